From an optimization exercise on the open Yosys and OpenROAD flow, aimed at small area, a short achievable clock period and few clock cycles per item; shortcuts taken in it are not production practice. Where RTL was checked, it was by simulation tests only, not by an equivalence proof against the original. Order is by start time. A run may have started before the one above it ended, and the first run may already hold edits. The series may have gaps, and a smaller design here may also do less where the tests do not look. Only the layout flow was run in runs 3 to 7; the RTL was not checked for function there.

File: design/flow/design.v
`timescale 1ns/10ps
module IOTDF( clk, rst, in_en, iot_in, fn_sel, busy, valid, iot_out);
input          clk;
input          rst;
input          in_en;
input  [7:0]   iot_in;
input  [2:0]   fn_sel;
output         busy;
output         valid;
output [127:0] iot_out;
    localparam S_IDLE = 0;
    localparam S_LOAD = 1;
    localparam S_ENC  = 2;
    localparam S_DEC  = 3;
    localparam S_CRC  = 4;
    localparam S_SORT = 5;
    localparam S_DONE = 6;
    reg [2:0]   state_r, state_w;
    reg [127:0] data_r, data_w, iot_out;
    reg [6:0]   cnt_r, cnt_w;
    reg [55:0]  cypher_key_r, cypher_key_w;
    reg [3:0]   crc_temp1_w;
    reg [3:0]   crc_one_r, crc_one_w;
    reg         busy, valid;
    integer i;
    wire [6:0] index_w = cnt_r << 3;
    wire [47:0] sub_key_w = PC2(cypher_key_r);
    wire xor1_w = crc_one_r[3];
    wire xor2_w = crc_temp1_w[3];
    wire pad_1_w = (cnt_r >= 4) ? data_r[cnt_r - 4] : 0;
    wire pad_2_w = (cnt_r >= 5) ? data_r[cnt_r - 5] : 0;
    wire cypher_key_en = (state_r == S_ENC || state_r == S_DEC);
    wire crc_en = (state_r == S_CRC || state_r == S_LOAD);
    wire high_en = (state_r == S_LOAD) || (state_r == S_SORT) || (state_r == S_CRC && cnt_r == 1);
    wire low_en = (state_r == S_LOAD) || (state_r == S_SORT) || (state_r == S_DEC) || (state_r == S_ENC) || (state_r == S_CRC && cnt_r == 1);
    always @(*) begin
        state_w = state_r;
        data_w = data_r;
        cnt_w = cnt_r;
        cypher_key_w = cypher_key_r;
        crc_one_w = crc_one_r;
        busy = 1;
        valid = 0;
        iot_out = data_r;
        crc_temp1_w = data_r[127 -: 4];
        case (state_r)
            S_IDLE: begin
                state_w = S_LOAD;
            end 
            S_LOAD: begin
                busy = 0;
                valid = 0;
                if (in_en) begin
                    data_w[index_w +: 8] = iot_in;
                    if (cnt_r == 15) begin
                        case (fn_sel)
                            1: state_w = S_ENC;
                            2: state_w = S_DEC;
                            3: begin
                                state_w = S_CRC;
                                crc_one_w = data_w[127:124];
                            end
                            4: state_w = S_SORT;
                        endcase
                        cnt_w = (state_w == S_CRC) ? 127 : 0;
                    end
                    else begin
                        cnt_w = cnt_r + 1;
                        state_w = S_LOAD;
                    end
                end
            end
            S_ENC: begin
                if (cnt_r == 0) begin
                    data_w[63:0] = initial_permutation(data_r[63:0]);
                    cypher_key_w = PC1(data_r[127:64]);
                    cypher_key_w[27:0] = {cypher_key_w[26:0], cypher_key_w[27]};
                    cypher_key_w[55:28] = {cypher_key_w[54:28], cypher_key_w[55]};
                    cnt_w = cnt_r + 1;
                end
                else if (cnt_r == 17) begin
                    data_w[63:0] = final_permutation({data_r[31:0], data_r[63:32]});
                    cnt_w = 0;
                    state_w = S_DONE;
                end
                else if (cnt_r == 1 || cnt_r == 8 || cnt_r == 15) begin
                    data_w[63:0] = {data_r[31:0], data_r[63:32] ^ F(data_r[31:0], sub_key_w)};
                    cypher_key_w[27:0] = {cypher_key_r[26:0], cypher_key_r[27]};
                    cypher_key_w[55:28] = {cypher_key_r[54:28], cypher_key_r[55]};
                    cnt_w = cnt_r + 1;
                end
                else begin
                    data_w[63:0] = {data_r[31:0], data_r[63:32] ^ F(data_r[31:0], sub_key_w)};
                    cypher_key_w[27:0] = {cypher_key_r[25:0], cypher_key_r[27:26]};
                    cypher_key_w[55:28] = {cypher_key_r[53:28], cypher_key_r[55:54]};
                    cnt_w = cnt_r + 1;
                end
            end
            S_DEC: begin
                if (cnt_r == 0) begin
                    data_w[63:0] = initial_permutation(data_r[63:0]);
                    cypher_key_w = PC1(data_r[127:64]);
                    cnt_w = cnt_r + 1;
                end
                else if (cnt_r == 17) begin
                    data_w[63:0] = final_permutation({data_r[31:0], data_r[63:32]});
                    cnt_w = 0;
                    state_w = S_DONE;
                end
                else if (cnt_r == 1 || cnt_r == 8 || cnt_r == 15) begin
                    data_w[63:0] = {data_r[31:0], data_r[63:32] ^ F(data_r[31:0], sub_key_w)};
                    cypher_key_w[27:0] = {cypher_key_r[0], cypher_key_r[27:1]};
                    cypher_key_w[55:28] = {cypher_key_r[28], cypher_key_r[55:29]};
                    cnt_w = cnt_r + 1;
                end
                else begin
                    data_w[63:0] = {data_r[31:0], data_r[63:32] ^ F(data_r[31:0], sub_key_w)};
                    cypher_key_w[27:0] = {cypher_key_r[1:0], cypher_key_r[27:2]};
                    cypher_key_w[55:28] = {cypher_key_r[29:28], cypher_key_r[55:30]};
                    cnt_w = cnt_r + 1;
                end
            end
            S_CRC: begin
                crc_temp1_w = xor1_w ? {(crc_one_r[2:0] ^ 3'b101), pad_1_w} : {crc_one_r[2:0], pad_1_w};
                crc_one_w = xor2_w ? {(crc_temp1_w[2:0] ^ 3'b101), pad_2_w} : {crc_temp1_w[2:0], pad_2_w};
                cnt_w = cnt_r - 2;
                if (cnt_r == 1) begin
                    state_w = S_DONE;
                    cnt_w = 0;
                    data_w = {125'b0, crc_one_w[3:1]};   
                    crc_one_w = 3'b0;
                end
            end
            S_SORT: begin
                if (cnt_r == 16) begin
                    state_w = S_DONE;
                    cnt_w = 0;
                end
                else begin
                    state_w = S_SORT;
                    cnt_w = cnt_r + 1;
                    if (cnt_r[0]) begin
                        for (i = 0; i < 16; i = i + 2) begin
                            if (data_r[i * 8 +: 8] > data_r[(i + 1) * 8 +: 8]) begin
                                data_w[i * 8 +: 8] = data_r[(i + 1) * 8 +: 8];
                                data_w[(i + 1) * 8 +: 8] = data_r[i * 8 +: 8];
                            end
                        end
                    end
                    else begin
                        for (i = 1; i < 15; i = i + 2) begin
                            if (data_r[i * 8 +: 8] > data_r[(i + 1) * 8 +: 8]) begin
                                data_w[i * 8 +: 8] = data_r[(i + 1) * 8 +: 8];
                                data_w[(i + 1) * 8 +: 8] = data_r[i * 8 +: 8];
                            end
                        end
                    end
                end
            end
            S_DONE: begin
                valid = 1;
                state_w = S_LOAD;
            end
        endcase
    end
    always @(posedge clk or posedge rst) begin
        if (rst) begin
            state_r <= S_IDLE;
            data_r <= 0;
            cnt_r <= 0;
            cypher_key_r <= 0;
            crc_one_r <= 0;
        end
        else begin
            state_r <= state_w;
            cnt_r <= cnt_w;
            if (cypher_key_en) begin
                cypher_key_r <= cypher_key_w;
            end
            if (high_en) begin
                data_r[127:64] <= data_w[127:64];
            end
            if (low_en) begin
                data_r[63:0] <= data_w[63:0];
            end
            if (crc_en) begin
                crc_one_r <= crc_one_w;
            end
        end
    end
    function automatic [63:0] initial_permutation;
        input [63:0] i_data;
        begin
            initial_permutation = {i_data[6],  i_data[14], i_data[22], i_data[30],
                                   i_data[38], i_data[46], i_data[54], i_data[62],
                                   i_data[4],  i_data[12], i_data[20], i_data[28],
                                   i_data[36], i_data[44], i_data[52], i_data[60],
                                   i_data[2],  i_data[10], i_data[18], i_data[26],
                                   i_data[34], i_data[42], i_data[50], i_data[58],
                                   i_data[0],  i_data[8],  i_data[16], i_data[24],
                                   i_data[32], i_data[40], i_data[48], i_data[56],
                                   i_data[7],  i_data[15], i_data[23], i_data[31],
                                   i_data[39], i_data[47], i_data[55], i_data[63],
                                   i_data[5],  i_data[13], i_data[21], i_data[29],
                                   i_data[37], i_data[45], i_data[53], i_data[61],
                                   i_data[3],  i_data[11], i_data[19], i_data[27],
                                   i_data[35], i_data[43], i_data[51], i_data[59],
                                   i_data[1],  i_data[9],  i_data[17], i_data[25],
                                   i_data[33], i_data[41], i_data[49], i_data[57]};
        end
    endfunction
    function automatic [63:0] final_permutation;
        input [63:0] i_data;
        begin
            final_permutation = {i_data[24], i_data[56], i_data[16], i_data[48],
                                 i_data[8],  i_data[40], i_data[0],  i_data[32],
                                 i_data[25], i_data[57], i_data[17], i_data[49],
                                 i_data[9],  i_data[41], i_data[1],  i_data[33],
                                 i_data[26], i_data[58], i_data[18], i_data[50],
                                 i_data[10], i_data[42], i_data[2],  i_data[34],
                                 i_data[27], i_data[59], i_data[19], i_data[51],
                                 i_data[11], i_data[43], i_data[3],  i_data[35],
                                 i_data[28], i_data[60], i_data[20], i_data[52],
                                 i_data[12], i_data[44], i_data[4],  i_data[36],
                                 i_data[29], i_data[61], i_data[21], i_data[53],
                                 i_data[13], i_data[45], i_data[5],  i_data[37],
                                 i_data[30], i_data[62], i_data[22], i_data[54],
                                 i_data[14], i_data[46], i_data[6],  i_data[38],
                                 i_data[31], i_data[63], i_data[23], i_data[55],
                                 i_data[15], i_data[47], i_data[7],  i_data[39]};
        end
    endfunction
    function automatic [31:0] P;
        input [31:0] i_data;
        begin
            P = {i_data[16], i_data[25], i_data[12], i_data[11],
                 i_data[3],  i_data[20], i_data[4],  i_data[15],
                 i_data[31], i_data[17], i_data[9],  i_data[6],
                 i_data[27], i_data[14], i_data[1],  i_data[22],
                 i_data[30], i_data[24], i_data[8],  i_data[18],
                 i_data[0],  i_data[5],  i_data[29], i_data[23],
                 i_data[13], i_data[19], i_data[2],  i_data[26],
                 i_data[10], i_data[21], i_data[28], i_data[7]};
        end
    endfunction
    function automatic [55:0] PC1;
        input [63:0] i_data;
        begin
            PC1 = {i_data[7],  i_data[15], i_data[23], i_data[31],
                   i_data[39], i_data[47], i_data[55], i_data[63],
                   i_data[6],  i_data[14], i_data[22], i_data[30],
                   i_data[38], i_data[46], i_data[54], i_data[62],
                   i_data[5],  i_data[13], i_data[21], i_data[29],
                   i_data[37], i_data[45], i_data[53], i_data[61],
                   i_data[4],  i_data[12], i_data[20], i_data[28],
                   i_data[1],  i_data[9],  i_data[17], i_data[25],
                   i_data[33], i_data[41], i_data[49], i_data[57],
                   i_data[2],  i_data[10], i_data[18], i_data[26],
                   i_data[34], i_data[42], i_data[50], i_data[58],
                   i_data[3],  i_data[11], i_data[19], i_data[27],
                   i_data[35], i_data[43], i_data[51], i_data[59],
                   i_data[36], i_data[44], i_data[52], i_data[60]};
        end
    endfunction
    function automatic [47:0] PC2;
        input [55:0] i_data;
        begin
            PC2 = {i_data[42], i_data[39], i_data[45], i_data[32], 
                   i_data[55], i_data[51], i_data[53], i_data[28],
                   i_data[41], i_data[50], i_data[35], i_data[46], 
                   i_data[33], i_data[37], i_data[44], i_data[52],
                   i_data[30], i_data[48], i_data[40], i_data[49], 
                   i_data[29], i_data[36], i_data[43], i_data[54],
                   i_data[15], i_data[4],  i_data[25], i_data[19], 
                   i_data[9],  i_data[1],  i_data[26], i_data[16],
                   i_data[5],  i_data[11], i_data[23], i_data[8], 
                   i_data[12], i_data[7],  i_data[17], i_data[0],
                   i_data[22], i_data[3],  i_data[10], i_data[14], 
                   i_data[6],  i_data[20], i_data[27], i_data[24]};
        end
    endfunction
    function automatic [47:0] expansion;
        input [31:0] i_data;
        begin
            expansion = {i_data[0],  i_data[31], i_data[30], i_data[29], i_data[28], i_data[27],
                         i_data[28], i_data[27], i_data[26], i_data[25], i_data[24], i_data[23],
                         i_data[24], i_data[23], i_data[22], i_data[21], i_data[20], i_data[19],
                         i_data[20], i_data[19], i_data[18], i_data[17], i_data[16], i_data[15],
                         i_data[16], i_data[15], i_data[14], i_data[13], i_data[12], i_data[11],
                         i_data[12], i_data[11], i_data[10], i_data[9],  i_data[8],  i_data[7],
                         i_data[8],  i_data[7],  i_data[6],  i_data[5],  i_data[4],  i_data[3],
                         i_data[4],  i_data[3],  i_data[2],  i_data[1],  i_data[0], i_data[31]};
        end
    endfunction
    function automatic [3:0] S1;
        input [5:0] i_data;
        begin
            reg [3:0] col_num_w;
            reg [1:0] row_num_w;
            col_num_w = i_data[4:1];
            row_num_w = {i_data[5], i_data[0]};
            case (col_num_w)
                4'b0000: begin
                    case (row_num_w)
                        2'b00: S1 = 14; 2'b01: S1 = 0; 2'b10: S1 = 4; 2'b11: S1 = 15; 
                    endcase
                end 
                4'b0001: begin
                    case (row_num_w)
                        2'b00: S1 = 4; 2'b01: S1 = 15; 2'b10: S1 = 1; 2'b11: S1 = 12; 
                    endcase
                end
                4'b0010: begin
                    case (row_num_w)
                        2'b00: S1 = 13; 2'b01: S1 = 7; 2'b10: S1 = 14; 2'b11: S1 = 8; 
                    endcase
                end
                4'b0011: begin
                    case (row_num_w)
                        2'b00: S1 = 1; 2'b01: S1 = 4; 2'b10: S1 = 8; 2'b11: S1 = 2; 
                    endcase
                end
                4'b0100: begin
                    case (row_num_w)
                        2'b00: S1 = 2; 2'b01: S1 = 14; 2'b10: S1 = 13; 2'b11: S1 = 4; 
                    endcase
                end
                4'b0101: begin
                    case (row_num_w)
                        2'b00: S1 = 15; 2'b01: S1 = 2; 2'b10: S1 = 6; 2'b11: S1 = 9; 
                    endcase
                end
                4'b0110: begin
                    case (row_num_w)
                        2'b00: S1 = 11; 2'b01: S1 = 13; 2'b10: S1 = 2; 2'b11: S1 = 1; 
                    endcase
                end
                4'b0111: begin
                    case (row_num_w)
                        2'b00: S1 = 8; 2'b01: S1 = 1; 2'b10: S1 = 11; 2'b11: S1 = 7; 
                    endcase
                end
                4'b1000: begin
                    case (row_num_w)
                        2'b00: S1 = 3; 2'b01: S1 = 10; 2'b10: S1 = 15; 2'b11: S1 = 5; 
                    endcase
                end
                4'b1001: begin
                    case (row_num_w)
                        2'b00: S1 = 10; 2'b01: S1 = 6; 2'b10: S1 = 12; 2'b11: S1 = 11; 
                    endcase
                end
                4'b1010: begin
                    case (row_num_w)
                        2'b00: S1 = 6; 2'b01: S1 = 12; 2'b10: S1 = 9; 2'b11: S1 = 3; 
                    endcase
                end
                4'b1011: begin
                    case (row_num_w)
                        2'b00: S1 = 12; 2'b01: S1 = 11; 2'b10: S1 = 7; 2'b11: S1 = 14; 
                    endcase
                end
                4'b1100: begin
                    case (row_num_w)
                        2'b00: S1 = 5; 2'b01: S1 = 9; 2'b10: S1 = 3; 2'b11: S1 = 10; 
                    endcase
                end
                4'b1101: begin
                    case (row_num_w)
                        2'b00: S1 = 9; 2'b01: S1 = 5; 2'b10: S1 = 10; 2'b11: S1 = 0; 
                    endcase
                end
                4'b1110: begin
                    case (row_num_w)
                        2'b00: S1 = 0; 2'b01: S1 = 3; 2'b10: S1 = 5; 2'b11: S1 = 6; 
                    endcase
                end
                4'b1111: begin
                    case (row_num_w)
                        2'b00: S1 = 7; 2'b01: S1 = 8; 2'b10: S1 = 0; 2'b11: S1 = 13; 
                    endcase
                end
            endcase
        end
    endfunction
    function automatic [3:0] S2;
        input [5:0] i_data;
        begin
            reg [3:0] col_num_w;
            reg [1:0] row_num_w;
            col_num_w = i_data[4:1];
            row_num_w = {i_data[5], i_data[0]};
            case (col_num_w)
                4'b0000: begin
                    case (row_num_w)
                        2'b00: S2 = 15; 2'b01: S2 = 3; 2'b10: S2 = 0; 2'b11: S2 = 13; 
                    endcase
                end 
                4'b0001: begin
                    case (row_num_w)
                        2'b00: S2 = 1; 2'b01: S2 = 13; 2'b10: S2 = 14; 2'b11: S2 = 8; 
                    endcase
                end
                4'b0010: begin
                    case (row_num_w)
                        2'b00: S2 = 8; 2'b01: S2 = 4; 2'b10: S2 = 7; 2'b11: S2 = 10; 
                    endcase
                end
                4'b0011: begin
                    case (row_num_w)
                        2'b00: S2 = 14; 2'b01: S2 = 7; 2'b10: S2 = 11; 2'b11: S2 = 1; 
                    endcase
                end
                4'b0100: begin
                    case (row_num_w)
                        2'b00: S2 = 6; 2'b01: S2 = 15; 2'b10: S2 = 10; 2'b11: S2 = 3; 
                    endcase
                end
                4'b0101: begin
                    case (row_num_w)
                        2'b00: S2 = 11; 2'b01: S2 = 2; 2'b10: S2 = 4; 2'b11: S2 = 15; 
                    endcase
                end
                4'b0110: begin
                    case (row_num_w)
                        2'b00: S2 = 3; 2'b01: S2 = 8; 2'b10: S2 = 13; 2'b11: S2 = 4; 
                    endcase
                end
                4'b0111: begin
                    case (row_num_w)
                        2'b00: S2 = 4; 2'b01: S2 = 14; 2'b10: S2 = 1; 2'b11: S2 = 2; 
                    endcase
                end
                4'b1000: begin
                    case (row_num_w)
                        2'b00: S2 = 9; 2'b01: S2 = 12; 2'b10: S2 = 5; 2'b11: S2 = 11; 
                    endcase
                end
                4'b1001: begin
                    case (row_num_w)
                        2'b00: S2 = 7; 2'b01: S2 = 0; 2'b10: S2 = 8; 2'b11: S2 = 6; 
                    endcase
                end
                4'b1010: begin
                    case (row_num_w)
                        2'b00: S2 = 2; 2'b01: S2 = 1; 2'b10: S2 = 12; 2'b11: S2 = 7; 
                    endcase
                end
                4'b1011: begin
                    case (row_num_w)
                        2'b00: S2 = 13; 2'b01: S2 = 10; 2'b10: S2 = 6; 2'b11: S2 = 12; 
                    endcase
                end
                4'b1100: begin
                    case (row_num_w)
                        2'b00: S2 = 12; 2'b01: S2 = 6; 2'b10: S2 = 9; 2'b11: S2 = 0; 
                    endcase
                end
                4'b1101: begin
                    case (row_num_w)
                        2'b00: S2 = 0; 2'b01: S2 = 9; 2'b10: S2 = 3; 2'b11: S2 = 5; 
                    endcase
                end
                4'b1110: begin
                    case (row_num_w)
                        2'b00: S2 = 5; 2'b01: S2 = 11; 2'b10: S2 = 2; 2'b11: S2 = 14; 
                    endcase
                end
                4'b1111: begin
                    case (row_num_w)
                        2'b00: S2 = 10; 2'b01: S2 = 5; 2'b10: S2 = 15; 2'b11: S2 = 9; 
                    endcase
                end
            endcase
        end
    endfunction
    function automatic [3:0] S3;
        input [5:0] i_data;
        begin
            reg [3:0] col_num_w;
            reg [1:0] row_num_w;
            col_num_w = i_data[4:1];
            row_num_w = {i_data[5], i_data[0]};
            case (col_num_w)
                4'b0000: begin
                    case (row_num_w)
                        2'b00: S3 = 10; 2'b01: S3 = 13; 2'b10: S3 = 13; 2'b11: S3 = 1; 
                    endcase
                end
                4'b0001: begin
                    case (row_num_w)
                        2'b00: S3 = 0; 2'b01: S3 = 7; 2'b10: S3 = 6; 2'b11: S3 = 10; 
                    endcase
                end
                4'b0010: begin
                    case (row_num_w)
                        2'b00: S3 = 9; 2'b01: S3 = 0; 2'b10: S3 = 4; 2'b11: S3 = 13; 
                    endcase
                end
                4'b0011: begin
                    case (row_num_w)
                        2'b00: S3 = 14; 2'b01: S3 = 9; 2'b10: S3 = 9; 2'b11: S3 = 0; 
                    endcase
                end
                4'b0100: begin
                    case (row_num_w)
                        2'b00: S3 = 6; 2'b01: S3 = 3; 2'b10: S3 = 8; 2'b11: S3 = 6; 
                    endcase
                end
                4'b0101: begin
                    case (row_num_w)
                        2'b00: S3 = 3; 2'b01: S3 = 4; 2'b10: S3 = 15; 2'b11: S3 = 9; 
                    endcase
                end
                4'b0110: begin
                    case (row_num_w)
                        2'b00: S3 = 15; 2'b01: S3 = 6; 2'b10: S3 = 3; 2'b11: S3 = 8; 
                    endcase
                end
                4'b0111: begin
                    case (row_num_w)
                        2'b00: S3 = 5; 2'b01: S3 = 10; 2'b10: S3 = 0; 2'b11: S3 = 7; 
                    endcase
                end
                4'b1000: begin
                    case (row_num_w)
                        2'b00: S3 = 1; 2'b01: S3 = 2; 2'b10: S3 = 11; 2'b11: S3 = 4; 
                    endcase
                end
                4'b1001: begin
                    case (row_num_w)
                        2'b00: S3 = 13; 2'b01: S3 = 8; 2'b10: S3 = 1; 2'b11: S3 = 15; 
                    endcase
                end
                4'b1010: begin
                    case (row_num_w)
                        2'b00: S3 = 12; 2'b01: S3 = 5; 2'b10: S3 = 2; 2'b11: S3 = 14; 
                    endcase
                end
                4'b1011: begin
                    case (row_num_w)
                        2'b00: S3 = 7; 2'b01: S3 = 14; 2'b10: S3 = 12; 2'b11: S3 = 3; 
                    endcase
                end
                4'b1100: begin
                    case (row_num_w)
                        2'b00: S3 = 11; 2'b01: S3 = 12; 2'b10: S3 = 5; 2'b11: S3 = 11; 
                    endcase
                end
                4'b1101: begin
                    case (row_num_w)
                        2'b00: S3 = 4; 2'b01: S3 = 11; 2'b10: S3 = 10; 2'b11: S3 = 5; 
                    endcase
                end
                4'b1110: begin
                    case (row_num_w)
                        2'b00: S3 = 2; 2'b01: S3 = 15; 2'b10: S3 = 14; 2'b11: S3 = 2; 
                    endcase
                end
                4'b1111: begin
                    case (row_num_w)
                        2'b00: S3 = 8; 2'b01: S3 = 1; 2'b10: S3 = 7; 2'b11: S3 = 12; 
                    endcase
                end
            endcase
        end
    endfunction
    function automatic [3:0] S4;
        input [5:0] i_data;
        begin
            reg [3:0] col_num_w;
            reg [1:0] row_num_w;
            col_num_w = i_data[4:1];
            row_num_w = {i_data[5], i_data[0]};
            case (col_num_w)
                4'b0000: begin
                    case (row_num_w)
                        2'b00: S4 = 7; 2'b01: S4 = 13; 2'b10: S4 = 10; 2'b11: S4 = 3; 
                    endcase
                end
                4'b0001: begin
                    case (row_num_w)
                        2'b00: S4 = 13; 2'b01: S4 = 8; 2'b10: S4 = 6; 2'b11: S4 = 15; 
                    endcase
                end
                4'b0010: begin
                    case (row_num_w)
                        2'b00: S4 = 14; 2'b01: S4 = 11; 2'b10: S4 = 9; 2'b11: S4 = 0; 
                    endcase
                end
                4'b0011: begin
                    case (row_num_w)
                        2'b00: S4 = 3; 2'b01: S4 = 5; 2'b10: S4 = 0; 2'b11: S4 = 6; 
                    endcase
                end
                4'b0100: begin
                    case (row_num_w)
                        2'b00: S4 = 0; 2'b01: S4 = 6; 2'b10: S4 = 12; 2'b11: S4 = 10; 
                    endcase
                end
                4'b0101: begin
                    case (row_num_w)
                        2'b00: S4 = 6; 2'b01: S4 = 15; 2'b10: S4 = 11; 2'b11: S4 = 1; 
                    endcase
                end
                4'b0110: begin
                    case (row_num_w)
                        2'b00: S4 = 9; 2'b01: S4 = 0; 2'b10: S4 = 7; 2'b11: S4 = 13; 
                    endcase
                end
                4'b0111: begin
                    case (row_num_w)
                        2'b00: S4 = 10; 2'b01: S4 = 3; 2'b10: S4 = 13; 2'b11: S4 = 8; 
                    endcase
                end
                4'b1000: begin
                    case (row_num_w)
                        2'b00: S4 = 1; 2'b01: S4 = 4; 2'b10: S4 = 15; 2'b11: S4 = 9; 
                    endcase
                end
                4'b1001: begin
                    case (row_num_w)
                        2'b00: S4 = 2; 2'b01: S4 = 7; 2'b10: S4 = 1; 2'b11: S4 = 4; 
                    endcase
                end
                4'b1010: begin
                    case (row_num_w)
                        2'b00: S4 = 8; 2'b01: S4 = 2; 2'b10: S4 = 3; 2'b11: S4 = 5; 
                    endcase
                end
                4'b1011: begin
                    case (row_num_w)
                        2'b00: S4 = 5; 2'b01: S4 = 12; 2'b10: S4 = 14; 2'b11: S4 = 11; 
                    endcase
                end
                4'b1100: begin
                    case (row_num_w)
                        2'b00: S4 = 11; 2'b01: S4 = 1; 2'b10: S4 = 5; 2'b11: S4 = 12; 
                    endcase
                end
                4'b1101: begin
                    case (row_num_w)
                        2'b00: S4 = 12; 2'b01: S4 = 10; 2'b10: S4 = 2; 2'b11: S4 = 7; 
                    endcase
                end
                4'b1110: begin
                    case (row_num_w)
                        2'b00: S4 = 4; 2'b01: S4 = 14; 2'b10: S4 = 8; 2'b11: S4 = 2; 
                    endcase
                end
                4'b1111: begin
                    case (row_num_w)
                        2'b00: S4 = 15; 2'b01: S4 = 9; 2'b10: S4 = 4; 2'b11: S4 = 14; 
                    endcase
                end
            endcase
        end
    endfunction
    function automatic [3:0] S5;
        input [5:0] i_data;
        begin
            reg [3:0] col_num_w;
            reg [1:0] row_num_w;
            col_num_w = i_data[4:1];
            row_num_w = {i_data[5], i_data[0]};
            case (col_num_w)
                4'b0000: begin
                    case (row_num_w)
                        2'b00: S5 = 2; 2'b01: S5 = 14; 2'b10: S5 = 4; 2'b11: S5 = 11; 
                    endcase
                end
                4'b0001: begin
                    case (row_num_w)
                        2'b00: S5 = 12; 2'b01: S5 = 11; 2'b10: S5 = 2; 2'b11: S5 = 8; 
                    endcase
                end
                4'b0010: begin
                    case (row_num_w)
                        2'b00: S5 = 4; 2'b01: S5 = 2; 2'b10: S5 = 1; 2'b11: S5 = 12; 
                    endcase
                end
                4'b0011: begin
                    case (row_num_w)
                        2'b00: S5 = 1; 2'b01: S5 = 12; 2'b10: S5 = 11; 2'b11: S5 = 7; 
                    endcase
                end
                4'b0100: begin
                    case (row_num_w)
                        2'b00: S5 = 7; 2'b01: S5 = 4; 2'b10: S5 = 10; 2'b11: S5 = 1; 
                    endcase
                end
                4'b0101: begin
                    case (row_num_w)
                        2'b00: S5 = 10; 2'b01: S5 = 7; 2'b10: S5 = 13; 2'b11: S5 = 14; 
                    endcase
                end
                4'b0110: begin
                    case (row_num_w)
                        2'b00: S5 = 11; 2'b01: S5 = 13; 2'b10: S5 = 7; 2'b11: S5 = 2; 
                    endcase
                end
                4'b0111: begin
                    case (row_num_w)
                        2'b00: S5 = 6; 2'b01: S5 = 1; 2'b10: S5 = 8; 2'b11: S5 = 13; 
                    endcase
                end
                4'b1000: begin
                    case (row_num_w)
                        2'b00: S5 = 8; 2'b01: S5 = 5; 2'b10: S5 = 15; 2'b11: S5 = 6; 
                    endcase
                end
                4'b1001: begin
                    case (row_num_w)
                        2'b00: S5 = 5; 2'b01: S5 = 0; 2'b10: S5 = 9; 2'b11: S5 = 15; 
                    endcase
                end
                4'b1010: begin
                    case (row_num_w)
                        2'b00: S5 = 3; 2'b01: S5 = 15; 2'b10: S5 = 12; 2'b11: S5 = 0; 
                    endcase
                end
                4'b1011: begin
                    case (row_num_w)
                        2'b00: S5 = 15; 2'b01: S5 = 10; 2'b10: S5 = 5; 2'b11: S5 = 9; 
                    endcase
                end
                4'b1100: begin
                    case (row_num_w)
                        2'b00: S5 = 13; 2'b01: S5 = 3; 2'b10: S5 = 6; 2'b11: S5 = 10; 
                    endcase
                end
                4'b1101: begin
                    case (row_num_w)
                        2'b00: S5 = 0; 2'b01: S5 = 9; 2'b10: S5 = 3; 2'b11: S5 = 4; 
                    endcase
                end
                4'b1110: begin
                    case (row_num_w)
                        2'b00: S5 = 14; 2'b01: S5 = 8; 2'b10: S5 = 0; 2'b11: S5 = 5; 
                    endcase
                end
                4'b1111: begin
                    case (row_num_w)
                        2'b00: S5 = 9; 2'b01: S5 = 6; 2'b10: S5 = 14; 2'b11: S5 = 3; 
                    endcase
                end
            endcase
        end
    endfunction
    function automatic [3:0] S6;
        input [5:0] i_data;
        begin
            reg [3:0] col_num_w;
            reg [1:0] row_num_w;
            col_num_w = i_data[4:1];
            row_num_w = {i_data[5], i_data[0]};
            case (col_num_w)
                4'b0000: begin
                    case (row_num_w)
                        2'b00: S6 = 12; 2'b01: S6 = 10; 2'b10: S6 = 9; 2'b11: S6 = 4; 
                    endcase
                end
                4'b0001: begin
                    case (row_num_w)
                        2'b00: S6 = 1; 2'b01: S6 = 15; 2'b10: S6 = 14; 2'b11: S6 = 3; 
                    endcase
                end
                4'b0010: begin
                    case (row_num_w)
                        2'b00: S6 = 10; 2'b01: S6 = 4; 2'b10: S6 = 15; 2'b11: S6 = 2; 
                    endcase
                end
                4'b0011: begin
                    case (row_num_w)
                        2'b00: S6 = 15; 2'b01: S6 = 2; 2'b10: S6 = 5; 2'b11: S6 = 12; 
                    endcase
                end
                4'b0100: begin
                    case (row_num_w)
                        2'b00: S6 = 9; 2'b01: S6 = 7; 2'b10: S6 = 2; 2'b11: S6 = 9; 
                    endcase
                end
                4'b0101: begin
                    case (row_num_w)
                        2'b00: S6 = 2; 2'b01: S6 = 12; 2'b10: S6 = 8; 2'b11: S6 = 5; 
                    endcase
                end
                4'b0110: begin
                    case (row_num_w)
                        2'b00: S6 = 6; 2'b01: S6 = 9; 2'b10: S6 = 12; 2'b11: S6 = 15; 
                    endcase
                end
                4'b0111: begin
                    case (row_num_w)
                        2'b00: S6 = 8; 2'b01: S6 = 5; 2'b10: S6 = 3; 2'b11: S6 = 10; 
                    endcase
                end
                4'b1000: begin
                    case (row_num_w)
                        2'b00: S6 = 0; 2'b01: S6 = 6; 2'b10: S6 = 7; 2'b11: S6 = 11; 
                    endcase
                end
                4'b1001: begin
                    case (row_num_w)
                        2'b00: S6 = 13; 2'b01: S6 = 1; 2'b10: S6 = 0; 2'b11: S6 = 14; 
                    endcase
                end
                4'b1010: begin
                    case (row_num_w)
                        2'b00: S6 = 3; 2'b01: S6 = 13; 2'b10: S6 = 4; 2'b11: S6 = 1; 
                    endcase
                end
                4'b1011: begin
                    case (row_num_w)
                        2'b00: S6 = 4; 2'b01: S6 = 14; 2'b10: S6 = 10; 2'b11: S6 = 7; 
                    endcase
                end
                4'b1100: begin
                    case (row_num_w)
                        2'b00: S6 = 14; 2'b01: S6 = 0; 2'b10: S6 = 1; 2'b11: S6 = 6; 
                    endcase
                end
                4'b1101: begin
                    case (row_num_w)
                        2'b00: S6 = 7; 2'b01: S6 = 11; 2'b10: S6 = 13; 2'b11: S6 = 0; 
                    endcase
                end
                4'b1110: begin
                    case (row_num_w)
                        2'b00: S6 = 5; 2'b01: S6 = 3; 2'b10: S6 = 11; 2'b11: S6 = 8; 
                    endcase
                end
                4'b1111: begin
                    case (row_num_w)
                        2'b00: S6 = 11; 2'b01: S6 = 8; 2'b10: S6 = 6; 2'b11: S6 = 13; 
                    endcase
                end
            endcase
        end
    endfunction
    function automatic [3:0] S7;
        input [5:0] i_data;
        begin
            reg [3:0] col_num_w;
            reg [1:0] row_num_w;
            col_num_w = i_data[4:1];
            row_num_w = {i_data[5], i_data[0]};
            case (col_num_w)
                4'b0000: begin
                    case (row_num_w)
                        2'b00: S7 = 4; 2'b01: S7 = 13; 2'b10: S7 = 1; 2'b11: S7 = 6; 
                    endcase
                end
                4'b0001: begin
                    case (row_num_w)
                        2'b00: S7 = 11; 2'b01: S7 = 0; 2'b10: S7 = 4; 2'b11: S7 = 11; 
                    endcase
                end
                4'b0010: begin
                    case (row_num_w)
                        2'b00: S7 = 2; 2'b01: S7 = 11; 2'b10: S7 = 11; 2'b11: S7 = 13; 
                    endcase
                end
                4'b0011: begin
                    case (row_num_w)
                        2'b00: S7 = 14; 2'b01: S7 = 7; 2'b10: S7 = 13; 2'b11: S7 = 8; 
                    endcase
                end
                4'b0100: begin
                    case (row_num_w)
                        2'b00: S7 = 15; 2'b01: S7 = 4; 2'b10: S7 = 12; 2'b11: S7 = 1; 
                    endcase
                end
                4'b0101: begin
                    case (row_num_w)
                        2'b00: S7 = 0; 2'b01: S7 = 9; 2'b10: S7 = 3; 2'b11: S7 = 4; 
                    endcase
                end
                4'b0110: begin
                    case (row_num_w)
                        2'b00: S7 = 8; 2'b01: S7 = 1; 2'b10: S7 = 7; 2'b11: S7 = 10; 
                    endcase
                end
                4'b0111: begin
                    case (row_num_w)
                        2'b00: S7 = 13; 2'b01: S7 = 10; 2'b10: S7 = 14; 2'b11: S7 = 7; 
                    endcase
                end
                4'b1000: begin
                    case (row_num_w)
                        2'b00: S7 = 3; 2'b01: S7 = 14; 2'b10: S7 = 10; 2'b11: S7 = 9; 
                    endcase
                end
                4'b1001: begin
                    case (row_num_w)
                        2'b00: S7 = 12; 2'b01: S7 = 3; 2'b10: S7 = 15; 2'b11: S7 = 5; 
                    endcase
                end
                4'b1010: begin
                    case (row_num_w)
                        2'b00: S7 = 9; 2'b01: S7 = 5; 2'b10: S7 = 6; 2'b11: S7 = 0; 
                    endcase
                end
                4'b1011: begin
                    case (row_num_w)
                        2'b00: S7 = 7; 2'b01: S7 = 12; 2'b10: S7 = 8; 2'b11: S7 = 15; 
                    endcase
                end
                4'b1100: begin
                    case (row_num_w)
                        2'b00: S7 = 5; 2'b01: S7 = 2; 2'b10: S7 = 0; 2'b11: S7 = 14; 
                    endcase
                end
                4'b1101: begin
                    case (row_num_w)
                        2'b00: S7 = 10; 2'b01: S7 = 15; 2'b10: S7 = 5; 2'b11: S7 = 2; 
                    endcase
                end
                4'b1110: begin
                    case (row_num_w)
                        2'b00: S7 = 6; 2'b01: S7 = 8; 2'b10: S7 = 9; 2'b11: S7 = 3; 
                    endcase
                end
                4'b1111: begin
                    case (row_num_w)
                        2'b00: S7 = 1; 2'b01: S7 = 6; 2'b10: S7 = 2; 2'b11: S7 = 12; 
                    endcase
                end
            endcase
        end
    endfunction
    function automatic [3:0] S8;
        input [5:0] i_data;
        begin
            reg [3:0] col_num_w;
            reg [1:0] row_num_w;
            col_num_w = i_data[4:1];
            row_num_w = {i_data[5], i_data[0]};
            case (col_num_w)
                4'b0000: begin
                    case (row_num_w)
                        2'b00: S8 = 13; 2'b01: S8 = 1; 2'b10: S8 = 7; 2'b11: S8 = 2; 
                    endcase
                end
                4'b0001: begin
                    case (row_num_w)
                        2'b00: S8 = 2; 2'b01: S8 = 15; 2'b10: S8 = 11; 2'b11: S8 = 1; 
                    endcase
                end
                4'b0010: begin
                    case (row_num_w)
                        2'b00: S8 = 8; 2'b01: S8 = 13; 2'b10: S8 = 4; 2'b11: S8 = 14; 
                    endcase
                end
                4'b0011: begin
                    case (row_num_w)
                        2'b00: S8 = 4; 2'b01: S8 = 8; 2'b10: S8 = 1; 2'b11: S8 = 7; 
                    endcase
                end
                4'b0100: begin
                    case (row_num_w)
                        2'b00: S8 = 6; 2'b01: S8 = 10; 2'b10: S8 = 9; 2'b11: S8 = 4; 
                    endcase
                end
                4'b0101: begin
                    case (row_num_w)
                        2'b00: S8 = 15; 2'b01: S8 = 3; 2'b10: S8 = 12; 2'b11: S8 = 10; 
                    endcase
                end
                4'b0110: begin
                    case (row_num_w)
                        2'b00: S8 = 11; 2'b01: S8 = 7; 2'b10: S8 = 14; 2'b11: S8 = 8; 
                    endcase
                end
                4'b0111: begin
                    case (row_num_w)
                        2'b00: S8 = 1; 2'b01: S8 = 4; 2'b10: S8 = 2; 2'b11: S8 = 13; 
                    endcase
                end
                4'b1000: begin
                    case (row_num_w)
                        2'b00: S8 = 10; 2'b01: S8 = 12; 2'b10: S8 = 0; 2'b11: S8 = 15; 
                    endcase
                end
                4'b1001: begin
                    case (row_num_w)
                        2'b00: S8 = 9; 2'b01: S8 = 5; 2'b10: S8 = 6; 2'b11: S8 = 12; 
                    endcase
                end
                4'b1010: begin
                    case (row_num_w)
                        2'b00: S8 = 3; 2'b01: S8 = 6; 2'b10: S8 = 10; 2'b11: S8 = 9; 
                    endcase
                end
                4'b1011: begin
                    case (row_num_w)
                        2'b00: S8 = 14; 2'b01: S8 = 11; 2'b10: S8 = 13; 2'b11: S8 = 0; 
                    endcase
                end
                4'b1100: begin
                    case (row_num_w)
                        2'b00: S8 = 5; 2'b01: S8 = 0; 2'b10: S8 = 15; 2'b11: S8 = 3; 
                    endcase
                end
                4'b1101: begin
                    case (row_num_w)
                        2'b00: S8 = 0; 2'b01: S8 = 14; 2'b10: S8 = 3; 2'b11: S8 = 5; 
                    endcase
                end
                4'b1110: begin
                    case (row_num_w)
                        2'b00: S8 = 12; 2'b01: S8 = 9; 2'b10: S8 = 5; 2'b11: S8 = 6; 
                    endcase
                end
                4'b1111: begin
                    case (row_num_w)
                        2'b00: S8 = 7; 2'b01: S8 = 2; 2'b10: S8 = 8; 2'b11: S8 = 11; 
                    endcase
                end
            endcase
        end
    endfunction
    function automatic [31:0] F;
        input [31:0] right_data;
        input [47:0] sub_key;
        begin
            reg [47:0] s_data;
            reg [31:0] sbox_out_w;
            s_data = expansion(right_data) ^ sub_key;
            sbox_out_w = {S1(s_data[47:42]), S2(s_data[41:36]), S3(s_data[35:30]), S4(s_data[29:24]), S5(s_data[23:18]), S6(s_data[17:12]), S7(s_data[11:6]), S8(s_data[5:0])};
            F = P(sbox_out_w);
        end
    endfunction
endmodule
File: design/flow/run.sh
#!/bin/bash
# synth_recipe.tcl (not shown) runs the flow's synth.tcl, then flattens the netlist and writes it again
# the make line also repeats each setting of config.mk as NAME=value (left out here)
make -C /OpenROAD-flow-scripts/flow DESIGN_CONFIG=/design/flow/config.mk WORK_HOME=/design/flow/orfs CLKGATE_MAP_FILE= SYNTH_SCRIPT=/design/flow/synth_recipe.tcl finish
File: design/flow/config.mk
export PLATFORM = sky130hd
export DESIGN_NAME = IOTDF
export DESIGN_NICKNAME = IOTDF
export VERILOG_FILES = /design/flow/design.v
export SDC_FILE = /design/flow/constraint.sdc
export NUM_CORES = 4
export LEC_CHECK = 0
export CAP_MARGIN = 20
export CORE_MARGIN = 2
export CORE_UTILIZATION = 40
export SLEW_MARGIN = 20
File: design/flow/constraint.sdc
create_clock -name core_clock -period 6.0 [get_ports {clk}]
set_input_delay 1.2000 -clock core_clock [delete_from_list [all_inputs] [get_ports {clk}]]
set_output_delay 1.2000 -clock core_clock [all_outputs]
set_load 0.01 [all_outputs]
==> impl_metrics.yaml, run 1 <==
clocking:
  worstSkewPairLatency_ps: 530
  htreeDepth: 4
  cts-buffers-inserted: 17
  cts-root-buf: "clkbuf_16"
  clk_pin_slew_worst_paths_ps: 90
  postCtsSetupBuffers: 0
  cts.path.max_buffers: 2
  cts_tree: "built"
  cts.sinks: 198
  ctsResizeCount: 0
  cts-hold-fix-buffers: 0
synthesis:
  async_flop_share: 1.000
  syn_avg_cell_area_um2: 7.442
  synthTopCellsByArea: "dfrtp_1 (19%), ha_1 (8.8%), a21oi_1 (8.1%)"
  synth_seq_cells: 198
  synth-main-ff-cell: "dfrtp_1"
  syn_nets: 3716
  ys_warn_count: 1
  synth_cells: 3518
  synth_seq_area_share: 0.1892
  synth_top_area_cell: "dfrtp_1"
  synth_cell_types: 90
  synth_edf_count: 0
  synth_top_area_frac: 0.1892
  syn_area_um2: 26180
drt:
  viasPerCell: 6.962
  drt_iter0_markers: 5477
  wire_per_inst_um: 29.99
  ant_nets: 0
  post-route-drc-count: 0
  drtPass1Iterations: 7
  drt-total-wl_mm: 130.7
  vias: 30350
final_layout:
  synthToLayoutAreaGrowth_pct: 10.38
  nFillCells: 6668
  finalNetCount: 3685
  drive_above_1_share: 0.07086
timing:
  skew_ps: 17.60
  worstMarginPinSlew_ps: 1211
  finalMaxSlewViolations: 0
  relSlewSlack: 0.1901
  tns_ps: 0
  final-hold-violation-count: 0
  final.period_utilization: 0.7137
  period_needed_ps: 4282
  timing.fmax_mhz: 233.5
  rsz0062_at_grt: "false"
  finalSetupViolCount: 0
global_route:
  grt_pass1_vias: 27530
  grt_pass1_wl_mm: 189.2
  antenna_found_initial: 6
  grt_max_degree: 134
  grt_overflow: 0
  grtUsageTotal: 0.3778
floorplan:
  core_um2: 64580
  die-area_um2: 67520
  fp.dieW_um: 259.8
  row_count: 93
  io_pins: 144
  dieHeight_um: 259.8
  start_util: 0.4054
worst_setup_path:
  cp.arrival_ps: 4700
  path_max_fanout: 16
  cp_common_cell: "a21oi_1"
  critPathKind: "reg -> reg"
  start_kind: "register"
  path_cells: "inv_1, ha_1, or3b_4, nor2_4, nand2_1, o21a_4, a21oi_4, o21ai_1, a21oi_1, a21oi_1, a31o_2"
  crit_required_ps: 6420
  crit_slowest_cell: "a21oi_1"
  crit_path_max_incr_delay_ps: 790
  crit_path_end_kind: "register"
placed_design:
  dp_hpwl_mm: 91.32
  port_buffers: 143
  place_congestion: 1.064
hold_path:
  hold_path_class: "reg -> reg"
status:
  status: "no timing/DRC/antenna violations"
run:
  cap_violations: 0
[kinds of logic (layout without fill, tap and decap cells)]
family,Yosys count,in the layout,share of synthesized area
simple gates,1011,1011,0.1688
fa+ha+maj,185,185,0.08832
buf+inv,468,450,0.07489
compound gates,1319,1319,0.3244
other cells,0,4,0
flops,198,198,0.1892
mux,189,189,0.1033
xor+xnor,148,148,0.05094
[metrics by stage]
step	hold slack (ps)	area, um2	utilization	instances	worst slack [ps]
finish	555.9	28900	0.4475	4359	1718
global route	584.4	28890	0.4474	4356	1621
CTS	547.3	28870	0.4470	4355	1926
detailed placement	529.1	28250	0.4375	4323	1928
global placement	523.5	28250	0.4375	4323	1995
floorplan	498.3	26190	-	3518	2240
[flip-flops by register name, indices dropped and copies added, names as in the netlist]
signal and flops:
data_r 128, cnt_r 7, crc_one_r 4, state_r 3, cypher_key_r 56
[critical path, delay by kind of cell, from the launching register on]
kind	cells	cell delay (ps)
AOI/OAI and AO/OA	6	1990
and+or+nand+nor	3	910
DFF	1	530
adders and majority gates	1	480
buffers and inverters	1	260
[path summary, 6_finish.rpt]
check,startpoint,endpoint,slack [ps],depth (start not counted)
setup / recovery,cnt_r[3],data_r[42],1720,11
setup reg to reg,cnt_r[3],data_r[42],1720,11
min in group asynchronous,rst,data_r[123],1210,3
hold / removal,crc_one_r[0],crc_one_r[0],560,2
hold reg to reg,crc_one_r[0],crc_one_r[0],560,2
max in group asynchronous,rst,cnt_r[0],3960,3
[per-layer routing]
metal / up-vias / part of all wire / global-route usage
li1: 12990 / - / -
met5: - / 0.00031 / 0
met3: 588 / 0.14 / 0.1365
met1: 14360 / 0.38 / 0.4885
met4: 6 / 0.074 / 0.2211
met2: 2404 / 0.40 / 0.5375
[cells in the mapped netlist (8+ instances only)]
library cell  number
a2111oi_0          9
a211oi_1          65
a21boi_0           8
a21o_1            33
a21oi_1          424
a221oi_1          29
a222oi_1           8
a22o_1            20
a22oi_1           16
a311oi_1          37
a31oi_1           56
a32oi_1           21
and2_1            12
and3_1            16
buf_1             22
buf_2             73
clkbuf_1         192
dfrtp_1          198
ha_1             184
inv_1            167
mux2_2            19
mux2i_1          112
mux4_1            17
mux4_2            41
nand2_1          394
nand2b_1          25
nand3_1           84
nand4_1           34
nor2_1           305
nor2b_1           32
nor3_1            73
nor4_1             8
o211ai_1          43
o21a_1            27
o21ai_0          248
o221ai_1          32
o22a_1            19
o22ai_1           87
o2bb2ai_1         46
o31ai_1            8
o32ai_1           10
xnor2_1           96
xor2_1            47
[final cells by class]
class	count	area, um2	share of cell area
multi-input combinational	2852	19360	0.6700
antenna	4	10.01	0.0003464
tap	855	1070	0.03702
sequential	198	4959	0.1716
inverter	169	638.1	0.02208
clock buffer	18	439.2	0.01520
clock inverter	14	178.9	0.006191
timing repair buffer	249	2243	0.07763
[layout by cell type, fill, tap and decap left out, types with 31 or more instances in the layout]
cell	Yosys	routed
a21oi_1	424	424
nand3_1	84	83
a31oi_1	56	55
nand4_1	34	34
nor2b_1	32	31
buf_4	1	104
nor3_1	73	73
a311oi_1	37	37
mux4_2	41	41
o22ai_1	87	87
a211oi_1	65	65
clkdlybuf4s50_1	0	143
o221ai_1	32	32
nor2_1	305	302
nand2_1	394	391
xor2_1	47	47
ha_1	184	183
o2bb2ai_1	46	46
a21o_1	33	33
dfrtp_1	198	197
xnor2_1	96	94
inv_1	167	166
o211ai_1	43	43
o21ai_0	248	248
mux2i_1	112	112
Testbench counts, summed over its fixed seeds: cycles 48,104, blocks 1,024.
Power of run 1 is not shown: the default activity estimate is doubtful for this run.
==> inputs of run 2 (changes only) <==
==> design/flow/design.v (replaced) <==
`timescale 1ns/10ps
module IOTDF( clk, rst, in_en, iot_in, fn_sel, busy, valid, iot_out);
input          clk;
input          rst;
input          in_en;
input  [7:0]   iot_in;
input  [2:0]   fn_sel;
output         busy;
output         valid;
output [127:0] iot_out;
    reg        v_r;           
    reg  [7:0] x_r;
    reg  [1:0] f_r;           
    reg  [3:0] cnt;           
    reg        ld;            
    reg  [1:0] ldf;           
    reg  [2:0] crc;           
    reg  [4:0] rnd;           
    reg        valid_r;
    reg        enc;           
    reg  [127:0] ir;
    reg  [55:0] kreg;         
    reg  [7:0]  par;          
    reg  [63:0] lr;           
    wire is16 = v_r ? (cnt == 4'd14) : (cnt == 4'd15);
    assign busy = is16 & (rnd > 5'd2);
    assign valid = valid_r;
    wire take = in_en & ~busy;
    always @(posedge clk or posedge rst) begin
        if (rst) v_r <= 1'b0;
        else     v_r <= take;
    end
    always @(posedge clk) begin
        x_r <= iot_in;
        f_r <= fn_sel[1:0];
    end
    wire smode = (f_r == 2'b00);
    wire cmode = (f_r == 2'b11);
    wire [7:0] xe = cmode ? 8'd0 : x_r;
    wire [7:0] ib0 = ir[7:0];
    wire [7:0] ib1 = ir[15:8];
    wire [7:0] ib2 = ir[23:16];
    wire [7:0] ib3 = ir[31:24];
    wire [7:0] ib4 = ir[39:32];
    wire [7:0] ib5 = ir[47:40];
    wire [7:0] ib6 = ir[55:48];
    wire [7:0] ib7 = ir[63:56];
    wire [7:0] ib8 = ir[71:64];
    wire [7:0] ib9 = ir[79:72];
    wire [7:0] ib10 = ir[87:80];
    wire [7:0] ib11 = ir[95:88];
    wire [7:0] ib12 = ir[103:96];
    wire [7:0] ib13 = ir[111:104];
    wire [7:0] ib14 = ir[119:112];
    wire [7:0] ib15 = ir[127:120];
    wire [7:0] xs = {xe[6], xe[7], xe[4], xe[5], xe[2], xe[3], xe[0], xe[1]};
    wire [7:0] cv0 = {ib0[6], ib0[7], ib0[4], ib0[5], ib0[2], ib0[3], ib0[0], ib0[1]};
    wire [7:0] cv1 = {ib1[6], ib1[7], ib1[4], ib1[5], ib1[2], ib1[3], ib1[0], ib1[1]};
    wire [7:0] cv2 = {ib2[6], ib2[7], ib2[4], ib2[5], ib2[2], ib2[3], ib2[0], ib2[1]};
    wire [7:0] cv3 = {ib3[6], ib3[7], ib3[4], ib3[5], ib3[2], ib3[3], ib3[0], ib3[1]};
    wire [7:0] cv4 = {ib4[6], ib4[7], ib4[4], ib4[5], ib4[2], ib4[3], ib4[0], ib4[1]};
    wire [7:0] cv5 = {ib5[6], ib5[7], ib5[4], ib5[5], ib5[2], ib5[3], ib5[0], ib5[1]};
    wire [7:0] cv6 = {ib6[6], ib6[7], ib6[4], ib6[5], ib6[2], ib6[3], ib6[0], ib6[1]};
    wire [7:0] cv7 = {ib7[6], ib7[7], ib7[4], ib7[5], ib7[2], ib7[3], ib7[0], ib7[1]};
    wire [7:0] cv8 = ib8;
    wire [7:0] cv9 = ib9;
    wire [7:0] cv10 = ib10;
    wire [7:0] cv11 = ib11;
    wire [7:0] cv12 = ib12;
    wire [7:0] cv13 = ib13;
    wire [7:0] cv14 = ib14;
    wire [7:0] cv15 = ib15;
    wire [15:0] c;
    assign c[0] = v_r & (~smode | 1'b1 | (cv0 < x_r));
    assign c[1] = v_r & (~smode | (cnt < 4'd15) | (cv1 < x_r));
    assign c[2] = v_r & (~smode | (cnt < 4'd14) | (cv2 < x_r));
    assign c[3] = v_r & (~smode | (cnt < 4'd13) | (cv3 < x_r));
    assign c[4] = v_r & (~smode | (cnt < 4'd12) | (cv4 < x_r));
    assign c[5] = v_r & (~smode | (cnt < 4'd11) | (cv5 < x_r));
    assign c[6] = v_r & (~smode | (cnt < 4'd10) | (cv6 < x_r));
    assign c[7] = v_r & (~smode | (cnt < 4'd9) | (cv7 < x_r));
    assign c[8] = v_r & (~smode | (cnt < 4'd8) | (cv8 < x_r));
    assign c[9] = v_r & (~smode | (cnt < 4'd7) | (cv9 < x_r));
    assign c[10] = v_r & (~smode | (cnt < 4'd6) | (cv10 < x_r));
    assign c[11] = v_r & (~smode | (cnt < 4'd5) | (cv11 < x_r));
    assign c[12] = v_r & (~smode | (cnt < 4'd4) | (cv12 < x_r));
    assign c[13] = v_r & (~smode | (cnt < 4'd3) | (cv13 < x_r));
    assign c[14] = v_r & (~smode | (cnt < 4'd2) | (cv14 < x_r));
    assign c[15] = v_r & (~smode | (cnt < 4'd1) | (cv15 < x_r));
    wire [127:0] ir_n;
    assign ir_n[7:0] = c[1] ? ib1 : (c[0] ? xs : ib0);
    assign ir_n[15:8] = c[2] ? ib2 : (c[1] ? xs : ib1);
    assign ir_n[23:16] = c[3] ? ib3 : (c[2] ? xs : ib2);
    assign ir_n[31:24] = c[4] ? ib4 : (c[3] ? xs : ib3);
    assign ir_n[39:32] = c[5] ? ib5 : (c[4] ? xs : ib4);
    assign ir_n[47:40] = c[6] ? ib6 : (c[5] ? xs : ib5);
    assign ir_n[55:48] = c[7] ? ib7 : (c[6] ? xs : ib6);
    assign ir_n[63:56] = c[8] ? (smode ? {ib8[6], ib8[7], ib8[4], ib8[5], ib8[2], ib8[3], ib8[0], ib8[1]} : ib8) : (c[7] ? xs : ib7);
    assign ir_n[71:64] = c[9] ? ib9 : (c[8] ? xe : ib8);
    assign ir_n[79:72] = c[10] ? ib10 : (c[9] ? xe : ib9);
    assign ir_n[87:80] = c[11] ? ib11 : (c[10] ? xe : ib10);
    assign ir_n[95:88] = c[12] ? ib12 : (c[11] ? xe : ib11);
    assign ir_n[103:96] = c[13] ? ib13 : (c[12] ? xe : ib12);
    assign ir_n[111:104] = c[14] ? ib14 : (c[13] ? xe : ib13);
    assign ir_n[119:112] = c[15] ? ib15 : (c[14] ? xe : ib14);
    assign ir_n[127:120] = c[15] ? xe : ib15;
    function [2:0] mulx;
        input [2:0] a;
        mulx = {a[1] ^ a[2], a[0], a[2]};
    endfunction
    function [2:0] bmod;
        input [7:0] bt;
        integer i;
        begin
            bmod = 3'd0;
            for (i = 7; i >= 0; i = i - 1) bmod = mulx(bmod) ^ {2'b0, bt[i]};
        end
    endfunction
    wire [2:0] crc_prev = (cnt == 4'd0) ? 3'd0 : mulx(mulx(mulx(mulx(mulx(mulx(crc))))));
    wire [2:0] crc_n = crc_prev ^ mulx(mulx(mulx(mulx(bmod(x_r)))));
    always @(posedge clk or posedge rst) begin
        if (rst) begin
            cnt <= 4'd0;
            ld <= 1'b0;
        end else begin
            if (v_r) cnt <= cnt + 4'd1;
            ld <= v_r & (cnt == 4'd15);
        end
    end
    always @(posedge clk) begin
        if (v_r) begin
            ir <= ir_n;
            crc <= crc_n;
        end
        if (v_r & (cnt == 4'd15)) ldf <= f_r;
    end
    wire ld_des = ldf[0] ^ ldf[1];
    wire ld_enc = ldf == 2'b01;
    wire ld_crc = ldf == 2'b11;
    wire [63:0] dlo = {ir[63:4], ir[3] | (ld_crc & crc[2]), ir[2], ir[1] | (ld_crc & crc[0]), ir[0] | (ld_crc & crc[1])};
    wire [63:0] dhi = ir[127:64];
    wire [63:0] ip_d = {dlo[6], dlo[14], dlo[22], dlo[30], dlo[38], dlo[46], dlo[54], dlo[62], dlo[4], dlo[12], dlo[20], dlo[28], dlo[36], dlo[44], dlo[52], dlo[60], dlo[2], dlo[10], dlo[18], dlo[26], dlo[34], dlo[42], dlo[50], dlo[58], dlo[0], dlo[8], dlo[16], dlo[24], dlo[32], dlo[40], dlo[48], dlo[56], dlo[7], dlo[15], dlo[23], dlo[31], dlo[39], dlo[47], dlo[55], dlo[63], dlo[5], dlo[13], dlo[21], dlo[29], dlo[37], dlo[45], dlo[53], dlo[61], dlo[3], dlo[11], dlo[19], dlo[27], dlo[35], dlo[43], dlo[51], dlo[59], dlo[1], dlo[9], dlo[17], dlo[25], dlo[33], dlo[41], dlo[49], dlo[57]};
    wire [55:0] pc1_d = {dhi[7], dhi[15], dhi[23], dhi[31], dhi[39], dhi[47], dhi[55], dhi[63], dhi[6], dhi[14], dhi[22], dhi[30], dhi[38], dhi[46], dhi[54], dhi[62], dhi[5], dhi[13], dhi[21], dhi[29], dhi[37], dhi[45], dhi[53], dhi[61], dhi[4], dhi[12], dhi[20], dhi[28], dhi[1], dhi[9], dhi[17], dhi[25], dhi[33], dhi[41], dhi[49], dhi[57], dhi[2], dhi[10], dhi[18], dhi[26], dhi[34], dhi[42], dhi[50], dhi[58], dhi[3], dhi[11], dhi[19], dhi[27], dhi[35], dhi[43], dhi[51], dhi[59], dhi[36], dhi[44], dhi[52], dhi[60]};
    wire [7:0] par_d = {dhi[56], dhi[48], dhi[40], dhi[32], dhi[24], dhi[16], dhi[8], dhi[0]};
    wire [31:0] L = lr[63:32];
    wire [31:0] R = lr[31:0];
    wire [47:0] K = {kreg[42], kreg[39], kreg[45], kreg[32], kreg[55], kreg[51], kreg[53], kreg[28], kreg[41], kreg[50], kreg[35], kreg[46], kreg[33], kreg[37], kreg[44], kreg[52], kreg[30], kreg[48], kreg[40], kreg[49], kreg[29], kreg[36], kreg[43], kreg[54], kreg[15], kreg[4], kreg[25], kreg[19], kreg[9], kreg[1], kreg[26], kreg[16], kreg[5], kreg[11], kreg[23], kreg[8], kreg[12], kreg[7], kreg[17], kreg[0], kreg[22], kreg[3], kreg[10], kreg[14], kreg[6], kreg[20], kreg[27], kreg[24]};
    wire [47:0] ER = {R[0], R[31], R[30], R[29], R[28], R[27], R[28], R[27], R[26], R[25], R[24], R[23], R[24], R[23], R[22], R[21], R[20], R[19], R[20], R[19], R[18], R[17], R[16], R[15], R[16], R[15], R[14], R[13], R[12], R[11], R[12], R[11], R[10], R[9], R[8], R[7], R[8], R[7], R[6], R[5], R[4], R[3], R[4], R[3], R[2], R[1], R[0], R[31]};
    wire [47:0] SX = ER ^ K;
    wire [31:0] SO;
    sbox1 u_s1 (.a(SX[47:42]), .y(SO[31:28]));
    sbox2 u_s2 (.a(SX[41:36]), .y(SO[27:24]));
    sbox3 u_s3 (.a(SX[35:30]), .y(SO[23:20]));
    sbox4 u_s4 (.a(SX[29:24]), .y(SO[19:16]));
    sbox5 u_s5 (.a(SX[23:18]), .y(SO[15:12]));
    sbox6 u_s6 (.a(SX[17:12]), .y(SO[11:8]));
    sbox7 u_s7 (.a(SX[11:6]), .y(SO[7:4]));
    sbox8 u_s8 (.a(SX[5:0]), .y(SO[3:0]));
    wire [31:0] F = {SO[16], SO[25], SO[12], SO[11], SO[3], SO[20], SO[4], SO[15], SO[31], SO[17], SO[9], SO[6], SO[27], SO[14], SO[1], SO[22], SO[30], SO[24], SO[8], SO[18], SO[0], SO[5], SO[29], SO[23], SO[13], SO[19], SO[2], SO[26], SO[10], SO[21], SO[28], SO[7]};
    wire [55:0] km = ld ? pc1_d : kreg;
    wire [27:0] kc = km[55:28];
    wire [27:0] kd = km[27:0];
    wire [55:0] k_l1 = {kc[26:0], kc[27], kd[26:0], kd[27]};
    wire [55:0] k_l2 = {kc[25:0], kc[27:26], kd[25:0], kd[27:26]};
    wire [55:0] k_r1 = {kc[0], kc[27:1], kd[0], kd[27:1]};
    wire [55:0] k_r2 = {kc[1:0], kc[27:2], kd[1:0], kd[27:2]};
    wire single = (rnd == 5'd16) | (rnd == 5'd9) | (rnd == 5'd2);
    reg [55:0] k_n;
    always @(*) begin
        if (ld)                   k_n = ld_enc ? k_l1 : km;
        else if (rnd == 5'd1)     k_n = enc ? km : k_r1;
        else if (single)          k_n = enc ? k_l1 : k_r1;
        else                      k_n = enc ? k_l2 : k_r2;
    end
    always @(posedge clk or posedge rst) begin
        if (rst) begin
            rnd <= 5'd0;
            valid_r <= 1'b0;
        end else begin
            if (ld) rnd <= ld_des ? 5'd16 : 5'd0;
            else if (rnd != 5'd0) rnd <= rnd - 5'd1;
            valid_r <= (ld & ~ld_des) | (rnd == 5'd1);
        end
    end
    always @(posedge clk) begin
        kreg <= k_n;
        lr <= ld ? ip_d : {R, L ^ F};
        if (ld) begin
            par <= par_d;
            enc <= ld_enc;
        end
    end
    wire [63:0] okey = {kreg[48], kreg[40], kreg[32], kreg[0], kreg[4], kreg[12], kreg[20], par[7], kreg[49], kreg[41], kreg[33], kreg[1], kreg[5], kreg[13], kreg[21], par[6], kreg[50], kreg[42], kreg[34], kreg[2], kreg[6], kreg[14], kreg[22], par[5], kreg[51], kreg[43], kreg[35], kreg[3], kreg[7], kreg[15], kreg[23], par[4], kreg[52], kreg[44], kreg[36], kreg[28], kreg[8], kreg[16], kreg[24], par[3], kreg[53], kreg[45], kreg[37], kreg[29], kreg[9], kreg[17], kreg[25], par[2], kreg[54], kreg[46], kreg[38], kreg[30], kreg[10], kreg[18], kreg[26], par[1], kreg[55], kreg[47], kreg[39], kreg[31], kreg[11], kreg[19], kreg[27], par[0]};
    wire [63:0] rl = {R, L};
    wire [63:0] odat = {rl[24], rl[56], rl[16], rl[48], rl[8], rl[40], rl[0], rl[32], rl[25], rl[57], rl[17], rl[49], rl[9], rl[41], rl[1], rl[33], rl[26], rl[58], rl[18], rl[50], rl[10], rl[42], rl[2], rl[34], rl[27], rl[59], rl[19], rl[51], rl[11], rl[43], rl[3], rl[35], rl[28], rl[60], rl[20], rl[52], rl[12], rl[44], rl[4], rl[36], rl[29], rl[61], rl[21], rl[53], rl[13], rl[45], rl[5], rl[37], rl[30], rl[62], rl[22], rl[54], rl[14], rl[46], rl[6], rl[38], rl[31], rl[63], rl[23], rl[55], rl[15], rl[47], rl[7], rl[39]};
    assign iot_out = {okey, odat};
endmodule
module sbox1(input [5:0] a, output reg [3:0] y);
    always @(*) begin
        case (a)
            6'd0: y = 4'd14;
            6'd1: y = 4'd0;
            6'd2: y = 4'd4;
            6'd3: y = 4'd15;
            6'd4: y = 4'd13;
            6'd5: y = 4'd7;
            6'd6: y = 4'd1;
            6'd7: y = 4'd4;
            6'd8: y = 4'd2;
            6'd9: y = 4'd14;
            6'd10: y = 4'd15;
            6'd11: y = 4'd2;
            6'd12: y = 4'd11;
            6'd13: y = 4'd13;
            6'd14: y = 4'd8;
            6'd15: y = 4'd1;
            6'd16: y = 4'd3;
            6'd17: y = 4'd10;
            6'd18: y = 4'd10;
            6'd19: y = 4'd6;
            6'd20: y = 4'd6;
            6'd21: y = 4'd12;
            6'd22: y = 4'd12;
            6'd23: y = 4'd11;
            6'd24: y = 4'd5;
            6'd25: y = 4'd9;
            6'd26: y = 4'd9;
            6'd27: y = 4'd5;
            6'd28: y = 4'd0;
            6'd29: y = 4'd3;
            6'd30: y = 4'd7;
            6'd31: y = 4'd8;
            6'd32: y = 4'd4;
            6'd33: y = 4'd15;
            6'd34: y = 4'd1;
            6'd35: y = 4'd12;
            6'd36: y = 4'd14;
            6'd37: y = 4'd8;
            6'd38: y = 4'd8;
            6'd39: y = 4'd2;
            6'd40: y = 4'd13;
            6'd41: y = 4'd4;
            6'd42: y = 4'd6;
            6'd43: y = 4'd9;
            6'd44: y = 4'd2;
            6'd45: y = 4'd1;
            6'd46: y = 4'd11;
            6'd47: y = 4'd7;
            6'd48: y = 4'd15;
            6'd49: y = 4'd5;
            6'd50: y = 4'd12;
            6'd51: y = 4'd11;
            6'd52: y = 4'd9;
            6'd53: y = 4'd3;
            6'd54: y = 4'd7;
            6'd55: y = 4'd14;
            6'd56: y = 4'd3;
            6'd57: y = 4'd10;
            6'd58: y = 4'd10;
            6'd59: y = 4'd0;
            6'd60: y = 4'd5;
            6'd61: y = 4'd6;
            6'd62: y = 4'd0;
            6'd63: y = 4'd13;
        endcase
    end
endmodule
module sbox2(input [5:0] a, output reg [3:0] y);
    always @(*) begin
        case (a)
            6'd0: y = 4'd15;
            6'd1: y = 4'd3;
            6'd2: y = 4'd1;
            6'd3: y = 4'd13;
            6'd4: y = 4'd8;
            6'd5: y = 4'd4;
            6'd6: y = 4'd14;
            6'd7: y = 4'd7;
            6'd8: y = 4'd6;
            6'd9: y = 4'd15;
            6'd10: y = 4'd11;
            6'd11: y = 4'd2;
            6'd12: y = 4'd3;
            6'd13: y = 4'd8;
            6'd14: y = 4'd4;
            6'd15: y = 4'd14;
            6'd16: y = 4'd9;
            6'd17: y = 4'd12;
            6'd18: y = 4'd7;
            6'd19: y = 4'd0;
            6'd20: y = 4'd2;
            6'd21: y = 4'd1;
            6'd22: y = 4'd13;
            6'd23: y = 4'd10;
            6'd24: y = 4'd12;
            6'd25: y = 4'd6;
            6'd26: y = 4'd0;
            6'd27: y = 4'd9;
            6'd28: y = 4'd5;
            6'd29: y = 4'd11;
            6'd30: y = 4'd10;
            6'd31: y = 4'd5;
            6'd32: y = 4'd0;
            6'd33: y = 4'd13;
            6'd34: y = 4'd14;
            6'd35: y = 4'd8;
            6'd36: y = 4'd7;
            6'd37: y = 4'd10;
            6'd38: y = 4'd11;
            6'd39: y = 4'd1;
            6'd40: y = 4'd10;
            6'd41: y = 4'd3;
            6'd42: y = 4'd4;
            6'd43: y = 4'd15;
            6'd44: y = 4'd13;
            6'd45: y = 4'd4;
            6'd46: y = 4'd1;
            6'd47: y = 4'd2;
            6'd48: y = 4'd5;
            6'd49: y = 4'd11;
            6'd50: y = 4'd8;
            6'd51: y = 4'd6;
            6'd52: y = 4'd12;
            6'd53: y = 4'd7;
            6'd54: y = 4'd6;
            6'd55: y = 4'd12;
            6'd56: y = 4'd9;
            6'd57: y = 4'd0;
            6'd58: y = 4'd3;
            6'd59: y = 4'd5;
            6'd60: y = 4'd2;
            6'd61: y = 4'd14;
            6'd62: y = 4'd15;
            6'd63: y = 4'd9;
        endcase
    end
endmodule
module sbox3(input [5:0] a, output reg [3:0] y);
    always @(*) begin
        case (a)
            6'd0: y = 4'd10;
            6'd1: y = 4'd13;
            6'd2: y = 4'd0;
            6'd3: y = 4'd7;
            6'd4: y = 4'd9;
            6'd5: y = 4'd0;
            6'd6: y = 4'd14;
            6'd7: y = 4'd9;
            6'd8: y = 4'd6;
            6'd9: y = 4'd3;
            6'd10: y = 4'd3;
            6'd11: y = 4'd4;
            6'd12: y = 4'd15;
            6'd13: y = 4'd6;
            6'd14: y = 4'd5;
            6'd15: y = 4'd10;
            6'd16: y = 4'd1;
            6'd17: y = 4'd2;
            6'd18: y = 4'd13;
            6'd19: y = 4'd8;
            6'd20: y = 4'd12;
            6'd21: y = 4'd5;
            6'd22: y = 4'd7;
            6'd23: y = 4'd14;
            6'd24: y = 4'd11;
            6'd25: y = 4'd12;
            6'd26: y = 4'd4;
            6'd27: y = 4'd11;
            6'd28: y = 4'd2;
            6'd29: y = 4'd15;
            6'd30: y = 4'd8;
            6'd31: y = 4'd1;
            6'd32: y = 4'd13;
            6'd33: y = 4'd1;
            6'd34: y = 4'd6;
            6'd35: y = 4'd10;
            6'd36: y = 4'd4;
            6'd37: y = 4'd13;
            6'd38: y = 4'd9;
            6'd39: y = 4'd0;
            6'd40: y = 4'd8;
            6'd41: y = 4'd6;
            6'd42: y = 4'd15;
            6'd43: y = 4'd9;
            6'd44: y = 4'd3;
            6'd45: y = 4'd8;
            6'd46: y = 4'd0;
            6'd47: y = 4'd7;
            6'd48: y = 4'd11;
            6'd49: y = 4'd4;
            6'd50: y = 4'd1;
            6'd51: y = 4'd15;
            6'd52: y = 4'd2;
            6'd53: y = 4'd14;
            6'd54: y = 4'd12;
            6'd55: y = 4'd3;
            6'd56: y = 4'd5;
            6'd57: y = 4'd11;
            6'd58: y = 4'd10;
            6'd59: y = 4'd5;
            6'd60: y = 4'd14;
            6'd61: y = 4'd2;
            6'd62: y = 4'd7;
            6'd63: y = 4'd12;
        endcase
    end
endmodule
module sbox4(input [5:0] a, output reg [3:0] y);
    always @(*) begin
        case (a)
            6'd0: y = 4'd7;
            6'd1: y = 4'd13;
            6'd2: y = 4'd13;
            6'd3: y = 4'd8;
            6'd4: y = 4'd14;
            6'd5: y = 4'd11;
            6'd6: y = 4'd3;
            6'd7: y = 4'd5;
            6'd8: y = 4'd0;
            6'd9: y = 4'd6;
            6'd10: y = 4'd6;
            6'd11: y = 4'd15;
            6'd12: y = 4'd9;
            6'd13: y = 4'd0;
            6'd14: y = 4'd10;
            6'd15: y = 4'd3;
            6'd16: y = 4'd1;
            6'd17: y = 4'd4;
            6'd18: y = 4'd2;
            6'd19: y = 4'd7;
            6'd20: y = 4'd8;
            6'd21: y = 4'd2;
            6'd22: y = 4'd5;
            6'd23: y = 4'd12;
            6'd24: y = 4'd11;
            6'd25: y = 4'd1;
            6'd26: y = 4'd12;
            6'd27: y = 4'd10;
            6'd28: y = 4'd4;
            6'd29: y = 4'd14;
            6'd30: y = 4'd15;
            6'd31: y = 4'd9;
            6'd32: y = 4'd10;
            6'd33: y = 4'd3;
            6'd34: y = 4'd6;
            6'd35: y = 4'd15;
            6'd36: y = 4'd9;
            6'd37: y = 4'd0;
            6'd38: y = 4'd0;
            6'd39: y = 4'd6;
            6'd40: y = 4'd12;
            6'd41: y = 4'd10;
            6'd42: y = 4'd11;
            6'd43: y = 4'd1;
            6'd44: y = 4'd7;
            6'd45: y = 4'd13;
            6'd46: y = 4'd13;
            6'd47: y = 4'd8;
            6'd48: y = 4'd15;
            6'd49: y = 4'd9;
            6'd50: y = 4'd1;
            6'd51: y = 4'd4;
            6'd52: y = 4'd3;
            6'd53: y = 4'd5;
            6'd54: y = 4'd14;
            6'd55: y = 4'd11;
            6'd56: y = 4'd5;
            6'd57: y = 4'd12;
            6'd58: y = 4'd2;
            6'd59: y = 4'd7;
            6'd60: y = 4'd8;
            6'd61: y = 4'd2;
            6'd62: y = 4'd4;
            6'd63: y = 4'd14;
        endcase
    end
endmodule
module sbox5(input [5:0] a, output reg [3:0] y);
    always @(*) begin
        case (a)
            6'd0: y = 4'd2;
            6'd1: y = 4'd14;
            6'd2: y = 4'd12;
            6'd3: y = 4'd11;
            6'd4: y = 4'd4;
            6'd5: y = 4'd2;
            6'd6: y = 4'd1;
            6'd7: y = 4'd12;
            6'd8: y = 4'd7;
            6'd9: y = 4'd4;
            6'd10: y = 4'd10;
            6'd11: y = 4'd7;
            6'd12: y = 4'd11;
            6'd13: y = 4'd13;
            6'd14: y = 4'd6;
            6'd15: y = 4'd1;
            6'd16: y = 4'd8;
            6'd17: y = 4'd5;
            6'd18: y = 4'd5;
            6'd19: y = 4'd0;
            6'd20: y = 4'd3;
            6'd21: y = 4'd15;
            6'd22: y = 4'd15;
            6'd23: y = 4'd10;
            6'd24: y = 4'd13;
            6'd25: y = 4'd3;
            6'd26: y = 4'd0;
            6'd27: y = 4'd9;
            6'd28: y = 4'd14;
            6'd29: y = 4'd8;
            6'd30: y = 4'd9;
            6'd31: y = 4'd6;
            6'd32: y = 4'd4;
            6'd33: y = 4'd11;
            6'd34: y = 4'd2;
            6'd35: y = 4'd8;
            6'd36: y = 4'd1;
            6'd37: y = 4'd12;
            6'd38: y = 4'd11;
            6'd39: y = 4'd7;
            6'd40: y = 4'd10;
            6'd41: y = 4'd1;
            6'd42: y = 4'd13;
            6'd43: y = 4'd14;
            6'd44: y = 4'd7;
            6'd45: y = 4'd2;
            6'd46: y = 4'd8;
            6'd47: y = 4'd13;
            6'd48: y = 4'd15;
            6'd49: y = 4'd6;
            6'd50: y = 4'd9;
            6'd51: y = 4'd15;
            6'd52: y = 4'd12;
            6'd53: y = 4'd0;
            6'd54: y = 4'd5;
            6'd55: y = 4'd9;
            6'd56: y = 4'd6;
            6'd57: y = 4'd10;
            6'd58: y = 4'd3;
            6'd59: y = 4'd4;
            6'd60: y = 4'd0;
            6'd61: y = 4'd5;
            6'd62: y = 4'd14;
            6'd63: y = 4'd3;
        endcase
    end
endmodule
module sbox6(input [5:0] a, output reg [3:0] y);
    always @(*) begin
        case (a)
            6'd0: y = 4'd12;
            6'd1: y = 4'd10;
            6'd2: y = 4'd1;
            6'd3: y = 4'd15;
            6'd4: y = 4'd10;
            6'd5: y = 4'd4;
            6'd6: y = 4'd15;
            6'd7: y = 4'd2;
            6'd8: y = 4'd9;
            6'd9: y = 4'd7;
            6'd10: y = 4'd2;
            6'd11: y = 4'd12;
            6'd12: y = 4'd6;
            6'd13: y = 4'd9;
            6'd14: y = 4'd8;
            6'd15: y = 4'd5;
            6'd16: y = 4'd0;
            6'd17: y = 4'd6;
            6'd18: y = 4'd13;
            6'd19: y = 4'd1;
            6'd20: y = 4'd3;
            6'd21: y = 4'd13;
            6'd22: y = 4'd4;
            6'd23: y = 4'd14;
            6'd24: y = 4'd14;
            6'd25: y = 4'd0;
            6'd26: y = 4'd7;
            6'd27: y = 4'd11;
            6'd28: y = 4'd5;
            6'd29: y = 4'd3;
            6'd30: y = 4'd11;
            6'd31: y = 4'd8;
            6'd32: y = 4'd9;
            6'd33: y = 4'd4;
            6'd34: y = 4'd14;
            6'd35: y = 4'd3;
            6'd36: y = 4'd15;
            6'd37: y = 4'd2;
            6'd38: y = 4'd5;
            6'd39: y = 4'd12;
            6'd40: y = 4'd2;
            6'd41: y = 4'd9;
            6'd42: y = 4'd8;
            6'd43: y = 4'd5;
            6'd44: y = 4'd12;
            6'd45: y = 4'd15;
            6'd46: y = 4'd3;
            6'd47: y = 4'd10;
            6'd48: y = 4'd7;
            6'd49: y = 4'd11;
            6'd50: y = 4'd0;
            6'd51: y = 4'd14;
            6'd52: y = 4'd4;
            6'd53: y = 4'd1;
            6'd54: y = 4'd10;
            6'd55: y = 4'd7;
            6'd56: y = 4'd1;
            6'd57: y = 4'd6;
            6'd58: y = 4'd13;
            6'd59: y = 4'd0;
            6'd60: y = 4'd11;
            6'd61: y = 4'd8;
            6'd62: y = 4'd6;
            6'd63: y = 4'd13;
        endcase
    end
endmodule
module sbox7(input [5:0] a, output reg [3:0] y);
    always @(*) begin
        case (a)
            6'd0: y = 4'd4;
            6'd1: y = 4'd13;
            6'd2: y = 4'd11;
            6'd3: y = 4'd0;
            6'd4: y = 4'd2;
            6'd5: y = 4'd11;
            6'd6: y = 4'd14;
            6'd7: y = 4'd7;
            6'd8: y = 4'd15;
            6'd9: y = 4'd4;
            6'd10: y = 4'd0;
            6'd11: y = 4'd9;
            6'd12: y = 4'd8;
            6'd13: y = 4'd1;
            6'd14: y = 4'd13;
            6'd15: y = 4'd10;
            6'd16: y = 4'd3;
            6'd17: y = 4'd14;
            6'd18: y = 4'd12;
            6'd19: y = 4'd3;
            6'd20: y = 4'd9;
            6'd21: y = 4'd5;
            6'd22: y = 4'd7;
            6'd23: y = 4'd12;
            6'd24: y = 4'd5;
            6'd25: y = 4'd2;
            6'd26: y = 4'd10;
            6'd27: y = 4'd15;
            6'd28: y = 4'd6;
            6'd29: y = 4'd8;
            6'd30: y = 4'd1;
            6'd31: y = 4'd6;
            6'd32: y = 4'd1;
            6'd33: y = 4'd6;
            6'd34: y = 4'd4;
            6'd35: y = 4'd11;
            6'd36: y = 4'd11;
            6'd37: y = 4'd13;
            6'd38: y = 4'd13;
            6'd39: y = 4'd8;
            6'd40: y = 4'd12;
            6'd41: y = 4'd1;
            6'd42: y = 4'd3;
            6'd43: y = 4'd4;
            6'd44: y = 4'd7;
            6'd45: y = 4'd10;
            6'd46: y = 4'd14;
            6'd47: y = 4'd7;
            6'd48: y = 4'd10;
            6'd49: y = 4'd9;
            6'd50: y = 4'd15;
            6'd51: y = 4'd5;
            6'd52: y = 4'd6;
            6'd53: y = 4'd0;
            6'd54: y = 4'd8;
            6'd55: y = 4'd15;
            6'd56: y = 4'd0;
            6'd57: y = 4'd14;
            6'd58: y = 4'd5;
            6'd59: y = 4'd2;
            6'd60: y = 4'd9;
            6'd61: y = 4'd3;
            6'd62: y = 4'd2;
            6'd63: y = 4'd12;
        endcase
    end
endmodule
module sbox8(input [5:0] a, output reg [3:0] y);
    always @(*) begin
        case (a)
            6'd0: y = 4'd13;
            6'd1: y = 4'd1;
            6'd2: y = 4'd2;
            6'd3: y = 4'd15;
            6'd4: y = 4'd8;
            6'd5: y = 4'd13;
            6'd6: y = 4'd4;
            6'd7: y = 4'd8;
            6'd8: y = 4'd6;
            6'd9: y = 4'd10;
            6'd10: y = 4'd15;
            6'd11: y = 4'd3;
            6'd12: y = 4'd11;
            6'd13: y = 4'd7;
            6'd14: y = 4'd1;
            6'd15: y = 4'd4;
            6'd16: y = 4'd10;
            6'd17: y = 4'd12;
            6'd18: y = 4'd9;
            6'd19: y = 4'd5;
            6'd20: y = 4'd3;
            6'd21: y = 4'd6;
            6'd22: y = 4'd14;
            6'd23: y = 4'd11;
            6'd24: y = 4'd5;
            6'd25: y = 4'd0;
            6'd26: y = 4'd0;
            6'd27: y = 4'd14;
            6'd28: y = 4'd12;
            6'd29: y = 4'd9;
            6'd30: y = 4'd7;
            6'd31: y = 4'd2;
            6'd32: y = 4'd7;
            6'd33: y = 4'd2;
            6'd34: y = 4'd11;
            6'd35: y = 4'd1;
            6'd36: y = 4'd4;
            6'd37: y = 4'd14;
            6'd38: y = 4'd1;
            6'd39: y = 4'd7;
            6'd40: y = 4'd9;
            6'd41: y = 4'd4;
            6'd42: y = 4'd12;
            6'd43: y = 4'd10;
            6'd44: y = 4'd14;
            6'd45: y = 4'd8;
            6'd46: y = 4'd2;
            6'd47: y = 4'd13;
            6'd48: y = 4'd0;
            6'd49: y = 4'd15;
            6'd50: y = 4'd6;
            6'd51: y = 4'd12;
            6'd52: y = 4'd10;
            6'd53: y = 4'd9;
            6'd54: y = 4'd13;
            6'd55: y = 4'd0;
            6'd56: y = 4'd15;
            6'd57: y = 4'd3;
            6'd58: y = 4'd3;
            6'd59: y = 4'd5;
            6'd60: y = 4'd5;
            6'd61: y = 4'd6;
            6'd62: y = 4'd8;
            6'd63: y = 4'd11;
        endcase
    end
endmodule
==> run 2 against run 1 <==
- area after synthesis down 15%
- via count decreased by 38%
- final area shrank 13%
- critical endpoint is now busy
- still clean on timing, DRC and antenna
- critical path type is now reg -> out
==> impl_metrics.yaml, run 2 <==
final_layout:
  largest_reg_flops: 128
  n_antenna_cell: 0
  synthToLayoutAreaGrowth_pct: 13.77
  top_register: "ir"
  finalNetCount: 2605
  multi_input_comb_area_um2: 14180
  top_regs: "ir x128, lr x64, kreg x56"
  final_cell_mix: "nor2_1 (283), ha_1 (171), mux2_2 (161), edfxtp_1 (142), clkdlybuf4s50_1 (142)"
  nFillCells: 5258
  finish.utilization: 0.4588
  fin_cells: 3149
  seqCellArea_um2: 7172
  drive_above_1_share: 0.1337
  final_common_cell: "nor2_1"
floorplan:
  row_count: 86
  die-area_um2: 57230
  core_um2: 54880
  start_util: 0.4033
  dieHeight_um: 239.2
  fp.dieW_um: 239.2
  io_pins: 144
worst_setup_path:
  start_kind: "register"
  cp.arrival_ps: 2640
  crit_required_ps: 4800
  path_max_fanout: 8
  crit_path_max_incr_delay_ps: 630
  critPathKind: "reg -> out"
  crit_path_end_kind: "output port"
  path_cells: "ha_1, mux2i_1, nor3b_1, clkdlybuf4s50_1"
  crit_slowest_cell: "clkdlybuf4s50_1"
synthesis:
  synth_seq_cells: 284
  synth_most_common_cell: "nor2_1"
  synthAdderAreaFrac: 0.09724
  async_flop_share: 0.04225
  synth_edf_count: 142
  muxShareOfSynthArea: 0.1809
  synth_cells: 2365
  synthTopCellsByCount: "nor2_1 (283), ha_1 (172), mux2_2 (161), edfxtp_1 (142), a21oi_1 (137)"
  synth-simple-area-share: 0.1384
  synth_seq_area_share: 0.3238
  syn_area_um2: 22130
  synth_top_family_by_area: "multiplexers"
  ys_warn_count: 9
  synth_cell_types: 79
  synth-compound-area-share: 0.1584
  synth_top_area_cell: "edfxtp_1"
  synth_xor_area_frac: 0.06134
  syn_nets: 2551
  synth_top_area_frac: 0.1927
  synthTopCellsByArea: "edfxtp_1 (19%), dfxtp_1 (12%), ha_1 (9.7%)"
  synth-main-ff-cell: "edfxtp_1"
  syn_avg_cell_area_um2: 9.358
clocking:
  cts.sinks: 284
  cts-hold-fix-buffers: 0
  cts-buffers-inserted: 34
  worstSkewPairLatency_ps: 530
  cts-root-buf: "clkbuf_16"
  cts.path.max_buffers: 3
  postCtsSetupBuffers: 0
  cts_tree: "built"
  ctsResizeCount: 0
  htreeDepth: 2
  clk_pin_slew_worst_paths_ps: 60
timing:
  period_needed_ps: 3836
  tns_ps: 0
  finalSetupViolCount: 0
  relSlewSlack: 0.2419
  hold_ws_ps: 471.9
  timing.fmax_mhz: 260.7
  final.period_utilization: 0.6393
  worstMarginPinSlew_ps: 1137
  rsz0062_at_grt: "false"
  finalMaxSlewViolations: 0
  skew_ps: 13.70
  final-hold-violation-count: 0
hold_path:
  hold_path_class: "reg -> reg"
placed_design:
  dp_hpwl_mm: 54.25
  port_buffers: 142
  place_congestion: 0.9070
  placed_cells: 3087
global_route:
  grt_overflow: 0
  grt_pass1_vias: 17650
  grt_max_degree: 90
  antenna_found_initial: 0
  grtUsageTotal: 0.2504
  grt_pass1_wl_mm: 109.8
drt:
  viasPerCell: 5.998
  post-route-drc-count: 0
  ant_nets: 0
  drt-total-wl_mm: 73.62
  vias: 18890
  drtPass1Iterations: 5
  drt_iter0_markers: 1976
  wire_per_inst_um: 23.38
status:
  status: "no timing/DRC/antenna violations"
run:
  cap_violations: 0
-- run 2: path summary, 6_finish.rpt --
check                        from  endpoint  slack, ps  cells past startpoint
setup / recovery           cnt[1]      busy       2160                      4
setup reg to reg           lr[27]    lr[23]       2470                      9
hold reg to reg             ir[6]    lr[63]        470                      1
hold / removal              ir[6]    lr[63]        470                      1
max in group asynchronous     rst        ld       4620                      2
min in group asynchronous     rst    rnd[0]       1000                      2
-- run 2: kinds of logic after synthesis --
kind of cell	Yosys count
AO/OA/AOI/OAI	532
XOR/XNOR	134
adder cells (fa/ha/maj)	172
buffers and inverters	219
flip-flops	284
multiplexers	341
AND/OR/NAND/NOR	683
-- run 2: cell type report --
cell class,instances,area share
flip-flops and latches,284,0.2848
inverters,68,0.01014
multi-input cells,1862,0.5632
clock buffers,45,0.03797
repair buffers,169,0.06450
well taps,704,0.03498
clock inverters,17,0.004373
-- run 2: layer usage --
metal  vias up  share of wire  global-route usage
li1       8802              -                   -
met1      9209           0.43              0.3399
met2       746           0.46              0.4041
met3       130          0.071             0.03849
met4         0          0.037             0.08958
met5         -              0                   0
-- run 2: per-stage QoR --
stage	setup WS (ps)	area, um2
after detailed placement	2549	24080
after global placement	2586	24070
final	2164	25180
after floorplan	2811	22130
after CTS	2143	25150
after global routing	2096	25180
-- run 2: critical path, delay by kind of cell, from the launching register on --
| family | cells | cell delay (ps) |
|---|---|---|
| adders and majority gates | 1 | 450 |
| buffers and inverters | 1 | 630 |
| muxes | 1 | 140 |
| DFF | 1 | 540 |
| and+or+nand+nor | 1 | 360 |
Testbench counts for the RTL of run 2, summed over its fixed seeds: cycles 16,979, blocks 1,024.
Power of run 2 is not shown: the default activity estimate is doubtful for this run.
==> inputs of run 3 (changes only) <==
--- a/design/flow/design.v
+++ b/design/flow/design.v
@@ -22,13 +22,24 @@
     reg  [55:0] kreg;         
     reg  [7:0]  par;          
     reg  [63:0] lr;           
-    wire is16 = v_r ? (cnt == 4'd14) : (cnt == 4'd15);
-    assign busy = is16 & (rnd > 5'd2);
+    wire ld_des = ldf[0] ^ ldf[1];
+    wire ld_enc = ldf == 2'b01;
+    wire ld_crc = ldf == 2'b11;
+    reg busy_r;
+    assign busy = busy_r;
     assign valid = valid_r;
-    wire take = in_en & ~busy;
+    wire take = in_en & ~busy_r;
+    wire [3:0] cnt_nx = cnt + {3'd0, v_r};
+    wire [4:0] rnd_nx = ld ? (ld_des ? 5'd16 : 5'd0) : (rnd != 5'd0) ? rnd - 5'd1 : 5'd0;
+    wire is16_nx = take ? (cnt_nx == 4'd14) : (cnt_nx == 4'd15);
     always @(posedge clk or posedge rst) begin
-        if (rst) v_r <= 1'b0;
-        else     v_r <= take;
+        if (rst) begin
+            v_r <= 1'b0;
+            busy_r <= 1'b0;
+        end else begin
+            v_r <= take;
+            busy_r <= is16_nx & (rnd_nx > 5'd2);
+        end
     end
     always @(posedge clk) begin
         x_r <= iot_in;
@@ -88,22 +99,23 @@
     assign c[14] = v_r & (~smode | (cnt < 4'd2) | (cv14 < x_r));
     assign c[15] = v_r & (~smode | (cnt < 4'd1) | (cv15 < x_r));
     wire [127:0] ir_n;
-    assign ir_n[7:0] = c[1] ? ib1 : (c[0] ? xs : ib0);
-    assign ir_n[15:8] = c[2] ? ib2 : (c[1] ? xs : ib1);
-    assign ir_n[23:16] = c[3] ? ib3 : (c[2] ? xs : ib2);
-    assign ir_n[31:24] = c[4] ? ib4 : (c[3] ? xs : ib3);
-    assign ir_n[39:32] = c[5] ? ib5 : (c[4] ? xs : ib4);
-    assign ir_n[47:40] = c[6] ? ib6 : (c[5] ? xs : ib5);
-    assign ir_n[55:48] = c[7] ? ib7 : (c[6] ? xs : ib6);
-    assign ir_n[63:56] = c[8] ? (smode ? {ib8[6], ib8[7], ib8[4], ib8[5], ib8[2], ib8[3], ib8[0], ib8[1]} : ib8) : (c[7] ? xs : ib7);
-    assign ir_n[71:64] = c[9] ? ib9 : (c[8] ? xe : ib8);
-    assign ir_n[79:72] = c[10] ? ib10 : (c[9] ? xe : ib9);
-    assign ir_n[87:80] = c[11] ? ib11 : (c[10] ? xe : ib10);
-    assign ir_n[95:88] = c[12] ? ib12 : (c[11] ? xe : ib11);
-    assign ir_n[103:96] = c[13] ? ib13 : (c[12] ? xe : ib12);
-    assign ir_n[111:104] = c[14] ? ib14 : (c[13] ? xe : ib13);
-    assign ir_n[119:112] = c[15] ? ib15 : (c[14] ? xe : ib14);
-    assign ir_n[127:120] = c[15] ? xe : ib15;
+    assign ir_n[7:0] = c[1] ? ib1 : xs;
+    assign ir_n[15:8] = c[2] ? ib2 : xs;
+    assign ir_n[23:16] = c[3] ? ib3 : xs;
+    assign ir_n[31:24] = c[4] ? ib4 : xs;
+    assign ir_n[39:32] = c[5] ? ib5 : xs;
+    assign ir_n[47:40] = c[6] ? ib6 : xs;
+    assign ir_n[55:48] = c[7] ? ib7 : xs;
+    assign ir_n[63:56] = c[8] ? (smode ? {ib8[6], ib8[7], ib8[4], ib8[5], ib8[2], ib8[3], ib8[0], ib8[1]} : ib8) : xs;
+    assign ir_n[71:64] = c[9] ? ib9 : xe;
+    assign ir_n[79:72] = c[10] ? ib10 : xe;
+    assign ir_n[87:80] = c[11] ? ib11 : xe;
+    assign ir_n[95:88] = c[12] ? ib12 : xe;
+    assign ir_n[103:96] = c[13] ? ib13 : xe;
+    assign ir_n[111:104] = c[14] ? ib14 : xe;
+    assign ir_n[119:112] = c[15] ? ib15 : xe;
+    assign ir_n[127:120] = xe;
+    integer i;
     function [2:0] mulx;
         input [2:0] a;
         mulx = {a[1] ^ a[2], a[0], a[2]};
@@ -123,20 +135,16 @@
             cnt <= 4'd0;
             ld <= 1'b0;
         end else begin
-            if (v_r) cnt <= cnt + 4'd1;
+            cnt <= cnt_nx;
             ld <= v_r & (cnt == 4'd15);
         end
     end
     always @(posedge clk) begin
-        if (v_r) begin
-            ir <= ir_n;
-            crc <= crc_n;
-        end
+        if (v_r) crc <= crc_n;
+        for (i = 0; i < 16; i = i + 1)
+            if (c[i]) ir[8*i +: 8] <= ir_n[8*i +: 8];
         if (v_r & (cnt == 4'd15)) ldf <= f_r;
     end
-    wire ld_des = ldf[0] ^ ldf[1];
-    wire ld_enc = ldf == 2'b01;
-    wire ld_crc = ldf == 2'b11;
     wire [63:0] dlo = {ir[63:4], ir[3] | (ld_crc & crc[2]), ir[2], ir[1] | (ld_crc & crc[0]), ir[0] | (ld_crc & crc[1])};
     wire [63:0] dhi = ir[127:64];
     wire [63:0] ip_d = {dlo[6], dlo[14], dlo[22], dlo[30], dlo[38], dlo[46], dlo[54], dlo[62], dlo[4], dlo[12], dlo[20], dlo[28], dlo[36], dlo[44], dlo[52], dlo[60], dlo[2], dlo[10], dlo[18], dlo[26], dlo[34], dlo[42], dlo[50], dlo[58], dlo[0], dlo[8], dlo[16], dlo[24], dlo[32], dlo[40], dlo[48], dlo[56], dlo[7], dlo[15], dlo[23], dlo[31], dlo[39], dlo[47], dlo[55], dlo[63], dlo[5], dlo[13], dlo[21], dlo[29], dlo[37], dlo[45], dlo[53], dlo[61], dlo[3], dlo[11], dlo[19], dlo[27], dlo[35], dlo[43], dlo[51], dlo[59], dlo[1], dlo[9], dlo[17], dlo[25], dlo[33], dlo[41], dlo[49], dlo[57]};
@@ -165,20 +173,20 @@
     wire [55:0] k_r1 = {kc[0], kc[27:1], kd[0], kd[27:1]};
     wire [55:0] k_r2 = {kc[1:0], kc[27:2], kd[1:0], kd[27:2]};
     wire single = (rnd == 5'd16) | (rnd == 5'd9) | (rnd == 5'd2);
-    reg [55:0] k_n;
-    always @(*) begin
-        if (ld)                   k_n = ld_enc ? k_l1 : km;
-        else if (rnd == 5'd1)     k_n = enc ? km : k_r1;
-        else if (single)          k_n = enc ? k_l1 : k_r1;
-        else                      k_n = enc ? k_l2 : k_r2;
-    end
+    wire last = (rnd == 5'd1);
+    wire s_id = ld ? ~ld_enc : last & enc;
+    wire s_l1 = ld ? ld_enc : ~last & single & enc;
+    wire s_r1 = ~ld & (last | single) & ~enc;
+    wire s_l2 = ~ld & ~single & ~last & enc;
+    wire s_r2 = ~ld & ~single & ~last & ~enc;
+    wire [55:0] k_n = ({56{s_id}} & km) | ({56{s_l1}} & k_l1) | ({56{s_l2}} & k_l2) |
+                      ({56{s_r1}} & k_r1) | ({56{s_r2}} & k_r2);
     always @(posedge clk or posedge rst) begin
         if (rst) begin
             rnd <= 5'd0;
             valid_r <= 1'b0;
         end else begin
-            if (ld) rnd <= ld_des ? 5'd16 : 5'd0;
-            else if (rnd != 5'd0) rnd <= rnd - 5'd1;
+            rnd <= rnd_nx;
             valid_r <= (ld & ~ld_des) | (rnd == 5'd1);
         end
     end
--- a/design/flow/config.mk
+++ b/design/flow/config.mk
@@ -8,4 +8,5 @@
 export CAP_MARGIN = 20
 export CORE_MARGIN = 2
 export CORE_UTILIZATION = 40
+export SETUP_SLACK_MARGIN = 3.0
 export SLEW_MARGIN = 20
==> run 3 against run 2 <==
- final cell count decreased by 7.7%
- worst hold slack got worse by 24 ps
- register-to-register slack improved by 550 ps
- global-route usage decreased by 1.0 points
- area after synthesis decreased by 6.1%
- maximum frequency increased by 27%
- critical path type unchanged
- still clean on timing, DRC and antenna
- non-clock buffer count increased by 67
- flip-flop and latch count increased by 1
- clock skew decreased by 2.6 ps
- via count decreased by 8.7%
- synthesized cell count decreased by 13%
- die area decreased by 6.0%
==> impl_metrics.yaml, run 3 <==
status:
  status: "no timing/DRC/antenna violations"
worst_setup_path:
  path_cells: "clkdlybuf4s50_1"
  critPathKind: "reg -> out"
  rrSetupSlack_ps: 3020
  crit_buf_inv: 1
  crit_path_end_kind: "output port"
  path_max_fanout: 5
  crit_slowest_cell: "dfxtp_1"
  crit_path_max_incr_delay_ps: 660
  cp.arrival_ps: 1830
  start_kind: "register"
  crit_family: "flip-flops"
  crit_required_ps: 4800
clocking:
  cts.path.max_buffers: 3
  cts-buffers-inserted: 34
  worstSkewPairLatency_ps: 530
  cts-hold-fix-buffers: 0
  cts_tree: "built"
  cts-root-buf: "clkbuf_16"
  cts.sinks: 285
  htreeDepth: 2
  clk_pin_slew_worst_paths_ps: 60
timing:
  final.period_utilization: 0.5048
  final-hold-violation-count: 0
  skew_ps: 11.10
  finalMaxSlewViolations: 0
  relSlewSlack: 0.2622
  finalSetupViolCount: 0
  period_needed_ps: 3029
  hold_ws_ps: 447.7
  timing.fmax_mhz: 330.1
  worstMarginPinSlew_ps: 1107
  rsz0062_at_grt: "true"
  tns_ps: 0
floorplan:
  core_um2: 51300
  row_count: 83
  dieHeight_um: 231.9
  die-area_um2: 53800
  start_util: 0.4051
  fp.dieW_um: 231.9
  io_pins: 144
drt:
  post-route-drc-count: 0
  drt-total-wl_mm: 65.98
  ant_nets: 0
  vias: 17250
  dr_wl_met2_mm: 30.67
  wire_per_inst_um: 22.69
  wl_met3_mm: 3.467
  drt_iter0_markers: 1551
  met1_length_mm: 29.36
  dr.max_layer_used: "met4"
  viasPerCell: 5.933
  drtPass1Iterations: 5
global_route:
  grt_max_degree: 114
  grt_overflow: 0
  grtUsageTotal: 0.2403
  antenna_found_initial: 1
  grt_pass1_wl_mm: 100.9
  grt_pass1_vias: 16520
synthesis:
  synth_cell_types: 81
  ys_warn_count: 9
  synth_edf_count: 142
  synth_cells: 2059
  synth-main-ff-cell: "edfxtp_1"
  synth_most_common_cell: "mux2_2"
  synth_seq_area_share: 0.3461
  syn_avg_cell_area_um2: 10.09
  async_flop_share: 0.04561
  synthTopCellsByCount: "mux2_2 (175), ha_1 (169), edfxtp_1 (142), a21oi_1 (133), dfxtp_1 (130)"
  synth_top_area_frac: 0.2052
  syn_nets: 2242
  synth_seq_cells: 285
  synth_top_area_cell: "edfxtp_1"
  synthTopCellsByArea: "edfxtp_1 (21%), dfxtp_1 (13%), ha_1 (10%)"
  syn_area_um2: 20780
final_layout:
  n_antenna_cell: 0
  final_common_cell: "mux2_2"
  stdcell_area_um2: 25020
  top_regs: "ir x128, lr x64, kreg x56"
  drive_above_1_share: 0.2024
  largest_reg_flops: 128
  final_cell_mix: "mux2_2 (175), ha_1 (164), edfxtp_1 (142), clkdlybuf4s50_1 (141), a21oi_1 (131)"
  finish.utilization: 0.4878
  finalNetCount: 2386
  top_register: "ir"
  synthToLayoutAreaGrowth_pct: 20.40
placed_design:
  dp_hpwl_mm: 47.89
  port_buffers: 142
  placed_area_um2: 22790
  place_congestion: 0.8957
hold_path:
  hold_path_class: "reg -> reg"
run:
  cap_violations: 0
run 3: cell types whose count changed after synthesis, moves of 14 or more:
cell | previous run | this run
nand2_1 | 128 | 110
mux2_1 | 20 | 0
o221ai_1 | 5 | 63
nor3_1 | 128 | 44
o21ai_1 | 30 | 6
a211oi_1 | 93 | 37
mux2i_1 | 131 | 84
a211o_1 | 8 | 59
xor2_1 | 47 | 62
mux2_2 | 161 | 175
nor2_1 | 283 | 128
run 3: cell families after synthesis:
kind of cell,count (synthesis),synth area share
compound gates,566,0.1948
xor+xnor,148,0.06911
fa+ha+maj,169,0.1017
buf+inv,181,0.03432
flops,285,0.3461
mux,279,0.1570
simple gates,431,0.09705
run 3: repair_timing:
| item | 4_1_cts | 5_1_grt |
|---|---|---|
| pin swaps | 10 | 5 |
| resized for setup | 48 | 45 |
| setup buffers | 34 | 32 |
| endpoints found under the setup margin | 243 | 100 |
run 3: worst paths after layout:
path	start	endpoint	cells after the start
hold / removal	ir[7]	lr[31]	2
setup reg to reg	lr[11]	lr[29]	7
hold reg to reg	ir[7]	lr[31]	2
setup / recovery	lr[20]	iot_out[28]	1
max in group asynchronous	rst	ld	2
min in group asynchronous	rst	ld	2
run 3: cell type report:
class / instances / area [um2]
tap: 680 / 850.8
multi-input combinational: 1593 / 13320
clock inverter: 11 / 107.6
clock buffer: 50 / 1040
timing repair buffer: 236 / 2251
fill: 4695 / 26280
inverter: 53 / 214.0
sequential: 285 / 7239
run 3: per-stage QoR:
step           cells  setup slack, ps
2_1_floorplan   2059             3119
3_3_place_gp    2780             2304
3_5_place_dp    2780             2231
4_1_cts         2875             2820
5_1_grt         2908             2894
6_report        2908             2971
run 3: layer usage:
| layer | track usage | up-vias |
|---|---|---|
| met5 | 0 | - |
| li1 | - | 8084 |
| met1 | 0.3287 | 8538 |
| met2 | 0.3854 | 517 |
| met3 | 0.03131 | 114 |
| met4 | 0.09235 | 0 |
Power of run 3 is left out: the tool's default activity adds up to more than one toggle a clock period on the data nets, which glitch-free logic cannot reach.
==> inputs of run 4 (changes only) <==
--- a/design/flow/config.mk
+++ b/design/flow/config.mk
@@ -8,5 +8,4 @@
 export CAP_MARGIN = 20
 export CORE_MARGIN = 2
 export CORE_UTILIZATION = 40
-export SETUP_SLACK_MARGIN = 3.0
 export SLEW_MARGIN = 20
==> run 4 against run 3 <==
- die area stayed put
- first-iteration DRC count is 0.71% higher
- global-route usage is 0.23 points lower
- final area is 4.0% lower
- synthesized cell count stayed put
- maximum frequency is 20% lower
- highest routed layer unchanged
==> impl_metrics.yaml, run 4 <==
floorplan:
  core_um2: 51300
  start_util: 0.4051
  die-area_um2: 53800
  fp.dieW_um: 231.9
  row_count: 83
  io_pins: 144
  dieHeight_um: 231.9
global_route:
  grt_use_met3: 0.02910
  grt_overflow: 0
  grt_max_degree: 114
  grtUsageTotal: 0.2380
  antenna_found_initial: 1
  top_usage_layer: "met2"
  grt_pass1_wl_mm: 99.87
  met1_usage: 0.3266
  met2_usage: 0.3830
  grt_pass1_vias: 16350
timing:
  relSlewSlack: 0.2586
  finalMaxSlewViolations: 0
  skew_ps: 9.410
  final.period_utilization: 0.6294
  rsz0062_at_grt: "false"
  timing.fmax_mhz: 264.8
  finalSetupViolCount: 0
  tns_ps: 0
  worstMarginPinSlew_ps: 1112
  final-hold-violation-count: 0
  period_needed_ps: 3776
final_layout:
  drive_above_1_share: 0.1502
  final_cell_mix: "mux2_2 (175), ha_1 (169), edfxtp_1 (142), clkdlybuf4s50_1 (142), a21oi_1 (131)"
  synthToLayoutAreaGrowth_pct: 15.55
  final_common_cell: "mux2_2"
  top_regs: "ir x128, lr x64, kreg x56"
  finalNetCount: 2322
  top_register: "ir"
  largest_reg_flops: 128
placed_design:
  port_buffers: 142
  dp_hpwl_mm: 47.89
  place_congestion: 0.8957
synthesis:
  syn_avg_cell_area_um2: 10.09
  synth_cells: 2059
  synth_seq_area_share: 0.3461
  ys_warn_count: 9
  synth_edf_count: 142
  synth_seq_cells: 285
  synth_top_area_frac: 0.2052
  synth_cell_types: 81
  syn_area_um2: 20780
  syn_nets: 2242
  synth_top_area_cell: "edfxtp_1"
  synth_most_common_cell: "mux2_2"
  synth-main-ff-cell: "edfxtp_1"
  synthTopCellsByArea: "edfxtp_1 (21%), dfxtp_1 (13%), ha_1 (10%)"
  async_flop_share: 0.04561
  synthTopCellsByCount: "mux2_2 (175), ha_1 (169), edfxtp_1 (142), a21oi_1 (133), dfxtp_1 (130)"
worst_setup_path:
  crit_required_ps: 6420
  start_kind: "register"
  cp.arrival_ps: 4190
  crit_path_end_kind: "register"
  critPathKind: "reg -> reg"
  path_max_fanout: 9
clocking:
  clk_pin_slew_worst_paths_ps: 60
  cts.path.max_buffers: 3
  cts_tree: "built"
  postCtsSetupBuffers: 0
  worstSkewPairLatency_ps: 540
  cts-hold-fix-buffers: 0
  ctsResizeCount: 0
  cts-buffers-inserted: 34
  htreeDepth: 2
  cts.sinks: 285
  cts-root-buf: "clkbuf_16"
drt:
  viasPerCell: 5.962
  wire_per_inst_um: 22.94
  drt_iter0_markers: 1562
  post-route-drc-count: 0
  ant_nets: 0
  vias: 16960
  drtPass1Iterations: 5
  drt-total-wl_mm: 65.25
run:
  cap_violations: 0
hold_path:
  hold_path_class: "reg -> reg"
status:
  status: "no timing/DRC/antenna violations"
-- run 4: layer usage --
metal,wire (um),vias up
met5,0,-
met4,2251,0
met3,3469,113
met2,30360,513
met1,29170,8362
li1,-,7973
-- run 4: area by class of cell --
type                            instances  area (um2)
Inverter                               53       198.9
Clock buffer                           50        1040
Sequential cell                       285        7196
Timing Repair Buffer                  172        1663
Multi-Input combinational cell       1593       12960
Tap cell                              680       850.8
Clock inverter                         11       107.6
Fill cell                            4811       27290
Antenna cell                            1       2.502
-- run 4: kinds of logic after synthesis --
family                     after synthesis  share of synthesized area
and+or+nand+nor                        431                    0.09705
xor gates and xnor gates               148                    0.06911
muxes                                  279                     0.1570
adders and majority gates              169                     0.1017
AOI/OAI and AO/OA                      566                     0.1948
DFF                                    285                     0.3461
buffers and inverters                  181                    0.03432
-- run 4: stage by stage --
| step | std cells | utilization | hold WS (ps) | setup WS (ps) | instance area [um2] |
|---|---|---|---|---|---|
| after floorplan | 2059 | - | 421.5 | 3119 | 20780 |
| after global placement | 2780 | 0.4442 | 427.9 | 2304 | 22790 |
| after detailed placement | 2780 | 0.4442 | 433.5 | 2231 | 22790 |
| after CTS | 2841 | 0.4666 | 447.3 | 2222 | 23940 |
| after global routing | 2844 | 0.4681 | 473.7 | 1884 | 24010 |
| final | 2845 | 0.4681 | 442.4 | 2224 | 24010 |
-- run 4: worst paths after layout --
check                           endpoint  slack [ps]  cells past startpoint    from
worst max-delay path              lr[29]        2220                     10  lr[12]
worst min-delay path              lr[31]         440                      2   ir[7]
worst max register to register    lr[29]        2220                     10  lr[12]
worst min register to register    lr[31]         440                      2   ir[7]
max in group asynchronous             ld        4660                      2     rst
min in group asynchronous             ld         980                      2     rst
-- run 4: critical path, cell delays in order, from the launching register on --
cell      delay [ps]
dfxtp_1          420
xnor2_1          750
inv_1            250
ha_1             550
inv_1            130
nand2b_1         180
a21o_1           150
a311oi_1          90
nor3_1           710
xor2_1           130
mux2_2           290
Power of run 4 is left out for the same reason.
==> inputs of run 5 (changes only) <==
--- a/design/flow/config.mk
+++ b/design/flow/config.mk
@@ -8,4 +8,5 @@
 export CAP_MARGIN = 20
 export CORE_MARGIN = 2
 export CORE_UTILIZATION = 40
+export SETUP_SLACK_MARGIN = 3.5
 export SLEW_MARGIN = 20
==> run 5 against run 4 <==
- via count is 8.4% higher
- utilization is 7.6 points higher
- synthesized cell count stayed put
- sequential share of layout area is 3.1 points lower
- count of clock-buffer cells in the layout is 3 lower
- worst hold slack better by 2.1 ps
- highest routed layer unchanged
- critical endpoint is now ir[91]
==> impl_metrics.yaml, run 5 <==
clocking:
  cts.path.max_buffers: 3
  cts-buffers-inserted: 35
  clk_pin_slew_worst_paths_ps: 60
  worstSkewPairLatency_ps: 560
  cts_tree: "built"
  htreeDepth: 2
  cts-root-buf: "clkbuf_16"
  cts.sinks: 285
synthesis:
  syn_nets: 2242
  async_flop_share: 0.04561
  synth_cells: 2059
  synth_seq_area_share: 0.3461
  synth_top_area_cell: "edfxtp_1"
  synthTopCellsByCount: "mux2_2 (175), ha_1 (169), edfxtp_1 (142), a21oi_1 (133), dfxtp_1 (130)"
  synthTopCellsByArea: "edfxtp_1 (21%), dfxtp_1 (13%), ha_1 (10%)"
  synth-main-ff-cell: "edfxtp_1"
  synth_cell_types: 81
  ys_warn_count: 9
  synth_seq_cells: 285
  synth_most_common_cell: "mux2_2"
  synth_top_area_frac: 0.2052
  synth_edf_count: 142
  syn_avg_cell_area_um2: 10.09
  syn_area_um2: 20780
global_route:
  grt_pass1_wl_mm: 105.8
  antenna_found_initial: 2
  grt_overflow: 0
  grt_max_degree: 113
  grtUsageTotal: 0.2547
  grt_pass1_vias: 17420
final_layout:
  nFillCells: 4360
  synthToLayoutAreaGrowth_pct: 34.20
  top_regs: "ir x128, lr x64, kreg x56"
  drive_above_1_share: 0.3271
  n_antenna_cell: 0
  final_common_cell: "edfxtp_1"
  top_register: "ir"
  largest_reg_flops: 128
  finalNetCount: 2516
  final_cell_mix: "edfxtp_1 (142), buf_4 (141), ha_1 (130), nor2_1 (123), dlygate4sd2_1 (120)"
  fin_cells: 3040
  finish.utilization: 0.5436
drt:
  drtPass1Iterations: 6
  drt_iter0_markers: 1724
  viasPerCell: 6.049
  ant_nets: 0
  wire_per_inst_um: 23.83
  drt-total-wl_mm: 72.45
  post-route-drc-count: 0
  vias: 18390
timing:
  worstMarginPinSlew_ps: 1130
  final-hold-violation-count: 0
  relSlewSlack: 0.2466
  period_needed_ps: 2671
  finalMaxSlewViolations: 0
  finalSetupViolCount: 0
  final.period_utilization: 0.4452
  timing.fmax_mhz: 374.4
  skew_ps: 21.56
  rsz0062_at_grt: "true"
  hold_ws_ps: 444.5
  tns_ps: 0
placed_design:
  dp_hpwl_mm: 47.06
  place_congestion: 0.9051
  port_buffers: 142
  placed_cells: 2779
floorplan:
  start_util: 0.4051
  dieHeight_um: 231.9
  die-area_um2: 53800
  fp.dieW_um: 231.9
  io_pins: 144
  row_count: 83
  core_um2: 51300
worst_setup_path:
  cp.arrival_ps: 2980
  crit_required_ps: 6310
  path_max_fanout: 7
  critPathKind: "reg -> reg"
  crit_path_end_kind: "register"
  start_kind: "register"
status:
  status: "no timing/DRC/antenna violations"
hold_path:
  hold_path_class: "reg -> reg"
run:
  cap_violations: 0
[run 5: cell counts after synthesis]
No cell type changed its count.
[run 5: path summary, 6_finish.rpt]
| path | cells past startpoint | end | slack (ps) | start |
|---|---|---|---|---|
| setup / recovery | 12 | ir[91] | 3330 | x_r[1] |
| hold reg to reg | 2 | lr[31] | 440 | ir[7] |
| setup reg to reg | 12 | ir[91] | 3330 | x_r[1] |
| max in group asynchronous | 2 | ld | 4620 | rst |
| hold / removal | 2 | lr[31] | 440 | ir[7] |
| min in group asynchronous | 2 | valid_r | 990 | rst |
[run 5: what timing repair did]
| item | in CTS | in global routing |
|---|---|---|
| pin swaps | 57 | 73 |
| setup buffers | 133 | 52 |
| gates cloned | 8 | 4 |
| endpoints found under the setup margin | 458 | 256 |
| hold buffers | 0 | 0 |
| gates resized for setup | 482 | 194 |
[run 5: stage by stage]
| stage | cell area (um2) | setup WS [ps] |
|---|---|---|
| 6_report | 27890 | 3329 |
| 3_3_place_gp | 23010 | 2672 |
| 2_1_floorplan | 21000 | 3347 |
| 3_5_place_dp | 23010 | 2583 |
| 4_1_cts | 26520 | 3281 |
| 5_1_grt | 27890 | 3255 |
[run 5: final cells by class]
type | instances | area, um2 | share of cell area
multi-input cells | 1599 | 14750 | 0.5288
flip-flops and latches | 285 | 7500 | 0.2689
repair buffers | 359 | 3408 | 0.1222
clock buffers | 47 | 984.7 | 0.03531
well taps | 680 | 850.8 | 0.03051
inverters | 53 | 246.5 | 0.008838
clock inverters | 17 | 152.6 | 0.005473
[run 5: cell families after synthesis]
| logic type | Yosys count | synth area share |
|---|---|---|
| AOI/OAI and AO/OA | 566 | 0.1948 |
| DFF | 285 | 0.3461 |
| xor gates and xnor gates | 148 | 0.06911 |
| and+or+nand+nor | 431 | 0.09705 |
| adders and majority gates | 169 | 0.1017 |
| muxes | 279 | 0.1570 |
| buffers and inverters | 181 | 0.03432 |
[run 5: metal layers]
| metal | global-route usage | vias up | part of all wire |
|---|---|---|---|
| met5 | 0 | - | 0 |
| met4 | 0.09255 | 0 | 0.034 |
| met3 | 0.02922 | 138 | 0.059 |
| met2 | 0.4211 | 773 | 0.48 |
| met1 | 0.3428 | 9121 | 0.43 |
| li1 | - | 8357 | - |
[run 5: critical path, stage by stage, from the launching register on]
cell	delay [ps]
dfxtp_4	360
clkinvlp_4	110
buf_6	150
buf_16	140
buf_8	120
ha_4	200
a21o_1	160
a21o_1	190
a21oi_2	190
o221ai_2	150
a21oi_4	180
buf_6	170
mux2_4	310
Power of run 5 is left out for the same reason.
==> inputs of run 6 (changes only) <==
--- a/design/flow/config.mk
+++ b/design/flow/config.mk
@@ -8,5 +8,5 @@
 export CAP_MARGIN = 20
 export CORE_MARGIN = 2
 export CORE_UTILIZATION = 40
-export SETUP_SLACK_MARGIN = 3.5
+export SETUP_SLACK_MARGIN = 4.0
 export SLEW_MARGIN = 20
==> run 6 against run 5 <==
- synthesized cell count stayed put
- final cell count rose by 7.9%
- clock skew is 6.4 ps lower
- worst hold slack improved by 32 ps
- via count grew 8.1%
- sequential share of layout area fell by 2.7 points
- count of clock-buffer cells in the layout increased by 2
- die area unchanged
- register-to-register slack better by 80 ps
- worst setup slack better by 82 ps
- area after synthesis is the same
- still clean on timing, DRC and antenna
==> impl_metrics.yaml, run 6 <==
synthesis:
  syn_nets: 2242
  syn_area_um2: 20780
  syn_avg_cell_area_um2: 10.09
  synth_cell_types: 81
  synth-main-ff-cell: "edfxtp_1"
  synthTopCellsByArea: "edfxtp_1 (21%), dfxtp_1 (13%), ha_1 (10%)"
  ys_warn_count: 9
  synth_cells: 2059
  synth_seq_cells: 285
  synthTopCellsByCount: "mux2_2 (175), ha_1 (169), edfxtp_1 (142), a21oi_1 (133), dfxtp_1 (130)"
  synth_top_area_frac: 0.2052
  async_flop_share: 0.04561
  synth_most_common_cell: "mux2_2"
  synth_edf_count: 142
  synth_seq_area_share: 0.3461
  synth_top_area_cell: "edfxtp_1"
worst_setup_path:
  critPathKind: "reg -> reg"
  crit_path_end_kind: "register"
  start_kind: "register"
  crit_required_ps: 6430
  path_max_fanout: 6
  cp.arrival_ps: 3020
timing:
  period_needed_ps: 2590
  final-hold-violation-count: 0
  tns_ps: 0
  hold_ws_ps: 476.7
  timing.fmax_mhz: 386.2
  rsz0062_at_grt: "true"
  finalSetupViolCount: 0
  worstMarginPinSlew_ps: 1112
  final.period_utilization: 0.4316
  skew_ps: 15.12
  relSlewSlack: 0.2588
  finalMaxSlewViolations: 0
hold_path:
  hold_path_class: "reg -> reg"
placed_design:
  port_buffers: 142
  dp_hpwl_mm: 48.86
  place_congestion: 0.8821
final_layout:
  n_antenna_cell: 0
  nFillCells: 4058
  top_register: "ir"
  top_regs: "ir x128, lr x64, kreg x56"
  synthToLayoutAreaGrowth_pct: 51.34
  drive_above_1_share: 0.5008
  largest_reg_flops: 128
  finalNetCount: 2755
  final_cell_mix: "buf_4 (306), buf_6 (196), mux2_2 (149), edfxtp_1 (142), ha_1 (122)"
  final_common_cell: "buf_4"
clocking:
  worstSkewPairLatency_ps: 550
  htreeDepth: 2
  cts_tree: "built"
  clk_pin_slew_worst_paths_ps: 60
  cts.sinks: 285
  cts.path.max_buffers: 3
  cts-root-buf: "clkbuf_16"
  cts-buffers-inserted: 36
global_route:
  grt_overflow: 0
  grt_max_degree: 114
  grtUsageTotal: 0.2910
  grt_pass1_vias: 19080
  antenna_found_initial: 0
  grt_pass1_wl_mm: 119.3
drt:
  drt_iter0_markers: 1929
  drt-total-wl_mm: 82.69
  vias: 19870
  ant_nets: 0
  wire_per_inst_um: 25.21
  viasPerCell: 6.059
  drtPass1Iterations: 6
  post-route-drc-count: 0
floorplan:
  dieHeight_um: 231.9
  io_pins: 144
  core_um2: 51300
  start_util: 0.4051
  fp.dieW_um: 231.9
  die-area_um2: 53800
  row_count: 83
run:
  cap_violations: 0
status:
  status: "no timing/DRC/antenna violations"
-- run 6: cell counts after synthesis --
Identical to the previous run, type by type.
-- run 6: per-layer routing --
layer	GRT usage	vias up	routed length [um]
met5	0	-	0
met4	0.1174	0	3731
met3	0.03598	191	5660
met2	0.4869	911	39640
met1	0.3807	9899	33660
li1	-	8873	-
-- run 6: path summary, 6_finish.rpt --
kind / from / slack [ps] / to / cells past startpoint
max in group asynchronous: rst / 4550 / ld / 2
worst min-delay path: busy_r / 480 / v_r / 1
worst max-delay path: lr[7] / 3410 / lr[21] / 7
worst max register to register: lr[7] / 3410 / lr[21] / 7
min in group asynchronous: rst / 1020 / rnd[1] / 2
worst min register to register: busy_r / 480 / v_r / 1
-- run 6: final cells by class --
type | instances | area, um2 | share of cell area
clock buffer | 49 | 991.0 | 0.03151
tap | 680 | 850.8 | 0.02705
multi-input combinational | 1609 | 15670 | 0.4983
clock inverter | 17 | 148.9 | 0.004734
sequential | 285 | 7611 | 0.2420
timing repair buffer | 587 | 5908 | 0.1878
inverter | 53 | 269.0 | 0.008553
-- run 6: metrics by stage --
stage	setup WS (ps)	instance area [um2]	instances	util
after floorplan	3350	21690	2059	-
after global placement	2684	23530	2774	0.4587
after detailed placement	2665	23530	2774	0.4587
after CTS	3436	29610	3184	0.5771
after global routing	3358	31450	3280	0.6131
final	3410	31450	3280	0.6131
-- run 6: cell families (layout without fill, tap and decap cells) --
group,Yosys count,after routing,share of synthesized area
compound gates,566,568,0.1948
simple gates,431,444,0.09705
flops,285,285,0.3461
mux,279,279,0.1570
buf+inv,181,706,0.03432
fa+ha+maj,169,169,0.1017
xor+xnor,148,149,0.06911
-- run 6: critical path, cell delays in order, from the launching register on --
cell and delay (ps):
dfxtp_4 410, xor2_4 310, inv_4 100, ha_4 200, mux4_2 450, mux4_2 580, xor2_1 170, mux2_2 260
-- run 6: repair_timing --
action                      CTS  global route
cloned                       14             6
setup endpoints to repair   472           459
pin swaps                   121           144
buffers inserted            330            90
hold buffers                  0             0
resized for setup          1101           212
Power of run 6 is left out for the same reason.
==> inputs of run 7 (changes only) <==
--- a/design/flow/config.mk
+++ b/design/flow/config.mk
@@ -7,6 +7,7 @@
 export LEC_CHECK = 0
 export CAP_MARGIN = 20
 export CORE_MARGIN = 2
-export CORE_UTILIZATION = 40
-export SETUP_SLACK_MARGIN = 4.0
+export CORE_UTILIZATION = 65
+export PLACE_DENSITY = 0.75
+export SETUP_SLACK_MARGIN = 3.0
 export SLEW_MARGIN = 20
==> run 7 against run 6 <==
- still clean on timing, DRC and antenna
- via count is 10% lower
- final area is 23% lower
- flip-flop and latch count stayed put
==> impl_metrics.yaml, run 7 <==
status:
  status: "no timing/DRC/antenna violations"
floorplan:
  start_util: 0.6586
  row_count: 65
  dieHeight_um: 182.8
  die-area_um2: 33420
  core_um2: 31560
  io_pins: 144
  fp.dieW_um: 182.8
timing:
  skew_ps: 20.80
  timing.fmax_mhz: 325.8
  tns_ps: 0
  finalSetupViolCount: 0
  rsz0062_at_grt: "true"
  period_needed_ps: 3069
  final.period_utilization: 0.5115
  worstMarginPinSlew_ps: 1137
  finalMaxSlewViolations: 0
  relSlewSlack: 0.2363
  final-hold-violation-count: 0
worst_setup_path:
  crit_family: "compound AO/OA/AOI/OAI gates"
  cp.arrival_ps: 3380
  start_kind: "register"
  critPathKind: "reg -> reg"
  crit_path_max_incr_delay_ps: 390
  path_max_fanout: 9
  path_cells: "clkinvlp_4, buf_4, buf_4, ha_1, a21o_1, a21o_1, a21oi_1, nor2b_1, o31ai_4, buf_4, mux2_2"
  crit_required_ps: 6310
  crit_slowest_cell: "dfxtp_2"
  crit_path_end_kind: "register"
  cp_common_cell: "buf_4"
  crit_buf_inv: 4
clocking:
  cts_tree: "built"
  clk_pin_slew_worst_paths_ps: 60
  cts-root-buf: "clkbuf_16"
  cts-buffers-inserted: 30
  cts-hold-fix-buffers: 0
  worstSkewPairLatency_ps: 570
  cts.path.max_buffers: 3
  htreeDepth: 1
  cts.sinks: 285
run:
  cap_violations: 0
final_layout:
  multi_input_comb_area_um2: 13260
  finish.utilization: 0.7703
  finalNetCount: 2374
  largest_reg_flops: 128
  top_register: "ir"
  synthToLayoutAreaGrowth_pct: 16.95
  top_regs: "ir x128, lr x64, kreg x56"
  seqCellArea_um2: 7233
  drive_above_1_share: 0.1901
  final_cell_mix: "mux2_2 (175), ha_1 (166), edfxtp_1 (142), clkdlybuf4s50_1 (142), a21oi_1 (133)"
  nFillCells: 2084
  final_common_cell: "mux2_2"
synthesis:
  syn_nets: 2242
  synth_most_common_cell: "mux2_2"
  synth_cell_types: 81
  syn_area_um2: 20780
  synth_cells: 2059
  synthTopCellsByArea: "edfxtp_1 (21%), dfxtp_1 (13%), ha_1 (10%)"
  syn_avg_cell_area_um2: 10.09
  synthTopCellsByCount: "mux2_2 (175), ha_1 (169), edfxtp_1 (142), a21oi_1 (133), dfxtp_1 (130)"
  synth_top_area_frac: 0.2052
  ys_warn_count: 9
  synth_seq_cells: 285
  synth_seq_area_share: 0.3461
  async_flop_share: 0.04561
  synth_edf_count: 142
  synth_top_area_cell: "edfxtp_1"
  synth-main-ff-cell: "edfxtp_1"
global_route:
  grt_overflow: 0
  grt_pass1_wl_mm: 97.12
  grtUsageTotal: 0.3720
  grt_pass1_vias: 17050
  grt_max_degree: 115
  antenna_found_initial: 2
drt:
  dr.max_layer_used: "met5"
  viasPerCell: 6.813
  wire_per_inst_um: 24.47
  post-route-drc-count: 0
  vias: 17840
  drtPass1Iterations: 6
  dr_wl_met2_mm: 30.67
  drt-total-wl_mm: 64.07
  met1_length_mm: 24.80
  drt_iter0_markers: 1880
  ant_nets: 0
  wl_met3_mm: 5.869
placed_design:
  port_buffers: 142
  place_congestion: 0.9167
  dp_hpwl_mm: 44.31
hold_path:
  hold_path_class: "reg -> reg"
run 7: cell counts after synthesis:
Identical to the previous run, type by type.
run 7: through the flow:
stage	cell area [um2]	setup slack, ps	instances	hold WS (ps)
after floorplan	20780	3119	2059	421.5
after global placement	22450	2470	2504	452.7
after detailed placement	22450	2426	2504	449.6
after CTS	23940	2979	2603	471.0
after global routing	24300	2879	2617	505.4
final	24310	2931	2618	468.1
run 7: repair_timing:
action,4_1_cts,5_1_grt
pin swaps,12,1
resized for setup,42,39
setup buffers,43,13
setup endpoints to repair,253,112
run 7: layer usage:
layer  global-route usage  up-vias
met5                    0        -
met4               0.1523        2
met3              0.06414      184
met2               0.6137      994
met1               0.4885     8596
li1                     -     8061
run 7: worst register-to-register path: cells and delay by family (launching register included):
| kind | cells | cell delay (ps) |
|---|---|---|
| simple gates | 1 | 150 |
| mux | 1 | 360 |
| compound gates | 4 | 960 |
| flops | 1 | 390 |
| fa+ha+maj | 1 | 290 |
| buf+inv | 4 | 670 |
run 7: layout make-up:
type | instances | area share
clock buffers | 42 | 0.03485
repair buffers | 228 | 0.08947
multi-input cells | 1593 | 0.5457
clock inverters | 14 | 0.002780
well taps | 402 | 0.02069
inverters | 53 | 0.008803
diodes | 1 | 0.0001030
flip-flops and latches | 285 | 0.2976
run 7: logic make-up after synthesis:
| kind of cell | after synthesis | share of synthesized area |
|---|---|---|
| AO/OA/AOI/OAI | 566 | 0.1948 |
| XOR/XNOR | 148 | 0.06911 |
| adder cells (fa/ha/maj) | 169 | 0.1017 |
| buffers and inverters | 181 | 0.03432 |
| flip-flops | 285 | 0.3461 |
| multiplexers | 279 | 0.1570 |
| AND/OR/NAND/NOR | 431 | 0.09705 |
run 7: path summary, 6_finish.rpt:
kind | to | slack (ps) | cells past startpoint | start
hold / removal | lr[31] | 470 | 2 | ir[7]
min in group asynchronous | valid_r | 990 | 2 | rst
setup / recovery | ir[114] | 2930 | 11 | x_r[1]
max in group asynchronous | ld | 4610 | 2 | rst
hold reg to reg | lr[31] | 470 | 2 | ir[7]
setup reg to reg | ir[114] | 2930 | 11 | x_r[1]
Power of run 7 is left out for the same reason.
==> inputs of run 8 (changes only) <==
--- a/design/flow/design.v
+++ b/design/flow/design.v
@@ -9,7 +9,8 @@
 output         valid;
 output [127:0] iot_out;
     reg        v_r;           
-    reg  [7:0] x_r;
+    reg  [7:0] x_r;           
+    reg  [7:0] xe;            
     reg  [1:0] f_r;           
     reg  [3:0] cnt;           
     reg        ld;            
@@ -43,11 +44,11 @@
     end
     always @(posedge clk) begin
         x_r <= iot_in;
+        xe <= (fn_sel[1:0] == 2'b11) ? 8'd0 : iot_in;
         f_r <= fn_sel[1:0];
     end
     wire smode = (f_r == 2'b00);
     wire cmode = (f_r == 2'b11);
-    wire [7:0] xe = cmode ? 8'd0 : x_r;
     wire [7:0] ib0 = ir[7:0];
     wire [7:0] ib1 = ir[15:8];
     wire [7:0] ib2 = ir[23:16];
@@ -81,23 +82,28 @@
     wire [7:0] cv13 = ib13;
     wire [7:0] cv14 = ib14;
     wire [7:0] cv15 = ib15;
+    function lt8;
+        input [7:0] a;
+        input [7:0] b;
+        lt8 = (a[7:4] < b[7:4]) | ((a[7:4] == b[7:4]) & (a[3:0] < b[3:0]));
+    endfunction
     wire [15:0] c;
-    assign c[0] = v_r & (~smode | 1'b1 | (cv0 < x_r));
-    assign c[1] = v_r & (~smode | (cnt < 4'd15) | (cv1 < x_r));
-    assign c[2] = v_r & (~smode | (cnt < 4'd14) | (cv2 < x_r));
-    assign c[3] = v_r & (~smode | (cnt < 4'd13) | (cv3 < x_r));
-    assign c[4] = v_r & (~smode | (cnt < 4'd12) | (cv4 < x_r));
-    assign c[5] = v_r & (~smode | (cnt < 4'd11) | (cv5 < x_r));
-    assign c[6] = v_r & (~smode | (cnt < 4'd10) | (cv6 < x_r));
-    assign c[7] = v_r & (~smode | (cnt < 4'd9) | (cv7 < x_r));
-    assign c[8] = v_r & (~smode | (cnt < 4'd8) | (cv8 < x_r));
-    assign c[9] = v_r & (~smode | (cnt < 4'd7) | (cv9 < x_r));
-    assign c[10] = v_r & (~smode | (cnt < 4'd6) | (cv10 < x_r));
-    assign c[11] = v_r & (~smode | (cnt < 4'd5) | (cv11 < x_r));
-    assign c[12] = v_r & (~smode | (cnt < 4'd4) | (cv12 < x_r));
-    assign c[13] = v_r & (~smode | (cnt < 4'd3) | (cv13 < x_r));
-    assign c[14] = v_r & (~smode | (cnt < 4'd2) | (cv14 < x_r));
-    assign c[15] = v_r & (~smode | (cnt < 4'd1) | (cv15 < x_r));
+    assign c[0] = v_r & (~smode | 1'b1 | lt8(cv0, x_r));
+    assign c[1] = v_r & (~smode | (cnt < 4'd15) | lt8(cv1, x_r));
+    assign c[2] = v_r & (~smode | (cnt < 4'd14) | lt8(cv2, x_r));
+    assign c[3] = v_r & (~smode | (cnt < 4'd13) | lt8(cv3, x_r));
+    assign c[4] = v_r & (~smode | (cnt < 4'd12) | lt8(cv4, x_r));
+    assign c[5] = v_r & (~smode | (cnt < 4'd11) | lt8(cv5, x_r));
+    assign c[6] = v_r & (~smode | (cnt < 4'd10) | lt8(cv6, x_r));
+    assign c[7] = v_r & (~smode | (cnt < 4'd9) | lt8(cv7, x_r));
+    assign c[8] = v_r & (~smode | (cnt < 4'd8) | lt8(cv8, x_r));
+    assign c[9] = v_r & (~smode | (cnt < 4'd7) | lt8(cv9, x_r));
+    assign c[10] = v_r & (~smode | (cnt < 4'd6) | lt8(cv10, x_r));
+    assign c[11] = v_r & (~smode | (cnt < 4'd5) | lt8(cv11, x_r));
+    assign c[12] = v_r & (~smode | (cnt < 4'd4) | lt8(cv12, x_r));
+    assign c[13] = v_r & (~smode | (cnt < 4'd3) | lt8(cv13, x_r));
+    assign c[14] = v_r & (~smode | (cnt < 4'd2) | lt8(cv14, x_r));
+    assign c[15] = v_r & (~smode | (cnt < 4'd1) | lt8(cv15, x_r));
     wire [127:0] ir_n;
     assign ir_n[7:0] = c[1] ? ib1 : xs;
     assign ir_n[15:8] = c[2] ? ib2 : xs;
--- a/design/flow/config.mk
+++ b/design/flow/config.mk
@@ -7,7 +7,6 @@
 export LEC_CHECK = 0
 export CAP_MARGIN = 20
 export CORE_MARGIN = 2
-export CORE_UTILIZATION = 65
-export PLACE_DENSITY = 0.75
-export SETUP_SLACK_MARGIN = 3.0
+export CORE_UTILIZATION = 40
+export SETUP_SLACK_MARGIN = 3.2
 export SLEW_MARGIN = 20
==> run 8 against run 7 <==
- critical endpoint is now iot_out[50]
- via count increased by 0.43%
- highest routed layer is now met4
- area after synthesis increased by 3.1%
- sequential share of layout area decreased by 0.61 points
- worst hold slack got worse by 20 ps
- final cell count increased by 12%
- global-route usage decreased by 11 points
- critical path depth decreased by 10
- final area increased by 7.0%
- flip-flop and latch count increased by 8
- synthesized cell count increased by 1.2%
==> impl_metrics.yaml, run 8 <==
timing:
  relSlewSlack: 0.2502
  tns_ps: 0
  worstMarginPinSlew_ps: 1123
  finalSetupViolCount: 0
  finalMaxSlewViolations: 0
  rsz0062_at_grt: "true"
  timing.fmax_mhz: 354.2
  final-hold-violation-count: 0
  final.period_utilization: 0.4706
  skew_ps: 15.18
  period_needed_ps: 2823
placed_design:
  port_buffers: 142
  place_congestion: 0.8947
  dp_hpwl_mm: 52.31
final_layout:
  top_register: "ir"
  finalNetCount: 2409
  nFillCells: 4734
  top_regs: "ir x128, lr x64, kreg x56"
  drive_above_1_share: 0.2340
  largest_reg_flops: 128
  final_cell_mix: "nand2_1 (163), ha_1 (163), mux2_2 (161), edfxtp_1 (142)"
  synthToLayoutAreaGrowth_pct: 21.45
status:
  status: "no timing/DRC/antenna violations"
worst_setup_path:
  crit_required_ps: 4800
  critPathKind: "reg -> out"
  cp-startpoint: "lr[9]"
  crit_path_end_kind: "output port"
  cp_num_cells: 1
  r2r-end: "ir[23]"
  path_cells: "clkdlybuf4s50_1"
  path_max_fanout: 4
  crit_path_max_incr_delay_ps: 620
  r2r-start: "x_r[1]"
  reg2regPathDepth: 10
  cp.arrival_ps: 1620
  cp-endpoint: "iot_out[50]"
  start_kind: "register"
  crit_family: "buffers and inverters"
  rrSetupSlack_ps: 3270
  crit_slowest_cell: "clkdlybuf4s50_1"
  crit_buf_inv: 1
synthesis:
  syn_area_um2: 21420
  syn_nets: 2267
  synth_edf_count: 142
  synth_top_area_frac: 0.1991
  synth_top_area_cell: "edfxtp_1"
  synth_cells: 2084
  synth-main-ff-cell: "edfxtp_1"
  async_flop_share: 0.04437
  ys_warn_count: 9
  synth_most_common_cell: "ha_1"
  synth_cell_types: 78
  synthTopCellsByArea: "edfxtp_1 (20%), dfxtp_1 (13%), ha_1 (9.9%)"
  synthTopCellsByCount: "ha_1 (169), nand2_1 (163), mux2_2 (161), edfxtp_1 (142), dfxtp_1 (138)"
  synth_seq_cells: 293
  synth_seq_area_share: 0.3432
  syn_avg_cell_area_um2: 10.28
global_route:
  grt_max_degree: 87
  grt_pass1_wl_mm: 110.3
  grt_overflow: 0
  antenna_found_initial: 5
  grt_pass1_vias: 17310
  grtUsageTotal: 0.2578
run:
  cap_violations: 0
clocking:
  clk_pin_slew_worst_paths_ps: 60
  cts.sinks: 293
  cts-root-buf: "clkbuf_16"
  cts.path.max_buffers: 3
  cts_tree: "built"
  worstSkewPairLatency_ps: 540
  htreeDepth: 2
  cts-buffers-inserted: 36
  cts-hold-fix-buffers: 0
floorplan:
  start_util: 0.4060
  core_um2: 52760
  fp.dieW_um: 235.4
  row_count: 84
  io_pins: 144
  dieHeight_um: 235.4
  die-area_um2: 55420
drt:
  post-route-drc-count: 0
  drt_iter0_markers: 1627
  drt-total-wl_mm: 73.43
  wire_per_inst_um: 24.97
  drtPass1Iterations: 7
  vias: 17910
  ant_nets: 0
  viasPerCell: 6.091
hold_path:
  hold_path_class: "reg -> reg"
  min_path_cells: 0
## run 8: cell types whose count changed in the layout (fill, tap and decap cells not counted), moves of 26 or more
cell and delta:
nand2_1 +53, nor2_1 -56, mux2i_1 +48, dfxtp_4 +49, a211o_1 -52, a21oi_1 -35, o211ai_1 +42, inv_1 +26
dfxtp_1 -46
## run 8: worst min-delay path by stage
stage / start / end / slack, ps
after floorplan: ir[5] / lr[23] / 420
after global placement: ir[5] / lr[23] / 430
after detailed placement: f_r[0] / ldf[0] / 440
after CTS: f_r[0] / ldf[0] / 450
after global routing: f_r[0] / ldf[0] / 460
final: f_r[0] / ldf[0] / 450
## run 8: cells by family after synthesis
| family | count (synthesis) | synth area share |
|---|---|---|
| and+or+nand+nor | 471 | 0.1068 |
| muxes | 337 | 0.1905 |
| AOI/OAI and AO/OA | 473 | 0.1629 |
| xor gates and xnor gates | 129 | 0.05952 |
| buffers and inverters | 212 | 0.03843 |
| DFF | 293 | 0.3432 |
| adders and majority gates | 169 | 0.09871 |
## run 8: layout make-up
class,count,area (um2),area share
diodes,1,2.502,0.00009619
clock buffers,51,1081,0.04155
clock inverters,13,110.1,0.004232
inverters,96,402.9,0.01549
multi-input cells,1582,13920,0.5349
flip-flops and latches,293,7584,0.2915
well taps,688,860.8,0.03309
repair buffers,217,2059,0.07916
## run 8: metrics by stage
stage / hold WS [ps] / area, um2 / instances / setup slack, ps / util
detailed placement: 440.1 / 23560 / 2830 / 2448 / 0.4465
floorplan: 421.5 / 21440 / 2084 / 3273 / -
global placement: 433.0 / 23550 / 2830 / 2402 / 0.4464
finish: 448.2 / 26020 / 2941 / 3177 / 0.4931
global route: 459.6 / 26010 / 2940 / 3156 / 0.4931
CTS: 445.5 / 25540 / 2919 / 3121 / 0.4840
## run 8: per-layer routing
metal | wire length, um | vias to the layer above | track usage | part of all wire
li1 | - | 8173 | - | -
met1 | 30860 | 8914 | 0.3445 | 0.42
met2 | 34580 | 705 | 0.4242 | 0.47
met3 | 5505 | 121 | 0.04034 | 0.075
met4 | 2477 | 0 | 0.08898 | 0.034
met5 | 0 | - | 0 | 0
## run 8: repair_timing
item,in CTS,in global routing
endpoints found under the hold margin,0,0
buffers inserted,24,19
endpoints found under the setup margin,352,298
gates resized for setup,193,51
pin swaps,7,18
cloned,1,2
Testbench counts for the RTL of run 8, summed over its fixed seeds: cycles 16,979, blocks 1,024.
Power of run 8 is not shown: the default activity estimate is doubtful for this run.
==> inputs of run 9 (changes only) <==
==> design/flow/flow/run.sh (new file) <==
#!/bin/bash
# The standard layout (standard.sh: standard synthesis, floorplan, place, CTS, route),
# with the port buffers made with buf_2 cells instead of the default pick.
set -euo pipefail
export BUFFER_PORTS_ARGS="-buffer_cell sky130_fd_sc_hd__buf_2"
bash standard.sh > standard.log 2>&1
==> design/flow/standard.sh (new file) <==
#!/bin/bash
# synth_recipe.tcl (not shown) runs the flow's synth.tcl, then flattens the netlist and writes it again
# the make line also repeats each setting of config.mk as NAME=value (left out here)
make -C /OpenROAD-flow-scripts/flow DESIGN_CONFIG=/design/flow/config.mk WORK_HOME=/design/flow/orfs CLKGATE_MAP_FILE= SYNTH_SCRIPT=/design/flow/synth_recipe.tcl "${@:-finish}"
removed: design/flow/run.sh
==> run 9 against run 8 <==
- wire length down 0.96%
- count of clock-buffer cells in the layout fell by 2
- synthesized cell count did not move
- sequential share of layout area increased by 0.33 points
- non-clock buffer count rose by 12
- worst setup slack better by 52 ps
- clock skew increased by 7.5 ps
- register-to-register slack lost 40 ps
- first-iteration DRC count is 5.4% higher
- area after synthesis stayed put
- maximum frequency rose by 1.9%
- via count decreased by 0.31%
==> impl_metrics.yaml, run 9 <==
status:
  status: "no timing/DRC/antenna violations"
clocking:
  cts.path.max_buffers: 3
  cts.sinks: 293
  cts-root-buf: "clkbuf_16"
  cts_tree: "built"
  htreeDepth: 2
  cts-buffers-inserted: 36
  clk_pin_slew_worst_paths_ps: 60
  worstSkewPairLatency_ps: 570
global_route:
  grt_pass1_vias: 16710
  grt_overflow: 0
  antenna_found_initial: 4
  grt_max_degree: 113
  grtUsageTotal: 0.2516
  grt_pass1_wl_mm: 106.9
final_layout:
  top_register: "ir"
  nFillCells: 4829
  largest_reg_flops: 128
  top_regs: "ir x128, lr x64, kreg x56"
  finish.utilization: 0.4760
  n_antenna_cell: 0
  finalNetCount: 2419
  drive_above_1_share: 0.2690
  stdcell_area_um2: 25110
  final_cell_mix: "nand2_1 (163), ha_1 (163), mux2_2 (161), edfxtp_1 (142), buf_2 (142)"
  synthToLayoutAreaGrowth_pct: 17.24
synthesis:
  synth_cells: 2084
  synth_cell_types: 78
  synth_seq_cells: 293
  synthTopCellsByCount: "ha_1 (169), nand2_1 (163), mux2_2 (161), edfxtp_1 (142), dfxtp_1 (138)"
  synth-main-ff-cell: "edfxtp_1"
  synthTopCellsByArea: "edfxtp_1 (20%), dfxtp_1 (13%), ha_1 (9.9%)"
  async_flop_share: 0.04437
  ys_warn_count: 9
  synth_seq_area_share: 0.3432
  synth_top_area_cell: "edfxtp_1"
  synth_edf_count: 142
  syn_avg_cell_area_um2: 10.28
  synth_top_area_frac: 0.1991
  syn_area_um2: 21420
  syn_nets: 2267
  synth_most_common_cell: "ha_1"
worst_setup_path:
  path_max_fanout: 10
  crit_slowest_cell: "dfxtp_2"
  crit_path_end_kind: "register"
  crit_path_max_incr_delay_ps: 520
  crit_required_ps: 6440
  critPathKind: "reg -> reg"
  path_cells: "xor2_4, ha_1, inv_1, nor2_1, a211o_1, a311oi_1, o21ai_0, a31o_2"
  cp.arrival_ps: 3210
  start_kind: "register"
drt:
  wire_per_inst_um: 24.64
  drt-total-wl_mm: 72.73
  ant_nets: 0
  viasPerCell: 6.049
  drt_iter0_markers: 1715
  vias: 17860
  drtPass1Iterations: 6
  post-route-drc-count: 0
floorplan:
  row_count: 84
  dieHeight_um: 235.4
  core_um2: 52760
  die-area_um2: 55420
  fp.dieW_um: 235.4
  start_util: 0.4060
  io_pins: 144
timing:
  final.period_utilization: 0.4620
  finalMaxSlewViolations: 0
  finalSetupViolCount: 0
  period_needed_ps: 2772
  timing.fmax_mhz: 360.8
  relSlewSlack: 0.2555
  tns_ps: 0
  hold_ws_ps: 452.7
  skew_ps: 22.70
  worstMarginPinSlew_ps: 1115
  rsz0062_at_grt: "true"
  final-hold-violation-count: 0
hold_path:
  hold_path_class: "reg -> reg"
placed_design:
  placed_area_um2: 22850
  dp_hpwl_mm: 52.14
  port_buffers: 142
  place_congestion: 0.9029
run:
  cap_violations: 0
-- run 9: path summary, 6_finish.rpt --
check	from	endpoint	slack (ps)	depth (start not counted)
max	lr[12]	lr[7]	3230	8
min	ir[5]	lr[23]	450	2
max reg2reg	lr[12]	lr[7]	3230	8
min reg2reg	ir[5]	lr[23]	450	2
max in group asynchronous	rst	ld	4970	2
min in group asynchronous	rst	cnt[2]	660	2
-- run 9: final cells by class --
cell class | instances | area (um2) | share of cell area
tap | 688 | 860.8 | 0.03428
clock buffer | 49 | 989.7 | 0.03941
clock inverter | 17 | 178.9 | 0.007124
timing repair buffer | 229 | 1401 | 0.05580
multi-input combinational | 1580 | 13910 | 0.5538
sequential | 293 | 7405 | 0.2948
inverter | 96 | 371.6 | 0.01480
-- run 9: metal layers --
| layer | wire length (um) | global-route usage | part of all wire | up-vias |
|---|---|---|---|---|
| met5 | 0 | 0 | 0 | - |
| met4 | 2533 | 0.08782 | 0.035 | 0 |
| met3 | 5238 | 0.04116 | 0.072 | 109 |
| met2 | 33800 | 0.4098 | 0.46 | 747 |
| met1 | 31150 | 0.3383 | 0.43 | 8795 |
| li1 | - | - | - | 8206 |
-- run 9: cells by family after synthesis --
group | count (synthesis) | synth area share
mux | 337 | 0.1905
buf+inv | 212 | 0.03843
flops | 293 | 0.3432
fa+ha+maj | 169 | 0.09871
xor+xnor | 129 | 0.05952
simple gates | 471 | 0.1068
compound gates | 473 | 0.1629
-- run 9: timing repair --
item	CTS	global route
setup endpoints to repair	322	257
pin swaps	10	16
gates cloned	0	1
setup buffers	17	38
hold buffers	0	0
gates resized for setup	85	40
-- run 9: through the flow --
stage | instances | worst slack (ps)
after floorplan | 2084 | 3273
after global placement | 2830 | 2440
after detailed placement | 2830 | 2405
after CTS | 2913 | 3103
after global routing | 2952 | 3095
final | 2952 | 3228
-- run 9: critical path: cells and delay by family (launching register included) --
family,cells,cell delay [ps]
AND/OR/NAND/NOR,1,90
adder cells (fa/ha/maj),1,410
buffers and inverters,1,230
flip-flops,1,520
XOR/XNOR,1,350
AO/OA/AOI/OAI,4,1040
Power of run 9 is left out: the tool's default activity adds up to more than one toggle a clock period on the data nets, which glitch-free logic cannot reach.
==> inputs of run 10 (changes only) <==
--- a/design/flow/config.mk
+++ b/design/flow/config.mk
@@ -8,5 +8,5 @@
 export CAP_MARGIN = 20
 export CORE_MARGIN = 2
 export CORE_UTILIZATION = 40
-export SETUP_SLACK_MARGIN = 3.2
+export SETUP_SLACK_MARGIN = 3.5
 export SLEW_MARGIN = 20
==> run 10 against run 9 <==
- area after synthesis is the same
- maximum frequency grew 2.7%
- highest routed layer is now met5
- die area is the same
- still clean
- worst setup slack gained 73 ps
- non-clock buffer count grew 95
- synthesized cell count is the same
- clock skew grew 11 ps
- critical endpoint is now ir[66]
- via count grew 5.9%
- first-iteration DRC count grew 2.7%
==> impl_metrics.yaml, run 10 <==
drt:
  drt_iter0_markers: 1762
  drt-total-wl_mm: 79.20
  vias: 18910
  post-route-drc-count: 0
  wire_per_inst_um: 25.96
  ant_nets: 0
  drtPass1Iterations: 5
  viasPerCell: 6.198
synthesis:
  synth_top_area_frac: 0.1991
  ys_warn_count: 9
  synth-simple-area-share: 0.1068
  muxShareOfSynthArea: 0.1905
  synth_top_area_cell: "edfxtp_1"
  synthTopCellsByCount: "ha_1 (169), nand2_1 (163), mux2_2 (161), edfxtp_1 (142), dfxtp_1 (138)"
  synth-main-ff-cell: "edfxtp_1"
  synth_top_family_by_area: "multiplexers"
  syn_area_um2: 21420
  synth_edf_count: 142
  synthTopCellsByArea: "edfxtp_1 (20%), dfxtp_1 (13%), ha_1 (9.9%)"
  synth_most_common_cell: "ha_1"
  synthAdderAreaFrac: 0.09871
  async_flop_share: 0.04437
  synth_xor_area_frac: 0.05952
  syn_nets: 2267
  synth-compound-area-share: 0.1629
  synth_cell_types: 78
  synth_seq_area_share: 0.3432
  synth_cells: 2084
  syn_avg_cell_area_um2: 10.28
  synth_seq_cells: 293
placed_design:
  port_buffers: 142
  dp_hpwl_mm: 52.71
  place_congestion: 0.9050
clocking:
  cts-root-buf: "clkbuf_16"
  worstSkewPairLatency_ps: 570
  htreeDepth: 2
  cts-hold-fix-buffers: 0
  cts-buffers-inserted: 35
  cts_tree: "built"
  clk_pin_slew_worst_paths_ps: 60
  cts.sinks: 293
  cts.path.max_buffers: 3
global_route:
  antenna_found_initial: 1
  grt_max_degree: 113
  grt_overflow: 0
  grt_pass1_wl_mm: 114.3
  grt_pass1_vias: 17990
  grtUsageTotal: 0.2685
timing:
  tns_ps: 0
  finalSetupViolCount: 0
  relSlewSlack: 0.2373
  timing.fmax_mhz: 370.6
  worstMarginPinSlew_ps: 1143
  final-hold-violation-count: 0
  skew_ps: 33.83
  final.period_utilization: 0.4498
  rsz0062_at_grt: "true"
  finalMaxSlewViolations: 0
  period_needed_ps: 2699
worst_setup_path:
  start_kind: "register"
  path_max_fanout: 6
  cp.arrival_ps: 2990
  critPathKind: "reg -> reg"
  crit_path_end_kind: "register"
  crit_required_ps: 6290
  rrSetupSlack_ps: 3300
final_layout:
  largest_reg_flops: 128
  nFillCells: 4560
  final_common_cell: "nand2_1"
  top_regs: "ir x128, lr x64, kreg x56"
  finalNetCount: 2519
  seqCellArea_um2: 7541
  synthToLayoutAreaGrowth_pct: 28.44
  drive_above_1_share: 0.3686
  top_register: "ir"
  n_antenna_cell: 0
  multi_input_comb_area_um2: 15040
  final_cell_mix: "nand2_1 (162), edfxtp_1 (142), buf_2 (142), mux2i_1 (131), ha_1 (129)"
  finish.utilization: 0.5215
floorplan:
  start_util: 0.4060
  io_pins: 144
  dieHeight_um: 235.4
  die-area_um2: 55420
  fp.dieW_um: 235.4
  core_um2: 52760
  row_count: 84
run:
  cap_violations: 0
hold_path:
  hold_path_class: "reg -> reg"
status:
  status: "no timing/DRC/antenna violations"
==> run 10: cell count changes in the layout (fill, tap and decap cells not counted), moves of 17 or more <==
cell	change
dfxtp_1	-47
buf_4	+45
mux2_4	+41
mux2_2	-40
buf_6	+36
ha_1	-34
dfxtp_4	+30
ha_4	+26
inv_1	-20
dfxtp_2	+17
==> run 10: path summary, 6_finish.rpt <==
check	from	end	cells past startpoint
max in group asynchronous	rst	ld	2
min in group asynchronous	rst	busy_r	2
worst min-delay path	ir[5]	lr[23]	2
worst min register to register	ir[5]	lr[23]	2
worst max register to register	x_r[1]	ir[66]	12
worst max-delay path	x_r[1]	ir[66]	12
==> run 10: cell type report <==
| class | instances | area share |
|---|---|---|
| Clock buffer | 40 | 0.03561 |
| Clock inverter | 24 | 0.008367 |
| Inverter | 96 | 0.01660 |
| Multi-Input combinational cell | 1586 | 0.5465 |
| Sequential cell | 293 | 0.2741 |
| Tap cell | 688 | 0.03129 |
| Timing Repair Buffer | 324 | 0.08754 |
==> run 10: what timing repair did <==
| item | in CTS | in global routing |
|---|---|---|
| setup endpoints to repair | 385 | 325 |
| cloned | 6 | 5 |
| resized for setup | 281 | 171 |
| pin swaps | 55 | 67 |
| setup buffers | 91 | 56 |
==> run 10: per-stage QoR <==
stage / hold WS, ps / area (um2) / setup WS (ps) / instances
final: 444.3 / 27510 / 3301 / 3051
after global placement: 429.7 / 22950 / 2554 / 2829
after detailed placement: 431.7 / 22950 / 2526 / 2829
after global routing: 458.7 / 27510 / 3229 / 3051
after floorplan: 421.5 / 21560 / 3424 / 2084
after CTS: 446.7 / 26280 / 3306 / 2990
==> run 10: worst max-delay path: stages, from the launching register on <==
cell and delay [ps]:
dfxtp_2 350, clkinvlp_4 100, buf_12 160, buf_6 110
buf_6 110, buf_6 110, ha_4 200, a21o_1 150
a21o_1 180, a2111oi_4 350, o41ai_4 110, buf_6 190
mux2_4 300
==> run 10: logic make-up after synthesis <==
group | count (synthesis)
compound gates | 473
simple gates | 471
mux | 337
flops | 293
buf+inv | 212
fa+ha+maj | 169
xor+xnor | 129
==> run 10: routing by layer <==
layer	GRT usage	part of all wire
met5	0	0.00016
met4	0.1042	0.038
met3	0.04268	0.073
met2	0.4404	0.48
met1	0.3555	0.41
Power of run 10 is left out for the same reason.

what the ideal ports hide:
Ports are ideal in the flow. The routed layouts listed here were re-timed in OpenROAD.
Step 1 assumes that a clkbuf_16 drives the clock port and a buf_2 every other input.
Step 2 also shifts input and output timing later by t, the mid clock arrival at the registers, as if the neighbouring blocks saw the same clock.
Slacks: ideal / step 1 / step 2; pairs: ideal / step 1.
| run | t (ns) | setup slack, ns | worst setup path at the end | worst slew at a driven data input, ns | pins driven straight from the clock port |
|---|---|---|---|---|---|
| run 1 | 0.579 | 1.718 / 1.718 / 1.718 | register to register | 0.04 | 1 |
| run 2 | 0.578 | 2.164 / 2.108 / 2.468 | register to register | 0.03 | 1 |
| run 3 | 0.583 | 2.971 / 2.917 / 3.017 | register to register | 0.04 | 1 |
| run 4 | 0.586 | 2.224 / 2.224 / 2.224 | register to register | 0.03 | 1 |
| run 5 | 0.603 | 3.329 / 3.329 / 3.329 | register to register | 0.04 | 1 |
| run 6 | 0.603 | 3.410 / 3.410 / 3.410 | register to register | 0.03 | 1 |
| run 7 | 0.614 | 2.931 / 2.931 / 2.931 | register to register | 0.03 | 1 |
| run 8 | 0.591 | 3.177 / 3.121 / 3.266 | register to register | 0.04 | 1 |
| run 9 | 0.609 | 3.228 / 3.228 / 3.228 | register to register | 0.04 | 1 |
| run 10 | 0.614 | 3.301 / 3.301 / 3.301 | register to register | 0.04 | 1 |
After both steps setup and hold are still met in every run listed.
